Source: an optimization exercise on an open RTL-to-GDS flow (aim: small area, a short achievable clock period and few clock cycles per item). Production flows keep margins and buffers that such runs may drop.
At most, simulation tests tie the RTL to the original design; equivalence was not proved.
Runs are listed by start time; runs that overlapped did not see each other's results, and the first one shown may already differ from the original design.
The series may have gaps, and a smaller design here may also do less where the tests do not look.
Function not checked in runs 5 to 10, 15, 16 and 24 to 29: the RTL went through the layout flow alone.
Power is estimated from default activity; no workload was simulated.

$ cat design/flow/config.mk
export PLATFORM = sky130hd
export DESIGN_NAME = processor
export DESIGN_NICKNAME = processor
export VERILOG_FILES = /design/flow/design.v
export SDC_FILE = /design/flow/constraint.sdc
export NUM_CORES = 4
export LEC_CHECK = 0
export CAP_MARGIN = 20
export CORE_MARGIN = 2
export CORE_UTILIZATION = 40
export PLACE_DENSITY = 0.6
export SLEW_MARGIN = 20
$ cat design/flow/constraint.sdc
create_clock -name core_clock -period 6.0 [get_ports {clk}]
set_input_delay 1.2000 -clock core_clock [delete_from_list [all_inputs] [get_ports {clk}]]
set_output_delay 1.2000 -clock core_clock [all_outputs]
set_load 0.01 [all_outputs]
$ cat design/flow/design.v
module instruction_memory(clk, state, imem_data, instr);
    input clk;
    input [2:0] state;
    input [31:0] imem_data;
    output reg[31:0] instr;
    always @(posedge clk) begin
        if(state == 3'd0) begin           
            instr <= imem_data;          
        end
    end
endmodule
module decoder(clk, state, instruct, 
    format, opcode, rs, rt, rd, 
    shift_amt, immediate, target);
    input [31:0] instruct;               
    input [2:0] state;
    input clk;
    output reg [1:0] format;
    output reg [4:0] rs, rt, rd, shift_amt;
    output reg [5:0] opcode;
    output reg [15:0] immediate;
    output reg [25:0] target;
    always @(posedge clk) begin
        if(state == 3'd1) begin                                 
            if(instruct[31:26] == 6'd0) begin                  
                format <= 2'd0;
                rs <= instruct[25:21];
                rt <= instruct[20:16];
                rd <= instruct[15:11];
                shift_amt <= instruct[10:6];
                opcode <= instruct[5:0];
            end
            else if(instruct[31:26] == 6'b000011) begin             
                format <= 2'd1;
                opcode <= instruct[31:26];
                target <= instruct[25:0];
            end
            else begin                                        
                format <= 2'd2;
                opcode <= instruct[31:26];
                rs <= instruct[25:21];
                if(instruct[31:26] == 6'b000100 || instruct[31:26] == 6'b000101) begin   
                    rt <= instruct[20:16];
                end
                else begin
                    rd <= instruct[20:16];
                end
                immediate <= instruct[15:0];
            end
        end
    end
endmodule
module register_file(clk, rst, state, read_address1, read_address2,
    write_address1, write_address2, write, format, valid, 
    read_out1, read_out2, write_in, done);
    input [7:0] write_in;
    input [4:0] read_address1, read_address2;
    input [4:0] write_address1, write_address2;
    input [2:0] state;
    input [1:0] format;
    input clk, rst, write, valid;
    output reg [7:0] read_out1, read_out2;
    output reg done;
    reg [7:0] registers[31:0];
    integer k;
    always @(posedge clk) begin
        if(rst == 1'b1) begin                         
            for(k = 0; k < 32; k = k + 1) begin
                registers[k] <= 8'd0;
            end
            done <= 1'b0;
        end
        else if(state == 3'd2) begin                        
            read_out1 <= registers[read_address1];
            read_out2 <= registers[read_address2];
        end
        else if(state == 3'd5) begin                  
            if(write == 1'b1 && valid == 1'b1) begin         
                if(format == 2'd1 && write_address2 != 5'd0) begin 
                    registers[write_address2] <= write_in;     
                end
                else if(write_address1 != 5'd0) begin
                    registers[write_address1] <= write_in;     
                end
            end
        end
        else if(state == 3'd6) begin                 
            read_out1 <= registers[4];
            done <= 1'b1;
        end
    end
endmodule
module data_memory(clk, state, data_en, 
    dmem_data, row_data);
    input clk, data_en;
    input [2:0] state;
    input [7:0] dmem_data;
    output reg [7:0] row_data;
    always @(posedge clk) begin
        if(state == 3'd4 && data_en == 1'b1) begin       
            row_data <= dmem_data;                       
        end
    end
endmodule
module alu_unit(clk, rst, state, pc, 
    format, opcode, op1, op2, 
    shift, imm, jumpt, new_pc, 
    data_addr, reg_addr, data_out, 
    data_en, valid, write);
    input clk, rst;
    input [1:0] format;
    input [2:0] state;
    input [4:0] shift;
    input [5:0] opcode;
    input [7:0] op1, op2, pc;
    input [15:0] imm;
    input [25:0] jumpt;
    output reg [7:0] data_out, new_pc;
    output reg [4:0] reg_addr;
    output reg [3:0] data_addr;
    output reg valid, write, data_en;
    always @(posedge clk) begin
        if(rst == 1'b1) begin
            data_addr <= 4'd0;                       
        end
        else if(state == 3'd3) begin
            valid <= 1'b1;
            write <= 1'b0;
            data_en <= 1'b0;
            reg_addr <= 5'd0;
            if(format == 2'd0) begin
                case (opcode) 
                    6'b101010: begin
                        if($signed(op1) < $signed(op2)) begin    
                            data_out <= 8'd1;        
                        end
                        else begin
                            data_out <= 8'd0;        
                        end
                        write <= 1'b1;               
                        new_pc <= pc + 1;
                    end
                    6'b100001: begin
                        data_out <= op1 + op2;       
                        write <= 1'b1;               
                        new_pc <= pc + 1;
                    end
                    6'b001000: begin
                        new_pc <= op1;               
                    end
                    default: begin
                        valid <= 1'b0;               
                        new_pc <= pc + 1;            
                    end
                endcase
            end
            else if(format == 2'd2) begin
                case (opcode)
                    6'b001001: begin
                        data_out <= op1 + imm[7:0];          
                        write <= 1'b1;                       
                        new_pc <= pc + 1;
                    end
                    6'b000100: begin
                        if(op1 == op2) begin
                            new_pc <= pc + imm[7:0];         
                        end
                        else begin
                            new_pc <= pc + 1;                
                        end
                    end
                    6'b100011: begin
                        data_addr <= op1 + imm[7:0];         
                        data_en <= 1'b1;                     
                        write <= 1'b1;                       
                        new_pc <= pc + 1;
                    end
                    6'b000101: begin
                        if(op1 != op2) begin
                            new_pc <= pc + imm[7:0];     
                        end
                        else begin
                            new_pc <= pc + 1;            
                        end
                    end
                    default: begin
                        valid <= 1'b0;               
                        new_pc <= pc + 1;            
                    end
                endcase
            end
            else if(format == 2'd1) begin              
                data_out <= pc + 8'd4;               
                reg_addr <= 5'd31;                   
                write <= 1'b1;                       
                new_pc <= jumpt[7:0];                
            end
            else begin
                valid <= 1'b0;               
                new_pc <= pc + 1;            
            end
        end
    end
endmodule
module processor(clk, rst, max_pc, imem_addr, imem_data, dmem_addr, dmem_data, done, out);
    input clk, rst;
    input [7:0] max_pc;                  
    output [7:0] imem_addr;              
    input [31:0] imem_data;              
    output [3:0] dmem_addr;              
    input [7:0] dmem_data;               
    output reg done;
    output reg [7:0] out;
    reg [2:0] state;
    reg [7:0] pc;
    wire [31:0] instr;
    wire [1:0] format;
    wire [5:0] opcode;
    wire [4:0] rs, rd, rt, shift;
    wire [15:0] imm;
    wire [25:0] jt;
    wire [7:0] r_data1, r_data2;
    reg [7:0] w_data;
    wire [3:0] data_addr;
    wire [4:0] reg_addr;
    wire valid, write, data_en, exec_done;
    wire [7:0] new_pc, res_data, data_out;
    assign imem_addr = pc;
    assign dmem_addr = data_addr;
    instruction_memory INSTR(clk, state, imem_data, instr);
    decoder DEC(clk, state, instr, 
            format, opcode, rs, rt, rd, 
            shift, imm, jt);
    register_file REGFILE(clk, rst, state, 
            rs, rt, rd, reg_addr, 
            write, format, valid, 
            r_data1, r_data2, w_data, 
            exec_done);
    alu_unit ALU(clk, rst, state, pc, 
            format, opcode, r_data1, r_data2, 
            shift, imm, jt, new_pc, 
            data_addr, reg_addr, res_data, 
            data_en, valid, write);
    data_memory DATA(clk, state, data_en, dmem_data, data_out);
    always @(posedge clk) begin
        if(rst == 1'b1) begin
            state <= 3'd0;
            done <= 1'd0;
            pc <= 0;
        end
        else begin
            if(state == 3'd5 && pc < max_pc) begin        
                state <= 3'd0;                           
            end
            else if(state != 3'd6) begin                 
                state <= state + 3'd1;                   
            end
            else begin                                   
                out <= r_data1;                          
                done <= exec_done;                       
            end
            if(state == 3'd4) begin
                pc <= new_pc;                            
            end
        end
    end
    always @(*) begin
        if(data_en == 1'b1) begin
            w_data = data_out;                   
        end
        else begin
            w_data = res_data;                   
        end
    end
endmodule
$ cat design/flow/run.sh
#!/bin/bash
# synth_recipe.tcl (not shown) runs the flow's synth.tcl, then flattens the netlist and writes it again
# the make line also repeats each setting of config.mk as NAME=value (left out here)
make -C /OpenROAD-flow-scripts/flow DESIGN_CONFIG=/design/flow/config.mk WORK_HOME=/design/flow/orfs CLKGATE_MAP_FILE= SYNTH_SCRIPT=/design/flow/synth_recipe.tcl finish
==> results.toml, run 1 <==
[run_status]
status = "timing/DRC/antenna clean"

[placement]
gp_congestion = 0.873
pre_cts_ws_ns = 2.09
io_buffers = 67
dpl.hpwl_mm = 35.8

[floorplanning]
io_pins = 71
die-area_mm2 = 0.0519
coreArea_mm2 = 0.0498
fp.dieH_um = 228
die_x_um = 228
initial_utilization_pct = 40.3
num_rows = 82

[timing]
fmax_mhz = 276
tightest_slew_ns = 1.05
max_slew_margin_pct = 30.1
setup_tns_ns = 0
finalSetupViolations = 0
hold_viol = 0
grt_setup_unrepaired = "false"
period_share_pct = 60.3
holdWs_ns = 0.439
slew_viol_final = 0
fin_worst_skew_ns = 0.0197
period_needed_ns = 3.62
finalWorstSetupSlack_ns = 2.38

[finish]
largest_reg_flops = 256
syn2layout_area_growth_pct = 14.3
multiInputGateArea_mm2 = 0.00790
drive_above_1_share_pct = 18.0
nNetsFinal = 1597
layout.area.seq_mm2 = 0.0117
fillCellCount = 4376
top_register = "REGFILE.registers"
top_regs = "REGFILE.registers: 256 flops, INSTR.instr: 29 flops"

[synth]
synth-seq-cells = 398
yosys-top-cells-count = "edfxtp_1, nor2_1, mux4_2"
synth_top_area_share_pct = 56.4
yosysTopAreaCell = "edfxtp_1"
netlist_area_mm2 = 0.0200
synthArstFlopShare_pct = 0
synth_edf_count = 376
synth-seq-area-share_pct = 58.6
yosysWarnings = 6
synth.distinct_cells = 59
synthTopCellsByArea = "edfxtp_1, mux4_2, nor2_1"
yosysMostFrequentCell = "edfxtp_1"
synth-main-ff-cell = "edfxtp_1"
avgSynthCellArea_um2 = 13.7
synthCells = 1457

[clock_network]
cts_max_path_buffers = 3
post_cts_resized = 0
cts.sinks = 398
insertion_delay_ns = 0.58
clockRootBuffer = "clkbuf_16"
cts.clk_slew.worst_paths_ns = 0.06
numCtsBuffers = 44
cts_htree_levels = 2
ctsHoldBuffers = 0
postCtsSetupRepairBufs = 0
cts_tree = "yes"

[route]
routed_via_density = 5.70
drt_drc_violations_left = 0
drt_iter0_drc = 1105
antenna_left = 0
wl_per_cell_um = 23.7
wl_mm = 52.5
vias = 12608
dr.pass1.iters = 7

[worst_setup_path]
startpoint_type = "flip-flop"
cp_num_buf_inv = 0
arrival_ns = 3.85
worstSetupEndpointType = "flip-flop"
cp_top_family = "simple AND/OR/NAND/NOR gates"
critPathMaxStageDelay_ns = 0.94
critPathRequiredTime_ns = 6.23
critical_path_class = "flip-flop to flip-flop"
critical_path.cell_chain = "ha_1 -> nand4_1 -> a211oi_1 -> nor4b_4 -> nand2_2 -> nand2b_1"
crit_path_max_fanout = 9
slowest_stage = "nor4b_4"

[grt]
grt-ovfl-total = 0
grt_max_degree = 65
grt.total_usage_pct = 20.4
antenna_found_initial = 2
grt_pass1_wl_mm = 79.4
grt_pass1_vias = 12846

[pwr]
peakVddDrop_v = 0.000171
powerDensity_mw_per_mm2 = 306
leakage_nw = 8.03

[run]
maxCapViolations = 0

[min_path]
min_path_type = "flip-flop to flip-flop"
stage by stage:
| step | cells | util (%) | area, µm² | power [mW] |
|---|---|---|---|---|
| floorplan | 1464 | - | 20100 | 4.01 |
| global placement | 2127 | 43.1 | 21400 | 4.34 |
| detailed placement | 2127 | 43.1 | 21400 | 4.36 |
| CTS | 2209 | 46.0 | 22900 | 7.06 |
| global route | 2209 | 46.0 | 22900 | 7.25 |
| finish | 2210 | 46.0 | 22900 | 7.02 |
power breakdown:
group,internal [mW],total [mW],switching (mW)
sequential,3.21,3.39,0.180
clock,1.58,2.71,1.13
combinational,0.418,0.921,0.503
total,5.21,7.02,1.81
metal layers:
metal  GRT usage [%]  vias to the layer above  part of all wire (%)
li1                -                     5592                     -
met1            27.5                     6374                    41
met2            32.6                      527                    47
met3            3.85                      113                   7.8
met4            8.63                        2                   4.0
met5               0                        -                 0.025
tightest hold or removal path, stage by stage, from the launching register on:
cell      delay (ns)
edfxtp_1        0.32
nand2_1         0.04
nand2_1         0.05
kinds of logic after synthesis:
kind of cell / count (synthesis) / synth area share [%]
xor+xnor: 26 / 1.14
flops: 398 / 58.6
buf+inv: 131 / 2.66
mux: 178 / 18.0
compound gates: 168 / 5.48
simple gates: 509 / 11.2
fa+ha+maj: 46 / 2.99
other cells: 1 / 0.0187
layout by cell type, fill, tap and decap left out, drive strengths merged, types with 8 or more instances in the layout:
cell type	count
a22oi	32
nand2	99
nor2	289
a21o	13
conb	8
xor2	11
xnor2	15
o21ai	28
nor2b	15
clkdlybuf4s50	66
mux2i	17
inv	35
buf	23
nor3	17
nand3	18
a211oi	10
clkbuf	52
edfxtp	376
nand2b	39
ha	43
clkinv	20
dfxtp	22
mux4	144
a21oi	51
mux2	17
path summary, 6_finish.rpt:
check | startpoint | cells after the start | end | slack [ns]
worst max-delay path | state[0]$_SDFFE_PP0N_ | 6 | REGFILE.registers[8][6]$_SDFFCE_PN0P_ | 2.38
worst min register to register | DEC.rs[2]$_DFFE_PP_ | 2 | flip-flop | 0.44
worst min-delay path | DEC.rs[2]$_DFFE_PP_ | 2 | flip-flop | 0.44
worst max register to register | state[0]$_SDFFE_PP0N_ | 6 | REGFILE.registers[8][6]$_SDFFCE_PN0P_ | 2.38
layout make-up:
class	count	area share [%]
inverter	33	0.541
multi-input combinational	935	34.5
clock inverter	30	1.22
sequential	398	51.3
timing repair buffer	89	3.68
tap	672	3.67
clock buffer	52	5.13
antenna	1	0.0109
Testbench counts, summed over its fixed seeds: cycles 92,064, instructions 15,104.
==> run 2, diff against run 1 <==
==> design/flow/design.v (replaced) <==
module register_file(clk, rst, ra1, ra2, wa, wd, rd1, rd2, r4);
    input clk, rst;
    input [4:0] ra1, ra2;
    input [4:0] wa;                
    input [7:0] wd;
    output [7:0] rd1, rd2;
    output [7:0] r4;
    reg [7:0] regs [1:31];
    wire [7:0] wd_m = rst ? 8'd0 : wd;
    genvar i;
    generate
        for (i = 1; i < 32; i = i + 1) begin : g_reg
            always @(posedge clk)
                if (rst || wa == i)
                    regs[i] <= wd_m;
        end
    endgenerate
    assign rd1 = (ra1 == 5'd0) ? 8'd0 : regs[ra1];
    assign rd2 = (ra2 == 5'd0) ? 8'd0 : regs[ra2];
    assign r4 = regs[4];
endmodule
module processor(clk, rst, max_pc, imem_addr, imem_data, dmem_addr, dmem_data, done, out);
    input clk, rst;
    input [7:0] max_pc;
    output [7:0] imem_addr;
    input [31:0] imem_data;
    output [3:0] dmem_addr;
    input [7:0] dmem_data;
    output reg done;
    output [7:0] out;
    reg       e_valid;           
    reg [7:0] e_pc;              
    reg [7:0] e_pc1;             
    reg [7:0] e_tgt;             
    reg [7:0] e_imm;             
    reg [7:0] e_a, e_b;          
    reg [4:0] e_wa;              
    reg       e_br, e_bne;       
    reg       e_jal, e_jr;
    reg       e_useimm;          
    reg       e_slt, e_lw;
    wire       eq    = (e_a == e_b);
    wire       taken = e_br & (eq ^ e_bne);
    wire [7:0] seq   = e_jal ? e_imm : (e_jr ? e_a : e_pc1);
    wire [7:0] npc   = taken ? e_tgt : seq;
    wire [7:0] sum   = e_a + (e_useimm ? e_imm : e_b);
    wire       lt    = $signed(e_a) < $signed(e_b);
    wire [7:0] wd    = e_lw  ? dmem_data :
                       e_jal ? (e_pc + 8'd4) :
                       e_slt ? {7'd0, lt} : sum;
    wire       finish = e_valid & (npc >= max_pc);
    assign imem_addr = npc;
    assign dmem_addr = sum[3:0];
    wire [4:0] f_rs = imem_data[25:21];
    wire [4:0] f_rt = imem_data[20:16];
    wire [7:0] rd1, rd2;
    register_file REGFILE(.clk(clk), .rst(rst), .ra1(f_rs), .ra2(f_rt),
                          .wa(e_wa), .wd(wd), .rd1(rd1), .rd2(rd2), .r4(out));
    wire [7:0] f_a = (f_rs != 5'd0 && f_rs == e_wa) ? wd : rd1;
    wire [7:0] f_b = (f_rt != 5'd0 && f_rt == e_wa) ? wd : rd2;
    wire [5:0] f_op = imem_data[31:26];
    wire [5:0] f_fn = imem_data[5:0];
    wire [7:0] f_imm = imem_data[7:0];
    wire f_rtype = (f_op == 6'b000000);
    wire f_slt   = f_rtype && f_fn == 6'b101010;
    wire f_addu  = f_rtype && f_fn == 6'b100001;
    wire f_jr    = f_rtype && f_fn == 6'b001000;
    wire f_jal   = (f_op == 6'b000011);
    wire f_addiu = (f_op == 6'b001001);
    wire f_beq   = (f_op == 6'b000100);
    wire f_bne   = (f_op == 6'b000101);
    wire f_lw    = (f_op == 6'b100011);
    wire [4:0] f_wa = (f_slt | f_addu)  ? imem_data[15:11] :
                      (f_addiu | f_lw)  ? f_rt :
                      f_jal             ? 5'd31 : 5'd0;
    wire go = ~rst & ~done & ~finish;
    always @(posedge clk) begin
        e_pc   <= npc;
        e_pc1  <= npc + 8'd1;
        e_tgt  <= npc + f_imm;
        e_a    <= f_a;
        e_b    <= f_b;
        e_useimm <= f_addiu | f_lw;
        e_slt  <= f_slt;
        e_lw   <= f_lw;
        e_jr   <= f_jr;
        e_bne  <= f_bne;
        if (rst) begin
            e_valid <= 1'b0;
            e_wa    <= 5'd0;
            e_br    <= 1'b0;
            e_jal   <= 1'b1;
            e_imm   <= 8'd0;
            done    <= 1'b0;
        end else begin
            e_valid <= go;
            e_wa    <= go ? f_wa : 5'd0;
            e_br    <= f_beq | f_bne;
            e_jal   <= f_jal;
            e_imm   <= f_imm;
            if (finish) done <= 1'b1;
        end
    end
endmodule
==> run 2 against run 1 <==
Compared with the run above:
- maximum frequency is 27% lower
- sequential share of layout area is 5.2 points lower
- clock skew is 0.0029 ns lower
- via count is 15% higher
- total power is 8.8% lower
- clock power is 15% lower
- count of clock-buffer cells in the layout is 4 lower
- critical endpoint is now imem_addr[1]
- largest cell class unchanged
==> results.toml, run 2 <==
[run_status]
status = "timing/DRC/antenna clean"

[finish]
nNetsFinal = 1626
syn2layout_area_growth_pct = 16.4
design_area_mm2 = 0.0189
top_register = "REGFILE.regs"
drive_above_1_share_pct = 13.5
layout_commonest_cell = "edfxtp_1"
layout_common_cells = "edfxtp_1, nand2_1, nand3_1"
largest_reg_flops = 248

[placement]
pre_cts_ws_ns = 1.64
dpl.hpwl_mm = 55.8
placed_area_mm2 = 0.0177
gp_congestion = 0.995
io_buffers = 67

[synth]
synth-adder-area-share_pct = 2.72
synth_top_family_by_area = "simple AND/OR/NAND/NOR gates"
synth-seq-cells = 310
yosysTopAreaCell = "edfxtp_1"
synth.distinct_cells = 80
synth-seq-area-share_pct = 53.6
synthMuxAreaShare_pct = 4.62
synth_top_area_share_pct = 45.9
synthCells = 1469
synth-main-ff-cell = "edfxtp_1"
yosysWarnings = 11
synth_compound_area_share_pct = 15.9
synthTopCellsByArea = "edfxtp_1, dfxtp_1, nand3_1"
synth_edf_count = 248
synthXorXnorAreaFrac_pct = 1.51
synthArstFlopShare_pct = 0
avgSynthCellArea_um2 = 11.0
synthSimpleGateAreaFrac_pct = 17.9
netlist_area_mm2 = 0.0162
yosys-top-cells-count = "edfxtp_1, nand2_1, nand3_1"
yosysMostFrequentCell = "edfxtp_1"

[clock_network]
cts.sinks = 310
postCtsSetupRepairBufs = 0
numCtsBuffers = 37
clockRootBuffer = "clkbuf_16"
insertion_delay_ns = 0.57
post_cts_resized = 0
ctsHoldBuffers = 0
cts_tree = "yes"
cts_htree_levels = 2
cts.clk_slew.worst_paths_ns = 0.06
cts_max_path_buffers = 3

[route]
drt_drc_violations_left = 0
antenna_left = 0
dr.pass1.iters = 8
wl_mm = 78.9
drt_iter0_drc = 2447
vias = 14468
routed_via_density = 6.90
wl_per_cell_um = 37.6

[timing]
finalSetupViolations = 0
period_needed_ns = 4.96
grt_setup_unrepaired = "false"
hold_viol = 0
fmax_mhz = 202
fin_worst_skew_ns = 0.0168
slew_viol_final = 0
finalWorstSetupSlack_ns = 1.04
tightest_slew_ns = 1.11
max_slew_margin_pct = 25.8
setup_tns_ns = 0
period_share_pct = 82.7

[floorplanning]
die-area_mm2 = 0.0422
num_rows = 73
coreArea_mm2 = 0.0399
io_pins = 71
initial_utilization_pct = 40.6
die_x_um = 205
fp.dieH_um = 205

[worst_setup_path]
critPathRequiredTime_ns = 4.80
critPathMaxStageDelay_ns = 0.63
critical_path_class = "flip-flop to output pin"
arrival_ns = 3.76
critical_path.cell_chain = "ha_1 -> nand4_1 -> or3_1 -> a21boi_2 -> o21ai_0 -> clkdlybuf4s50_1"
worstSetupEndpointType = "output pin"
crit_path_max_fanout = 16
slowest_stage = "clkdlybuf4s50_1"
startpoint_type = "flip-flop"

[grt]
grt_pass1_vias = 13702
grt_max_degree = 32
antenna_found_initial = 3
grt_pass1_wl_mm = 108
grt-ovfl-total = 0
grt.total_usage_pct = 37.4

[min_path]
min_path_type = "flip-flop to flip-flop"

[pwr]
peakVddDrop_v = 0.000254
leakage_nw = 6.78
powerDensity_mw_per_mm2 = 339

[run]
maxCapViolations = 0
[run 2: cell count changes after synthesis, moves of 27 or more]
cell | previous run | this run
nor2_1 | 289 | 50
mux4_2 | 144 | 1
edfxtp_1 | 376 | 248
nand3_1 | 18 | 98
o21ai_0 | 28 | 82
a32oi_1 | 2 | 47
nand4_1 | 4 | 45
dfxtp_1 | 22 | 62
and3_1 | 5 | 37
a31oi_1 | 2 | 31
buf_2 | 9 | 36
[run 2: routing by layer]
metal	track usage, %	share of wire [%]	vias up
met5	0	0.015	-
met4	20.0	6.6	2
met3	10.4	12	278
met2	55.1	42	1154
met1	50.0	40	7134
li1	-	-	5900
[run 2: power breakdown]
part / switching, mW / internal [mW] / leakage, nW
Combinational: 0.756 / 0.397 / 3.14
Sequential: 0.231 / 2.72 / 3.05
Clock: 0.974 / 1.33 / 0.591
[run 2: per-stage QoR]
stage / total power, mW / utilization, % / std cells / hold WS (ns)
floorplan: 3.48 / - / 1469 / 0.484
global placement: 4.08 / 44.2 / 2028 / 0.544
detailed placement: 4.09 / 44.2 / 2028 / 0.554
CTS: 6.36 / 47.3 / 2096 / 0.571
global route: 6.55 / 47.3 / 2096 / 0.592
finish: 6.40 / 47.3 / 2097 / 0.575
[run 2: logic make-up after synthesis]
| group | after synthesis |
|---|---|
| simple gates | 527 |
| compound gates | 362 |
| flops | 310 |
| buf+inv | 139 |
| mux | 69 |
| fa+ha+maj | 34 |
| xor+xnor | 28 |
[run 2: path summary, 6_finish.rpt]
kind         slack, ns  cells after the start                          from               end
max reg2reg       1.72                     12                e_a[7]$_DFF_P_  e_tgt[7]$_DFF_P_
min               0.58                      2  REGFILE.regs[1][1]$_DFFE_PP_    e_b[1]$_DFF_P_
min reg2reg       0.58                      2  REGFILE.regs[1][1]$_DFFE_PP_    e_b[1]$_DFF_P_
max               1.04                      6                e_a[7]$_DFF_P_      imem_addr[1]
[run 2: final cells by class]
| cell class | count | area [µm²] |
|---|---|---|
| antenna | 1 | 2.50 |
| clock buffer | 48 | 1050 |
| clock inverter | 20 | 165 |
| fill | 3715 | 21000 |
| inverter | 35 | 131 |
| multi-input combinational | 1020 | 7020 |
| sequential | 310 | 8690 |
| tap | 525 | 657 |
| timing repair buffer | 138 | 1160 |
[run 2: critical path, delay by kind of cell, from the launching register on]
| kind | cells | cell delay, ns |
|---|---|---|
| AOI/OAI and AO/OA | 2 | 1.19 |
| adders and majority gates | 1 | 0.37 |
| DFF | 1 | 0.35 |
| buffers and inverters | 1 | 0.63 |
| and+or+nand+nor | 2 | 0.65 |
Testbench counts for the RTL of run 2, summed over its fixed seeds: cycles 16,064, instructions 15,104.
==> run 3, diff against run 2 <==
--- a/design/flow/config.mk
+++ b/design/flow/config.mk
@@ -11,2 +11,3 @@
 export PLACE_DENSITY = 0.6
+export SETUP_SLACK_MARGIN = 3
 export SLEW_MARGIN = 20
==> run 3 against run 2 <==
Compared with the run above:
- area after synthesis is the same
- core utilization grew 3.2 points
- wire length up 2.9%
- clock skew up 0.017 ns
- count of clock-buffer cells in the layout rose by 1
- die area did not move
- non-clock buffer count increased by 54
- critical endpoint is now imem_addr[6]
==> results.toml, run 3 <==
[floorplanning]
die_x_um = 205
initial_utilization_pct = 40.6
fp.dieH_um = 205
io_pins = 71
coreArea_mm2 = 0.0399
die-area_mm2 = 0.0422
num_rows = 73

[grt]
grt-ovfl-total = 0
grt_pass1_vias = 14051
grt_max_degree = 39
grt.total_usage_pct = 38.2
grt_pass1_wl_mm = 110
antenna_found_initial = 1

[finish]
layout.area.seq_mm2 = 0.00870
fillCellCount = 3546
largest_reg_flops = 248
nNetsFinal = 1681
instances_no_fill = 2153
multiInputGateArea_mm2 = 0.00760
syn2layout_area_growth_pct = 24.2
utilization_pct = 50.5
drive_above_1_share_pct = 22.8
top_register = "REGFILE.regs"
layout_common_cells = "edfxtp_1, nand2_1, nand3_1"
design_area_mm2 = 0.0201
layout_commonest_cell = "edfxtp_1"

[clock_network]
cts_max_path_buffers = 3
cts.sinks = 310
cts.clk_slew.worst_paths_ns = 0.07
cts_tree = "yes"
ctsHoldBuffers = 0
insertion_delay_ns = 0.59
clockRootBuffer = "clkbuf_16"
cts_htree_levels = 2
numCtsBuffers = 36

[synth]
synth-seq-area-share_pct = 53.6
synth-main-ff-cell = "edfxtp_1"
yosys-top-cells-count = "edfxtp_1, nand2_1, nand3_1"
synthTopCellsByArea = "edfxtp_1, dfxtp_1, nand3_1"
synthCells = 1469
synth_edf_count = 248
synthArstFlopShare_pct = 0
yosysTopAreaCell = "edfxtp_1"
yosysWarnings = 11
avgSynthCellArea_um2 = 11.0
netlist_area_mm2 = 0.0162
yosysMostFrequentCell = "edfxtp_1"
synth_top_area_share_pct = 45.9
synth-seq-cells = 310
synth.distinct_cells = 80

[worst_setup_path]
rr_startpoint = "e_b[7]$_DFF_P_"
critical_path_class = "flip-flop to output pin"
worstSetupEndpointType = "output pin"
crit_path_max_fanout = 8
arrival_ns = 2.73
startpoint_type = "flip-flop"
r2r_setup_slack_ns = 2.46
critPathRequiredTime_ns = 4.80
r2r_cells = 18
rr_endpoint = "e_wa[2]$_SDFF_PP0_"

[timing]
fmax_mhz = 255
grt_setup_unrepaired = "true"
max_slew_margin_pct = 24.6
period_share_pct = 65.5
tightest_slew_ns = 1.12
hold_viol = 0
slew_viol_final = 0
period_needed_ns = 3.93
finalSetupViolations = 0
setup_tns_ns = 0
fin_worst_skew_ns = 0.0343

[pwr]
switching_share_pct = 30.8
p_comb_share_pct = 20.8
total_power_mw = 6.61
switchingPower_mw = 2.04
powerDensity_mw_per_mm2 = 328
leakage_nw = 7.32
clkPwrFrac_pct = 34.5
seq_power_share_pct = 44.7
peakVddDrop_v = 0.000201
p_int_mw = 4.58

[run_status]
status = "timing/DRC/antenna clean"

[min_path]
min_path_type = "flip-flop to flip-flop"
holdCritStartpoint = "REGFILE.regs[1][7]$_DFFE_PP_"
hold_end = "e_b[7]$_DFF_P_"
min_path_cells = 2

[route]
wl_per_cell_um = 37.7
vias = 14790
routed_via_density = 6.87
dr.pass1.iters = 8
drt_iter0_drc = 2090
drt_drc_violations_left = 0
wl_mm = 81.2
antenna_left = 0

[placement]
io_buffers = 67
dp_cells = 2026
placed_area_mm2 = 0.0178
dpl.hpwl_mm = 55.9
gp_congestion = 1.03

[run]
maxCapViolations = 0
-- run 3: cell counts after synthesis --
Identical to the previous run, type by type.
-- run 3: metrics by stage --
| stage | worst slack [ns] | hold WS [ns] |
|---|---|---|
| global route | 2.02 | 0.587 |
| CTS | 2.05 | 0.554 |
| detailed placement | 1.54 | 0.540 |
| global placement | 1.54 | 0.542 |
| finish | 2.07 | 0.563 |
| floorplan | 2.89 | 0.513 |
-- run 3: kinds of logic after synthesis --
kind of cell    synth area share, %
flops                          53.6
buf+inv                        3.83
mux                            4.62
fa+ha+maj                      2.72
simple gates                   17.9
xor+xnor                       1.51
compound gates                 15.9
-- run 3: worst max-delay path, cell delays in order, from the launching register on --
cell,delay [ns]
dfxtp_2,0.35
inv_2,0.05
ha_4,0.27
nand4_1,0.10
buf_6,0.15
or3_4,0.38
a21boi_4,0.17
buf_12,0.16
buf_6,0.10
mux2_4,0.30
buf_6,0.12
-- run 3: per-layer routing --
metal  share of wire [%]  global-route usage, %  vias up
met5                   0                      0        -
met4                 6.4                   19.6        0
met3                  13                   12.1      278
met2                  43                   58.0     1144
met1                  38                   49.1     7351
li1                    -                      -     6017
-- run 3: layout make-up --
class	instances	area share, %
tap	525	3.26
antenna	3	0.0373
timing repair buffer	192	9.08
clock buffer	49	5.17
clock inverter	17	0.838
sequential	310	43.2
inverter	35	0.677
multi-input combinational	1022	37.7
-- run 3: what timing repair did --
item / in CTS / in global routing
endpoints found under the setup margin: 227 / 138
cloned: 3 / 0
gates resized for setup: 155 / 74
setup buffers: 36 / 19
pin swaps: 24 / 32
-- run 3: worst max-delay path by stage --
stage	startpoint	to	slack, ns	cells after the start
global placement	imem_data[24]	e_a[5]$_DFF_P_	1.54	8
finish	e_b[7]$_DFF_P_	imem_addr[6]	2.07	10
CTS	e_b[7]$_DFF_P_	imem_addr[6]	2.05	10
detailed placement	imem_data[19]	e_b[0]$_DFF_P_	1.54	8
global route	e_b[7]$_DFF_P_	imem_addr[6]	2.02	10
floorplan	e_b[5]$_DFF_P_	e_tgt[6]$_DFF_P_	2.89	15
-- run 3: power by group through the flow --
stage	registers (mW)	logic, mW	clock network (mW)
finish	2.96	1.38	2.28
global route	2.97	1.43	2.36
floorplan	2.86	0.638	0
global placement	2.98	1.13	0
CTS	2.94	1.25	2.28
detailed placement	2.98	1.14	0
==> run 4, diff against run 3 <==
--- a/design/flow/config.mk
+++ b/design/flow/config.mk
@@ -11,3 +11,3 @@
 export PLACE_DENSITY = 0.6
-export SETUP_SLACK_MARGIN = 3
+export SETUP_SLACK_MARGIN = 2
 export SLEW_MARGIN = 20
==> run 4 against run 3 <==
Compared with the run above:
- sequential power about the same
- setup slack lost 0.072 ns
- still clean on timing, DRC and antenna
- critical endpoint is now imem_addr[3]
- clock power about the same
- cell count down 1.5%
- first-iteration DRC count rose by 15%
- non-clock buffer count down 32
- worst hold slack better by 0.014 ns
- sequential share of layout area rose by 2.2 points
- register-to-register slack worse by 0.29 ns
==> results.toml, run 4 <==
[floorplanning]
coreArea_mm2 = 0.0399
die_x_um = 205
initial_utilization_pct = 40.6
fp.dieH_um = 205
die-area_mm2 = 0.0422
num_rows = 73
io_pins = 71

[synth]
synth-main-ff-cell = "edfxtp_1"
yosysWarnings = 11
yosysMostFrequentCell = "edfxtp_1"
netlist_area_mm2 = 0.0162
synthArstFlopShare_pct = 0
synthTopCellsByArea = "edfxtp_1, dfxtp_1, nand3_1"
avgSynthCellArea_um2 = 11.0
yosys-top-cells-count = "edfxtp_1, nand2_1, nand3_1"
synth-seq-cells = 310
synth-seq-area-share_pct = 53.6
synth_top_area_share_pct = 45.9
synthCells = 1469
synth.distinct_cells = 80
synth_edf_count = 248
yosysTopAreaCell = "edfxtp_1"

[worst_setup_path]
arrival_ns = 2.80
crit_path_max_fanout = 3
startpoint_type = "flip-flop"
worstSetupEndpointType = "output pin"
critPathRequiredTime_ns = 4.80
critical_path_class = "flip-flop to output pin"

[finish]
largest_reg_flops = 248
fillCellCount = 3683
layout_commonest_cell = "edfxtp_1"
drive_above_1_share_pct = 16.3
design_area_mm2 = 0.0192
nNetsFinal = 1648
layout_common_cells = "edfxtp_1, nand2_1, nand3_1"
syn2layout_area_growth_pct = 18.2
top_register = "REGFILE.regs"

[grt]
antenna_found_initial = 3
grt_pass1_vias = 13867
grt_max_degree = 32
grt.total_usage_pct = 37.7
grt-ovfl-total = 0
grt_pass1_wl_mm = 109

[route]
dr.pass1.iters = 6
antenna_left = 0
wl_per_cell_um = 37.5
drt_drc_violations_left = 0
vias = 14530
wl_mm = 79.5
drt_iter0_drc = 2412
routed_via_density = 6.85

[placement]
pre_cts_ws_ns = 1.64
placed_area_mm2 = 0.0177
gp_congestion = 0.995
dpl.hpwl_mm = 55.8
io_buffers = 67

[min_path]
min_path_type = "flip-flop to flip-flop"

[timing]
holdWs_ns = 0.577
tightest_slew_ns = 1.12
slew_viol_final = 0
grt_setup_unrepaired = "true"
period_needed_ns = 4.00
setup_tns_ns = 0
finalWorstSetupSlack_ns = 2.00
hold_viol = 0
max_slew_margin_pct = 25.4
fin_worst_skew_ns = 0.0172
finalSetupViolations = 0
period_share_pct = 66.7
fmax_mhz = 250

[pwr]
total_power_mw = 6.44
powerDensity_mw_per_mm2 = 336
p_comb_share_pct = 18.3
leakage_nw = 6.93
p_int_mw = 4.46
seq_power_share_pct = 45.9
clkPwrFrac_pct = 35.8
switching_share_pct = 30.7
switchingPower_mw = 1.98
peakVddDrop_v = 0.000256

[clock_network]
numCtsBuffers = 37
cts.sinks = 310
insertion_delay_ns = 0.57
cts_max_path_buffers = 3
cts.clk_slew.worst_paths_ns = 0.06
clockRootBuffer = "clkbuf_16"
cts_tree = "yes"
cts_htree_levels = 2

[run_status]
status = "timing/DRC/antenna clean"

[run]
maxCapViolations = 0
==> run 4: worst max-delay path: stages, from the launching register on <==
cell      delay [ns]
dfxtp_1         0.36
ha_1            0.29
nand4_1         0.22
or3_4           0.45
a21boi_4        0.21
buf_6           0.14
buf_4           0.11
mux2_4          0.33
buf_6           0.13
==> run 4: through the flow <==
step           util [%]  std cells
6_report           48.0       2120
5_1_grt            48.0       2118
4_1_cts            47.9       2114
3_5_place_dp       44.2       2028
3_3_place_gp       44.2       2028
2_1_floorplan         -       1469
==> run 4: what timing repair did <==
item	CTS	global route
setup endpoints to repair	80	9
hold buffers	0	0
resized for setup	45	21
setup buffers	18	4
pin swaps	3	4
==> run 4: cells by family (layout without fill, tap and decap cells) <==
kind of cell    Yosys count  count (layout)  share of synthesized area (%)
mux                      69              69                           4.62
flops                   310             310                           53.6
compound gates          362             362                           15.9
buf+inv                 139             263                           3.83
other cells               0               2                              0
xor+xnor                 28              28                           1.51
simple gates            527             527                           17.9
fa+ha+maj                34              34                           2.72
==> run 4: worst paths after layout <==
path	start	end	slack (ns)	cells after the start
max reg2reg	e_a[4]$_DFF_P_	e_tgt[6]$_DFF_P_	2.17	16
max	e_a[4]$_DFF_P_	imem_addr[3]	2.00	8
min reg2reg	REGFILE.regs[1][3]$_DFFE_PP_	e_a[3]$_DFF_P_	0.58	2
min	REGFILE.regs[1][3]$_DFFE_PP_	e_a[3]$_DFF_P_	0.58	2
==> run 4: power by group through the flow <==
| stage | combinational [mW] | clock [mW] | sequential, mW |
|---|---|---|---|
| after global routing | 1.24 | 2.37 | 2.97 |
| final | 1.18 | 2.31 | 2.96 |
| after CTS | 1.14 | 2.31 | 2.94 |
| after global placement | 1.10 | 0 | 2.98 |
| after detailed placement | 1.11 | 0 | 2.97 |
| after floorplan | 0.619 | 0 | 2.86 |
==> run 4: final cells by class <==
cell class | count | area [µm²] | area share [%]
antenna | 2 | 5.00 | 0.0261
clock buffer | 48 | 1050 | 5.48
clock inverter | 20 | 165 | 0.861
inverter | 35 | 131 | 0.685
multi-input combinational | 1020 | 7120 | 37.1
sequential | 310 | 8700 | 45.4
tap | 525 | 657 | 3.43
timing repair buffer | 160 | 1350 | 7.02
==> run 4: routing by layer <==
| metal | track usage (%) | wire (µm) | up-vias |
|---|---|---|---|
| met1 | 50.2 | 31400 | 7217 |
| met4 | 19.9 | 5390 | 2 |
| met5 | 0 | 12 | - |
| li1 | - | - | 5946 |
| met3 | 10.4 | 9590 | 267 |
| met2 | 56.0 | 33200 | 1098 |
==> run 5, diff against run 4 <==
--- a/design/flow/design.v
+++ b/design/flow/design.v
@@ -31,22 +31,16 @@
     reg       e_valid;           
-    reg [7:0] e_pc;              
-    reg [7:0] e_pc1;             
+    reg       e_taken;           
     reg [7:0] e_tgt;             
-    reg [7:0] e_imm;             
+    reg [7:0] e_seq;             
     reg [7:0] e_a, e_b;          
     reg [4:0] e_wa;              
-    reg       e_br, e_bne;       
-    reg       e_jal, e_jr;
-    reg       e_useimm;          
-    reg       e_slt, e_lw;
-    wire       eq    = (e_a == e_b);
-    wire       taken = e_br & (eq ^ e_bne);
-    wire [7:0] seq   = e_jal ? e_imm : (e_jr ? e_a : e_pc1);
-    wire [7:0] npc   = taken ? e_tgt : seq;
-    wire [7:0] sum   = e_a + (e_useimm ? e_imm : e_b);
+    reg       e_jal, e_slt, e_lw;
+    reg [7:0] mp;                
+    wire [7:0] npc   = e_taken ? e_tgt : e_seq;
+    wire [7:0] sum   = e_a + e_b;
     wire       lt    = $signed(e_a) < $signed(e_b);
     wire [7:0] wd    = e_lw  ? dmem_data :
-                       e_jal ? (e_pc + 8'd4) :
+                       e_jal ? e_tgt :
                        e_slt ? {7'd0, lt} : sum;
-    wire       finish = e_valid & (npc >= max_pc);
+    wire       finish = e_valid & (npc >= mp);
     assign imem_addr = npc;
@@ -75,14 +69,14 @@
                       f_jal             ? 5'd31 : 5'd0;
+    wire f_eq    = (f_a == f_b);
+    wire f_taken = (f_beq & f_eq) | (f_bne & ~f_eq);
+    wire [7:0] f_seq = f_jal ? f_imm : f_jr ? f_a : npc + 8'd1;
     wire go = ~rst & ~done & ~finish;
     always @(posedge clk) begin
-        e_pc   <= npc;
-        e_pc1  <= npc + 8'd1;
-        e_tgt  <= npc + f_imm;
+        mp     <= max_pc;
+        e_tgt  <= npc + (f_jal ? 8'd4 : f_imm);
         e_a    <= f_a;
-        e_b    <= f_b;
-        e_useimm <= f_addiu | f_lw;
+        e_b    <= (f_addiu | f_lw) ? f_imm : f_b;
         e_slt  <= f_slt;
         e_lw   <= f_lw;
-        e_jr   <= f_jr;
-        e_bne  <= f_bne;
+        e_jal  <= f_jal;
         if (rst) begin
@@ -90,5 +84,4 @@
             e_wa    <= 5'd0;
-            e_br    <= 1'b0;
-            e_jal   <= 1'b1;
-            e_imm   <= 8'd0;
+            e_taken <= 1'b0;
+            e_seq   <= 8'd0;
             done    <= 1'b0;
@@ -97,5 +90,4 @@
             e_wa    <= go ? f_wa : 5'd0;
-            e_br    <= f_beq | f_bne;
-            e_jal   <= f_jal;
-            e_imm   <= f_imm;
+            e_taken <= f_taken;
+            e_seq   <= f_seq;
             if (finish) done <= 1'b1;
--- a/design/flow/config.mk
+++ b/design/flow/config.mk
@@ -11,3 +11,3 @@
 export PLACE_DENSITY = 0.6
-export SETUP_SLACK_MARGIN = 2
+export SETUP_SLACK_MARGIN = 2.5
 export SLEW_MARGIN = 20
==> run 5 against run 4 <==
Compared with the run above:
- setup slack better by 0.39 ns
- non-clock buffer count is 84 higher
- global-route usage is 1.3 points lower
- register-to-register slack better by 0.48 ns
- worst hold slack better by 0.019 ns
- critical path depth is 5 higher
- largest cell class unchanged
==> results.toml, run 5 <==
[synth]
yosysTopAreaCell = "edfxtp_1"
synthCells = 1505
synth-seq-area-share_pct = 52.4
synth-main-ff-cell = "edfxtp_1"
synth_top_area_share_pct = 46.0
avgSynthCellArea_um2 = 10.7
synthArstFlopShare_pct = 0
yosysWarnings = 11
synthTopCellsByArea = "edfxtp_1, dfxtp_1, nand3_1"
synth.distinct_cells = 87
synth-seq-cells = 299
yosysMostFrequentCell = "edfxtp_1"
yosys-top-cells-count = "edfxtp_1, nand2_1, nand3_1"
netlist_area_mm2 = 0.0162
synth_edf_count = 248

[route]
antenna_left = 0
vias = 15380
wl_mm = 79.5
dr.pass1.iters = 8
routed_via_density = 6.90
drt_iter0_drc = 2517
wl_per_cell_um = 35.7
drt_drc_violations_left = 0

[grt]
grt_use_met3_pct = 11.6
grt-ovfl-total = 0
busiest_layer = "met2"
antenna_found_initial = 3
grt_max_degree = 35
grt_pass1_wl_mm = 106
grt.total_usage_pct = 36.4
grt_pass1_vias = 13875
use_met2_pct = 52.1
grt_use_met1_pct = 47.0

[placement]
dp_cells = 2088
gp_congestion = 1.04
io_buffers = 67
placed_area_mm2 = 0.0179
dpl.hpwl_mm = 53.5

[clock_network]
clockRootBuffer = "clkbuf_16"
cts.sinks = 299
ctsHoldBuffers = 0
numCtsBuffers = 35
insertion_delay_ns = 0.57
cts.clk_slew.worst_paths_ns = 0.06
cts_htree_levels = 2
cts_tree = "yes"
cts_max_path_buffers = 3

[finish]
syn2layout_area_growth_pct = 27.5
instances_no_fill = 2229
largest_reg_flops = 248
layout_common_cells = "edfxtp_1, buf_4, nand2_1"
drive_above_1_share_pct = 22.1
design_area_mm2 = 0.0206
nNetsFinal = 1761
layout_commonest_cell = "edfxtp_1"
top_register = "REGFILE.regs"

[floorplanning]
initial_utilization_pct = 40.6
num_rows = 73
io_pins = 71
die_x_um = 205
fp.dieH_um = 205
die-area_mm2 = 0.0421
coreArea_mm2 = 0.0398

[timing]
fin_worst_skew_ns = 0.0359
slew_viol_final = 0
tightest_slew_ns = 1.18
max_slew_margin_pct = 21.0
period_needed_ns = 3.61
setup_tns_ns = 0
grt_setup_unrepaired = "true"
finalSetupViolations = 0
period_share_pct = 60.2
holdWs_ns = 0.596
hold_viol = 0
fmax_mhz = 277

[worst_setup_path]
cp_num_buf_inv = 3
critical_path.cell_chain = "buf_12 -> buf_12 -> nand3b_1 -> nor2_1 -> buf_4 -> a22oi_1 -> nand4_1 -> or4_4 -> a32o_2 -> xor2_1 -> nand3_1 -> o31a_1 -> o2111a_1"
worstSetupEndpointType = "flip-flop"
arrival_ns = 4.04
critPathMaxStageDelay_ns = 0.52
cpMostUsedCell = "buf_12"
r2r_setup_slack_ns = 2.65
critical_path_class = "input pin to flip-flop"
critPathRequiredTime_ns = 6.43
crit_path_max_fanout = 22
cp_top_family = "simple AND/OR/NAND/NOR gates"
slowest_stage = "or4_4"
startpoint_type = "input pin"

[run]
maxCapViolations = 0

[pwr]
leakage_nw = 7.91
peakVddDrop_v = 0.000260
powerDensity_mw_per_mm2 = 358

[min_path]
min_path_type = "flip-flop to flip-flop"

[run_status]
status = "timing/DRC/antenna clean"
run 5: worst paths after layout:
path	startpoint	to	cells past startpoint
worst min-delay path	done$_SDFFE_PP0P_	done$_SDFFE_PP0P_	3
worst max register to register	e_b[0]$_DFF_P_	e_taken$_SDFF_PP0_	12
worst max-delay path	imem_data[18]	e_taken$_SDFF_PP0_	13
worst min register to register	done$_SDFFE_PP0P_	done$_SDFFE_PP0P_	3
run 5: power by group:
part | total, mW | switching, mW | leakage (nW) | internal [mW]
sequential | 3.43 | 0.403 | 2.95 | 3.03
clock | 2.13 | 0.901 | 0.549 | 1.23
combinational | 1.81 | 1.13 | 4.40 | 0.674
total | 7.37 | 2.44 | 7.91 | 4.93
run 5: routing by layer:
metal	share of wire [%]	vias up
met5	0.031	-
met4	9.0	4
met3	14	406
met2	40	1368
met1	36	7443
li1	-	6159
run 5: cell type report:
cell class,instances,area (µm²)
flip-flops and latches,299,8470
inverters,46,176
clock inverters,22,181
fillers,3608,19200
well taps,525,657
clock buffers,40,926
repair buffers,244,2510
multi-input cells,1052,7700
diodes,1,2.50
run 5: timing repair:
action / 4_1_cts / 5_1_grt
gates cloned: 2 / 7
pin swaps: 9 / 41
hold endpoints to repair: 0 / 0
endpoints found under the setup margin: 24 / 5
gates resized for setup: 106 / 88
buffers inserted: 22 / 47
run 5: per-stage QoR:
| stage | worst slack, ns | utilization (%) | power, mW |
|---|---|---|---|
| CTS | 2.39 | 49.4 | 7.19 |
| global route | 2.42 | 51.8 | 7.56 |
| detailed placement | 1.00 | 44.9 | 5.01 |
| floorplan | 2.40 | - | 4.12 |
| global placement | 1.02 | 44.9 | 5.01 |
| finish | 2.39 | 51.8 | 7.37 |
run 5: tightest hold or removal path, stage by stage (launching register included):
cell	delay [ns]
dfxtp_1	0.33
inv_1	0.06
o21ai_0	0.06
and2_1	0.12
run 5: cell families (layout without fill, tap and decap cells):
group | after synthesis | count (layout) | share of synthesized area, %
AOI/OAI and AO/OA | 337 | 337 | 15.5
DFF | 299 | 299 | 52.4
and+or+nand+nor | 593 | 594 | 19.6
adders and majority gates | 33 | 33 | 2.65
other | 0 | 1 | 0
muxes | 56 | 56 | 3.77
buffers and inverters | 155 | 352 | 4.42
xor gates and xnor gates | 32 | 32 | 1.73
==> run 6, diff against run 5 <==
--- a/design/flow/config.mk
+++ b/design/flow/config.mk
@@ -7,2 +7,3 @@
 export LEC_CHECK = 0
+export ABC_AREA = 1
 export CAP_MARGIN = 20
==> run 6 against run 5 <==
Compared with the run above:
- synthesized cell count up 35%
- die area rose by 1.4%
- sequential power is 6% lower
- clock power increased by 19%
- cell count rose by 21%
- sequential share of layout area up 2.4 points
- register-to-register slack improved by 0.14 ns
- critical path depth is 6 higher
- design area is 5.4% lower
- non-clock buffer count fell by 119
- maximum frequency rose by 2.9%
- worst hold slack got worse by 0.080 ns
- largest power group unchanged
- highest routed layer is now met4
==> results.toml, run 6 <==
[synth]
synthArstFlopShare_pct = 0
synth_top_area_share_pct = 45.4
synthSimpleGateAreaFrac_pct = 34.7
synth-seq-cells = 299
avgSynthCellArea_um2 = 8.06
yosysMostFrequentCell = "nand2_1"
synth_compound_area_share_pct = 4.58
synth-adder-area-share_pct = 2.61
synthTopCellsByArea = "edfxtp_1, nand2_1, dfxtp_1"
synthXorXnorAreaFrac_pct = 1.12
synthCells = 2034
synth_edf_count = 248
yosysTopAreaCell = "edfxtp_1"
synthMuxAreaShare_pct = 0.137
yosys-top-cells-count = "nand2_1, nor2_1, edfxtp_1"
yosysWarnings = 11
synth-seq-area-share_pct = 51.6
synth-main-ff-cell = "edfxtp_1"
netlist_area_mm2 = 0.0164
synth_top_family_by_area = "simple AND/OR/NAND/NOR gates"
synth.distinct_cells = 44

[finish]
layout_commonest_cell = "nand2_1"
drive_above_1_share_pct = 11.9
largest_reg_flops = 248
top_register = "REGFILE.regs"
syn2layout_area_growth_pct = 18.9
layout_common_cells = "nand2_1, edfxtp_1, nor2_1"
nNetsFinal = 2227
fillCellCount = 3942
instances_no_fill = 2706

[timing]
finalSetupViolations = 0
setup_tns_ns = 0
max_slew_margin_pct = 27.7
slew_viol_final = 0
hold_viol = 0
grt_setup_unrepaired = "true"
fmax_mhz = 285
period_share_pct = 58.5
finalWorstSetupSlack_ns = 2.49
period_needed_ns = 3.51
tightest_slew_ns = 1.08
fin_worst_skew_ns = 0.0258

[worst_setup_path]
crit_path_max_fanout = 51
startpoint_type = "input pin"
critPathRequiredTime_ns = 6.47
critPathMaxStageDelay_ns = 0.56
rr_startpoint = "e_taken$_SDFF_PP0_"
cp_num_buf_inv = 3
critical_path.cell_chain = "buf_2 -> buf_6 -> nand2_2 -> nor2_2 -> nand2_1 -> nand2_1 -> nor2_1 -> nand2_1 -> nor2_1 -> nand2_1 -> a21oi_1 -> nand2_1 -> nand2_1 -> inv_1 -> nand3_1 -> nor2_1 -> nand3_1 -> nand2_1 -> nor2_1"
crit_path_start = "imem_data[20]"
cp_top_family = "simple AND/OR/NAND/NOR gates"
slowest_stage = "nor2_2"
worstSetupEndpointType = "flip-flop"
arrival_ns = 3.98
cpMostUsedCell = "nand2_1"
critical_path_class = "input pin to flip-flop"
r2r_setup_slack_ns = 2.79

[placement]
gp_congestion = 0.991
dpl.hpwl_mm = 52.3
dp_cells = 2626
pre_cts_ws_ns = 1.29
io_buffers = 67

[pwr]
switching_share_pct = 31.6
p_comb_share_pct = 19.8
seq_power_share_pct = 45.0
clkPwrFrac_pct = 35.3
powerDensity_mw_per_mm2 = 369
p_int_mw = 4.93
switchingPower_mw = 2.27
peakVddDrop_v = 0.000241
leakage_nw = 8.86
total_power_mw = 7.20

[grt]
grt_pass1_vias = 14446
antenna_found_initial = 1
grt_pass1_wl_mm = 98.3
grt.total_usage_pct = 33.1
grt-ovfl-total = 0
grt_max_degree = 52

[clock_network]
insertion_delay_ns = 0.58
clockRootBuffer = "clkbuf_16"
cts.clk_slew.worst_paths_ns = 0.06
cts_tree = "yes"
cts_max_path_buffers = 3
ctsHoldBuffers = 0
cts.sinks = 299
cts_htree_levels = 2
numCtsBuffers = 37

[floorplanning]
die_x_um = 206
initial_utilization_pct = 40.4
fp.dieH_um = 206
num_rows = 74
io_pins = 71
coreArea_mm2 = 0.0406
die-area_mm2 = 0.0426

[min_path]
min_path_type = "flip-flop to flip-flop"
holdCritStartpoint = "e_valid$_SDFF_PP0_"

[route]
wl_mm = 69.3
dr.pass1.iters = 6
routed_via_density = 5.64
drt_iter0_drc = 1975
antenna_left = 0
vias = 15261
wl_per_cell_um = 25.6
drt_drc_violations_left = 0

[run]
maxCapViolations = 0

[run_status]
status = "timing/DRC/antenna clean"
## run 6: changes by cell type in the layout (fill, tap and decap cells not counted), moves of 33 or more
cell	previous run	this run
inv_1	42	130
nor2_2	5	43
and3_1	36	3
nand3_1	101	141
mux2i_1	36	0
nand2_1	121	785
buf_4	140	55
nor2_1	73	234
## run 6: layout make-up
class / instances / area [µm²] / area share [%]
clock inverters: 25 / 382 / 1.96
inverters: 144 / 554 / 2.84
flip-flops and latches: 299 / 8470 / 43.4
multi-input cells: 1536 / 7370 / 37.8
diodes: 2 / 5.00 / 0.0257
repair buffers: 125 / 1070 / 5.51
repair inverters: 1 / 5.00 / 0.0257
clock buffers: 42 / 976 / 5.00
well taps: 532 / 666 / 3.41
## run 6: worst reg2reg max path: stages, from the launching register on
cell	delay, ns
dfxtp_2	0.41
o21ai_0	0.37
inv_1	0.20
ha_1	0.32
o21ai_0	0.08
nand2_1	0.08
a21o_1	0.18
a21oi_1	0.35
o21ai_0	0.20
a21oi_1	0.17
o21bai_1	0.08
a21oi_1	0.18
nand2_1	0.26
a21oi_1	0.24
## run 6: power groups by stage
stage	logic [mW]	registers, mW	clock network (mW)
floorplan	0.749	3.18	0
global placement	1.34	3.26	0
detailed placement	1.37	3.27	0
CTS	1.39	3.24	2.55
global route	1.55	3.29	2.63
finish	1.42	3.24	2.54
## run 6: metal layers
layer	part of all wire, %	global-route usage (%)	up-vias
met2	43	49.5	898
met4	5.8	17.0	0
met1	42	45.8	7226
met5	0	0	-
li1	-	-	6931
met3	9.6	5.87	206
## run 6: path summary, 6_finish.rpt
path | end | cells past startpoint
worst max-delay path | e_taken$_SDFF_PP0_ | 19
worst min-delay path | done$_SDFFE_PP0P_ | 2
worst max register to register | e_wa[3]$_SDFF_PP0_ | 13
worst min register to register | done$_SDFFE_PP0P_ | 2
## run 6: stage by stage
stage / instance area [µm²] / utilization (%) / hold slack, ns
2_1_floorplan: 16400 / - / 0.455
3_3_place_gp: 17800 / 43.8 / 0.479
3_5_place_dp: 17800 / 43.9 / 0.506
4_1_cts: 19400 / 47.8 / 0.524
5_1_grt: 19500 / 48.0 / 0.555
6_report: 19500 / 48.0 / 0.517
## run 6: cell families after synthesis
| group | Yosys count |
|---|---|
| xor gates and xnor gates | 21 |
| and+or+nand+nor | 1336 |
| buffers and inverters | 199 |
| DFF | 299 |
| AOI/OAI and AO/OA | 144 |
| muxes | 2 |
| adders and majority gates | 33 |
## run 6: what timing repair did
item	4_1_cts	5_1_grt
pin swaps	3	0
gates cloned	1	0
buffers inserted	7	2
gates resized for setup	59	32
setup endpoints to repair	27	19
==> run 7, diff against run 6 <==
--- a/design/flow/design.v
+++ b/design/flow/design.v
@@ -31,3 +31,4 @@
     reg       e_valid;           
-    reg       e_taken;           
+    reg       e_beq, e_bne;      
+    reg       e_eql, e_eqh;      
     reg [7:0] e_tgt;             
@@ -38,3 +39,5 @@
     reg [7:0] mp;                
-    wire [7:0] npc   = e_taken ? e_tgt : e_seq;
+    wire       e_eq  = e_eql & e_eqh;
+    wire       taken = (e_beq & e_eq) | (e_bne & ~e_eq);
+    wire [7:0] npc   = taken ? e_tgt : e_seq;
     wire [7:0] sum   = e_a + e_b;
@@ -69,4 +72,2 @@
                       f_jal             ? 5'd31 : 5'd0;
-    wire f_eq    = (f_a == f_b);
-    wire f_taken = (f_beq & f_eq) | (f_bne & ~f_eq);
     wire [7:0] f_seq = f_jal ? f_imm : f_jr ? f_a : npc + 8'd1;
@@ -81,2 +82,4 @@
         e_jal  <= f_jal;
+        e_eql  <= (f_a[3:0] == f_b[3:0]);
+        e_eqh  <= (f_a[7:4] == f_b[7:4]);
         if (rst) begin
@@ -84,3 +87,4 @@
             e_wa    <= 5'd0;
-            e_taken <= 1'b0;
+            e_beq   <= 1'b0;
+            e_bne   <= 1'b0;
             e_seq   <= 8'd0;
@@ -90,3 +94,4 @@
             e_wa    <= go ? f_wa : 5'd0;
-            e_taken <= f_taken;
+            e_beq   <= f_beq;
+            e_bne   <= f_bne;
             e_seq   <= f_seq;
==> run 7 against run 6 <==
Compared with the run above:
- still clean
- cell count rose by 0.18%
- synthesized cell count rose by 1.1%
- flip-flop and latch count rose by 3
- sequential share of layout area rose by 0.42 points
- worst hold slack got worse by 0.012 ns
- non-clock buffer count rose by 1
- die area rose by 0.98%
- wire length rose by 4.8%
- maximum frequency fell by 1.1%
- clock power fell by 11%
- global-route usage fell by 0.052 points
- critical endpoint is now e_eql$_DFF_P_
==> results.toml, run 7 <==
[run_status]
status = "timing/DRC/antenna clean"

[route]
antenna_left = 0
met2_length_mm = 31.8
dr.pass1.iters = 5
dr.max_layer_used = "met5"
vias = 15772
wl_mm = 72.6
dr_wl_met3_mm = 7.39
drt_iter0_drc = 2260
routed_via_density = 5.82
drt_drc_violations_left = 0
wl_per_cell_um = 26.8
drt-met1-wl_mm = 28.7

[pwr]
peakVddDrop_v = 0.000238
powerDensity_mw_per_mm2 = 366
leakage_nw = 8.65

[worst_setup_path]
worstSetupEndpointType = "flip-flop"
crit_path_max_fanout = 7
critPathMaxStageDelay_ns = 0.59
startpoint_type = "input pin"
critical_path_class = "input pin to flip-flop"
arrival_ns = 4.04
critical_path.cell_chain = "clkdlybuf4s15_1 -> inv_2 -> nand2_2 -> nor3_2 -> nand2_1 -> nand2_1 -> nor2_1 -> nand2_1 -> nor2_1 -> nand2_1 -> nand2_1 -> nand2_1 -> nand2_1 -> nand2_1 -> nand2_1 -> nor2_1"
cpMostUsedCell = "nand2_1"
critPathRequiredTime_ns = 6.49
slowest_stage = "nor3_2"

[finish]
fillCellCount = 4017
layout_commonest_cell = "nand2_1"
design_area_mm2 = 0.0195
largest_reg_flops = 248
instances_no_fill = 2711
top_register = "REGFILE.regs"
nNetsFinal = 2235
drive_above_1_share_pct = 10.4
syn2layout_area_growth_pct = 17.4
insertedDiodeCount = 0
layout_common_cells = "nand2_1, edfxtp_1, nor2_1"

[grt]
grt_pass1_wl_mm = 102
antenna_found_initial = 5
grt_max_degree = 76
grt_pass1_vias = 14720
grt-ovfl-total = 0
grt.total_usage_pct = 33.0

[clock_network]
numCtsBuffers = 37
insertion_delay_ns = 0.58
cts.clk_slew.worst_paths_ns = 0.06
ctsHoldBuffers = 0
clockRootBuffer = "clkbuf_16"
cts_htree_levels = 2
cts.sinks = 302
cts_tree = "yes"
cts_max_path_buffers = 3

[timing]
hold_viol = 0
tightest_slew_ns = 1.15
fin_worst_skew_ns = 0.0416
grt_setup_unrepaired = "true"
slew_viol_final = 0
period_share_pct = 59.2
holdWs_ns = 0.505
fmax_mhz = 282
max_slew_margin_pct = 22.7
period_needed_ns = 3.55
finalSetupViolations = 0
setup_tns_ns = 0

[synth]
yosysMostFrequentCell = "nand2_1"
synth_top_area_share_pct = 45.0
avgSynthCellArea_um2 = 8.06
synthTopCellsByArea = "edfxtp_1, nand2_1, dfxtp_1"
synth_edf_count = 248
synthCells = 2056
synth-main-ff-cell = "edfxtp_1"
netlist_area_mm2 = 0.0166
synthArstFlopShare_pct = 0
synth.distinct_cells = 45
yosysWarnings = 11
synth-seq-area-share_pct = 51.5
synth-seq-cells = 302
yosys-top-cells-count = "nand2_1, nor2_1, edfxtp_1"
yosysTopAreaCell = "edfxtp_1"

[floorplanning]
fp.dieH_um = 208
die-area_mm2 = 0.0431
die_x_um = 208
io_pins = 71
coreArea_mm2 = 0.0408
num_rows = 74
initial_utilization_pct = 40.6

[placement]
io_buffers = 67
dp_cells = 2630
gp_congestion = 1.03
placed_area_mm2 = 0.0179
dpl.hpwl_mm = 53.5

[min_path]
min_path_type = "flip-flop to flip-flop"

[run]
maxCapViolations = 0
## run 7: cell types whose count changed after synthesis, moves of 10 or more
cell,previous run,this run
a21oi_1,70,58
nand4_1,53,83
nor2_2,27,15
nor3_1,12,22
nand2_1,787,714
nand3_1,141,205
buf_2,16,29
buf_1,3,13
## run 7: power breakdown
group	switching [mW]	internal, mW
registers	0.315	3.01
clock network	0.924	1.33
logic	1.12	0.408
total	2.36	4.75
## run 7: through the flow
stage                     worst slack [ns]  util, %  power [mW]
after floorplan                       2.72        -        4.00
after global placement                1.58     43.8        4.79
after detailed placement              1.58     43.8        4.82
after CTS                             2.44     47.4        7.07
after global routing                  2.45     47.6        7.35
final                                 2.45     47.6        7.11
## run 7: final timing paths
kind         slack, ns               start  cells past startpoint                       endpoint
max               2.45       imem_data[21]                     16                  e_eql$_DFF_P_
min               0.50  e_valid$_SDFF_PP0_                      2              done$_SDFFE_PP0P_
max reg2reg       3.05  e_wa[4]$_SDFF_PP0_                      2  REGFILE.regs[25][6]$_DFFE_PP_
min reg2reg       0.50  e_valid$_SDFF_PP0_                      2              done$_SDFFE_PP0P_
## run 7: critical path, delay by kind of cell
family,cells,cell delay [ns]
buf+inv,2,0.66
simple gates,14,2.17
## run 7: repair_timing
item | in CTS | in global routing
pin swaps | 4 | 3
endpoints found under the hold margin | 0 | 0
buffers inserted | 10 | 4
setup endpoints to repair | 34 | 24
cloned | 1 | 0
gates resized for setup | 50 | 28
## run 7: layout make-up
class	instances	area [µm²]	share of cell area [%]
Clock buffer	50	1030	5.27
Sequential cell	302	8530	43.8
Tap cell	532	666	3.42
Clock inverter	16	176	0.907
Timing Repair Buffer	126	1120	5.77
Multi-Input combinational cell	1540	7390	38.0
Inverter	145	544	2.80
## run 7: routing by layer
metal / GRT usage (%) / up-vias
li1: - / 7062
met1: 44.2 / 7543
met2: 49.9 / 945
met3: 6.51 / 214
met4: 19.0 / 8
met5: 0 / -
## run 7: kinds of logic (layout without fill, tap and decap cells)
family | count (synthesis) | count (layout) | share of synthesized area (%)
compound gates | 145 | 146 | 4.63
flops | 302 | 302 | 51.5
simple gates | 1346 | 1346 | 35.0
buf+inv | 215 | 337 | 5.48
fa+ha+maj | 33 | 33 | 2.58
xor+xnor | 15 | 15 | 0.793
==> run 8, diff against run 7 <==
--- a/design/flow/design.v
+++ b/design/flow/design.v
@@ -31,4 +31,3 @@
     reg       e_valid;           
-    reg       e_beq, e_bne;      
-    reg       e_eql, e_eqh;      
+    reg       e_taken;           
     reg [7:0] e_tgt;             
@@ -39,5 +38,3 @@
     reg [7:0] mp;                
-    wire       e_eq  = e_eql & e_eqh;
-    wire       taken = (e_beq & e_eq) | (e_bne & ~e_eq);
-    wire [7:0] npc   = taken ? e_tgt : e_seq;
+    wire [7:0] npc   = e_taken ? e_tgt : e_seq;
     wire [7:0] sum   = e_a + e_b;
@@ -72,2 +69,4 @@
                       f_jal             ? 5'd31 : 5'd0;
+    wire f_eq    = (f_a == f_b);
+    wire f_taken = (f_beq & f_eq) | (f_bne & ~f_eq);
     wire [7:0] f_seq = f_jal ? f_imm : f_jr ? f_a : npc + 8'd1;
@@ -82,4 +81,2 @@
         e_jal  <= f_jal;
-        e_eql  <= (f_a[3:0] == f_b[3:0]);
-        e_eqh  <= (f_a[7:4] == f_b[7:4]);
         if (rst) begin
@@ -87,4 +84,3 @@
             e_wa    <= 5'd0;
-            e_beq   <= 1'b0;
-            e_bne   <= 1'b0;
+            e_taken <= 1'b0;
             e_seq   <= 8'd0;
@@ -94,4 +90,3 @@
             e_wa    <= go ? f_wa : 5'd0;
-            e_beq   <= f_beq;
-            e_bne   <= f_bne;
+            e_taken <= f_taken;
             e_seq   <= f_seq;
--- a/design/flow/config.mk
+++ b/design/flow/config.mk
@@ -12,3 +12,3 @@
 export PLACE_DENSITY = 0.6
-export SETUP_SLACK_MARGIN = 2.5
+export SETUP_SLACK_MARGIN = 3.2
 export SLEW_MARGIN = 20
==> run 8 against run 7 <==
Compared with the run above:
- clock power decreased by 5%
- clock skew decreased by 0.0063 ns
- sequential share of layout area decreased by 4.8 points
- wire length increased by 1.6%
- register-to-register slack improved by 0.26 ns
- maximum frequency increased by 19%
- largest cell class unchanged
- critical endpoint is now dmem_addr[2]
- critical path depth decreased by 12
==> results.toml, run 8 <==
[placement]
dpl.hpwl_mm = 52.5
io_buffers = 67
gp_congestion = 0.999
pre_cts_ws_ns = 1.32

[clock_network]
insertion_delay_ns = 0.57
clockRootBuffer = "clkbuf_16"
cts.sinks = 299
numCtsBuffers = 37
cts_htree_levels = 2
cts.clk_slew.worst_paths_ns = 0.06
cts_max_path_buffers = 3
cts_tree = "yes"

[grt]
antenna_found_initial = 1
grt.total_usage_pct = 34.4
grt_pass1_wl_mm = 102
grt-ovfl-total = 0
grt_max_degree = 48
grt_pass1_vias = 14942

[worst_setup_path]
critical_path_class = "flip-flop to output pin"
worstSetupEndpointType = "output pin"
arrival_ns = 1.78
r2r_setup_slack_ns = 3.31
crit_path_max_fanout = 2
startpoint_type = "flip-flop"
critPathRequiredTime_ns = 4.80

[synth]
yosysWarnings = 11
avgSynthCellArea_um2 = 8.06
synth-seq-area-share_pct = 51.6
synthArstFlopShare_pct = 0
synth.distinct_cells = 44
yosys-top-cells-count = "nand2_1, nor2_1, edfxtp_1"
synth-seq-cells = 299
netlist_area_mm2 = 0.0164
synth_edf_count = 248
yosysMostFrequentCell = "nand2_1"
synth_top_area_share_pct = 45.4
synthTopCellsByArea = "edfxtp_1, nand2_1, dfxtp_1"
synthCells = 2034
synth-main-ff-cell = "edfxtp_1"
yosysTopAreaCell = "edfxtp_1"

[route]
antenna_left = 0
wl_mm = 73.8
vias = 16066
drt_drc_violations_left = 0
dr.pass1.iters = 5
routed_via_density = 5.66
wl_per_cell_um = 26.0
drt_iter0_drc = 2055

[run]
maxCapViolations = 0

[timing]
period_share_pct = 49.7
slew_viol_final = 0
finalWorstSetupSlack_ns = 3.02
setup_tns_ns = 0
max_slew_margin_pct = 46.8
tightest_slew_ns = 0.797
grt_setup_unrepaired = "true"
holdWs_ns = 0.618
fin_worst_skew_ns = 0.0353
finalSetupViolations = 0
fmax_mhz = 336
period_needed_ns = 2.98
hold_viol = 0

[floorplanning]
initial_utilization_pct = 40.4
num_rows = 74
die_x_um = 206
fp.dieH_um = 206
coreArea_mm2 = 0.0406
die-area_mm2 = 0.0426
io_pins = 71

[finish]
layout_commonest_cell = "nand2_1"
drive_above_1_share_pct = 23.6
largest_reg_flops = 248
top_register = "REGFILE.regs"
insertedDiodeCount = 0
nNetsFinal = 2365
syn2layout_area_growth_pct = 32.6
layout_common_cells = "nand2_1, edfxtp_1, nor2_1"

[pwr]
peakVddDrop_v = 0.000221
powerDensity_mw_per_mm2 = 325
leakage_nw = 9.76

[min_path]
min_path_type = "flip-flop to flip-flop"

[run_status]
status = "timing/DRC/antenna clean"
-- run 8: layer usage --
| metal | track usage [%] | vias up | share of wire, % |
|---|---|---|---|
| met2 | 51.6 | 991 | 43 |
| li1 | - | 7229 | - |
| met1 | 46.2 | 7592 | 39 |
| met5 | 0 | - | 0.018 |
| met4 | 20.3 | 2 | 7.2 |
| met3 | 6.54 | 252 | 10 |
-- run 8: timing repair --
item	in CTS	in global routing
pin swaps	46	57
buffers inserted	69	78
gates resized for setup	271	138
endpoints found under the hold margin	0	0
cloned	4	2
endpoints found under the setup margin	163	100
hold buffers	0	0
-- run 8: logic make-up after synthesis --
group                      synth area share [%]
xor gates and xnor gates                   1.12
buffers and inverters                      5.23
muxes                                     0.137
AOI/OAI and AO/OA                          4.58
and+or+nand+nor                            34.7
adders and majority gates                  2.61
DFF                                        51.6
-- run 8: cell type report --
| cell class | instances | area [µm²] |
|---|---|---|
| clock buffer | 50 | 1030 |
| clock inverter | 16 | 108 |
| fill | 3708 | 18900 |
| inverter | 144 | 609 |
| multi-input combinational | 1536 | 8310 |
| sequential | 299 | 8480 |
| tap | 532 | 666 |
| timing repair buffer | 260 | 2510 |
| timing repair inverter | 4 | 35.0 |
-- run 8: report_power, final --
part	switching (mW)	internal, mW	leakage, nW
sequential	0.284	2.97	2.95
clock	0.904	1.24	0.555
combinational	1.13	0.538	6.26
-- run 8: final timing paths --
| kind | from | endpoint | depth (start not counted) |
|---|---|---|---|
| setup / recovery | e_b[0]$_DFF_P_ | dmem_addr[2] | 4 |
| hold / removal | e_valid$_SDFF_PP0_ | e_wa[3]$_SDFF_PP0_ | 3 |
| setup reg to reg | e_taken$_SDFF_PP0_ | e_wa[1]$_SDFF_PP0_ | 13 |
| hold reg to reg | e_valid$_SDFF_PP0_ | e_wa[3]$_SDFF_PP0_ | 3 |
-- run 8: through the flow --
stage | power (mW) | std cells | utilization (%) | cell area, µm²
2_1_floorplan | 3.96 | 2034 | - | 16800
5_1_grt | 7.35 | 2841 | 53.5 | 21700
3_3_place_gp | 4.64 | 2621 | 44.4 | 18000
3_5_place_dp | 4.66 | 2622 | 44.4 | 18100
6_report | 7.07 | 2841 | 53.5 | 21700
4_1_cts | 6.95 | 2761 | 50.6 | 20600
-- run 8: critical path, stage by stage (launching register included) --
cell and delay [ns]:
dfxtp_2 0.33, ha_4 0.16, fa_2 0.37, xnor2_2 0.20
buf_2 0.17
==> run 9, diff against run 8 <==
--- a/design/flow/design.v
+++ b/design/flow/design.v
@@ -1,21 +1,89 @@
-module register_file(clk, rst, ra1, ra2, wa, wd, rd1, rd2, r4);
-    input clk, rst;
-    input [4:0] ra1, ra2;
-    input [4:0] wa;                
+module rf_read_port(ra, we, wa, wd, rall, rd);
+    input [4:0] ra;
+    input we;
+    input [4:0] wa;
     input [7:0] wd;
-    output [7:0] rd1, rd2;
-    output [7:0] r4;
-    reg [7:0] regs [1:31];
-    wire [7:0] wd_m = rst ? 8'd0 : wd;
-    genvar i;
+    input [255:0] rall;
+    output [7:0] rd;
+    wire byp;
+    wire [3:0] nlo;
+    wire [7:0] nhi;
+    rf_bypass BYP(.ra(ra), .we(we), .wa(wa), .byp(byp));
+    rf_predecode PDEC(.ra(ra), .nlo(nlo), .nhi(nhi));
+    wire [31:0] s;
+    assign s[0] = byp;
+    genvar i, b;
     generate
-        for (i = 1; i < 32; i = i + 1) begin : g_reg
-            always @(posedge clk)
-                if (rst || wa == i)
-                    regs[i] <= wd_m;
+        for (i = 1; i < 32; i = i + 1) begin : g_sel
+            rf_nor3 SEL(.a(nlo[i % 4]), .b(nhi[i / 4]), .c(byp), .y(s[i]));
+        end
+        for (b = 0; b < 8; b = b + 1) begin : g_bit
+            wire [31:0] d;
+            wire [10:0] g;
+            wire [2:0] p;
+            assign d[0] = wd[b];
+            for (i = 1; i < 32; i = i + 1) begin : g_d
+                assign d[i] = rall[8 * i + b];
+            end
+            for (i = 0; i < 10; i = i + 1) begin : g_aoi
+                rf_a222oi AOI(.a1(s[3*i]), .a2(d[3*i]), .b1(s[3*i+1]), .b2(d[3*i+1]),
+                              .c1(s[3*i+2]), .c2(d[3*i+2]), .y(g[i]));
+            end
+            rf_a22oi AOI2(.a1(s[30]), .a2(d[30]), .b1(s[31]), .b2(d[31]), .y(g[10]));
+            rf_nand4 N0(.a(g[0]), .b(g[1]), .c(g[2]), .d(g[3]), .y(p[0]));
+            rf_nand4 N1(.a(g[4]), .b(g[5]), .c(g[6]), .d(g[7]), .y(p[1]));
+            rf_nand3 N2(.a(g[8]), .b(g[9]), .c(g[10]), .y(p[2]));
+            rf_or3 O(.a(p[0]), .b(p[1]), .c(p[2]), .y(rd[b]));
         end
     endgenerate
-    assign rd1 = (ra1 == 5'd0) ? 8'd0 : regs[ra1];
-    assign rd2 = (ra2 == 5'd0) ? 8'd0 : regs[ra2];
-    assign r4 = regs[4];
+endmodule
+module rf_bypass(ra, we, wa, byp);
+    input [4:0] ra, wa;
+    input we;
+    output byp;
+    assign byp = we & (ra == wa);
+endmodule
+module rf_predecode(ra, nlo, nhi);
+    input [4:0] ra;
+    output [3:0] nlo;
+    output [7:0] nhi;
+    genvar j;
+    generate
+        for (j = 0; j < 4; j = j + 1) begin : g_lo
+            assign nlo[j] = ~(ra[1:0] == j);
+        end
+        for (j = 0; j < 8; j = j + 1) begin : g_hi
+            assign nhi[j] = ~(ra[4:2] == j);
+        end
+    endgenerate
+endmodule
+module rf_nor3(a, b, c, y);
+    input a, b, c;
+    output y;
+    assign y = ~(a | b | c);
+endmodule
+module rf_a222oi(a1, a2, b1, b2, c1, c2, y);
+    input a1, a2, b1, b2, c1, c2;
+    output y;
+    assign y = ~((a1 & a2) | (b1 & b2) | (c1 & c2));
+endmodule
+module rf_a22oi(a1, a2, b1, b2, y);
+    input a1, a2, b1, b2;
+    output y;
+    assign y = ~((a1 & a2) | (b1 & b2));
+endmodule
+module rf_nand4(a, b, c, d, y);
+    input a, b, c, d;
+    output y;
+    assign y = ~(a & b & c & d);
+endmodule
+module rf_nand3(a, b, c, y);
+    input a, b, c;
+    output y;
+    assign y = ~(a & b & c);
+endmodule
+module rf_or3(a, b, c, y);
+    input a, b, c;
+    output y;
+    assign y = a | b | c;
 endmodule
@@ -31,3 +99,4 @@
     reg       e_valid;           
-    reg       e_taken;           
+    reg       e_beq, e_bne;      
+    reg       e_eql, e_eqh;      
     reg [7:0] e_tgt;             
@@ -38,3 +107,5 @@
     reg [7:0] mp;                
-    wire [7:0] npc   = e_taken ? e_tgt : e_seq;
+    wire       e_eq  = e_eql & e_eqh;
+    wire       taken = (e_beq & e_eq) | (e_bne & ~e_eq);
+    wire [7:0] npc   = taken ? e_tgt : e_seq;
     wire [7:0] sum   = e_a + e_b;
@@ -47,9 +118,22 @@
     assign dmem_addr = sum[3:0];
+    reg [7:0] rf [1:31];
+    wire [255:0] rall;
+    wire [7:0] wd_m = rst ? 8'd0 : wd;
+    assign rall[7:0] = 8'd0;
+    genvar i;
+    generate
+        for (i = 1; i < 32; i = i + 1) begin : g_rf
+            always @(posedge clk)
+                if (rst || e_wa == i)
+                    rf[i] <= wd_m;
+            assign rall[8 * i +: 8] = rf[i];
+        end
+    endgenerate
+    assign out = rf[4];
     wire [4:0] f_rs = imem_data[25:21];
     wire [4:0] f_rt = imem_data[20:16];
-    wire [7:0] rd1, rd2;
-    register_file REGFILE(.clk(clk), .rst(rst), .ra1(f_rs), .ra2(f_rt),
-                          .wa(e_wa), .wd(wd), .rd1(rd1), .rd2(rd2), .r4(out));
-    wire [7:0] f_a = (f_rs != 5'd0 && f_rs == e_wa) ? wd : rd1;
-    wire [7:0] f_b = (f_rt != 5'd0 && f_rt == e_wa) ? wd : rd2;
+    wire       e_we = (e_wa != 5'd0);
+    wire [7:0] f_a, f_b;     
+    rf_read_port RPA(.ra(f_rs), .we(e_we), .wa(e_wa), .wd(wd), .rall(rall), .rd(f_a));
+    rf_read_port RPB(.ra(f_rt), .we(e_we), .wa(e_wa), .wd(wd), .rall(rall), .rd(f_b));
     wire [5:0] f_op = imem_data[31:26];
@@ -69,4 +153,2 @@
                       f_jal             ? 5'd31 : 5'd0;
-    wire f_eq    = (f_a == f_b);
-    wire f_taken = (f_beq & f_eq) | (f_bne & ~f_eq);
     wire [7:0] f_seq = f_jal ? f_imm : f_jr ? f_a : npc + 8'd1;
@@ -81,2 +163,4 @@
         e_jal  <= f_jal;
+        e_eql  <= (f_a[3:0] == f_b[3:0]);
+        e_eqh  <= (f_a[7:4] == f_b[7:4]);
         if (rst) begin
@@ -84,3 +168,4 @@
             e_wa    <= 5'd0;
-            e_taken <= 1'b0;
+            e_beq   <= 1'b0;
+            e_bne   <= 1'b0;
             e_seq   <= 8'd0;
@@ -90,3 +175,4 @@
             e_wa    <= go ? f_wa : 5'd0;
-            e_taken <= f_taken;
+            e_beq   <= f_beq;
+            e_bne   <= f_bne;
             e_seq   <= f_seq;
--- a/design/flow/config.mk
+++ b/design/flow/config.mk
@@ -7,3 +7,2 @@
 export LEC_CHECK = 0
-export ABC_AREA = 1
 export CAP_MARGIN = 20
@@ -12,3 +11,5 @@
 export PLACE_DENSITY = 0.6
-export SETUP_SLACK_MARGIN = 3.2
+export SETUP_SLACK_MARGIN = 2.5
 export SLEW_MARGIN = 20
+export SYNTH_HIERARCHICAL = 1
+export SYNTH_MINIMUM_KEEP_SIZE = 0
==> run 9 against run 8 <==
Compared with the run above:
- synthesized cell count fell by 50%
- cell count fell by 42%
- sequential power rose by 4%
- wire length fell by 38%
- area after synthesis fell by 13%
- largest cell class unchanged
- register-to-register slack got worse by 0.89 ns
- critical endpoint is now e_eqh$_DFF_P_
- critical path type is now input pin to flip-flop
- total power fell by 3.4%
- non-clock buffer count fell by 148
- worst hold slack got worse by 0.12 ns
- core utilization fell by 3.4 points
- critical path depth rose by 9
- design area fell by 20%
==> results.toml, run 9 <==
[clock_network]
numCtsBuffers = 34
cts.sinks = 302
cts_htree_levels = 2
cts_max_path_buffers = 3
clockRootBuffer = "clkbuf_16"
cts_tree = "yes"
insertion_delay_ns = 0.53
ctsHoldBuffers = 0
cts.clk_slew.worst_paths_ns = 0.06

[route]
routed_via_density = 6.67
antenna_left = 0
wl_per_cell_um = 27.8
drt_iter0_drc = 1696
vias = 10895
drt_drc_violations_left = 0
wl_mm = 45.5
dr.pass1.iters = 7

[finish]
nNetsFinal = 1234
drive_above_1_share_pct = 23.5
design_area_mm2 = 0.0174
syn2layout_area_growth_pct = 22.4
multiInputGateArea_mm2 = 0.00596
layout_common_cells = "edfxtp_1, a222oi_1, clkdlybuf4s50_1"
insertedDiodeCount = 0
layout.area.seq_mm2 = 0.00853
instances_no_fill = 1634
largest_reg_flops = 248
top_register = "rf"
fillCellCount = 2969
layout_commonest_cell = "edfxtp_1"

[worst_setup_path]
worstSetupEndpointType = "flip-flop"
crit_path_max_fanout = 8
critPathRequiredTime_ns = 6.41
critical_path_class = "input pin to flip-flop"
startpoint_type = "input pin"
arrival_ns = 4.09

[grt]
use_met2_pct = 39.0
grt_pass1_vias = 10607
grt_use_met1_pct = 32.1
antenna_found_initial = 0
grt_max_degree = 46
grt_use_met3_pct = 5.42
grt-ovfl-total = 0
grt.total_usage_pct = 24.3
busiest_layer = "met2"
grt_pass1_wl_mm = 66.2

[placement]
dpl.hpwl_mm = 30.9
io_buffers = 67
gp_congestion = 0.976
placed_area_mm2 = 0.0155
dp_cells = 1529
pre_cts_ws_ns = 0.816

[floorplanning]
num_rows = 68
initial_utilization_pct = 40.9
die-area_mm2 = 0.0370
fp.dieH_um = 192
io_pins = 71
coreArea_mm2 = 0.0347
die_x_um = 192

[synth]
synthCells = 1017
avgSynthCellArea_um2 = 14.0
netlist_area_mm2 = 0.0142
yosysWarnings = 8

[timing]
tightest_slew_ns = 1.06
finalWorstSetupSlack_ns = 2.32
grt_setup_unrepaired = "true"
fin_worst_skew_ns = 0.0211
fmax_mhz = 272
max_slew_margin_pct = 29.0
hold_viol = 0
slew_viol_final = 0
setup_tns_ns = 0
period_share_pct = 61.4
period_needed_ns = 3.68
finalSetupViolations = 0

[min_path]
min_path_type = "flip-flop to flip-flop"

[pwr]
leakage_nw = 6.04
powerDensity_mw_per_mm2 = 393
peakVddDrop_v = 0.000273
total_power_mw = 6.82

[run]
maxCapViolations = 0

[run_status]
status = "timing/DRC/antenna clean"
-- run 9: critical path, stage by stage --
cell and delay [ns]:
buf_12 0.11, xor2_2 0.14, nor4_2 0.27, buf_4 0.17, buf_6 0.11, and3_4 0.25
buf_12 0.12, nor3_2 0.08, a222oi_1 0.42, nand4_1 0.33, or3_4 0.45, xor2_1 0.17
nor4_1 0.26
-- run 9: worst paths after layout --
check,from,endpoint,slack (ns),cells after the start
max,imem_data[16],e_eqh$_DFF_P_,2.32,13
min,done$_SDFFE_PP0P_,done$_SDFFE_PP0P_,0.50,2
max reg2reg,e_wa[2]$_SDFF_PP0_,e_eqh$_DFF_P_,2.42,9
min reg2reg,done$_SDFFE_PP0P_,done$_SDFFE_PP0P_,0.50,2
-- run 9: cell type report --
type	count	share of cell area, %
repair buffers	112	6.10
inverters	38	0.821
clock inverters	10	0.569
well taps	455	3.28
flip-flops and latches	302	49.1
clock buffers	52	5.81
multi-input cells	665	34.3
-- run 9: per-layer routing --
layer | wire length [µm] | up-vias
met5 | 0 | -
met4 | 1810 | 0
met3 | 4780 | 106
met2 | 21100 | 724
met1 | 17800 | 5344
li1 | - | 4721
-- run 9: where the power goes --
| part | internal, mW | total [mW] | leakage, nW | switching, mW |
|---|---|---|---|---|
| Sequential | 3.07 | 3.39 | 2.98 | 0.325 |
| Clock | 1.25 | 2.07 | 0.541 | 0.820 |
| Combinational | 0.504 | 1.37 | 2.51 | 0.862 |
-- run 9: repair_timing --
item | CTS | global route
buffers inserted | 27 | 6
gates cloned | 9 | 1
endpoints found under the setup margin | 33 | 29
pin swaps | 95 | 35
gates resized for setup | 111 | 34
-- run 9: per-stage QoR --
step	hold slack, ns	utilization (%)
finish	0.502	50.1
floorplan	0.512	-
global route	0.534	50.1
global placement	0.474	44.5
CTS	0.507	49.5
detailed placement	0.497	44.5
==> run 10, diff against run 9 <==
--- a/design/flow/config.mk
+++ b/design/flow/config.mk
@@ -11,3 +11,3 @@
 export PLACE_DENSITY = 0.6
-export SETUP_SLACK_MARGIN = 2.5
+export SETUP_SLACK_MARGIN = 3.2
 export SLEW_MARGIN = 20
==> run 10 against run 9 <==
Compared with the run above:
- still clean on timing, DRC and antenna
- setup slack got worse by 0.11 ns
- wire length up 2.5%
- flip-flop and latch count unchanged
- worst hold slack better by 0.0044 ns
- maximum frequency decreased by 3.0%
- design area increased by 3.7%
- first-iteration DRC count grew 5.4%
- critical endpoint is now e_b[6]$_DFF_P_
- largest power group unchanged
- highest routed layer unchanged
==> results.toml, run 10 <==
[timing]
tightest_slew_ns = 1.00
setup_tns_ns = 0
grt_setup_unrepaired = "true"
fin_worst_skew_ns = 0.0139
finalSetupViolations = 0
period_needed_ns = 3.79
hold_viol = 0
slew_viol_final = 0
fmax_mhz = 264
period_share_pct = 63.2
max_slew_margin_pct = 32.9

[worst_setup_path]
rr_endpoint = "e_eqh$_DFF_P_"
startpoint_type = "input pin"
rr_startpoint = "e_wa[4]$_SDFF_PP0_"
cp_num_buf_inv = 3
slowest_stage = "a222oi_1"
r2r_setup_slack_ns = 2.33
worstSetupPathDepth = 11
cp_top_family = "simple AND/OR/NAND/NOR gates"
cpMostUsedCell = "buf_4"
crit_path_max_fanout = 8
critPathRequiredTime_ns = 6.45
critical_path_class = "input pin to flip-flop"
critical_path.cell_chain = "buf_12 -> xor2_4 -> nor4_4 -> buf_4 -> and3_4 -> nor3_4 -> a222oi_1 -> nand4_1 -> or3_4 -> buf_4 -> mux2_4"
arrival_ns = 4.25
r2r_cells = 9
critPathMaxStageDelay_ns = 0.58
worstSetupEndpointType = "flip-flop"

[floorplanning]
io_pins = 71
fp.dieH_um = 192
coreArea_mm2 = 0.0347
die-area_mm2 = 0.0370
num_rows = 68
die_x_um = 192
initial_utilization_pct = 40.9

[pwr]
leakage_nw = 6.28
total_power_mw = 6.85
powerDensity_mw_per_mm2 = 380
peakVddDrop_v = 0.000250

[grt]
grt-ovfl-total = 0
antenna_found_initial = 0
grt_pass1_vias = 10724
grt_max_degree = 32
grt.total_usage_pct = 24.6
grt_pass1_wl_mm = 67.4

[finish]
fillCellCount = 2875
syn2layout_area_growth_pct = 26.9
nNetsFinal = 1282
top_register = "rf"
largest_reg_flops = 248
insertedDiodeCount = 0
drive_above_1_share_pct = 32.4
layout_commonest_cell = "edfxtp_1"
layout_common_cells = "edfxtp_1, a222oi_1, buf_4"

[run_status]
status = "timing/DRC/antenna clean"

[clock_network]
cts_htree_levels = 1
cts.sinks = 302
cts.clk_slew.worst_paths_ns = 0.06
clockRootBuffer = "clkbuf_16"
ctsHoldBuffers = 0
insertion_delay_ns = 0.58
cts_tree = "yes"
numCtsBuffers = 31
cts_max_path_buffers = 3

[synth]
avgSynthCellArea_um2 = 14.0
synthCells = 1017
netlist_area_mm2 = 0.0142
yosysWarnings = 8

[min_path]
holdCritStartpoint = "done$_SDFFE_PP0P_"
min_path_cells = 2
hold_end = "done$_SDFFE_PP0P_"
min_path_type = "flip-flop to flip-flop"

[placement]
dpl.hpwl_mm = 31.0
io_buffers = 67
gp_congestion = 0.999

[route]
antenna_left = 0
routed_via_density = 6.70
vias = 11266
drt_iter0_drc = 1788
wl_per_cell_um = 27.7
wl_mm = 46.6
drt_drc_violations_left = 0
dr.pass1.iters = 10

[run]
maxCapViolations = 0
## run 10: power breakdown
group	switching, mW	internal (mW)
Sequential	0.326	3.07
Combinational	0.902	0.582
Clock	0.815	1.16
## run 10: timing repair
action                     CTS  global route
gates cloned                 9             0
hold endpoints to repair     0             0
pin swaps                  105            73
gates resized for setup    237            70
buffers inserted            50            37
setup endpoints to repair  141            86
## run 10: final cells by class
cell class,count,area (µm²),area share (%)
Inverter,38,148,0.819
Tap cell,455,569,3.16
Sequential cell,302,8550,47.4
Timing Repair Buffer,165,1500,8.31
Clock buffer,39,836,4.64
Clock inverter,19,206,1.15
Multi-Input combinational cell,663,6210,34.5
## run 10: worst reg2reg max path, stage by stage, from the launching register on
cell and delay [ns]:
dfxtp_1 0.62, nor3_1 0.19, nand2_1 0.35, and3_4 0.35, nor3_2 0.12, a222oi_1 0.60, nand4_1 0.37, or3_4 0.49
xor2_1 0.18, nor4_2 0.28
## run 10: per-layer routing
layer	up-vias	share of wire, %	wire, µm	GRT usage (%)
met5	-	0	0	0
met4	0	5.2	2410	10.9
met3	157	9.6	4500	5.11
met2	718	46	21600	40.0
met1	5585	39	18100	31.8
li1	4806	-	-	-
## run 10: through the flow
| stage | instance area (µm²) | hold WS [ns] | utilization, % | worst slack [ns] | std cells |
|---|---|---|---|---|---|
| 6_report | 18000 | 0.507 | 51.9 | 2.21 | 1681 |
| 2_1_floorplan | 14300 | 0.512 | - | 2.39 | 1017 |
| 3_3_place_gp | 15500 | 0.475 | 44.6 | 0.924 | 1527 |
| 3_5_place_dp | 15500 | 0.488 | 44.6 | 0.780 | 1527 |
| 4_1_cts | 17500 | 0.506 | 50.4 | 2.43 | 1644 |
| 5_1_grt | 18000 | 0.522 | 51.9 | 2.28 | 1681 |
## run 10: worst max path at each step
stage	start	slack (ns)	end
after floorplan	imem_data[21]	2.39	e_eql$_DFF_P_
after global placement	imem_data[25]	0.92	e_eqh$_DFF_P_
after detailed placement	imem_data[25]	0.78	e_eqh$_DFF_P_
after CTS	imem_data[18]	2.43	e_eqh$_DFF_P_
after global routing	imem_data[23]	2.28	e_eqh$_DFF_P_
final	imem_data[18]	2.21	e_b[6]$_DFF_P_
==> run 11, diff against run 10 <==
--- a/design/flow/design.v
+++ b/design/flow/design.v
@@ -7,9 +7,9 @@
     output [7:0] rd;
-    wire byp;
+    wire byp, nbyp;
     wire [3:0] nlo;
     wire [7:0] nhi;
-    rf_bypass BYP(.ra(ra), .we(we), .wa(wa), .byp(byp));
+    rf_bypass BYP(.ra(ra), .we(we), .wa(wa), .byp(byp), .nbyp(nbyp));
     rf_predecode PDEC(.ra(ra), .nlo(nlo), .nhi(nhi));
     wire [31:0] s;
-    assign s[0] = byp;
+    assign s[0] = 1'b0;
     genvar i, b;
@@ -17,17 +17,14 @@
         for (i = 1; i < 32; i = i + 1) begin : g_sel
-            rf_nor3 SEL(.a(nlo[i % 4]), .b(nhi[i / 4]), .c(byp), .y(s[i]));
+            rf_nor2 SEL(.a(nlo[i % 4]), .b(nhi[i / 4]), .y(s[i]));
         end
         for (b = 0; b < 8; b = b + 1) begin : g_bit
-            wire [31:0] d;
             wire [10:0] g;
             wire [2:0] p;
-            assign d[0] = wd[b];
-            for (i = 1; i < 32; i = i + 1) begin : g_d
-                assign d[i] = rall[8 * i + b];
+            wire t, nwd;
+            for (i = 0; i < 10; i = i + 1) begin : g_aoi
+                rf_a222oi AOI(.a1(s[3*i+1]), .a2(rall[8*(3*i+1)+b]),
+                              .b1(s[3*i+2]), .b2(rall[8*(3*i+2)+b]),
+                              .c1(s[3*i+3]), .c2(rall[8*(3*i+3)+b]), .y(g[i]));
             end
-            for (i = 0; i < 10; i = i + 1) begin : g_aoi
-                rf_a222oi AOI(.a1(s[3*i]), .a2(d[3*i]), .b1(s[3*i+1]), .b2(d[3*i+1]),
-                              .c1(s[3*i+2]), .c2(d[3*i+2]), .y(g[i]));
-            end
-            rf_a22oi AOI2(.a1(s[30]), .a2(d[30]), .b1(s[31]), .b2(d[31]), .y(g[10]));
+            rf_nand2 AOI1(.a(s[31]), .b(rall[8*31+b]), .y(g[10]));
             rf_nand4 N0(.a(g[0]), .b(g[1]), .c(g[2]), .d(g[3]), .y(p[0]));
@@ -35,3 +32,5 @@
             rf_nand3 N2(.a(g[8]), .b(g[9]), .c(g[10]), .y(p[2]));
-            rf_or3 O(.a(p[0]), .b(p[1]), .c(p[2]), .y(rd[b]));
+            rf_nor3 T(.a(p[0]), .b(p[1]), .c(p[2]), .y(t));
+            rf_inv IW(.a(wd[b]), .y(nwd));
+            rf_o22ai O(.a1(t), .a2(byp), .b1(nbyp), .b2(nwd), .y(rd[b]));
         end
@@ -39,7 +38,8 @@
 endmodule
-module rf_bypass(ra, we, wa, byp);
+module rf_bypass(ra, we, wa, byp, nbyp);
     input [4:0] ra, wa;
     input we;
-    output byp;
+    output byp, nbyp;
     assign byp = we & (ra == wa);
+    assign nbyp = ~byp;
 endmodule
@@ -69,6 +69,21 @@
 endmodule
-module rf_a22oi(a1, a2, b1, b2, y);
+module rf_o22ai(a1, a2, b1, b2, y);
     input a1, a2, b1, b2;
     output y;
-    assign y = ~((a1 & a2) | (b1 & b2));
+    assign y = ~((a1 | a2) & (b1 | b2));
+endmodule
+module rf_nor2(a, b, y);
+    input a, b;
+    output y;
+    assign y = ~(a | b);
+endmodule
+module rf_nand2(a, b, y);
+    input a, b;
+    output y;
+    assign y = ~(a & b);
+endmodule
+module rf_inv(a, y);
+    input a;
+    output y;
+    assign y = ~a;
 endmodule
@@ -83,7 +98,2 @@
     assign y = ~(a & b & c);
-endmodule
-module rf_or3(a, b, c, y);
-    input a, b, c;
-    output y;
-    assign y = a | b | c;
 endmodule
@@ -106,3 +116,2 @@
     reg       e_jal, e_slt, e_lw;
-    reg [7:0] mp;                
     wire       e_eq  = e_eql & e_eqh;
@@ -115,3 +124,5 @@
                        e_slt ? {7'd0, lt} : sum;
-    wire       finish = e_valid & (npc >= mp);
+    wire       tgt_ge = (e_tgt >= max_pc);
+    wire       seq_ge = (e_seq >= max_pc);
+    wire       finish = e_valid & (taken ? tgt_ge : seq_ge);
     assign imem_addr = npc;
@@ -156,3 +167,2 @@
     always @(posedge clk) begin
-        mp     <= max_pc;
         e_tgt  <= npc + (f_jal ? 8'd4 : f_imm);
==> design/flow/flow/run.sh (new file) <==
#!/bin/bash
# The standard layout, with strong buffers on the ports (in place of the
# delay cells buffer_ports picks by default) and cell sizing in repair not
# held to the original cell's footprint.
set -euo pipefail
export BUFFER_PORTS_ARGS="-buffer_cell sky130_fd_sc_hd__buf_4"
bash standard.sh MATCH_CELL_FOOTPRINT=0 finish > standard.log 2>&1
==> design/flow/standard.sh (new file) <==
#!/bin/bash
# synth_recipe.tcl (not shown) runs the flow's synth.tcl, then flattens the netlist and writes it again
# the make line also repeats each setting of config.mk as NAME=value (left out here)
make -C /OpenROAD-flow-scripts/flow DESIGN_CONFIG=/design/flow/config.mk WORK_HOME=/design/flow/orfs CLKGATE_MAP_FILE= SYNTH_SCRIPT=/design/flow/synth_recipe.tcl "${@:-finish}"
--- a/design/flow/config.mk
+++ b/design/flow/config.mk
@@ -11,3 +11,3 @@
 export PLACE_DENSITY = 0.6
-export SETUP_SLACK_MARGIN = 3.2
+export SETUP_SLACK_MARGIN = 2.5
 export SLEW_MARGIN = 20
removed: design/flow/run.sh
==> run 11 against run 10 <==
Compared with the run above:
- core utilization fell by 5.6 points
- wire length fell by 10%
- design area fell by 11%
- critical path type unchanged
- worst hold slack improved by 0.13 ns
- sequential power fell by 2%
- global-route usage fell by 2.1 points
- cell count fell by 2.0%
- critical path depth fell by 2
- setup slack improved by 0.33 ns
- largest power group unchanged
- largest cell class unchanged
- die area fell by 1.1%
- clock skew fell by 0.00055 ns
==> results.toml, run 11 <==
[floorplanning]
die_x_um = 191
initial_utilization_pct = 40.6
die-area_mm2 = 0.0366
num_rows = 68
fp.dieH_um = 191
coreArea_mm2 = 0.0345
io_pins = 71

[clock_network]
cts_max_path_buffers = 3
cts_htree_levels = 1
cts.sinks = 294
insertion_delay_ns = 0.57
cts_tree = "yes"
numCtsBuffers = 31
clockRootBuffer = "clkbuf_16"
ctsHoldBuffers = 0
cts.clk_slew.worst_paths_ns = 0.06

[synth]
synthCells = 1085
yosysWarnings = 8
avgSynthCellArea_um2 = 12.9
netlist_area_mm2 = 0.0140

[pwr]
leakage_nw = 5.85
powerDensity_mw_per_mm2 = 398
peakVddDrop_v = 0.000264
p_int_mw = 4.45
seq_power_share_pct = 52.0
switching_share_pct = 30.2
switchingPower_mw = 1.93
total_power_mw = 6.38
clkPwrFrac_pct = 27.3
p_comb_share_pct = 20.7

[worst_setup_path]
crit_path_max_fanout = 9
worstSetupEndpointType = "flip-flop"
critical_path_class = "input pin to flip-flop"
startpoint_type = "input pin"
critPathRequiredTime_ns = 6.44
arrival_ns = 3.90

[grt]
grt-ovfl-total = 0
grt_pass1_wl_mm = 61.9
grt_pass1_vias = 10244
grt.total_usage_pct = 22.5
grt_max_degree = 59
antenna_found_initial = 0

[timing]
finalSetupViolations = 0
period_needed_ns = 3.47
tightest_slew_ns = 1.02
setup_tns_ns = 0
fmax_mhz = 289
hold_viol = 0
grt_setup_unrepaired = "false"
max_slew_margin_pct = 32.0
fin_worst_skew_ns = 0.0134
holdWs_ns = 0.634
period_share_pct = 57.8
slew_viol_final = 0

[placement]
io_buffers = 67
gp_congestion = 0.960
dp_cells = 1589
dpl.hpwl_mm = 30.7

[finish]
insertedDiodeCount = 0
nNetsFinal = 1260
instances_no_fill = 1647
largest_reg_flops = 248
syn2layout_area_growth_pct = 14.2
top_register = "rf"
layout_commonest_cell = "edfxtp_1"
layout_common_cells = "edfxtp_1, a222oi_1, nor2_1"
drive_above_1_share_pct = 15.4

[route]
dr.max_layer_used = "met4"
wl_mm = 41.8
dr.pass1.iters = 8
drt-met1-wl_mm = 17.1
drt_iter0_drc = 1836
antenna_left = 0
vias = 10545
drt_drc_violations_left = 0
routed_via_density = 6.40
dr_wl_met3_mm = 3.78
wl_per_cell_um = 25.4
met2_length_mm = 18.9

[min_path]
min_path_type = "flip-flop to flip-flop"

[run_status]
status = "timing/DRC/antenna clean"

[run]
maxCapViolations = 0
run 11: worst max-delay path: stages:
cell and delay (ns):
buf_4 0.16, or3b_1 0.48, nor2_1 0.56, a222oi_1 0.22, nand4_1 0.19, nor3_2 0.07
o22ai_1 0.46, xor2_1 0.14, nor4_1 0.41
run 11: metal layers:
layer	GRT usage, %	vias to the layer above
li1	-	4717
met1	30.1	5118
met2	35.8	605
met3	3.69	105
met4	10.7	0
met5	0	-
run 11: path summary, 6_finish.rpt:
kind	slack (ns)	endpoint	depth (start not counted)	start
setup / recovery	2.53	e_eqh$_DFF_P_	9	imem_data[25]
hold / removal	0.63	e_valid$_SDFF_PP0_	3	e_valid$_SDFF_PP0_
setup reg to reg	2.88	rf[19][2]$_DFFE_PP_	7	e_a[0]$_DFF_P_
hold reg to reg	0.63	e_valid$_SDFF_PP0_	3	e_valid$_SDFF_PP0_
run 11: cell type report:
class | count | area (µm²)
fill | 3131 | 18500
timing repair buffer | 76 | 583
clock inverter | 19 | 119
clock buffer | 37 | 798
multi-input combinational | 718 | 5400
tap | 455 | 569
sequential | 294 | 8370
inverter | 48 | 180
run 11: power by group through the flow:
stage | sequential, mW | combinational [mW] | clock, mW
floorplan | 3.24 | 0.780 | 0
global placement | 3.32 | 1.30 | 0
detailed placement | 3.35 | 1.32 | 0
CTS | 3.31 | 1.32 | 1.77
global route | 3.37 | 1.43 | 1.85
finish | 3.32 | 1.32 | 1.74
run 11: repair_timing:
item,in CTS,in global routing
resized for setup,0,7
gates cloned,0,0
pin swaps,0,1
buffers inserted,2,0
endpoints found under the setup margin,2,4
run 11: metrics by stage:
stage	worst slack, ns	util, %	cell area, µm²
2_1_floorplan	2.56	-	14000
6_report	2.53	46.4	16000
5_1_grt	2.51	46.4	16000
3_5_place_dp	1.97	43.6	15100
4_1_cts	2.55	46.3	16000
3_3_place_gp	2.04	43.6	15000
Testbench counts for the RTL of run 11, summed over its fixed seeds: cycles 16,064, instructions 15,104.
==> run 12, diff against run 11 <==
==> design/flow/run.sh (new file) <==
#!/bin/bash
# synth_recipe.tcl (not shown) runs the flow's synth.tcl, then flattens the netlist and writes it again
# the make line also repeats each setting of config.mk as NAME=value (left out here)
make -C /OpenROAD-flow-scripts/flow DESIGN_CONFIG=/design/flow/config.mk WORK_HOME=/design/flow/orfs CLKGATE_MAP_FILE= SYNTH_SCRIPT=/design/flow/synth_recipe.tcl finish
removed: design/flow/flow/run.sh
removed: design/flow/standard.sh
==> run 12 against run 11 <==
Compared with the run above:
- core utilization rose by 1.5 points
- sequential share of layout area decreased by 1.6 points
- setup slack worse by 0.15 ns
- flip-flop and latch count unchanged
- synthesized cell count did not move
- count of clock-buffer cells in the layout fell by 2
- clock skew increased by 0.0041 ns
- register-to-register slack gained 0.02 ns
- design area rose by 3.3%
- combinational power increased by 3%
- area after synthesis stayed put
- critical path type unchanged
- largest power group unchanged
- highest routed layer unchanged
==> results.toml, run 12 <==
[route]
drt_drc_violations_left = 0
dr.pass1.iters = 11
vias = 10604
wl_per_cell_um = 25.8
antenna_left = 0
drt_iter0_drc = 1666
routed_via_density = 6.41
wl_mm = 42.6

[min_path]
holdCritStartpoint = "e_valid$_SDFF_PP0_"
min_path_type = "flip-flop to flip-flop"
hold_end = "e_valid$_SDFF_PP0_"
min_path_cells = 3

[worst_setup_path]
cp_top_family = "simple AND/OR/NAND/NOR gates"
crit_path_max_fanout = 10
arrival_ns = 4.09
critical_path.cell_chain = "dlygate4sd2_1 -> or3b_1 -> nor2_2 -> a222oi_1 -> nand4_1 -> nor3_2 -> o22ai_1 -> xor2_1 -> nor4_1"
critical_path_class = "input pin to flip-flop"
cp_num_buf_inv = 1
critPathMaxStageDelay_ns = 0.60
r2r_setup_slack_ns = 2.90
rr_endpoint = "rf[20][1]$_DFFE_PP_"
critPathRequiredTime_ns = 6.48
r2r_cells = 7
worstSetupEndpointType = "flip-flop"
rr_startpoint = "e_a[0]$_DFF_P_"
worstSetupPathDepth = 9
slowest_stage = "dlygate4sd2_1"
startpoint_type = "input pin"

[timing]
grt_setup_unrepaired = "false"
slew_viol_final = 0
fin_worst_skew_ns = 0.0175
setup_tns_ns = 0
period_share_pct = 60.2
period_needed_ns = 3.61
fmax_mhz = 277
holdWs_ns = 0.652
finalSetupViolations = 0
max_slew_margin_pct = 34.7
finalWorstSetupSlack_ns = 2.39
tightest_slew_ns = 0.978
hold_viol = 0

[finish]
drive_above_1_share_pct = 15.3
top_register = "rf"
syn2layout_area_growth_pct = 17.9
nNetsFinal = 1266
insertedDiodeCount = 0
layout_commonest_cell = "edfxtp_1"
instances_no_fill = 1654
layout_common_cells = "edfxtp_1, a222oi_1, nand2_1"
largest_reg_flops = 248

[pwr]
switching_share_pct = 30.1
p_int_mw = 4.61
seq_power_share_pct = 50.4
total_power_mw = 6.59
peakVddDrop_v = 0.000267
switchingPower_mw = 1.98
powerDensity_mw_per_mm2 = 398
clkPwrFrac_pct = 29.0
p_comb_share_pct = 20.6
leakage_nw = 5.96

[floorplanning]
die_x_um = 191
io_pins = 71
die-area_mm2 = 0.0366
num_rows = 68
coreArea_mm2 = 0.0345
fp.dieH_um = 191
initial_utilization_pct = 40.6

[clock_network]
clockRootBuffer = "clkbuf_16"
cts_tree = "yes"
insertion_delay_ns = 0.57
cts_htree_levels = 1
cts_max_path_buffers = 3
cts.clk_slew.worst_paths_ns = 0.06
ctsHoldBuffers = 0
cts.sinks = 294
numCtsBuffers = 30

[placement]
gp_congestion = 1.01
pre_cts_ws_ns = 1.41
io_buffers = 67
dp_cells = 1591
dpl.hpwl_mm = 30.2

[synth]
synthCells = 1085
netlist_area_mm2 = 0.0140
avgSynthCellArea_um2 = 12.9
yosysWarnings = 8

[grt]
grt_pass1_vias = 10094
grt-ovfl-total = 0
antenna_found_initial = 0
grt_pass1_wl_mm = 62.4
grt.total_usage_pct = 22.8
grt_max_degree = 59

[run_status]
status = "timing/DRC/antenna clean"

[run]
maxCapViolations = 0
[run 12: worst reg2reg max path, delay by kind of cell, from the launching register on]
kind                       cells  cell delay, ns
and+or+nand+nor                2            0.91
adders and majority gates      2            0.74
AOI/OAI and AO/OA              2            0.58
buffers and inverters          1            0.36
DFF                            1            0.31
[run 12: repair_timing]
action / CTS / global route
pin swaps: 1 / 6
setup endpoints to repair: 32 / 14
buffers inserted: 3 / 4
resized for setup: 60 / 45
[run 12: metrics by stage]
stage,utilization [%],area [µm²]
floorplan,-,14000
global placement,44.1,15200
detailed placement,44.1,15200
CTS,47.5,16400
global route,47.9,16500
finish,47.9,16500
[run 12: power by group through the flow]
stage               clock network, mW  logic, mW  registers [mW]
finish                           1.91       1.36            3.32
global route                     2.02       1.48            3.38
CTS                              1.93       1.35            3.30
detailed placement                  0       1.34            3.34
global placement                    0       1.32            3.32
floorplan                           0      0.780            3.24
[run 12: layer usage]
layer	wire (µm)	part of all wire [%]	vias to the layer above	global-route usage [%]
met5	0	0	-	0
met2	19800	46	569	37.3
met1	17700	41	5232	31.0
li1	-	-	4716	-
met4	1400	3.3	0	8.34
met3	3750	8.8	87	3.25
[run 12: how the worst max path moves through the flow]
stage | startpoint | endpoint | slack, ns
floorplan | imem_data[26] | e_tgt[6]$_DFF_P_ | 2.56
global placement | imem_data[21] | e_eqh$_DFF_P_ | 1.52
detailed placement | imem_data[25] | e_eqh$_DFF_P_ | 1.41
CTS | e_eqh$_DFF_P_ | imem_addr[1] | 2.41
global route | imem_data[16] | e_eqh$_DFF_P_ | 2.48
finish | imem_data[19] | e_eqh$_DFF_P_ | 2.39
[run 12: layout make-up]
class | instances | area (µm²)
fillers | 3066 | 18000
flip-flops and latches | 294 | 8370
multi-input cells | 718 | 5630
clock buffers | 35 | 791
repair buffers | 83 | 774
well taps | 455 | 569
clock inverters | 21 | 221
inverters | 48 | 180
==> run 13, diff against run 12 <==
==> design/flow/flow/run.sh (new file) <==
#!/bin/bash
# The standard layout, with strong buffers on the ports (in place of the
# delay cells buffer_ports picks by default) and cell sizing in repair not
# held to the original cell's footprint.
set -euo pipefail
export BUFFER_PORTS_ARGS="-buffer_cell sky130_fd_sc_hd__buf_4"
bash standard.sh MATCH_CELL_FOOTPRINT=0 finish > standard.log 2>&1
==> design/flow/standard.sh (new file) <==
#!/bin/bash
# synth_recipe.tcl (not shown) runs the flow's synth.tcl, then flattens the netlist and writes it again
# the make line also repeats each setting of config.mk as NAME=value (left out here)
make -C /OpenROAD-flow-scripts/flow DESIGN_CONFIG=/design/flow/config.mk WORK_HOME=/design/flow/orfs CLKGATE_MAP_FILE= SYNTH_SCRIPT=/design/flow/synth_recipe.tcl "${@:-finish}"
--- a/design/flow/config.mk
+++ b/design/flow/config.mk
@@ -10,4 +10,5 @@
 export CORE_UTILIZATION = 40
+export CTS_BUF_LIST = sky130_fd_sc_hd__clkbuf_4 sky130_fd_sc_hd__clkbuf_8
 export PLACE_DENSITY = 0.6
-export SETUP_SLACK_MARGIN = 2.5
+export SETUP_SLACK_MARGIN = 3.2
 export SLEW_MARGIN = 20
removed: design/flow/run.sh
==> run 13 against run 12 <==
Compared with the run above:
- via count up 6.6%
- global-route usage up 1.6 points
- wire length up 7.7%
- clock skew up 0.0039 ns
- highest routed layer unchanged
==> results.toml, run 13 <==
[route]
antenna_left = 0
routed_via_density = 6.35
dr.pass1.iters = 9
wl_mm = 45.9
vias = 11300
drt_iter0_drc = 1881
drt_drc_violations_left = 0
wl_per_cell_um = 25.8

[clock_network]
cts.sinks = 294
cts_htree_levels = 2
numCtsBuffers = 49
clockRootBuffer = "clkbuf_8"
cts_tree = "yes"
cts.clk_slew.worst_paths_ns = 0.07
cts_max_path_buffers = 3
insertion_delay_ns = 0.59

[timing]
grt_setup_unrepaired = "true"
tightest_slew_ns = 0.981
fin_worst_skew_ns = 0.0213
hold_viol = 0
period_share_pct = 52.4
max_slew_margin_pct = 34.5
finalWorstSetupSlack_ns = 2.86
period_needed_ns = 3.14
setup_tns_ns = 0
fmax_mhz = 318
slew_viol_final = 0
finalSetupViolations = 0

[grt]
antenna_found_initial = 0
grt-ovfl-total = 0
grt_max_degree = 59
grt.total_usage_pct = 24.4
grt_pass1_vias = 10840
grt_pass1_wl_mm = 66.3

[pwr]
leakage_nw = 6.58
powerDensity_mw_per_mm2 = 371
switching_share_pct = 31.6
p_int_mw = 4.54
seq_power_share_pct = 50.1
switchingPower_mw = 2.10
p_comb_share_pct = 23.5
peakVddDrop_v = 0.000243
clkPwrFrac_pct = 26.4

[worst_setup_path]
startpoint_type = "flip-flop"
crit_path_max_fanout = 6
critPathRequiredTime_ns = 4.80
critical_path_class = "flip-flop to output pin"
arrival_ns = 1.94
worstSetupEndpointType = "output pin"

[placement]
placed_area_mm2 = 0.0154
gp_congestion = 1.03
io_buffers = 67
pre_cts_ws_ns = 2.18
dpl.hpwl_mm = 31.1

[finish]
fillCellCount = 3012
multiInputGateArea_mm2 = 0.00620
layout_commonest_cell = "edfxtp_1"
nNetsFinal = 1378
utilization_pct = 51.8
insertedDiodeCount = 0
layout_common_cells = "edfxtp_1, a222oi_1, buf_4"
design_area_mm2 = 0.0179
syn2layout_area_growth_pct = 27.6
top_register = "rf"
drive_above_1_share_pct = 33.7
largest_reg_flops = 248
layout.area.seq_mm2 = 0.00838

[run]
maxCapViolations = 0

[floorplanning]
coreArea_mm2 = 0.0345
num_rows = 68
die_x_um = 191
io_pins = 71
fp.dieH_um = 191
die-area_mm2 = 0.0366
initial_utilization_pct = 40.6

[min_path]
min_path_type = "flip-flop to flip-flop"

[synth]
avgSynthCellArea_um2 = 12.9
netlist_area_mm2 = 0.0140
synthCells = 1085
yosysWarnings = 8

[run_status]
status = "timing/DRC/antenna clean"
## run 13: power by group through the flow
stage                     clock network (mW)  registers, mW  logic (mW)
after floorplan                            0           3.24       0.807
final                                   1.75           3.33        1.56
after global routing                    1.86           3.38        1.67
after global placement                     0           3.32        1.32
after CTS                               1.77           3.31        1.48
after detailed placement                   0           3.34        1.35
## run 13: layer usage
metal / up-vias / wire length, µm / global-route usage, % / share of wire [%]
li1: 4960 / - / - / -
met2: 644 / 21700 / 39.6 / 47
met4: 0 / 1610 / 9.50 / 3.5
met5: - / 0 / 0 / 0
met3: 98 / 4070 / 4.31 / 8.9
met1: 5598 / 18500 / 32.6 / 40
## run 13: worst paths after layout
kind | endpoint | slack, ns | cells after the start | from
max | imem_addr[4] | 2.86 | 6 | e_eql$_DFF_P_
min | e_valid$_SDFF_PP0_ | 0.68 | 3 | e_valid$_SDFF_PP0_
max reg2reg | e_tgt[7]$_DFF_P_ | 3.01 | 21 | e_eql$_DFF_P_
min reg2reg | e_valid$_SDFF_PP0_ | 0.68 | 3 | e_valid$_SDFF_PP0_
## run 13: area by class of cell
type,count,share of cell area [%]
Multi-Input combinational cell,718,34.7
Sequential cell,294,46.8
Timing Repair Buffer,176,9.01
Clock inverter,29,1.06
Tap cell,455,3.18
Inverter,48,1.01
Clock buffer,60,4.26
## run 13: through the flow
stage | hold WS, ns | power (mW) | cells
after floorplan | 0.562 | 4.05 | 1085
after global placement | 0.610 | 4.64 | 1590
after detailed placement | 0.626 | 4.69 | 1590
after CTS | 0.640 | 6.57 | 1752
after global routing | 0.727 | 6.92 | 1780
final | 0.681 | 6.65 | 1780
## run 13: worst max-delay path: stages, from the launching register on
cell and delay [ns]:
dfxtp_2 0.33, nand2_4 0.08, mux2i_4 0.24, buf_12 0.16, buf_8 0.11, mux2_4 0.31
buf_6 0.12
## run 13: repair_timing
| item | in CTS | in global routing |
|---|---|---|
| pin swaps | 87 | 95 |
| buffers inserted | 73 | 27 |
| setup endpoints to repair | 80 | 47 |
| resized for setup | 98 | 71 |
| hold buffers | 0 | 0 |
| cloned | 0 | 1 |
==> run 14, diff against run 13 <==
--- a/design/flow/config.mk
+++ b/design/flow/config.mk
@@ -10,3 +10,2 @@
 export CORE_UTILIZATION = 40
-export CTS_BUF_LIST = sky130_fd_sc_hd__clkbuf_4 sky130_fd_sc_hd__clkbuf_8
 export PLACE_DENSITY = 0.6
==> run 14 against run 13 <==
Compared with the run above:
- combinational power is essentially flat
- count of clock-buffer cells in the layout down 29
- cell count fell by 3.1%
- setup slack got worse by 0.0074 ns
==> results.toml, run 14 <==
[route]
dr.pass1.iters = 9
antenna_left = 0
routed_via_density = 6.41
drt_drc_violations_left = 0
wl_mm = 44.8
wl_per_cell_um = 26.0
drt_iter0_drc = 1753
vias = 11058

[floorplanning]
fp.dieH_um = 191
num_rows = 68
io_pins = 71
coreArea_mm2 = 0.0345
initial_utilization_pct = 40.6
die-area_mm2 = 0.0366
die_x_um = 191

[placement]
gp_congestion = 1.03
io_buffers = 67
dpl.hpwl_mm = 31.1

[clock_network]
insertion_delay_ns = 0.58
clockRootBuffer = "clkbuf_16"
cts.clk_slew.worst_paths_ns = 0.07
numCtsBuffers = 31
cts_max_path_buffers = 3
ctsHoldBuffers = 0
cts_htree_levels = 1
cts.sinks = 294
cts_tree = "yes"

[pwr]
peakVddDrop_v = 0.000263
powerDensity_mw_per_mm2 = 387
leakage_nw = 6.45
total_power_mw = 6.85

[finish]
fillCellCount = 3021
layout_common_cells = "edfxtp_1, a222oi_1, buf_4"
top_register = "rf"
multiInputGateArea_mm2 = 0.00613
layout.area.seq_mm2 = 0.00838
insertedDiodeCount = 0
largest_reg_flops = 248
drive_above_1_share_pct = 31.1
nNetsFinal = 1336
syn2layout_area_growth_pct = 26.2
layout_commonest_cell = "edfxtp_1"

[worst_setup_path]
rr_endpoint = "e_tgt[7]$_DFF_P_"
worstSetupEndpointType = "output pin"
endpoint = "imem_addr[4]"
r2r_cells = 16
crit_path_start = "e_eql$_DFF_P_"
startpoint_type = "flip-flop"
critPathRequiredTime_ns = 4.80
arrival_ns = 1.95
crit_path_max_fanout = 6
critical_path_class = "flip-flop to output pin"
r2r_setup_slack_ns = 3.07
rr_startpoint = "e_eql$_DFF_P_"

[grt]
grt_use_met3_pct = 2.86
use_met2_pct = 39.8
grt_max_degree = 59
grt_pass1_wl_mm = 65.6
grt_use_met1_pct = 32.8
grt.total_usage_pct = 24.1
grt-ovfl-total = 0
busiest_layer = "met2"
antenna_found_initial = 0
grt_pass1_vias = 10559

[synth]
synthCells = 1085
yosysWarnings = 8
avgSynthCellArea_um2 = 12.9
netlist_area_mm2 = 0.0140

[timing]
period_needed_ns = 3.15
fmax_mhz = 317
fin_worst_skew_ns = 0.0241
setup_tns_ns = 0
hold_viol = 0
grt_setup_unrepaired = "true"
tightest_slew_ns = 0.998
period_share_pct = 52.5
slew_viol_final = 0
holdWs_ns = 0.641
finalSetupViolations = 0
max_slew_margin_pct = 33.3

[run_status]
status = "timing/DRC/antenna clean"

[min_path]
min_path_type = "flip-flop to flip-flop"

[run]
maxCapViolations = 0
-- run 14: worst min path at each step --
| stage | start | end | slack (ns) | cells after the start |
|---|---|---|---|---|
| after floorplan | e_valid$_SDFF_PP0_ | e_valid$_SDFF_PP0_ | 0.56 | 3 |
| after global placement | e_valid$_SDFF_PP0_ | e_valid$_SDFF_PP0_ | 0.61 | 3 |
| after detailed placement | e_valid$_SDFF_PP0_ | e_valid$_SDFF_PP0_ | 0.63 | 3 |
| after CTS | e_valid$_SDFF_PP0_ | e_valid$_SDFF_PP0_ | 0.64 | 3 |
| after global routing | e_valid$_SDFF_PP0_ | e_valid$_SDFF_PP0_ | 0.69 | 3 |
| final | e_valid$_SDFF_PP0_ | e_valid$_SDFF_PP0_ | 0.64 | 3 |
-- run 14: what timing repair did --
item                                    CTS  global route
endpoints found under the setup margin   83            63
cloned                                    0             0
buffers inserted                         62            15
gates resized for setup                 104            36
pin swaps                                77            58
-- run 14: report_power, final --
| group | internal [mW] | leakage [nW] | switching [mW] |
|---|---|---|---|
| clock | 1.10 | 0.506 | 0.863 |
| sequential | 3.01 | 2.91 | 0.311 |
| combinational | 0.598 | 3.03 | 0.964 |
-- run 14: per-layer routing --
metal	routed length, µm	share of wire, %
met5	0	0
met4	1630	3.6
met3	3830	8.5
met2	21100	47
met1	18300	41
-- run 14: through the flow --
stage	util (%)	std cells	cell area, µm²	setup WS [ns]
after floorplan	-	1085	14400	2.77
after global placement	44.6	1590	15400	2.24
after detailed placement	44.6	1590	15400	2.18
after CTS	50.5	1710	17400	2.84
after global routing	51.3	1725	17700	2.82
final	51.3	1725	17700	2.85
-- run 14: worst max-delay path, stage by stage (launching register included) --
cell and delay [ns]:
dfxtp_1 0.31, nand2_2 0.10, mux2i_4 0.26, buf_12 0.16, buf_8 0.11, mux2_4 0.31, buf_6 0.12
-- run 14: cell type report --
type | count | area share (%)
inverters | 48 | 1.02
clock inverters | 27 | 1.56
flip-flops and latches | 294 | 47.3
multi-input cells | 718 | 34.6
repair buffers | 152 | 7.91
well taps | 455 | 3.22
clock buffers | 31 | 4.38
==> run 15, diff against run 14 <==
--- a/design/flow/design.v
+++ b/design/flow/design.v
@@ -20,15 +20,18 @@
         for (b = 0; b < 8; b = b + 1) begin : g_bit
-            wire [10:0] g;
-            wire [2:0] p;
+            wire [15:0] g;
+            wire [3:0] p;
+            wire [1:0] x;
             wire t, nwd;
-            for (i = 0; i < 10; i = i + 1) begin : g_aoi
-                rf_a222oi AOI(.a1(s[3*i+1]), .a2(rall[8*(3*i+1)+b]),
-                              .b1(s[3*i+2]), .b2(rall[8*(3*i+2)+b]),
-                              .c1(s[3*i+3]), .c2(rall[8*(3*i+3)+b]), .y(g[i]));
+            for (i = 0; i < 15; i = i + 1) begin : g_aoi
+                rf_a22oi AOI(.a1(s[2*i+1]), .a2(rall[8*(2*i+1)+b]),
+                             .b1(s[2*i+2]), .b2(rall[8*(2*i+2)+b]), .y(g[i]));
             end
-            rf_nand2 AOI1(.a(s[31]), .b(rall[8*31+b]), .y(g[10]));
+            rf_nand2 AOI1(.a(s[31]), .b(rall[8*31+b]), .y(g[15]));
             rf_nand4 N0(.a(g[0]), .b(g[1]), .c(g[2]), .d(g[3]), .y(p[0]));
             rf_nand4 N1(.a(g[4]), .b(g[5]), .c(g[6]), .d(g[7]), .y(p[1]));
-            rf_nand3 N2(.a(g[8]), .b(g[9]), .c(g[10]), .y(p[2]));
-            rf_nor3 T(.a(p[0]), .b(p[1]), .c(p[2]), .y(t));
+            rf_nand4 N2(.a(g[8]), .b(g[9]), .c(g[10]), .d(g[11]), .y(p[2]));
+            rf_nand4 N3(.a(g[12]), .b(g[13]), .c(g[14]), .d(g[15]), .y(p[3]));
+            rf_nor2 X0(.a(p[0]), .b(p[1]), .y(x[0]));
+            rf_nor2 X1(.a(p[2]), .b(p[3]), .y(x[1]));
+            rf_and2 T(.a(x[0]), .b(x[1]), .y(t));
             rf_inv IW(.a(wd[b]), .y(nwd));
@@ -59,11 +62,11 @@
 endmodule
-module rf_nor3(a, b, c, y);
-    input a, b, c;
+module rf_a22oi(a1, a2, b1, b2, y);
+    input a1, a2, b1, b2;
     output y;
-    assign y = ~(a | b | c);
+    assign y = ~((a1 & a2) | (b1 & b2));
 endmodule
-module rf_a222oi(a1, a2, b1, b2, c1, c2, y);
-    input a1, a2, b1, b2, c1, c2;
+module rf_and2(a, b, y);
+    input a, b;
     output y;
-    assign y = ~((a1 & a2) | (b1 & b2) | (c1 & c2));
+    assign y = a & b;
 endmodule
@@ -94,7 +97,2 @@
 endmodule
-module rf_nand3(a, b, c, y);
-    input a, b, c;
-    output y;
-    assign y = ~(a & b & c);
-endmodule
 module processor(clk, rst, max_pc, imem_addr, imem_data, dmem_addr, dmem_data, done, out);
@@ -109,4 +107,3 @@
     reg       e_valid;           
-    reg       e_beq, e_bne;      
-    reg       e_eql, e_eqh;      
+    reg       e_taken;           
     reg [7:0] e_tgt;             
@@ -116,5 +113,3 @@
     reg       e_jal, e_slt, e_lw;
-    wire       e_eq  = e_eql & e_eqh;
-    wire       taken = (e_beq & e_eq) | (e_bne & ~e_eq);
-    wire [7:0] npc   = taken ? e_tgt : e_seq;
+    wire [7:0] npc   = e_taken ? e_tgt : e_seq;
     wire [7:0] sum   = e_a + e_b;
@@ -126,3 +121,3 @@
     wire       seq_ge = (e_seq >= max_pc);
-    wire       finish = e_valid & (taken ? tgt_ge : seq_ge);
+    wire       finish = e_valid & (e_taken ? tgt_ge : seq_ge);
     assign imem_addr = npc;
@@ -164,2 +159,4 @@
                       f_jal             ? 5'd31 : 5'd0;
+    wire f_eq    = (f_a == f_b);
+    wire f_taken = (f_beq & f_eq) | (f_bne & ~f_eq);
     wire [7:0] f_seq = f_jal ? f_imm : f_jr ? f_a : npc + 8'd1;
@@ -173,4 +170,2 @@
         e_jal  <= f_jal;
-        e_eql  <= (f_a[3:0] == f_b[3:0]);
-        e_eqh  <= (f_a[7:4] == f_b[7:4]);
         if (rst) begin
@@ -178,4 +173,3 @@
             e_wa    <= 5'd0;
-            e_beq   <= 1'b0;
-            e_bne   <= 1'b0;
+            e_taken <= 1'b0;
             e_seq   <= 8'd0;
@@ -185,4 +179,3 @@
             e_wa    <= go ? f_wa : 5'd0;
-            e_beq   <= f_beq;
-            e_bne   <= f_bne;
+            e_taken <= f_taken;
             e_seq   <= f_seq;
--- a/design/flow/config.mk
+++ b/design/flow/config.mk
@@ -11,3 +11,3 @@
 export PLACE_DENSITY = 0.6
-export SETUP_SLACK_MARGIN = 3.2
+export SETUP_SLACK_MARGIN = 3.0
 export SLEW_MARGIN = 20
==> run 15 against run 14 <==
Compared with the run above:
- still clean
- non-clock buffer count is 62 higher
- first-iteration DRC count decreased by 47%
- cell count increased by 15%
- critical path type is now input pin to flip-flop
==> results.toml, run 15 <==
[pwr]
total_power_mw = 7.19
p_comb_share_pct = 23.9
leakage_nw = 7.07
p_int_mw = 4.91
switching_share_pct = 31.8
clkPwrFrac_pct = 29.5
switchingPower_mw = 2.29
seq_power_share_pct = 46.6
powerDensity_mw_per_mm2 = 349
peakVddDrop_v = 0.000248

[clock_network]
insertion_delay_ns = 0.53
cts_htree_levels = 2
clockRootBuffer = "clkbuf_16"
cts_max_path_buffers = 3
cts.sinks = 291
cts.clk_slew.worst_paths_ns = 0.06
numCtsBuffers = 34
cts_tree = "yes"

[timing]
finalWorstSetupSlack_ns = 2.76
setup_tns_ns = 0
slew_viol_final = 0
grt_setup_unrepaired = "true"
fin_worst_skew_ns = 0.0150
hold_viol = 0
tightest_slew_ns = 0.939
fmax_mhz = 309
finalSetupViolations = 0
max_slew_margin_pct = 37.0
period_share_pct = 54.0
period_needed_ns = 3.24
holdWs_ns = 0.670

[synth]
synthCells = 1218
avgSynthCellArea_um2 = 12.7
yosysWarnings = 8
netlist_area_mm2 = 0.0155

[grt]
grt_pass1_wl_mm = 72.6
grt_pass1_vias = 11870
grt.total_usage_pct = 23.9
antenna_found_initial = 1
grt-ovfl-total = 0
grt_max_degree = 38

[route]
dr.pass1.iters = 5
drt_drc_violations_left = 0
antenna_left = 0
routed_via_density = 5.91
vias = 11768
wl_mm = 49.5
drt_iter0_drc = 927
wl_per_cell_um = 24.9

[min_path]
min_path_type = "flip-flop to flip-flop"
holdCritStartpoint = "e_valid$_SDFF_PP0_"
min_path_cells = 3
hold_end = "done$_SDFFE_PP0P_"

[run]
maxCapViolations = 0

[worst_setup_path]
worstSetupEndpointType = "flip-flop"
crit_path_start = "imem_data[20]"
critPathRequiredTime_ns = 6.43
r2r_setup_slack_ns = 2.92
crit_path_max_fanout = 6
arrival_ns = 3.66
critical_path.cell_chain = "buf_12 -> or3b_4 -> nor2_4 -> buf_12 -> a22oi_2 -> nand4_1 -> nor2_2 -> and2_4 -> o22ai_4 -> xnor2_2 -> nand4_1 -> nor2_2 -> xnor2_1 -> nor4b_1"
critical_path_class = "input pin to flip-flop"
critPathMaxStageDelay_ns = 0.47
r2r_cells = 14
startpoint_type = "input pin"
slowest_stage = "or3b_4"
rr_startpoint = "e_b[0]$_DFF_P_"
cp_num_buf_inv = 2
rr_endpoint = "e_taken$_SDFF_PP0_"
cp_top_family = "simple AND/OR/NAND/NOR gates"

[floorplanning]
fp.dieH_um = 201
io_pins = 71
die-area_mm2 = 0.0403
coreArea_mm2 = 0.0385
num_rows = 72
initial_utilization_pct = 40.3
die_x_um = 201

[finish]
largest_reg_flops = 248
layout_common_cells = "edfxtp_1, a22oi_2, buf_4"
nNetsFinal = 1537
design_area_mm2 = 0.0206
instances_no_fill = 1990
utilization_pct = 53.6
layout_commonest_cell = "edfxtp_1"
drive_above_1_share_pct = 47.7
syn2layout_area_growth_pct = 33.1
top_register = "rf"
insertedDiodeCount = 0

[placement]
dpl.hpwl_mm = 34.0
dp_cells = 1796
placed_area_mm2 = 0.0173
gp_congestion = 0.891
io_buffers = 67
pre_cts_ws_ns = 2.02

[run_status]
status = "timing/DRC/antenna clean"
run 15: worst max-delay path by stage:
stage	depth (start not counted)	slack (ns)	end
2_1_floorplan	12	2.84	e_tgt[7]$_DFF_P_
3_3_place_gp	13	2.02	e_taken$_SDFF_PP0_
3_5_place_dp	13	2.02	e_taken$_SDFF_PP0_
4_1_cts	3	2.75	imem_addr[2]
5_1_grt	17	2.71	e_taken$_SDFF_PP0_
6_report	14	2.76	e_taken$_SDFF_PP0_
run 15: power groups by stage:
stage	combinational (mW)	sequential [mW]	clock (mW)
floorplan	0.859	3.30	0
global placement	1.38	3.36	0
detailed placement	1.40	3.39	0
CTS	1.54	3.35	2.15
global route	1.83	3.41	2.23
finish	1.72	3.35	2.12
run 15: final cells by class:
class	instances	area, µm²
clock buffers	41	898
clock inverters	21	243
fillers	3207	17800
inverters	54	206
multi-input cells	851	7950
flip-flops and latches	291	8310
well taps	518	648
repair buffers	214	2360
run 15: layer usage:
| metal | wire length (µm) | part of all wire (%) | vias up | global-route usage [%] |
|---|---|---|---|---|
| li1 | - | - | 5304 | - |
| met1 | 21300 | 43 | 5937 | 31.7 |
| met2 | 22900 | 46 | 422 | 37.9 |
| met3 | 3630 | 7.3 | 103 | 5.68 |
| met4 | 1700 | 3.4 | 2 | 9.15 |
| met5 | 13 | 0.026 | - | 0 |
run 15: what timing repair did:
action,4_1_cts,5_1_grt
pin swaps,78,93
resized for setup,60,77
endpoints found under the setup margin,279,35
hold buffers,0,0
cloned,2,1
buffers inserted,86,43
run 15: worst reg2reg max path: cells and delay by family (launching register included):
kind | cells | cell delay [ns]
AND/OR/NAND/NOR | 5 | 0.87
AO/OA/AOI/OAI | 4 | 0.83
adder cells (fa/ha/maj) | 2 | 0.58
flip-flops | 1 | 0.32
XOR/XNOR | 2 | 0.24
buffers and inverters | 1 | 0.13
==> run 16, diff against run 15 <==
--- a/design/flow/design.v
+++ b/design/flow/design.v
@@ -12,4 +12,3 @@
     rf_predecode PDEC(.ra(ra), .nlo(nlo), .nhi(nhi));
-    wire [31:0] s;
-    assign s[0] = 1'b0;
+    wire [31:1] s;
     genvar i, b;
@@ -20,20 +19,18 @@
         for (b = 0; b < 8; b = b + 1) begin : g_bit
-            wire [15:0] g;
-            wire [3:0] p;
-            wire [1:0] x;
-            wire t, nwd;
-            for (i = 0; i < 15; i = i + 1) begin : g_aoi
-                rf_a22oi AOI(.a1(s[2*i+1]), .a2(rall[8*(2*i+1)+b]),
-                             .b1(s[2*i+2]), .b2(rall[8*(2*i+2)+b]), .y(g[i]));
+            wire [31:1] n;
+            wire [7:0] p;
+            wire [2:0] x;
+            wire nbw;
+            for (i = 1; i < 32; i = i + 1) begin : g_n
+                rf_nand2 N(.a(s[i]), .b(rall[8*i+b]), .y(n[i]));
             end
-            rf_nand2 AOI1(.a(s[31]), .b(rall[8*31+b]), .y(g[15]));
-            rf_nand4 N0(.a(g[0]), .b(g[1]), .c(g[2]), .d(g[3]), .y(p[0]));
-            rf_nand4 N1(.a(g[4]), .b(g[5]), .c(g[6]), .d(g[7]), .y(p[1]));
-            rf_nand4 N2(.a(g[8]), .b(g[9]), .c(g[10]), .d(g[11]), .y(p[2]));
-            rf_nand4 N3(.a(g[12]), .b(g[13]), .c(g[14]), .d(g[15]), .y(p[3]));
-            rf_nor2 X0(.a(p[0]), .b(p[1]), .y(x[0]));
-            rf_nor2 X1(.a(p[2]), .b(p[3]), .y(x[1]));
-            rf_and2 T(.a(x[0]), .b(x[1]), .y(t));
-            rf_inv IW(.a(wd[b]), .y(nwd));
-            rf_o22ai O(.a1(t), .a2(byp), .b1(nbyp), .b2(nwd), .y(rd[b]));
+            for (i = 0; i < 7; i = i + 1) begin : g_p
+                rf_nand4 P(.a(n[4*i+1]), .b(n[4*i+2]), .c(n[4*i+3]), .d(n[4*i+4]), .y(p[i]));
+            end
+            rf_nand3 P7(.a(n[29]), .b(n[30]), .c(n[31]), .y(p[7]));
+            rf_o31ai X0(.a1(p[0]), .a2(p[1]), .a3(p[2]), .b1(nbyp), .y(x[0]));
+            rf_o31ai X1(.a1(p[3]), .a2(p[4]), .a3(p[5]), .b1(nbyp), .y(x[1]));
+            rf_o21ai X2(.a1(p[6]), .a2(p[7]), .b1(nbyp), .y(x[2]));
+            rf_nand2 BW(.a(byp), .b(wd[b]), .y(nbw));
+            rf_nand4 O(.a(x[0]), .b(x[1]), .c(x[2]), .d(nbw), .y(rd[b]));
         end
@@ -62,17 +59,2 @@
 endmodule
-module rf_a22oi(a1, a2, b1, b2, y);
-    input a1, a2, b1, b2;
-    output y;
-    assign y = ~((a1 & a2) | (b1 & b2));
-endmodule
-module rf_and2(a, b, y);
-    input a, b;
-    output y;
-    assign y = a & b;
-endmodule
-module rf_o22ai(a1, a2, b1, b2, y);
-    input a1, a2, b1, b2;
-    output y;
-    assign y = ~((a1 | a2) & (b1 | b2));
-endmodule
 module rf_nor2(a, b, y);
@@ -87,7 +69,2 @@
 endmodule
-module rf_inv(a, y);
-    input a;
-    output y;
-    assign y = ~a;
-endmodule
 module rf_nand4(a, b, c, d, y);
@@ -96,2 +73,17 @@
     assign y = ~(a & b & c & d);
+endmodule
+module rf_nand3(a, b, c, y);
+    input a, b, c;
+    output y;
+    assign y = ~(a & b & c);
+endmodule
+module rf_o31ai(a1, a2, a3, b1, y);
+    input a1, a2, a3, b1;
+    output y;
+    assign y = ~((a1 | a2 | a3) & b1);
+endmodule
+module rf_o21ai(a1, a2, b1, y);
+    input a1, a2, b1;
+    output y;
+    assign y = ~((a1 | a2) & b1);
 endmodule
@@ -119,5 +111,3 @@
                        e_slt ? {7'd0, lt} : sum;
-    wire       tgt_ge = (e_tgt >= max_pc);
-    wire       seq_ge = (e_seq >= max_pc);
-    wire       finish = e_valid & (e_taken ? tgt_ge : seq_ge);
+    wire       finish = e_valid & (npc >= max_pc);
     assign imem_addr = npc;
--- a/design/flow/config.mk
+++ b/design/flow/config.mk
@@ -11,3 +11,3 @@
 export PLACE_DENSITY = 0.6
-export SETUP_SLACK_MARGIN = 3.0
+export SETUP_SLACK_MARGIN = 3.2
 export SLEW_MARGIN = 20
==> run 16 against run 15 <==
Compared with the run above:
- still clean on timing, DRC and antenna
- combinational power decreased by 7%
- count of clock-buffer cells in the layout is 7 higher
- worst hold slack lost 0.16 ns
- die area down 4.6%
- global-route usage increased by 1.7 points
- first-iteration DRC count is 32% higher
- flip-flop and latch count unchanged
- wire length increased by 0.93%
- sequential power decreased by 2%
- clock power shrank 2%
- sequential share of layout area is 3.3 points higher
- clock skew rose by 0.014 ns
- highest routed layer is now met4
==> results.toml, run 16 <==
[grt]
grt_max_degree = 51
antenna_found_initial = 0
grt-ovfl-total = 0
grt_pass1_wl_mm = 73.7
grt_pass1_vias = 12141
grt.total_usage_pct = 25.6

[pwr]
leakage_nw = 7.05
peakVddDrop_v = 0.000240
total_power_mw = 6.95
powerDensity_mw_per_mm2 = 364

[worst_setup_path]
rr_startpoint = "e_b[2]$_DFF_P_"
critPathRequiredTime_ns = 6.41
crit_path_start = "imem_data[20]"
worstSetupEndpointType = "flip-flop"
critical_path_class = "input pin to flip-flop"
crit_path_max_fanout = 10
endpoint = "e_taken$_SDFF_PP0_"
startpoint_type = "input pin"
arrival_ns = 3.64
r2r_cells = 14
r2r_setup_slack_ns = 2.89
rr_endpoint = "e_taken$_SDFF_PP0_"

[finish]
insertedDiodeCount = 0
fillCellCount = 3135
syn2layout_area_growth_pct = 29.4
utilization_pct = 52.4
nNetsFinal = 1733
layout_common_cells = "nand2_1, edfxtp_1, nand4_1"
design_area_mm2 = 0.0191
drive_above_1_share_pct = 24.7
instances_no_fill = 2143
layout_commonest_cell = "nand2_1"
largest_reg_flops = 248
top_register = "rf"

[floorplanning]
fp.dieH_um = 196
io_pins = 71
die_x_um = 196
num_rows = 70
die-area_mm2 = 0.0385
coreArea_mm2 = 0.0364
initial_utilization_pct = 40.5

[timing]
fin_worst_skew_ns = 0.0286
setup_tns_ns = 0
finalSetupViolations = 0
fmax_mhz = 309
period_share_pct = 53.9
grt_setup_unrepaired = "true"
period_needed_ns = 3.23
holdWs_ns = 0.511
finalWorstSetupSlack_ns = 2.77
slew_viol_final = 0
tightest_slew_ns = 1.06
hold_viol = 0
max_slew_margin_pct = 29.5

[clock_network]
numCtsBuffers = 35
cts_max_path_buffers = 3
clockRootBuffer = "clkbuf_16"
cts.sinks = 291
cts.clk_slew.worst_paths_ns = 0.06
insertion_delay_ns = 0.54
cts_tree = "yes"
ctsHoldBuffers = 0
cts_htree_levels = 2

[route]
vias = 12399
antenna_left = 0
drt_drc_violations_left = 0
routed_via_density = 5.79
wl_mm = 50.0
drt_iter0_drc = 1225
dr.pass1.iters = 5
wl_per_cell_um = 23.3

[synth]
avgSynthCellArea_um2 = 10.1
yosysWarnings = 8
synthCells = 1468
netlist_area_mm2 = 0.0148

[placement]
pre_cts_ws_ns = 1.59
io_buffers = 67
gp_congestion = 0.955
dp_cells = 1986
placed_area_mm2 = 0.0161
dpl.hpwl_mm = 33.4

[run_status]
status = "timing/DRC/antenna clean"

[min_path]
min_path_type = "flip-flop to flip-flop"
min_path_cells = 1

[run]
maxCapViolations = 0
==> run 16: how the worst min path moves through the flow <==
stage	slack [ns]	startpoint	endpoint
floorplan	0.55	done$_SDFFE_PP0P_	done$_SDFFE_PP0P_
global placement	0.49	done$_SDFFE_PP0P_	done$_SDFFE_PP0P_
detailed placement	0.51	done$_SDFFE_PP0P_	done$_SDFFE_PP0P_
CTS	0.52	done$_SDFFE_PP0P_	done$_SDFFE_PP0P_
global route	0.54	done$_SDFFE_PP0P_	done$_SDFFE_PP0P_
finish	0.51	done$_SDFFE_PP0P_	done$_SDFFE_PP0P_
==> run 16: what timing repair did <==
| action | CTS | global route |
|---|---|---|
| endpoints found under the setup margin | 118 | 87 |
| pin swaps | 66 | 70 |
| resized for setup | 151 | 57 |
| cloned | 3 | 2 |
| setup buffers | 73 | 16 |
==> run 16: critical path, cell delays in order <==
cell	delay, ns
buf_6	0.14
or3b_4	0.33
nor2_4	0.09
nand2_1	0.09
nand4_1	0.20
o31ai_4	0.40
nand4_1	0.19
xor2_1	0.22
nor4_2	0.29
nand2_1	0.14
xnor2_1	0.14
and4b_1	0.20
==> run 16: power by group <==
group	switching, mW	internal [mW]	total, mW
registers	0.294	2.97	3.27
logic	0.977	0.628	1.60
clock network	0.841	1.23	2.08
==> run 16: final cells by class <==
type / count / area, µm² / share of cell area [%]
inverter: 30 / 115 / 0.603
multi-input combinational: 1125 / 7350 / 38.5
tap: 468 / 586 / 3.07
timing repair buffer: 166 / 1620 / 8.48
clock buffer: 48 / 946 / 4.95
clock inverter: 15 / 156 / 0.819
sequential: 291 / 8320 / 43.6
==> run 16: routing by layer <==
metal  wire, µm  part of all wire (%)  global-route usage (%)  up-vias
met1      20300                    41                    33.6     5979
li1           -                     -                       -     5664
met5          0                     0                       0        -
met2      23300                    47                    41.9      617
met3       3970                   7.9                    3.89      139
met4       2460                   4.9                    12.0        0
==> run 17, diff against run 16 <==
--- a/design/flow/design.v
+++ b/design/flow/design.v
@@ -12,3 +12,4 @@
     rf_predecode PDEC(.ra(ra), .nlo(nlo), .nhi(nhi));
-    wire [31:1] s;
+    wire [31:0] s;
+    assign s[0] = 1'b0;
     genvar i, b;
@@ -19,18 +20,17 @@
         for (b = 0; b < 8; b = b + 1) begin : g_bit
-            wire [31:1] n;
-            wire [7:0] p;
-            wire [2:0] x;
-            wire nbw;
-            for (i = 1; i < 32; i = i + 1) begin : g_n
-                rf_nand2 N(.a(s[i]), .b(rall[8*i+b]), .y(n[i]));
+            wire [10:0] g;
+            wire [2:0] p;
+            wire t, nwd;
+            for (i = 0; i < 10; i = i + 1) begin : g_aoi
+                rf_a222oi AOI(.a1(s[3*i+1]), .a2(rall[8*(3*i+1)+b]),
+                              .b1(s[3*i+2]), .b2(rall[8*(3*i+2)+b]),
+                              .c1(s[3*i+3]), .c2(rall[8*(3*i+3)+b]), .y(g[i]));
             end
-            for (i = 0; i < 7; i = i + 1) begin : g_p
-                rf_nand4 P(.a(n[4*i+1]), .b(n[4*i+2]), .c(n[4*i+3]), .d(n[4*i+4]), .y(p[i]));
-            end
-            rf_nand3 P7(.a(n[29]), .b(n[30]), .c(n[31]), .y(p[7]));
-            rf_o31ai X0(.a1(p[0]), .a2(p[1]), .a3(p[2]), .b1(nbyp), .y(x[0]));
-            rf_o31ai X1(.a1(p[3]), .a2(p[4]), .a3(p[5]), .b1(nbyp), .y(x[1]));
-            rf_o21ai X2(.a1(p[6]), .a2(p[7]), .b1(nbyp), .y(x[2]));
-            rf_nand2 BW(.a(byp), .b(wd[b]), .y(nbw));
-            rf_nand4 O(.a(x[0]), .b(x[1]), .c(x[2]), .d(nbw), .y(rd[b]));
+            rf_nand2 AOI1(.a(s[31]), .b(rall[8*31+b]), .y(g[10]));
+            rf_nand4 N0(.a(g[0]), .b(g[1]), .c(g[2]), .d(g[3]), .y(p[0]));
+            rf_nand4 N1(.a(g[4]), .b(g[5]), .c(g[6]), .d(g[7]), .y(p[1]));
+            rf_nand3 N2(.a(g[8]), .b(g[9]), .c(g[10]), .y(p[2]));
+            rf_nor3 T(.a(p[0]), .b(p[1]), .c(p[2]), .y(t));
+            rf_inv IW(.a(wd[b]), .y(nwd));
+            rf_o22ai O(.a1(t), .a2(byp), .b1(nbyp), .b2(nwd), .y(rd[b]));
         end
@@ -59,2 +59,17 @@
 endmodule
+module rf_nor3(a, b, c, y);
+    input a, b, c;
+    output y;
+    assign y = ~(a | b | c);
+endmodule
+module rf_a222oi(a1, a2, b1, b2, c1, c2, y);
+    input a1, a2, b1, b2, c1, c2;
+    output y;
+    assign y = ~((a1 & a2) | (b1 & b2) | (c1 & c2));
+endmodule
+module rf_o22ai(a1, a2, b1, b2, y);
+    input a1, a2, b1, b2;
+    output y;
+    assign y = ~((a1 | a2) & (b1 | b2));
+endmodule
 module rf_nor2(a, b, y);
@@ -68,2 +83,7 @@
     assign y = ~(a & b);
+endmodule
+module rf_inv(a, y);
+    input a;
+    output y;
+    assign y = ~a;
 endmodule
@@ -79,12 +99,2 @@
 endmodule
-module rf_o31ai(a1, a2, a3, b1, y);
-    input a1, a2, a3, b1;
-    output y;
-    assign y = ~((a1 | a2 | a3) & b1);
-endmodule
-module rf_o21ai(a1, a2, b1, y);
-    input a1, a2, b1;
-    output y;
-    assign y = ~((a1 | a2) & b1);
-endmodule
 module processor(clk, rst, max_pc, imem_addr, imem_data, dmem_addr, dmem_data, done, out);
@@ -99,3 +109,4 @@
     reg       e_valid;           
-    reg       e_taken;           
+    reg       e_beq, e_bne;      
+    reg       e_eql, e_eqh;      
     reg [7:0] e_tgt;             
@@ -105,3 +116,5 @@
     reg       e_jal, e_slt, e_lw;
-    wire [7:0] npc   = e_taken ? e_tgt : e_seq;
+    wire       e_eq  = e_eql & e_eqh;
+    wire       taken = (e_beq & e_eq) | (e_bne & ~e_eq);
+    wire [7:0] npc   = taken ? e_tgt : e_seq;
     wire [7:0] sum   = e_a + e_b;
@@ -149,4 +162,2 @@
                       f_jal             ? 5'd31 : 5'd0;
-    wire f_eq    = (f_a == f_b);
-    wire f_taken = (f_beq & f_eq) | (f_bne & ~f_eq);
     wire [7:0] f_seq = f_jal ? f_imm : f_jr ? f_a : npc + 8'd1;
@@ -160,2 +171,4 @@
         e_jal  <= f_jal;
+        e_eql  <= (f_a[3:0] == f_b[3:0]);
+        e_eqh  <= (f_a[7:4] == f_b[7:4]);
         if (rst) begin
@@ -163,3 +176,4 @@
             e_wa    <= 5'd0;
-            e_taken <= 1'b0;
+            e_beq   <= 1'b0;
+            e_bne   <= 1'b0;
             e_seq   <= 8'd0;
@@ -169,3 +183,4 @@
             e_wa    <= go ? f_wa : 5'd0;
-            e_taken <= f_taken;
+            e_beq   <= f_beq;
+            e_bne   <= f_bne;
             e_seq   <= f_seq;
==> run 17 against run 16 <==
Compared with the run above:
- count of clock-buffer cells in the layout down 11
- combinational power about the same
- area after synthesis decreased by 6.8%
- critical path depth is 7 lower
- sequential share of layout area grew 5.0 points
- worst hold slack improved by 0.010 ns
- synthesized cell count down 27%
- via count shrank 13%
- register-to-register slack gained 0.28 ns
- highest routed layer unchanged
- still clean on timing, DRC and antenna
- critical path type is now flip-flop to output pin
- wire length shrank 11%
- first-iteration DRC count up 21%
- die area shrank 6.7%
==> results.toml, run 17 <==
[synth]
yosysWarnings = 8
synthCells = 1066
avgSynthCellArea_um2 = 12.9
netlist_area_mm2 = 0.0138

[min_path]
min_path_type = "flip-flop to flip-flop"

[placement]
io_buffers = 67
gp_congestion = 0.893
placed_area_mm2 = 0.0151
dpl.hpwl_mm = 31.0

[finish]
layout_common_cells = "edfxtp_1, a222oi_1, buf_4"
design_area_mm2 = 0.0172
layout_commonest_cell = "edfxtp_1"
syn2layout_area_growth_pct = 25.2
top_register = "rf"
drive_above_1_share_pct = 29.3
fillCellCount = 2915
nNetsFinal = 1301
largest_reg_flops = 248
insertedDiodeCount = 0

[floorplanning]
die-area_mm2 = 0.0359
coreArea_mm2 = 0.0337
num_rows = 67
fp.dieH_um = 189
io_pins = 71
die_x_um = 189
initial_utilization_pct = 40.8

[grt]
grt_pass1_vias = 10418
grt.total_usage_pct = 24.0
grt_pass1_wl_mm = 64.5
grt_max_degree = 52
grt-ovfl-total = 0
antenna_found_initial = 0

[worst_setup_path]
slowest_stage = "dfxtp_4"
r2r_setup_slack_ns = 3.17
cp_num_buf_inv = 2
worstSetupEndpointType = "output pin"
critPathMaxStageDelay_ns = 0.37
critPathRequiredTime_ns = 4.80
startpoint_type = "flip-flop"
critical_path.cell_chain = "and3_4 -> nor2_4 -> mux2i_4 -> inv_2 -> buf_4"
critical_path_class = "flip-flop to output pin"
cp_top_family = "simple AND/OR/NAND/NOR gates"
crit_path_max_fanout = 4
arrival_ns = 1.88

[route]
wl_per_cell_um = 26.3
drt_iter0_drc = 1482
drt_drc_violations_left = 0
vias = 10782
wl_mm = 44.4
antenna_left = 0
routed_via_density = 6.38
dr.pass1.iters = 7

[timing]
max_slew_margin_pct = 29.9
slew_viol_final = 0
fin_worst_skew_ns = 0.0130
grt_setup_unrepaired = "true"
finalSetupViolations = 0
tightest_slew_ns = 1.05
period_share_pct = 51.4
hold_viol = 0
setup_tns_ns = 0
period_needed_ns = 3.08
fmax_mhz = 325

[clock_network]
cts_tree = "yes"
cts_max_path_buffers = 3
cts.sinks = 294
clockRootBuffer = "clkbuf_16"
insertion_delay_ns = 0.59
cts.clk_slew.worst_paths_ns = 0.07
numCtsBuffers = 31
cts_htree_levels = 1

[pwr]
leakage_nw = 6.25
peakVddDrop_v = 0.000220
powerDensity_mw_per_mm2 = 394

[run]
maxCapViolations = 0

[run_status]
status = "timing/DRC/antenna clean"
[run 17: metal layers]
metal	up-vias	track usage [%]	wire, µm
met3	107	3.41	3630
met2	574	39.4	20700
met4	0	10.2	2070
li1	4770	-	-
met5	-	0	0
met1	5331	31.9	18000
[run 17: per-stage QoR]
step	std cells	util (%)	setup slack [ns]	hold slack (ns)	power (mW)
2_1_floorplan	1066	-	2.67	0.512	4.07
6_report	1689	51.1	2.92	0.522	6.79
5_1_grt	1689	51.1	2.86	0.567	7.07
3_5_place_dp	1564	44.7	2.04	0.497	4.70
4_1_cts	1659	49.9	2.94	0.511	6.75
3_3_place_gp	1564	44.7	2.07	0.480	4.65
[run 17: worst reg2reg max path, cell delays in order (launching register included)]
cell and delay [ns]:
dfxtp_4 0.37, and3_4 0.20, nor2_4 0.22, mux2i_4 0.29
inv_2 0.07, buf_4 0.16, ha_4 0.21, a21o_1 0.18
a21o_1 0.19, a21oi_2 0.14, a21boi_1 0.09, or3_4 0.48
nor2_1 0.16
[run 17: worst paths after layout]
kind | start | end | depth (start not counted)
worst max-delay path | e_eqh$_DFF_P_ | imem_addr[5] | 5
worst min-delay path | done$_SDFFE_PP0P_ | done$_SDFFE_PP0P_ | 2
worst max register to register | e_eqh$_DFF_P_ | e_wa[3]$_SDFF_PP0_ | 12
worst min register to register | done$_SDFFE_PP0P_ | done$_SDFFE_PP0P_ | 2
[run 17: final cells by class]
type                       count  area (µm²)  area share (%)
clock buffer                  37         798            4.63
clock inverter                17         171           0.995
inverter                      55         206            1.20
multi-input combinational    692        5850            34.0
sequential                   294        8380            48.6
tap                          448         561            3.25
timing repair buffer         146        1260            7.34
[run 17: timing repair]
action | CTS | global route
resized for setup | 119 | 41
hold buffers | 0 | 0
setup endpoints to repair | 154 | 87
buffers inserted | 40 | 30
pin swaps | 90 | 69
gates cloned | 1 | 0
endpoints found under the hold margin | 0 | 0
[run 17: where the power goes]
group          leakage (nW)  internal (mW)  total, mW  switching, mW
Sequential             2.92           3.03       3.34          0.308
Combinational          2.87          0.621       1.59          0.967
Clock                 0.464           1.07       1.86          0.795
Testbench counts for the RTL of run 17, summed over its fixed seeds: cycles 16,064, instructions 15,104.
==> run 18, diff against run 17 <==
--- a/design/flow/flow/run.sh
+++ b/design/flow/flow/run.sh
@@ -5,3 +5,3 @@
 set -euo pipefail
-export BUFFER_PORTS_ARGS="-buffer_cell sky130_fd_sc_hd__buf_4"
+export BUFFER_PORTS_ARGS="-buffer_cell sky130_fd_sc_hd__buf_2"
 bash standard.sh MATCH_CELL_FOOTPRINT=0 finish > standard.log 2>&1
--- a/design/flow/config.mk
+++ b/design/flow/config.mk
@@ -10,2 +10,4 @@
 export CORE_UTILIZATION = 40
+export CTS_CLUSTER_DIAMETER = 100
+export CTS_CLUSTER_SIZE = 30
 export PLACE_DENSITY = 0.6
==> run 18 against run 17 <==
Compared with the run above:
- via count down 0.59%
- area after synthesis unchanged
- synthesized cell count stayed put
- largest cell class unchanged
- still clean
- total power shrank 11%
- critical path type is now input pin to flip-flop
- non-clock buffer count is 3 higher
- critical endpoint is now e_eql$_DFF_P_
- wire length shrank 2.1%
- die area is the same
- worst hold slack worse by 0.0075 ns
- cell count is 1.8% lower
- flip-flop and latch count is the same
- setup slack worse by 0.13 ns
- sequential power is essentially flat
==> results.toml, run 18 <==
[placement]
io_buffers = 67
dpl.hpwl_mm = 30.6
gp_congestion = 0.894
pre_cts_ws_ns = 1.94
dp_cells = 1565

[grt]
grt_pass1_wl_mm = 62.5
grt.total_usage_pct = 23.4
grt-ovfl-total = 0
antenna_found_initial = 0
grt_pass1_vias = 10084
grt_max_degree = 52

[pwr]
peakVddDrop_v = 0.000195
leakage_nw = 5.98
powerDensity_mw_per_mm2 = 363

[route]
antenna_left = 0
wl_per_cell_um = 26.2
vias = 10718
dr.max_layer_used = "met4"
drt_drc_violations_left = 0
dr_wl_met3_mm = 3.89
dr.pass1.iters = 9
routed_via_density = 6.46
drt_iter0_drc = 1632
wl_mm = 43.5
met2_length_mm = 20.2
drt-met1-wl_mm = 17.8

[finish]
fillCellCount = 3003
top_register = "rf"
largest_reg_flops = 248
syn2layout_area_growth_pct = 20.8
drive_above_1_share_pct = 28.3
layout_common_cells = "edfxtp_1, a222oi_1, buf_4"
nNetsFinal = 1287
instances_no_fill = 1659
utilization_pct = 49.3
layout_commonest_cell = "edfxtp_1"

[timing]
finalSetupViolations = 0
grt_setup_unrepaired = "true"
tightest_slew_ns = 1.00
holdWs_ns = 0.514
setup_tns_ns = 0
fin_worst_skew_ns = 0.0186
finalWorstSetupSlack_ns = 2.79
period_share_pct = 53.6
fmax_mhz = 311
max_slew_margin_pct = 33.1
hold_viol = 0
slew_viol_final = 0
period_needed_ns = 3.21

[synth]
synthCells = 1066
netlist_area_mm2 = 0.0138
avgSynthCellArea_um2 = 12.9
yosysWarnings = 8

[worst_setup_path]
slowest_stage = "a222oi_1"
r2r_setup_slack_ns = 3.04
critical_path_class = "input pin to flip-flop"
critical_path.cell_chain = "buf_12 -> or3b_4 -> nor2_4 -> a222oi_1 -> nand4_1 -> nor3_2 -> o22ai_1 -> xor2_1 -> nor4_2"
critPathRequiredTime_ns = 6.40
arrival_ns = 3.61
worstSetupEndpointType = "flip-flop"
critPathMaxStageDelay_ns = 0.51
startpoint_type = "input pin"
crit_path_max_fanout = 10

[clock_network]
numCtsBuffers = 14
insertion_delay_ns = 0.52
ctsHoldBuffers = 0
clockRootBuffer = "clkbuf_16"
cts_max_path_buffers = 3
cts_htree_levels = 1
cts.sinks = 294
cts.clk_slew.worst_paths_ns = 0.11
cts_tree = "yes"

[floorplanning]
fp.dieH_um = 189
coreArea_mm2 = 0.0337
io_pins = 71
num_rows = 67
die-area_mm2 = 0.0359
die_x_um = 189
initial_utilization_pct = 40.8

[run_status]
status = "timing/DRC/antenna clean"

[run]
maxCapViolations = 0

[min_path]
min_path_type = "flip-flop to flip-flop"
## run 18: critical path: cells and delay by family
family          cells  cell delay (ns)
xor+xnor            1             0.20
compound gates      2             0.66
simple gates        5             1.40
buf+inv             1             0.13
## run 18: layer usage
| metal | vias to the layer above | global-route usage [%] |
|---|---|---|
| met5 | - | 0 |
| met4 | 0 | 8.11 |
| met3 | 73 | 3.74 |
| met2 | 604 | 38.1 |
| met1 | 5308 | 31.7 |
| li1 | 4733 | - |
## run 18: per-stage QoR
stage / cell area, µm² / total power, mW
after floorplan: 14100 / 4.07
after global placement: 14900 / 4.62
after detailed placement: 14900 / 4.67
after CTS: 16100 / 5.94
after global routing: 16600 / 6.29
final: 16600 / 6.04
## run 18: power by group
| group | internal [mW] | switching [mW] | total [mW] |
|---|---|---|---|
| sequential | 3.02 | 0.309 | 3.33 |
| combinational | 0.602 | 0.965 | 1.57 |
| clock | 0.474 | 0.661 | 1.14 |
| total | 4.10 | 1.94 | 6.04 |
## run 18: what timing repair did
item / 4_1_cts / 5_1_grt
buffers inserted: 41 / 29
resized for setup: 130 / 44
gates cloned: 2 / 1
pin swaps: 75 / 60
setup endpoints to repair: 182 / 118
## run 18: worst paths after layout
kind	startpoint	endpoint	cells past startpoint
max	imem_data[20]	e_eql$_DFF_P_	9
min	done$_SDFFE_PP0P_	done$_SDFFE_PP0P_	2
max reg2reg	e_eql$_DFF_P_	e_wa[0]$_SDFF_PP0_	14
min reg2reg	done$_SDFFE_PP0P_	done$_SDFFE_PP0P_	2
## run 18: final cells by class
type	instances	area, µm²	area share (%)
multi-input combinational	692	5860	35.2
clock buffer	17	383	2.30
inverter	55	206	1.24
antenna	1	2.50	0.0151
clock inverter	3	43.8	0.263
tap	448	561	3.37
timing repair buffer	149	1190	7.18
sequential	294	8380	50.4
==> run 19, diff against run 18 <==
--- a/design/flow/flow/run.sh
+++ b/design/flow/flow/run.sh
@@ -5,3 +5,3 @@
 set -euo pipefail
-export BUFFER_PORTS_ARGS="-buffer_cell sky130_fd_sc_hd__buf_2"
+export BUFFER_PORTS_ARGS="-buffer_cell sky130_fd_sc_hd__buf_4"
 bash standard.sh MATCH_CELL_FOOTPRINT=0 finish > standard.log 2>&1
--- a/design/flow/config.mk
+++ b/design/flow/config.mk
@@ -9,6 +9,4 @@
 export CORE_MARGIN = 2
-export CORE_UTILIZATION = 40
-export CTS_CLUSTER_DIAMETER = 100
-export CTS_CLUSTER_SIZE = 30
-export PLACE_DENSITY = 0.6
+export CORE_UTILIZATION = 55
+export PLACE_DENSITY = 0.7
 export SETUP_SLACK_MARGIN = 3.2
==> run 19 against run 18 <==
Compared with the run above:
- critical path depth stayed put
- flip-flop and latch count is the same
- combinational power rose by 5%
- setup slack improved by 0.069 ns
- wire length rose by 3.3%
==> results.toml, run 19 <==
[finish]
layout_commonest_cell = "edfxtp_1"
design_area_mm2 = 0.0175
instances_no_fill = 1592
drive_above_1_share_pct = 31.7
layout_common_cells = "edfxtp_1, a222oi_1, buf_4"
largest_reg_flops = 248
insertedDiodeCount = 0
top_register = "rf"
syn2layout_area_growth_pct = 26.8
nNetsFinal = 1327

[worst_setup_path]
critical_path.cell_chain = "buf_12 -> or3b_4 -> nor2_4 -> a222oi_1 -> nand4_1 -> nor3_2 -> o22ai_2 -> xor2_1 -> nor4_1"
startpoint_type = "input pin"
r2r_setup_slack_ns = 3.14
critPathMaxStageDelay_ns = 0.63
arrival_ns = 3.59
slowest_stage = "a222oi_1"
critical_path_class = "input pin to flip-flop"
worstSetupEndpointType = "flip-flop"
cp_num_buf_inv = 1
critPathRequiredTime_ns = 6.45
cp_top_family = "simple AND/OR/NAND/NOR gates"
crit_path_max_fanout = 8

[placement]
dp_cells = 1439
io_buffers = 67
dpl.hpwl_mm = 29.9
gp_congestion = 0.954
placed_area_mm2 = 0.0149

[pwr]
total_power_mw = 6.86
powerDensity_mw_per_mm2 = 393
leakage_nw = 6.42
peakVddDrop_v = 0.000319

[floorplanning]
initial_utilization_pct = 56.2
die_x_um = 162
num_rows = 57
fp.dieH_um = 162
die-area_mm2 = 0.0263
coreArea_mm2 = 0.0245
io_pins = 71

[route]
wl_mm = 45.0
antenna_left = 0
vias = 11304
drt_drc_violations_left = 0
drt_iter0_drc = 2284
dr.pass1.iters = 10
wl_per_cell_um = 28.2
routed_via_density = 7.10

[clock_network]
cts_tree = "yes"
cts.sinks = 294
insertion_delay_ns = 0.56
clockRootBuffer = "clkbuf_16"
cts.clk_slew.worst_paths_ns = 0.07
cts_htree_levels = 1
cts_max_path_buffers = 3
numCtsBuffers = 30

[timing]
period_needed_ns = 3.15
grt_setup_unrepaired = "true"
fin_worst_skew_ns = 0.0138
setup_tns_ns = 0
slew_viol_final = 0
hold_viol = 0
finalSetupViolations = 0
holdWs_ns = 0.526
period_share_pct = 52.4
fmax_mhz = 318
tightest_slew_ns = 0.989
max_slew_margin_pct = 33.9

[synth]
avgSynthCellArea_um2 = 12.9
netlist_area_mm2 = 0.0138
synthCells = 1066
yosysWarnings = 8

[grt]
grt-ovfl-total = 0
grt_pass1_vias = 10799
grt.total_usage_pct = 32.9
grt_max_degree = 52
antenna_found_initial = 0
grt_pass1_wl_mm = 64.7

[run_status]
status = "timing/DRC/antenna clean"

[run]
maxCapViolations = 0

[min_path]
min_path_type = "flip-flop to flip-flop"
-- run 19: per-layer routing --
layer / global-route usage, % / routed length [µm]
met1: 44.0 / 16700
met2: 52.4 / 20600
met3: 6.41 / 4980
met4: 15.6 / 2700
met5: 0 / 0
-- run 19: worst min-delay path: cells and delay by family (launching register included) --
kind	cells	cell delay [ns]
flops	1	0.35
simple gates	2	0.14
-- run 19: power by group --
| group | total (mW) | switching [mW] | internal [mW] |
|---|---|---|---|
| clock | 1.85 | 0.771 | 1.08 |
| sequential | 3.36 | 0.324 | 3.04 |
| combinational | 1.65 | 0.993 | 0.658 |
-- run 19: path summary, 6_finish.rpt --
kind,end,cells past startpoint,start
worst min-delay path,done$_SDFFE_PP0P_,2,done$_SDFFE_PP0P_
worst min register to register,done$_SDFFE_PP0P_,2,done$_SDFFE_PP0P_
worst max register to register,e_wa[4]$_SDFF_PP0_,14,e_eql$_DFF_P_
worst max-delay path,e_eql$_DFF_P_,9,imem_data[24]
-- run 19: cell type report --
type | count | area [µm²]
Multi-Input combinational cell | 692 | 5920
Timing Repair Buffer | 173 | 1570
Sequential cell | 294 | 8380
Clock buffer | 39 | 806
Inverter | 55 | 206
Clock inverter | 15 | 170
Fill cell | 1629 | 7010
Tap cell | 324 | 405
-- run 19: timing repair --
| item | in CTS | in global routing |
|---|---|---|
| cloned | 1 | 0 |
| endpoints found under the setup margin | 152 | 80 |
| buffers inserted | 63 | 34 |
| hold buffers | 0 | 0 |
| resized for setup | 122 | 54 |
| pin swaps | 110 | 77 |
-- run 19: through the flow --
stage               utilization (%)  setup slack (ns)
floorplan                         -              2.67
global placement               60.9              2.17
detailed placement             60.9              2.18
CTS                            69.1              2.96
global route                   71.3              2.87
finish                         71.3              2.85
==> run 20, diff against run 19 <==
--- a/design/flow/config.mk
+++ b/design/flow/config.mk
@@ -9,4 +9,6 @@
 export CORE_MARGIN = 2
-export CORE_UTILIZATION = 55
-export PLACE_DENSITY = 0.7
+export CORE_UTILIZATION = 40
+export CTS_CLUSTER_DIAMETER = 80
+export CTS_CLUSTER_SIZE = 22
+export PLACE_DENSITY = 0.6
 export SETUP_SLACK_MARGIN = 3.2
==> run 20 against run 19 <==
Compared with the run above:
- still clean on timing, DRC and antenna
- critical path depth did not move
- total power fell by 8.9%
- wire length down 2.2%
- via count fell by 5.3%
- cell count is 4.6% higher
- worst hold slack barely moved
- sequential power barely moved
- design area down 3.3%
- synthesized cell count is the same
- register-to-register slack improved by 0.07 ns
- first-iteration DRC count shrank 28%
==> results.toml, run 20 <==
[worst_setup_path]
worstSetupEndpointType = "flip-flop"
crit_path_max_fanout = 10
critPathRequiredTime_ns = 6.41
arrival_ns = 3.57
startpoint_type = "input pin"
critical_path_class = "input pin to flip-flop"

[synth]
synthCells = 1066
avgSynthCellArea_um2 = 12.9
netlist_area_mm2 = 0.0138
yosysWarnings = 8

[timing]
setup_tns_ns = 0
period_needed_ns = 3.16
tightest_slew_ns = 1.01
fmax_mhz = 317
max_slew_margin_pct = 32.3
period_share_pct = 52.6
finalSetupViolations = 0
grt_setup_unrepaired = "true"
hold_viol = 0
fin_worst_skew_ns = 0.0251
slew_viol_final = 0

[finish]
largest_reg_flops = 248
nNetsFinal = 1290
layout_common_cells = "edfxtp_1, a222oi_1, buf_4"
syn2layout_area_growth_pct = 22.6
fillCellCount = 2935
insertedDiodeCount = 0
layout_commonest_cell = "edfxtp_1"
top_register = "rf"
drive_above_1_share_pct = 28.8

[placement]
dpl.hpwl_mm = 31.0
io_buffers = 67
gp_congestion = 0.893

[floorplanning]
num_rows = 67
die_x_um = 189
coreArea_mm2 = 0.0337
die-area_mm2 = 0.0359
io_pins = 71
fp.dieH_um = 189
initial_utilization_pct = 40.8

[grt]
grt_pass1_vias = 10287
antenna_found_initial = 0
grt_pass1_wl_mm = 63.7
grt.total_usage_pct = 23.8
grt-ovfl-total = 0
grt_max_degree = 52

[pwr]
powerDensity_mw_per_mm2 = 371
total_power_mw = 6.25
peakVddDrop_v = 0.000220
leakage_nw = 6.07

[run_status]
status = "timing/DRC/antenna clean"

[clock_network]
cts_tree = "yes"
cts_htree_levels = 1
ctsHoldBuffers = 0
numCtsBuffers = 19
cts_max_path_buffers = 3
cts.clk_slew.worst_paths_ns = 0.08
clockRootBuffer = "clkbuf_16"
cts.sinks = 294
insertion_delay_ns = 0.54

[run]
maxCapViolations = 0

[route]
wl_per_cell_um = 26.4
drt_drc_violations_left = 0
drt_iter0_drc = 1637
vias = 10705
antenna_left = 0
dr.pass1.iters = 7
routed_via_density = 6.43
wl_mm = 44.0

[min_path]
min_path_type = "flip-flop to flip-flop"
-- run 20: changes by cell type in the layout (fill, tap and decap cells not counted), sizes merged --
cell      delta
bufinv       -3
clkinvlp     -1
inv          +5
buf         -27
clkbuf      -16
clkinv       -9
-- run 20: worst paths after layout --
| kind | from | endpoint | slack (ns) | cells after the start |
|---|---|---|---|---|
| worst max-delay path | imem_data[20] | e_eql$_DFF_P_ | 2.84 | 9 |
| worst min-delay path | done$_SDFFE_PP0P_ | done$_SDFFE_PP0P_ | 0.53 | 2 |
| worst max register to register | e_eql$_DFF_P_ | e_wa[0]$_SDFF_PP0_ | 3.21 | 12 |
| worst min register to register | done$_SDFFE_PP0P_ | done$_SDFFE_PP0P_ | 0.53 | 2 |
-- run 20: worst max-delay path, stage by stage --
cell and delay, ns:
buf_8 0.13, or3b_4 0.31, nor2_4 0.09, a222oi_1 0.52, nand4_1 0.33, nor3_2 0.34
o22ai_2 0.13, xor2_1 0.19, nor4_2 0.30
-- run 20: per-layer routing --
layer	vias to the layer above	wire length [µm]	global-route usage [%]
li1	4743	-	-
met1	5288	17600	31.8
met2	570	20600	39.1
met3	104	3790	3.45
met4	0	1940	9.54
met5	-	0	0
-- run 20: what timing repair did --
item,CTS,global route
pin swaps,100,76
gates cloned,2,0
resized for setup,117,40
setup endpoints to repair,160,90
setup buffers,43,27
-- run 20: per-stage QoR --
stage / instance area (µm²) / util [%] / setup WS, ns / instances / hold slack, ns
floorplan: 14100 / - / 2.67 / 1066 / 0.512
global placement: 15100 / 44.7 / 2.07 / 1564 / 0.480
detailed placement: 15100 / 44.7 / 2.04 / 1564 / 0.497
CTS: 16500 / 48.9 / 2.96 / 1638 / 0.513
global route: 16900 / 50.1 / 2.89 / 1665 / 0.542
finish: 16900 / 50.1 / 2.84 / 1665 / 0.526
-- run 20: where the power goes --
part / total, mW / switching (mW) / leakage, nW / internal, mW
registers: 3.34 / 0.308 / 2.92 / 3.03
logic: 1.58 / 0.963 / 2.87 / 0.619
clock network: 1.33 / 0.718 / 0.282 / 0.616
total: 6.25 / 1.99 / 6.07 / 4.26
-- run 20: layout make-up --
class,instances,area [µm²],share of cell area (%)
sequential,294,8380,49.7
clock buffer,22,497,2.94
tap,448,561,3.32
clock inverter,7,76.3,0.452
multi-input combinational,692,5830,34.6
timing repair buffer,147,1320,7.80
inverter,55,206,1.22
==> run 21, diff against run 20 <==
--- a/design/flow/config.mk
+++ b/design/flow/config.mk
@@ -10,6 +10,4 @@
 export CORE_UTILIZATION = 40
-export CTS_CLUSTER_DIAMETER = 80
-export CTS_CLUSTER_SIZE = 22
 export PLACE_DENSITY = 0.6
-export SETUP_SLACK_MARGIN = 3.2
+export SETUP_SLACK_MARGIN = 3.5
 export SLEW_MARGIN = 20
==> run 21 against run 20 <==
Compared with the run above:
- area after synthesis stayed put
- register-to-register slack hardly changed
- first-iteration DRC count is 18% higher
- maximum frequency is 1.6% higher
- wire length is 5.9% higher
- worst hold slack worse by 0.018 ns
- die area stayed put
- critical path type unchanged
==> results.toml, run 21 <==
[timing]
fin_worst_skew_ns = 0.0133
slew_viol_final = 0
fmax_mhz = 322
max_slew_margin_pct = 30.2
hold_viol = 0
grt_setup_unrepaired = "true"
period_needed_ns = 3.11
period_share_pct = 51.8
finalSetupViolations = 0
tightest_slew_ns = 1.04
setup_tns_ns = 0
holdWs_ns = 0.508

[floorplanning]
num_rows = 67
io_pins = 71
die-area_mm2 = 0.0359
initial_utilization_pct = 40.8
coreArea_mm2 = 0.0337
fp.dieH_um = 189
die_x_um = 189

[pwr]
powerDensity_mw_per_mm2 = 406
leakage_nw = 6.55
seq_power_share_pct = 45.9
p_comb_share_pct = 26.8
p_int_mw = 5.07
peakVddDrop_v = 0.000295
switching_share_pct = 30.6
switchingPower_mw = 2.24
clkPwrFrac_pct = 27.2

[finish]
layout_common_cells = "edfxtp_1, a222oi_1, buf_4"
layout_commonest_cell = "edfxtp_1"
nNetsFinal = 1335
top_register = "rf"
drive_above_1_share_pct = 34.2
insertedDiodeCount = 0
largest_reg_flops = 248
syn2layout_area_growth_pct = 30.6
fillCellCount = 2821

[synth]
synthCells = 1066
avgSynthCellArea_um2 = 12.9
netlist_area_mm2 = 0.0138
yosysWarnings = 8

[route]
routed_via_density = 6.49
dr.pass1.iters = 9
antenna_left = 0
drt_iter0_drc = 1934
wl_mm = 46.6
drt_drc_violations_left = 0
vias = 11210
wl_per_cell_um = 27.0

[min_path]
holdCritStartpoint = "done$_SDFFE_PP0P_"
min_path_type = "flip-flop to flip-flop"

[grt]
grt_pass1_wl_mm = 66.8
grt-ovfl-total = 0
grt_max_degree = 55
grt.total_usage_pct = 25.0
antenna_found_initial = 1
grt_pass1_vias = 10603

[clock_network]
cts_tree = "yes"
numCtsBuffers = 31
cts.sinks = 294
clockRootBuffer = "clkbuf_16"
ctsHoldBuffers = 0
insertion_delay_ns = 0.58
cts.clk_slew.worst_paths_ns = 0.06
cts_htree_levels = 1
cts_max_path_buffers = 3

[placement]
io_buffers = 67
dpl.hpwl_mm = 31.1
gp_congestion = 1.00

[worst_setup_path]
critPathRequiredTime_ns = 6.46
crit_path_start = "imem_data[17]"
critical_path_class = "input pin to flip-flop"
crit_path_max_fanout = 8
worstSetupEndpointType = "flip-flop"
arrival_ns = 3.57
rr_startpoint = "e_b[0]$_DFF_P_"
startpoint_type = "input pin"

[run]
maxCapViolations = 0

[run_status]
status = "timing/DRC/antenna clean"
## run 21: path summary, 6_finish.rpt
path                                     endpoint  slack [ns]  cells after the start
worst min-delay path            done$_SDFFE_PP0P_        0.51                      2
worst max-delay path                e_eqh$_DFF_P_        2.89                     10
worst max register to register      e_eqh$_DFF_P_        3.22                     14
worst min register to register  done$_SDFFE_PP0P_        0.51                      2
## run 21: power by group through the flow
stage                     sequential [mW]  clock [mW]  combinational (mW)
final                                3.35        1.99                1.96
after global routing                 3.42        2.08                2.06
after CTS                            3.34        2.00                1.75
after detailed placement             3.37           0                1.39
after global placement               3.34           0                1.38
after floorplan                      3.26           0               0.851
## run 21: routing by layer
metal,wire length [µm],track usage (%)
met1,18500,34.2
met2,21600,39.3
met3,4250,3.78
met4,2190,12.0
met5,13,0
## run 21: critical path, cell delays in order
cell and delay, ns:
buf_4 0.15, nand2b_4 0.27, buf_4 0.16, nor2_4 0.05
a222oi_1 0.51, nand4_1 0.38, nor3_2 0.23, o22ai_2 0.12
xor2_1 0.19, nor4_1 0.30
## run 21: what timing repair did
action | in CTS | in global routing
pin swaps | 90 | 86
setup endpoints to repair | 236 | 234
setup buffers | 65 | 38
cloned | 3 | 2
resized for setup | 126 | 63
## run 21: area by class of cell
cell class	count	area (µm²)	share of cell area, %
Sequential cell	294	8390	46.7
Multi-Input combinational cell	695	6100	34.0
Timing Repair Buffer	177	1670	9.29
Clock buffer	39	816	4.54
Tap cell	448	561	3.12
Clock inverter	19	231	1.29
Inverter	55	206	1.15
## run 21: per-stage QoR
step	util (%)	cell area [µm²]	cells	total power [mW]	setup slack (ns)
6_report	53.3	18000	1727	7.30	2.89
5_1_grt	53.3	18000	1727	7.56	2.88
4_1_cts	51.6	17400	1687	7.09	2.87
3_5_place_dp	45.2	15200	1561	4.76	2.28
3_3_place_gp	45.2	15200	1561	4.72	2.31
2_1_floorplan	-	14300	1066	4.11	2.67
==> run 22, diff against run 21 <==
--- a/design/flow/flow/run.sh
+++ b/design/flow/flow/run.sh
@@ -5,3 +5,3 @@
 set -euo pipefail
-export BUFFER_PORTS_ARGS="-buffer_cell sky130_fd_sc_hd__buf_4"
+export BUFFER_PORTS_ARGS="-buffer_cell sky130_fd_sc_hd__buf_2"
 bash standard.sh MATCH_CELL_FOOTPRINT=0 finish > standard.log 2>&1
--- a/design/flow/config.mk
+++ b/design/flow/config.mk
@@ -11,3 +11,3 @@
 export PLACE_DENSITY = 0.6
-export SETUP_SLACK_MARGIN = 3.5
+export SETUP_SLACK_MARGIN = 3.2
 export SLEW_MARGIN = 20
==> run 22 against run 21 <==
Compared with the run above:
- critical endpoint is now e_eql$_DFF_P_
- largest cell class unchanged
- maximum frequency is 2.2% lower
- design area is 3.7% lower
- synthesized cell count is the same
- core utilization shrank 2.0 points
- clock power about the same
- sequential power barely moved
- cell count down 1.5%
- critical path type unchanged
==> results.toml, run 22 <==
[worst_setup_path]
startpoint_type = "input pin"
critPathMaxStageDelay_ns = 0.57
critical_path_class = "input pin to flip-flop"
cp_num_buf_inv = 1
cp_top_family = "simple AND/OR/NAND/NOR gates"
arrival_ns = 3.57
crit_path_max_fanout = 8
slowest_stage = "a222oi_1"
critPathRequiredTime_ns = 6.39
worstSetupEndpointType = "flip-flop"
critical_path.cell_chain = "buf_12 -> or3b_4 -> nor2_4 -> a222oi_1 -> nand4_1 -> nor3_2 -> o22ai_2 -> xor2_1 -> nor4_2"

[pwr]
clkPwrFrac_pct = 29.1
leakage_nw = 6.31
p_comb_share_pct = 22.5
peakVddDrop_v = 0.000291
powerDensity_mw_per_mm2 = 400
switchingPower_mw = 2.13
p_int_mw = 4.79
switching_share_pct = 30.8
seq_power_share_pct = 48.4

[timing]
max_slew_margin_pct = 32.1
hold_viol = 0
fin_worst_skew_ns = 0.0234
tightest_slew_ns = 1.02
grt_setup_unrepaired = "true"
holdWs_ns = 0.502
period_share_pct = 53.0
fmax_mhz = 315
slew_viol_final = 0
finalSetupViolations = 0
period_needed_ns = 3.18
setup_tns_ns = 0

[finish]
layout.area.seq_mm2 = 0.00838
largest_reg_flops = 248
top_register = "rf"
layout_commonest_cell = "edfxtp_1"
design_area_mm2 = 0.0173
drive_above_1_share_pct = 29.9
fillCellCount = 2905
nNetsFinal = 1309
multiInputGateArea_mm2 = 0.00584
syn2layout_area_growth_pct = 25.8
layout_common_cells = "edfxtp_1, a222oi_1, buf_4"

[route]
wl_per_cell_um = 26.3
wl_mm = 44.7
routed_via_density = 6.44
drt_drc_violations_left = 0
dr.pass1.iters = 9
vias = 10952
antenna_left = 0
drt_iter0_drc = 1733

[floorplanning]
io_pins = 71
coreArea_mm2 = 0.0337
die-area_mm2 = 0.0359
fp.dieH_um = 189
num_rows = 67
die_x_um = 189
initial_utilization_pct = 40.8

[grt]
grt_pass1_wl_mm = 64.1
grt_max_degree = 52
grt-ovfl-total = 0
grt_pass1_vias = 10300
grt.total_usage_pct = 24.0
antenna_found_initial = 0

[placement]
io_buffers = 67
gp_congestion = 0.894
placed_area_mm2 = 0.0149
dpl.hpwl_mm = 30.6

[clock_network]
insertion_delay_ns = 0.53
cts.clk_slew.worst_paths_ns = 0.06
cts_tree = "yes"
numCtsBuffers = 34
cts_max_path_buffers = 3
cts.sinks = 294
clockRootBuffer = "clkbuf_16"
cts_htree_levels = 2

[synth]
yosysWarnings = 8
netlist_area_mm2 = 0.0138
synthCells = 1066
avgSynthCellArea_um2 = 12.9

[min_path]
min_path_type = "flip-flop to flip-flop"

[run_status]
status = "timing/DRC/antenna clean"

[run]
maxCapViolations = 0
[run 22: final timing paths]
path                            slack, ns  depth (start not counted)                 to               from
worst min-delay path                 0.50                          2  done$_SDFFE_PP0P_  done$_SDFFE_PP0P_
worst max register to register       3.05                         12      e_eqh$_DFF_P_     e_b[1]$_DFF_P_
worst min register to register       0.50                          2  done$_SDFFE_PP0P_  done$_SDFFE_PP0P_
worst max-delay path                 2.82                          9      e_eql$_DFF_P_      imem_data[25]
[run 22: per-stage QoR]
stage	cells	util [%]	total power, mW	setup WS (ns)
finish	1701	51.4	6.92	2.82
global route	1700	51.4	7.19	2.81
global placement	1565	44.2	4.62	2.01
detailed placement	1565	44.2	4.67	1.94
CTS	1669	50.1	6.85	2.96
floorplan	1066	-	4.07	2.67
[run 22: per-layer routing]
metal  track usage (%)  vias to the layer above  share of wire, %  wire [µm]
met5                 0                        -                 0          0
met3              3.69                       98               9.4       4200
met2              38.8                      648                46      20800
met4              8.20                        0               3.5       1550
met1              33.0                     5398                41      18200
li1                  -                     4808                 -          -
[run 22: final cells by class]
class / count / area share (%)
diodes: 1 / 0.0145
clock buffers: 41 / 5.19
clock inverters: 19 / 1.07
inverters: 55 / 1.19
multi-input cells: 692 / 33.7
flip-flops and latches: 294 / 48.4
well taps: 448 / 3.24
repair buffers: 151 / 7.19
[run 22: power by group through the flow]
stage	clock network, mW	logic, mW	registers [mW]
floorplan	0	0.804	3.26
global placement	0	1.29	3.33
detailed placement	0	1.31	3.36
CTS	2.04	1.48	3.33
global route	2.13	1.66	3.40
finish	2.02	1.56	3.34
[run 22: what timing repair did]
item,CTS,global route
gates cloned,3,2
hold buffers,0,0
buffers inserted,41,29
gates resized for setup,141,32
pin swaps,75,25
endpoints found under the setup margin,162,102
[run 22: tightest hold or removal path: stages, from the launching register on]
cell	delay (ns)
dfxtp_1	0.34
nor2_1	0.05
nor2_1	0.07
==> run 23, diff against run 22 <==
--- a/design/flow/flow/run.sh
+++ b/design/flow/flow/run.sh
@@ -5,3 +5,3 @@
 set -euo pipefail
-export BUFFER_PORTS_ARGS="-buffer_cell sky130_fd_sc_hd__buf_2"
+export BUFFER_PORTS_ARGS="-buffer_cell sky130_fd_sc_hd__buf_4"
 bash standard.sh MATCH_CELL_FOOTPRINT=0 finish > standard.log 2>&1
--- a/design/flow/config.mk
+++ b/design/flow/config.mk
@@ -11,3 +11,3 @@
 export PLACE_DENSITY = 0.6
-export SETUP_SLACK_MARGIN = 3.2
+export SETUP_SLACK_MARGIN = 2.9
 export SLEW_MARGIN = 20
==> run 23 against run 22 <==
Compared with the run above:
- still clean on timing, DRC and antenna
- sequential share of layout area grew 1.8 points
- synthesized cell count stayed put
- core utilization fell by 1.9 points
- register-to-register slack improved by 0.04 ns
- setup slack improved by 0.013 ns
- non-clock buffer count decreased by 49
- wire length down 3.4%
- first-iteration DRC count fell by 6.6%
- combinational power is 4% lower
- clock power about the same
- total power fell by 0.96%
- critical endpoint is now e_eqh$_DFF_P_
- largest power group unchanged
- highest routed layer is now met5
==> results.toml, run 23 <==
[clock_network]
cts.sinks = 294
insertion_delay_ns = 0.52
cts.clk_slew.worst_paths_ns = 0.06
ctsHoldBuffers = 0
clockRootBuffer = "clkbuf_16"
cts_max_path_buffers = 3
cts_tree = "yes"
numCtsBuffers = 34
cts_htree_levels = 2

[pwr]
seq_power_share_pct = 48.9
switching_share_pct = 30.5
powerDensity_mw_per_mm2 = 411
switchingPower_mw = 2.09
total_power_mw = 6.85
leakage_nw = 6.03
p_comb_share_pct = 22.0
peakVddDrop_v = 0.000282
clkPwrFrac_pct = 29.2
p_int_mw = 4.76

[route]
wl_per_cell_um = 26.2
vias = 10670
drt_iter0_drc = 1619
routed_via_density = 6.47
wl_mm = 43.2
dr.pass1.iters = 7
drt_drc_violations_left = 0
antenna_left = 0

[worst_setup_path]
crit_path_max_fanout = 10
worstSetupPathDepth = 9
startpoint_type = "input pin"
critical_path_class = "input pin to flip-flop"
cp_num_buf_inv = 1
cp_top_family = "simple AND/OR/NAND/NOR gates"
r2r_cells = 13
worstSetupEndpointType = "flip-flop"
critPathRequiredTime_ns = 6.42
arrival_ns = 3.58
critical_path.cell_chain = "buf_4 -> or3b_4 -> nor2_4 -> a222oi_1 -> nand4_1 -> nor3_2 -> o22ai_1 -> xor2_1 -> nor4_2"
critPathMaxStageDelay_ns = 0.55
slowest_stage = "a222oi_1"

[timing]
finalWorstSetupSlack_ns = 2.83
slew_viol_final = 0
hold_viol = 0
period_share_pct = 52.8
setup_tns_ns = 0
fmax_mhz = 316
grt_setup_unrepaired = "true"
period_needed_ns = 3.17
fin_worst_skew_ns = 0.0291
max_slew_margin_pct = 31.4
tightest_slew_ns = 1.03
finalSetupViolations = 0

[finish]
top_register = "rf"
largest_reg_flops = 248
layout_common_cells = "edfxtp_1, a222oi_1, buf_4"
nNetsFinal = 1260
utilization_pct = 49.5
drive_above_1_share_pct = 25.3
syn2layout_area_growth_pct = 21.3
design_area_mm2 = 0.0167
fillCellCount = 2965
layout_commonest_cell = "edfxtp_1"
insertedDiodeCount = 0

[placement]
pre_cts_ws_ns = 1.84
placed_area_mm2 = 0.0148
gp_congestion = 0.942
io_buffers = 67
dpl.hpwl_mm = 30.7

[floorplanning]
coreArea_mm2 = 0.0337
fp.dieH_um = 189
num_rows = 67
die_x_um = 189
die-area_mm2 = 0.0359
io_pins = 71
initial_utilization_pct = 40.8

[synth]
synthCells = 1066
avgSynthCellArea_um2 = 12.9
yosysWarnings = 8
netlist_area_mm2 = 0.0138

[grt]
antenna_found_initial = 0
grt_max_degree = 52
grt_pass1_wl_mm = 62.8
grt_pass1_vias = 10199
grt-ovfl-total = 0
grt.total_usage_pct = 23.4

[min_path]
min_path_cells = 2
min_path_type = "flip-flop to flip-flop"

[run]
maxCapViolations = 0

[run_status]
status = "timing/DRC/antenna clean"
run 23: changes by cell type in the layout (fill, tap and decap cells not counted), sizes merged:
cell / previous run / this run
clkinvlp: 4 / 1
diode: 1 / 0
buf: 146 / 102
clkinv: 10 / 18
inv: 58 / 55
bufinv: 2 / 3
clkbuf: 46 / 37
run 23: tightest hold or removal path: stages (launching register included):
cell and delay (ns):
dfxtp_1 0.32, nor2_1 0.10, nor2_1 0.04
run 23: path summary, 6_finish.rpt:
check	startpoint	to	slack, ns
worst max register to register	e_b[1]$_DFF_P_	e_seq[7]$_SDFF_PP0_	3.09
worst min register to register	done$_SDFFE_PP0P_	done$_SDFFE_PP0P_	0.50
worst max-delay path	imem_data[19]	e_eqh$_DFF_P_	2.83
worst min-delay path	done$_SDFFE_PP0P_	done$_SDFFE_PP0P_	0.50
run 23: power by group through the flow:
stage / Clock, mW / Sequential (mW) / Combinational, mW
after floorplan: 0 / 3.26 / 0.787
after global placement: 0 / 3.34 / 1.31
after detailed placement: 0 / 3.37 / 1.34
after CTS: 2.02 / 3.33 / 1.44
after global routing: 2.10 / 3.41 / 1.62
final: 2.00 / 3.35 / 1.50
run 23: area by class of cell:
cell class	instances	area (µm²)	share of cell area, %
Clock inverter	22	201	1.21
Timing Repair Buffer	102	815	4.88
Clock buffer	37	862	5.17
Multi-Input combinational cell	692	5670	34.0
Inverter	55	206	1.24
Sequential cell	294	8370	50.2
Tap cell	448	561	3.36
run 23: through the flow:
stage,std cells,hold slack [ns]
2_1_floorplan,1066,0.512
5_1_grt,1650,0.559
4_1_cts,1629,0.500
3_3_place_gp,1563,0.484
6_report,1650,0.497
3_5_place_dp,1564,0.488
run 23: timing repair:
action	4_1_cts	5_1_grt
setup endpoints to repair	70	78
buffers inserted	6	21
gates resized for setup	81	76
pin swaps	22	68
run 23: metal layers:
layer / routed length (µm) / GRT usage (%) / up-vias
met5: 77 / 1.51 / -
met4: 1530 / 9.09 / 2
met3: 4250 / 4.43 / 92
met2: 20400 / 37.7 / 631
met1: 16900 / 31.1 / 5238
li1: - / - / 4707
==> run 24, diff against run 23 <==
--- a/design/flow/design.v
+++ b/design/flow/design.v
@@ -1,2 +1,2 @@
-module rf_read_port(ra, we, wa, wd, rall, rd);
+module rf_read_port(ra, we, wa, wd, rall, rd, rdn_raw, byp);
     input [4:0] ra;
@@ -7,3 +7,5 @@
     output [7:0] rd;
-    wire byp, nbyp;
+    output [7:0] rdn_raw;        
+    output byp;                  
+    wire nbyp;
     wire [3:0] nlo;
@@ -35,2 +37,3 @@
             rf_o22ai O(.a1(t), .a2(byp), .b1(nbyp), .b2(nwd), .y(rd[b]));
+            assign rdn_raw[b] = t;
         end
@@ -116,5 +119,7 @@
     reg       e_jal, e_slt, e_lw;
-    wire       e_eq  = e_eql & e_eqh;
-    wire       taken = (e_beq & e_eq) | (e_bne & ~e_eq);
-    wire [7:0] npc   = taken ? e_tgt : e_seq;
+    wire [7:0] npc;              
+    next_pc NPCL(.eql(e_eql), .eqh(e_eqh), .beq(e_beq), .bne(e_bne),
+                 .tgt(e_tgt[3:0]), .seq(e_seq[3:0]), .npc(npc[3:0]));
+    next_pc NPCH(.eql(e_eql), .eqh(e_eqh), .beq(e_beq), .bne(e_bne),
+                 .tgt(e_tgt[7:4]), .seq(e_seq[7:4]), .npc(npc[7:4]));
     wire [7:0] sum   = e_a + e_b;
@@ -145,4 +150,13 @@
     wire [7:0] f_a, f_b;     
-    rf_read_port RPA(.ra(f_rs), .we(e_we), .wa(e_wa), .wd(wd), .rall(rall), .rd(f_a));
-    rf_read_port RPB(.ra(f_rt), .we(e_we), .wa(e_wa), .wd(wd), .rall(rall), .rd(f_b));
+    wire [7:0] f_an, f_bn;   
+    wire       f_ba, f_bb;   
+    rf_read_port RPA(.ra(f_rs), .we(e_we), .wa(e_wa), .wd(wd), .rall(rall), .rd(f_a),
+                     .rdn_raw(f_an), .byp(f_ba));
+    rf_read_port RPB(.ra(f_rt), .we(e_we), .wa(e_wa), .wd(wd), .rall(rall), .rd(f_b),
+                     .rdn_raw(f_bn), .byp(f_bb));
+    wire [7:0] x_ab = f_an ^ f_bn;       
+    wire [7:0] x_wb = ~(wd ^ f_bn);      
+    wire [7:0] x_aw = ~(wd ^ f_an);      
+    wire f_eql = f_ba ? (f_bb | ~|x_wb[3:0]) : (f_bb ? ~|x_aw[3:0] : ~|x_ab[3:0]);
+    wire f_eqh = f_ba ? (f_bb | ~|x_wb[7:4]) : (f_bb ? ~|x_aw[7:4] : ~|x_ab[7:4]);
     wire [5:0] f_op = imem_data[31:26];
@@ -171,4 +185,4 @@
         e_jal  <= f_jal;
-        e_eql  <= (f_a[3:0] == f_b[3:0]);
-        e_eqh  <= (f_a[7:4] == f_b[7:4]);
+        e_eql  <= f_eql;
+        e_eqh  <= f_eqh;
         if (rst) begin
@@ -190 +204,9 @@
 endmodule
+module next_pc(eql, eqh, beq, bne, tgt, seq, npc);
+    input eql, eqh, beq, bne;
+    input [3:0] tgt, seq;
+    output [3:0] npc;
+    wire eq = eql & eqh;
+    wire taken = (beq & eq) | (bne & ~eq);
+    assign npc = taken ? tgt : seq;
+endmodule
--- a/design/flow/config.mk
+++ b/design/flow/config.mk
@@ -11,3 +11,3 @@
 export PLACE_DENSITY = 0.6
-export SETUP_SLACK_MARGIN = 2.9
+export SETUP_SLACK_MARGIN = 3.2
 export SLEW_MARGIN = 20
==> run 24 against run 23 <==
Compared with the run above:
- clock skew fell by 0.015 ns
- non-clock buffer count rose by 72
- design area rose by 10%
- first-iteration DRC count rose by 26%
- count of clock-buffer cells in the layout fell by 4
- synthesized cell count rose by 6.6%
- critical endpoint unchanged
- critical path type unchanged
- register-to-register slack barely moved
- still clean
- area after synthesis rose by 4.0%
- maximum frequency fell by 8.7%
==> results.toml, run 24 <==
[timing]
max_slew_margin_pct = 33.4
finalSetupViolations = 0
period_share_pct = 57.8
fin_worst_skew_ns = 0.0140
finalWorstSetupSlack_ns = 2.53
hold_viol = 0
grt_setup_unrepaired = "true"
period_needed_ns = 3.47
fmax_mhz = 288
slew_viol_final = 0
setup_tns_ns = 0
tightest_slew_ns = 0.996

[clock_network]
insertion_delay_ns = 0.59
numCtsBuffers = 31
cts_tree = "yes"
cts_max_path_buffers = 3
clockRootBuffer = "clkbuf_16"
cts.clk_slew.worst_paths_ns = 0.07
cts_htree_levels = 1
cts.sinks = 294

[min_path]
min_path_cells = 4
min_path_type = "flip-flop to flip-flop"

[run]
maxCapViolations = 0

[grt]
grt_pass1_vias = 10776
grt_pass1_wl_mm = 66.3
antenna_found_initial = 0
grt-ovfl-total = 0
grt.total_usage_pct = 24.0
grt_max_degree = 54

[worst_setup_path]
critical_path_class = "input pin to flip-flop"
critPathMaxStageDelay_ns = 0.36
startpoint_type = "input pin"
crit_path_max_fanout = 8
r2r_cells = 8
slowest_stage = "a222oi_1"
arrival_ns = 4.00
r2r_setup_slack_ns = 3.08
critPathRequiredTime_ns = 6.53
worstSetupEndpointType = "flip-flop"
critical_path.cell_chain = "buf_12 -> or3b_4 -> buf_4 -> nor2_4 -> a222oi_1 -> nand4_1 -> nor3_4 -> buf_12 -> xnor2_1 -> a221o_1 -> a221o_1 -> o41ai_2 -> and4_1"

[pwr]
switchingPower_mw = 2.40
p_comb_share_pct = 28.3
switching_share_pct = 32.2
p_int_mw = 5.06
powerDensity_mw_per_mm2 = 406
leakage_nw = 6.75
clkPwrFrac_pct = 27.1
seq_power_share_pct = 44.6
peakVddDrop_v = 0.000291

[floorplanning]
die_x_um = 193
die-area_mm2 = 0.0373
io_pins = 71
initial_utilization_pct = 40.4
coreArea_mm2 = 0.0354
fp.dieH_um = 193
num_rows = 69

[route]
dr.pass1.iters = 8
vias = 11494
wl_per_cell_um = 26.2
drt_drc_violations_left = 0
drt_iter0_drc = 2043
wl_mm = 46.8
antenna_left = 0
routed_via_density = 6.44

[finish]
top_register = "rf"
nNetsFinal = 1382
utilization_pct = 51.9
multiInputGateArea_mm2 = 0.00644
drive_above_1_share_pct = 31.3
layout.area.seq_mm2 = 0.00838
largest_reg_flops = 248
layout_common_cells = "edfxtp_1, a222oi_1, buf_4"
instances_no_fill = 1785
fillCellCount = 2995
layout_commonest_cell = "edfxtp_1"
syn2layout_area_growth_pct = 28.4

[synth]
avgSynthCellArea_um2 = 12.6
netlist_area_mm2 = 0.0143
yosysWarnings = 8
synthCells = 1136

[run_status]
status = "timing/DRC/antenna clean"

[placement]
dpl.hpwl_mm = 31.9
pre_cts_ws_ns = 1.59
gp_congestion = 0.975
io_buffers = 67
dp_cells = 1629
## run 24: through the flow
stage	instance area (µm²)	total power, mW	hold slack [ns]
floorplan	14700	4.32	0.566
global placement	15600	4.89	0.612
detailed placement	15600	4.93	0.604
CTS	17500	7.18	0.620
global route	18400	7.72	0.698
finish	18400	7.45	0.618
## run 24: timing repair
| item | in CTS | in global routing |
|---|---|---|
| hold buffers | 0 | 0 |
| gates cloned | 1 | 4 |
| pin swaps | 81 | 100 |
| buffers inserted | 46 | 46 |
| resized for setup | 96 | 84 |
| endpoints found under the setup margin | 198 | 170 |
## run 24: final timing paths
kind,startpoint,end
min,e_valid$_SDFF_PP0_,done$_SDFFE_PP0P_
max,imem_data[23],e_eqh$_DFF_P_
max reg2reg,e_wa[0]$_SDFF_PP0_,e_seq[3]$_SDFF_PP0_
min reg2reg,e_valid$_SDFF_PP0_,done$_SDFFE_PP0P_
## run 24: layout make-up
cell class                      count  area share, %
Sequential cell                   294           45.6
Antenna cell                        1         0.0136
Clock buffer                       33           4.26
Tap cell                          461           3.14
Clock inverter                     24           1.55
Inverter                           52           1.06
Multi-Input combinational cell    746           35.1
Timing Repair Buffer              174           9.30
## run 24: power groups by stage
stage / Sequential (mW) / Clock, mW / Combinational [mW]
after floorplan: 3.23 / 0 / 1.08
after global placement: 3.32 / 0 / 1.57
after detailed placement: 3.34 / 0 / 1.58
after CTS: 3.31 / 2.04 / 1.84
after global routing: 3.37 / 2.11 / 2.23
final: 3.32 / 2.02 / 2.11
## run 24: worst max-delay path: cells and delay by family
family          cells  cell delay (ns)
compound gates      4             1.20
simple gates        5             1.13
buf+inv             3             0.40
xor+xnor            1             0.06
## run 24: per-layer routing
layer | wire length (µm) | up-vias | global-route usage, %
met5 | 0 | - | 0
met2 | 22000 | 644 | 39.2
met1 | 18600 | 5666 | 32.1
li1 | - | 5045 | -
met4 | 2320 | 0 | 11.3
met3 | 3910 | 139 | 2.91
==> run 25, diff against run 24 <==
--- a/design/flow/config.mk
+++ b/design/flow/config.mk
@@ -11,3 +11,3 @@
 export PLACE_DENSITY = 0.6
-export SETUP_SLACK_MARGIN = 3.2
+export SETUP_SLACK_MARGIN = 3.5
 export SLEW_MARGIN = 20
==> run 25 against run 24 <==
Compared with the run above:
- still clean
- critical path depth shrank 1
- design area shrank 0.17%
- synthesized cell count is the same
- count of clock-buffer cells in the layout grew 4
- sequential power is essentially flat
- register-to-register slack gained 0.04 ns
- critical endpoint unchanged
- largest cell class unchanged
==> results.toml, run 25 <==
[finish]
insertedDiodeCount = 0
syn2layout_area_growth_pct = 28.2
top_register = "rf"
layout_commonest_cell = "edfxtp_1"
nNetsFinal = 1376
instances_no_fill = 1778
largest_reg_flops = 248
layout_common_cells = "edfxtp_1, a222oi_1, buf_4"
drive_above_1_share_pct = 31.1

[clock_network]
cts.clk_slew.worst_paths_ns = 0.06
cts_htree_levels = 1
clockRootBuffer = "clkbuf_16"
numCtsBuffers = 31
insertion_delay_ns = 0.60
cts_max_path_buffers = 3
cts_tree = "yes"
cts.sinks = 294
ctsHoldBuffers = 0

[timing]
tightest_slew_ns = 1.00
holdWs_ns = 0.636
max_slew_margin_pct = 33.3
period_share_pct = 59.1
finalWorstSetupSlack_ns = 2.45
finalSetupViolations = 0
fmax_mhz = 282
period_needed_ns = 3.55
grt_setup_unrepaired = "true"
slew_viol_final = 0
hold_viol = 0
fin_worst_skew_ns = 0.0233
setup_tns_ns = 0

[pwr]
total_power_mw = 7.65
leakage_nw = 6.72
clkPwrFrac_pct = 25.5
p_comb_share_pct = 31.1
peakVddDrop_v = 0.000372
powerDensity_mw_per_mm2 = 417
seq_power_share_pct = 43.4
switching_share_pct = 32.6
p_int_mw = 5.16
switchingPower_mw = 2.49

[floorplanning]
die-area_mm2 = 0.0373
coreArea_mm2 = 0.0354
num_rows = 69
die_x_um = 193
initial_utilization_pct = 40.4
fp.dieH_um = 193
io_pins = 71

[route]
dr.pass1.iters = 11
routed_via_density = 6.53
vias = 11603
antenna_left = 0
drt_iter0_drc = 1853
wl_mm = 46.8
drt_drc_violations_left = 0
wl_per_cell_um = 26.3

[synth]
netlist_area_mm2 = 0.0143
avgSynthCellArea_um2 = 12.6
synthCells = 1136
yosysWarnings = 8

[worst_setup_path]
critPathRequiredTime_ns = 6.52
arrival_ns = 4.06
crit_path_max_fanout = 8
critical_path_class = "input pin to flip-flop"
worstSetupEndpointType = "flip-flop"
startpoint_type = "input pin"

[grt]
antenna_found_initial = 1
grt_pass1_wl_mm = 68.0
grt_max_degree = 60
grt-ovfl-total = 0
grt.total_usage_pct = 24.7
grt_pass1_vias = 10967

[placement]
io_buffers = 67
dp_cells = 1624
gp_congestion = 1.03
pre_cts_ws_ns = 1.61
dpl.hpwl_mm = 31.3

[run]
maxCapViolations = 0

[run_status]
status = "timing/DRC/antenna clean"

[min_path]
min_path_type = "flip-flop to flip-flop"
==> run 25: worst paths after layout <==
path	slack (ns)	startpoint	cells past startpoint	end
hold / removal	0.64	e_valid$_SDFF_PP0_	4	done$_SDFFE_PP0P_
setup reg to reg	3.12	rf[13][7]$_DFFE_PP_	9	e_eqh$_DFF_P_
hold reg to reg	0.64	e_valid$_SDFF_PP0_	4	done$_SDFFE_PP0P_
setup / recovery	2.45	imem_data[22]	12	e_eqh$_DFF_P_
==> run 25: repair_timing <==
action / 4_1_cts / 5_1_grt
pin swaps: 98 / 39
cloned: 6 / 0
resized for setup: 145 / 40
endpoints found under the setup margin: 269 / 251
buffers inserted: 69 / 22
==> run 25: power groups by stage <==
| stage | registers (mW) | clock network (mW) | logic [mW] |
|---|---|---|---|
| after floorplan | 3.23 | 0 | 1.12 |
| after global placement | 3.32 | 0 | 1.56 |
| after detailed placement | 3.35 | 0 | 1.59 |
| after CTS | 3.31 | 1.96 | 2.16 |
| after global routing | 3.38 | 2.05 | 2.51 |
| final | 3.32 | 1.95 | 2.38 |
==> run 25: layout make-up <==
cell class	count	area, µm²
clock inverters	20	205
clock buffers	37	841
fillers	2983	17100
repair buffers	162	1570
inverters	52	195
multi-input cells	752	6570
well taps	461	577
flip-flops and latches	294	8380
==> run 25: per-stage QoR <==
step | utilization, % | cell area [µm²]
after global routing | 51.8 | 18300
after CTS | 50.9 | 18000
after floorplan | - | 14800
after detailed placement | 44.1 | 15600
after global placement | 44.1 | 15600
final | 51.8 | 18300
==> run 25: worst max-delay path, cell delays in order <==
cell	delay, ns
buf_8	0.12
nand2b_4	0.25
nor2_4	0.09
a222oi_1	0.52
nand4_1	0.30
nor3_4	0.26
buf_6	0.16
xnor2_1	0.06
a221o_1	0.32
a221o_1	0.32
o41ai_1	0.21
and4_1	0.23
==> run 25: per-layer routing <==
metal	share of wire, %	global-route usage, %
met2	47	41.1
met3	10	3.64
met4	4.3	9.35
met1	39	32.8
met5	0.028	0
==> run 26, diff against run 25 <==
--- a/design/flow/design.v
+++ b/design/flow/design.v
@@ -1,2 +1,2 @@
-module rf_read_port(ra, we, wa, wd, rall, rd, rdn_raw, byp);
+module rf_read_port(ra, we, wa, wd, rall, rd);
     input [4:0] ra;
@@ -7,5 +7,3 @@
     output [7:0] rd;
-    output [7:0] rdn_raw;        
-    output byp;                  
-    wire nbyp;
+    wire byp, nbyp;
     wire [3:0] nlo;
@@ -37,3 +35,2 @@
             rf_o22ai O(.a1(t), .a2(byp), .b1(nbyp), .b2(nwd), .y(rd[b]));
-            assign rdn_raw[b] = t;
         end
@@ -119,6 +116,10 @@
     reg       e_jal, e_slt, e_lw;
-    wire [7:0] npc;              
-    next_pc NPCL(.eql(e_eql), .eqh(e_eqh), .beq(e_beq), .bne(e_bne),
+    wire [7:0] npc, npc_out;
+    next_pc NPOL(.eql(e_eql), .eqh(e_eqh), .beq(e_beq), .bne(e_bne),
+                 .tgt(e_tgt[3:0]), .seq(e_seq[3:0]), .npc(npc_out[3:0]));
+    next_pc NPOH(.eql(e_eql), .eqh(e_eqh), .beq(e_beq), .bne(e_bne),
+                 .tgt(e_tgt[7:4]), .seq(e_seq[7:4]), .npc(npc_out[7:4]));
+    next_pc NPIL(.eql(e_eql), .eqh(e_eqh), .beq(e_beq), .bne(e_bne),
                  .tgt(e_tgt[3:0]), .seq(e_seq[3:0]), .npc(npc[3:0]));
-    next_pc NPCH(.eql(e_eql), .eqh(e_eqh), .beq(e_beq), .bne(e_bne),
+    next_pc NPIH(.eql(e_eql), .eqh(e_eqh), .beq(e_beq), .bne(e_bne),
                  .tgt(e_tgt[7:4]), .seq(e_seq[7:4]), .npc(npc[7:4]));
@@ -130,3 +131,3 @@
     wire       finish = e_valid & (npc >= max_pc);
-    assign imem_addr = npc;
+    assign imem_addr = npc_out;
     assign dmem_addr = sum[3:0];
@@ -150,13 +151,4 @@
     wire [7:0] f_a, f_b;     
-    wire [7:0] f_an, f_bn;   
-    wire       f_ba, f_bb;   
-    rf_read_port RPA(.ra(f_rs), .we(e_we), .wa(e_wa), .wd(wd), .rall(rall), .rd(f_a),
-                     .rdn_raw(f_an), .byp(f_ba));
-    rf_read_port RPB(.ra(f_rt), .we(e_we), .wa(e_wa), .wd(wd), .rall(rall), .rd(f_b),
-                     .rdn_raw(f_bn), .byp(f_bb));
-    wire [7:0] x_ab = f_an ^ f_bn;       
-    wire [7:0] x_wb = ~(wd ^ f_bn);      
-    wire [7:0] x_aw = ~(wd ^ f_an);      
-    wire f_eql = f_ba ? (f_bb | ~|x_wb[3:0]) : (f_bb ? ~|x_aw[3:0] : ~|x_ab[3:0]);
-    wire f_eqh = f_ba ? (f_bb | ~|x_wb[7:4]) : (f_bb ? ~|x_aw[7:4] : ~|x_ab[7:4]);
+    rf_read_port RPA(.ra(f_rs), .we(e_we), .wa(e_wa), .wd(wd), .rall(rall), .rd(f_a));
+    rf_read_port RPB(.ra(f_rt), .we(e_we), .wa(e_wa), .wd(wd), .rall(rall), .rd(f_b));
     wire [5:0] f_op = imem_data[31:26];
@@ -185,4 +177,4 @@
         e_jal  <= f_jal;
-        e_eql  <= f_eql;
-        e_eqh  <= f_eqh;
+        e_eql  <= (f_a[3:0] == f_b[3:0]);
+        e_eqh  <= (f_a[7:4] == f_b[7:4]);
         if (rst) begin
--- a/design/flow/config.mk
+++ b/design/flow/config.mk
@@ -11,3 +11,3 @@
 export PLACE_DENSITY = 0.6
-export SETUP_SLACK_MARGIN = 3.5
+export SETUP_SLACK_MARGIN = 3.2
 export SLEW_MARGIN = 20
==> run 26 against run 25 <==
Compared with the run above:
- sequential share of layout area rose by 1.5 points
- clock skew shrank 0.0077 ns
- cell count is 3.8% lower
- first-iteration DRC count down 2.5%
- critical path type is now flip-flop to output pin
==> results.toml, run 26 <==
[pwr]
leakage_nw = 6.47
peakVddDrop_v = 0.000244
switchingPower_mw = 2.13
switching_share_pct = 30.8
powerDensity_mw_per_mm2 = 390
clkPwrFrac_pct = 29.0
seq_power_share_pct = 47.6
p_comb_share_pct = 23.4
p_int_mw = 4.80

[route]
antenna_left = 0
wl_mm = 46.6
wl_per_cell_um = 27.3
dr.pass1.iters = 12
routed_via_density = 6.56
vias = 11219
drt_iter0_drc = 1806
drt_drc_violations_left = 0

[finish]
layout_common_cells = "edfxtp_1, a222oi_1, buf_4"
drive_above_1_share_pct = 31.0
top_register = "rf"
fillCellCount = 2930
largest_reg_flops = 248
layout_commonest_cell = "edfxtp_1"
nNetsFinal = 1313
instances_no_fill = 1710
syn2layout_area_growth_pct = 27.5
insertedDiodeCount = 0
design_area_mm2 = 0.0178

[timing]
holdWs_ns = 0.625
finalWorstSetupSlack_ns = 2.80
max_slew_margin_pct = 45.9
period_share_pct = 53.4
finalSetupViolations = 0
slew_viol_final = 0
tightest_slew_ns = 0.806
setup_tns_ns = 0
hold_viol = 0
period_needed_ns = 3.20
grt_setup_unrepaired = "true"
fmax_mhz = 312
fin_worst_skew_ns = 0.0156

[min_path]
min_path_cells = 3
holdCritStartpoint = "e_valid$_SDFF_PP0_"
hold_end = "done$_SDFFE_PP0P_"
min_path_type = "flip-flop to flip-flop"

[run]
maxCapViolations = 0

[placement]
placed_area_mm2 = 0.0154
gp_congestion = 0.984
io_buffers = 67
dp_cells = 1579
pre_cts_ws_ns = 2.15
dpl.hpwl_mm = 31.5

[clock_network]
numCtsBuffers = 31
insertion_delay_ns = 0.58
cts_tree = "yes"
cts.clk_slew.worst_paths_ns = 0.06
cts_htree_levels = 1
cts.sinks = 294
clockRootBuffer = "clkbuf_16"
ctsHoldBuffers = 0
cts_max_path_buffers = 3

[synth]
avgSynthCellArea_um2 = 13.1
yosysWarnings = 8
synthCells = 1062
netlist_area_mm2 = 0.0139

[run_status]
status = "timing/DRC/antenna clean"

[floorplanning]
num_rows = 68
die-area_mm2 = 0.0363
fp.dieH_um = 191
io_pins = 71
die_x_um = 191
initial_utilization_pct = 40.4
coreArea_mm2 = 0.0345

[worst_setup_path]
critical_path_class = "flip-flop to output pin"
crit_path_max_fanout = 3
worstSetupEndpointType = "output pin"
rr_endpoint = "e_eqh$_DFF_P_"
r2r_setup_slack_ns = 3.05
rr_startpoint = "e_lw$_DFF_P_"
arrival_ns = 2.00
critPathRequiredTime_ns = 4.80
startpoint_type = "flip-flop"
r2r_cells = 9

[grt]
grt-ovfl-total = 0
grt.total_usage_pct = 25.0
grt_pass1_vias = 10750
antenna_found_initial = 0
grt_pass1_wl_mm = 67.1
grt_max_degree = 38
[run 26: worst max path at each step]
stage / startpoint / depth (start not counted) / endpoint / slack, ns
CTS: e_b[1]$_DFF_P_ / 7 / dmem_addr[3] / 2.80
global route: e_b[1]$_DFF_P_ / 7 / dmem_addr[3] / 2.75
global placement: imem_data[25] / 9 / e_eql$_DFF_P_ / 2.17
finish: e_b[1]$_DFF_P_ / 7 / dmem_addr[3] / 2.80
detailed placement: imem_data[25] / 9 / e_eql$_DFF_P_ / 2.15
floorplan: imem_data[26] / 12 / e_tgt[6]$_DFF_P_ / 3.03
[run 26: through the flow]
step,utilization (%),power (mW)
after floorplan,-,4.00
after global placement,44.8,4.59
after detailed placement,44.8,4.64
after CTS,50.1,6.81
after global routing,51.5,7.19
final,51.5,6.94
[run 26: critical path, cell delays in order (launching register included)]
cell and delay (ns):
dfxtp_2 0.32, inv_1 0.06, ha_4 0.26, nor2b_1 0.06
o21ba_2 0.21, or3_4 0.34, nand2_2 0.09, buf_6 0.10
[run 26: cell type report]
type / instances / area, µm² / share of cell area, %
clock inverters: 26 / 288 / 1.62
flip-flops and latches: 294 / 8380 / 47.2
well taps: 455 / 569 / 3.21
clock buffers: 32 / 779 / 4.39
inverters: 46 / 176 / 0.993
multi-input cells: 703 / 6120 / 34.4
repair buffers: 154 / 1450 / 8.15
[run 26: power by group through the flow]
stage / logic [mW] / registers, mW / clock network (mW)
after floorplan: 0.789 / 3.21 / 0
after global placement: 1.30 / 3.29 / 0
after detailed placement: 1.32 / 3.32 / 0
after CTS: 1.48 / 3.28 / 2.04
after global routing: 1.72 / 3.36 / 2.11
final: 1.62 / 3.30 / 2.01
[run 26: timing repair]
item / CTS / global route
resized for setup: 78 / 63
pin swaps: 101 / 87
endpoints found under the setup margin: 299 / 130
cloned: 2 / 1
buffers inserted: 49 / 21
[run 26: metal layers]
layer | global-route usage (%) | share of wire [%]
met1 | 33.2 | 39
met3 | 4.32 | 11
met2 | 41.2 | 47
met4 | 8.65 | 4.0
met5 | 0 | 0
==> run 27, diff against run 26 <==
--- a/design/flow/config.mk
+++ b/design/flow/config.mk
@@ -11,3 +11,3 @@
 export PLACE_DENSITY = 0.6
-export SETUP_SLACK_MARGIN = 3.2
+export SETUP_SLACK_MARGIN = 3.5
 export SLEW_MARGIN = 20
==> run 27 against run 26 <==
Compared with the run above:
- synthesized cell count unchanged
- total power is 0.23% lower
- clock power shrank 6%
- count of clock-buffer cells in the layout grew 11
- design area rose by 2.2%
- die area is the same
==> results.toml, run 27 <==
[finish]
syn2layout_area_growth_pct = 30.3
top_register = "rf"
drive_above_1_share_pct = 34.4
insertedDiodeCount = 0
fillCellCount = 2809
nNetsFinal = 1336
largest_reg_flops = 248
layout_commonest_cell = "edfxtp_1"
layout_common_cells = "edfxtp_1, a222oi_1, buf_4"
design_area_mm2 = 0.0182

[clock_network]
cts.clk_slew.worst_paths_ns = 0.06
cts_max_path_buffers = 3
clockRootBuffer = "clkbuf_16"
cts_tree = "yes"
insertion_delay_ns = 0.58
cts.sinks = 294
ctsHoldBuffers = 0
cts_htree_levels = 1
numCtsBuffers = 31

[worst_setup_path]
arrival_ns = 1.98
startpoint_type = "flip-flop"
critical_path_class = "flip-flop to output pin"
worstSetupEndpointType = "output pin"
slowest_stage = "dfxtp_2"
critical_path.cell_chain = "inv_2 -> ha_4 -> nor2b_4 -> o21ba_4 -> or3_4 -> nand2_2 -> buf_6"
critPathMaxStageDelay_ns = 0.34
r2r_setup_slack_ns = 3.31
critPathRequiredTime_ns = 4.80
crit_path_max_fanout = 2
r2r_cells = 10

[floorplanning]
die_x_um = 191
fp.dieH_um = 191
die-area_mm2 = 0.0363
io_pins = 71
num_rows = 68
initial_utilization_pct = 40.4
coreArea_mm2 = 0.0345

[route]
vias = 11400
dr_wl_met3_mm = 4.30
drt_drc_violations_left = 0
met2_length_mm = 21.8
dr.pass1.iters = 10
wl_per_cell_um = 27.3
drt-met1-wl_mm = 18.7
drt_iter0_drc = 2060
routed_via_density = 6.58
dr.max_layer_used = "met4"
antenna_left = 0
wl_mm = 47.2

[grt]
grt_pass1_vias = 10759
grt-ovfl-total = 0
antenna_found_initial = 0
grt_max_degree = 32
grt_pass1_wl_mm = 68.2
grt.total_usage_pct = 25.2

[placement]
dpl.hpwl_mm = 31.3
placed_area_mm2 = 0.0155
io_buffers = 67
pre_cts_ws_ns = 2.28
gp_congestion = 1.02

[min_path]
min_path_type = "flip-flop to flip-flop"
min_path_cells = 3

[timing]
period_share_pct = 53.0
grt_setup_unrepaired = "true"
finalSetupViolations = 0
period_needed_ns = 3.18
hold_viol = 0
max_slew_margin_pct = 53.4
finalWorstSetupSlack_ns = 2.82
tightest_slew_ns = 0.699
fmax_mhz = 314
setup_tns_ns = 0
fin_worst_skew_ns = 0.0217
slew_viol_final = 0
holdWs_ns = 0.600

[synth]
avgSynthCellArea_um2 = 13.1
netlist_area_mm2 = 0.0139
synthCells = 1062
yosysWarnings = 8

[pwr]
powerDensity_mw_per_mm2 = 381
leakage_nw = 6.62
peakVddDrop_v = 0.000297

[run]
maxCapViolations = 0

[run_status]
status = "timing/DRC/antenna clean"
run 27: worst paths after layout:
| path | from | to |
|---|---|---|
| hold reg to reg | e_valid$_SDFF_PP0_ | done$_SDFFE_PP0P_ |
| hold / removal | e_valid$_SDFF_PP0_ | done$_SDFFE_PP0P_ |
| setup / recovery | e_b[1]$_DFF_P_ | dmem_addr[3] |
| setup reg to reg | e_b[0]$_DFF_P_ | e_eqh$_DFF_P_ |
run 27: repair_timing:
item                                    CTS  global route
endpoints found under the setup margin  423           210
setup buffers                            69            22
cloned                                    5             2
resized for setup                       142            54
pin swaps                                94            75
run 27: power by group:
group	total (mW)	internal (mW)	switching, mW	leakage, nW
registers	3.30	2.99	0.312	2.91
logic	1.74	0.690	1.05	3.24
clock network	1.88	1.09	0.791	0.471
total	6.92	4.77	2.15	6.62
run 27: critical path: cells and delay by family (launching register included):
family	cells	cell delay, ns
AND/OR/NAND/NOR	3	0.45
flip-flops	1	0.34
adder cells (fa/ha/maj)	1	0.28
AO/OA/AOI/OAI	1	0.19
buffers and inverters	2	0.14
run 27: per-layer routing:
| layer | up-vias | track usage (%) |
|---|---|---|
| li1 | 4876 | - |
| met1 | 5617 | 34.3 |
| met2 | 774 | 40.8 |
| met3 | 133 | 3.18 |
| met4 | 0 | 10.6 |
| met5 | - | 0 |
run 27: final cells by class:
type | instances | area, µm² | area share (%)
clock buffer | 43 | 831 | 4.57
clock inverter | 15 | 151 | 0.834
inverter | 46 | 179 | 0.985
multi-input combinational | 706 | 6370 | 35.1
sequential | 294 | 8380 | 46.2
tap | 455 | 569 | 3.13
timing repair buffer | 173 | 1670 | 9.18
timing repair inverter | 1 | 7.51 | 0.0413
run 27: stage by stage:
stage                     std cells  power [mW]  util, %
after floorplan                1062        4.03        -
after global placement         1577        4.60     45.0
after detailed placement       1577        4.65     45.0
after CTS                      1709        6.80     51.5
after global routing           1733        7.16     52.7
final                          1733        6.92     52.7
==> run 28, diff against run 27 <==
--- a/design/flow/design.v
+++ b/design/flow/design.v
@@ -132,3 +132,3 @@
     assign imem_addr = npc_out;
-    assign dmem_addr = sum[3:0];
+    addr4 DADDR(.a(e_a[3:0]), .b(e_b[3:0]), .s(dmem_addr));
     reg [7:0] rf [1:31];
@@ -204 +204,6 @@
 endmodule
+module addr4(a, b, s);
+    input [3:0] a, b;
+    output [3:0] s;
+    assign s = a + b;
+endmodule
--- a/design/flow/config.mk
+++ b/design/flow/config.mk
@@ -11,3 +11,3 @@
 export PLACE_DENSITY = 0.6
-export SETUP_SLACK_MARGIN = 3.5
+export SETUP_SLACK_MARGIN = 3.2
 export SLEW_MARGIN = 20
==> run 28 against run 27 <==
Compared with the run above:
- critical path depth up 3
- setup slack better by 0.070 ns
- first-iteration DRC count shrank 16%
- sequential share of layout area is 1.5 points higher
- clock skew fell by 0.0076 ns
- clock power is 2% higher
- sequential power is 3% lower
- design area decreased by 3.1%
- largest cell class unchanged
- worst hold slack barely moved
- flip-flop and latch count is the same
- cell count decreased by 2.6%
==> results.toml, run 28 <==
[run_status]
status = "timing/DRC/antenna clean"

[finish]
layout_common_cells = "edfxtp_1, a222oi_1, buf_4"
insertedDiodeCount = 0
utilization_pct = 50.9
instances_no_fill = 1688
layout_commonest_cell = "edfxtp_1"
syn2layout_area_growth_pct = 25.5
drive_above_1_share_pct = 29.2
nNetsFinal = 1297
largest_reg_flops = 248
design_area_mm2 = 0.0176
top_register = "rf"

[floorplanning]
coreArea_mm2 = 0.0345
io_pins = 71
fp.dieH_um = 191
die_x_um = 191
num_rows = 68
die-area_mm2 = 0.0366
initial_utilization_pct = 40.6

[worst_setup_path]
rr_startpoint = "e_a[0]$_DFF_P_"
critical_path_class = "input pin to flip-flop"
r2r_cells = 12
worstSetupEndpointType = "flip-flop"
crit_path_max_fanout = 8
endpoint = "e_eqh$_DFF_P_"
startpoint_type = "input pin"
crit_path_start = "imem_data[25]"
r2r_setup_slack_ns = 3.24
arrival_ns = 3.57
critPathRequiredTime_ns = 6.46
rr_endpoint = "e_eqh$_DFF_P_"

[pwr]
clkPwrFrac_pct = 29.1
total_power_mw = 6.58
leakage_nw = 6.42
switchingPower_mw = 1.97
switching_share_pct = 29.9
p_int_mw = 4.61
p_comb_share_pct = 22.4
seq_power_share_pct = 48.5
peakVddDrop_v = 0.000222
powerDensity_mw_per_mm2 = 374

[route]
dr.max_layer_used = "met4"
routed_via_density = 6.35
drt_drc_violations_left = 0
dr_wl_met3_mm = 3.87
drt_iter0_drc = 1739
dr.pass1.iters = 10
met2_length_mm = 21.1
vias = 10720
wl_per_cell_um = 26.1
drt-met1-wl_mm = 17.6
antenna_left = 0
wl_mm = 44.0

[synth]
yosysWarnings = 8
synthCells = 1070
avgSynthCellArea_um2 = 13.1
netlist_area_mm2 = 0.0140

[placement]
gp_congestion = 0.856
dpl.hpwl_mm = 31.1
pre_cts_ws_ns = 2.11
io_buffers = 67
placed_area_mm2 = 0.0155
dp_cells = 1580

[timing]
period_share_pct = 51.8
hold_viol = 0
period_needed_ns = 3.11
fin_worst_skew_ns = 0.0141
holdWs_ns = 0.600
grt_setup_unrepaired = "true"
fmax_mhz = 321
max_slew_margin_pct = 30.5
finalSetupViolations = 0
finalWorstSetupSlack_ns = 2.89
setup_tns_ns = 0
slew_viol_final = 0
tightest_slew_ns = 1.04

[clock_network]
cts_htree_levels = 1
cts.sinks = 294
insertion_delay_ns = 0.57
clockRootBuffer = "clkbuf_16"
cts.clk_slew.worst_paths_ns = 0.07
ctsHoldBuffers = 0
cts_max_path_buffers = 3
numCtsBuffers = 31
cts_tree = "yes"

[grt]
grt-ovfl-total = 0
grt.total_usage_pct = 23.6
antenna_found_initial = 0
grt_pass1_vias = 10426
grt_max_degree = 52
grt_pass1_wl_mm = 64.4

[min_path]
min_path_type = "flip-flop to flip-flop"

[run]
maxCapViolations = 0
-- run 28: power groups by stage --
stage	Clock, mW	Combinational (mW)	Sequential, mW
2_1_floorplan	0	0.742	3.12
3_3_place_gp	0	1.21	3.19
3_5_place_dp	0	1.23	3.21
4_1_cts	1.94	1.39	3.18
5_1_grt	2.03	1.59	3.24
6_report	1.92	1.47	3.19
-- run 28: worst min-delay path by stage --
stage                             startpoint                end  slack, ns  cells past startpoint
final                     e_valid$_SDFF_PP0_  done$_SDFFE_PP0P_       0.60                      2
after global routing      e_valid$_SDFF_PP0_  done$_SDFFE_PP0P_       0.65                      2
after CTS                 e_valid$_SDFF_PP0_  done$_SDFFE_PP0P_       0.55                      2
after detailed placement  e_valid$_SDFF_PP0_  done$_SDFFE_PP0P_       0.52                      2
after global placement    e_valid$_SDFF_PP0_  done$_SDFFE_PP0P_       0.50                      2
after floorplan           e_valid$_SDFF_PP0_  done$_SDFFE_PP0P_       0.49                      2
-- run 28: cell type report --
type | instances | area [µm²]
multi-input cells | 705 | 6170
repair buffers | 128 | 1260
flip-flops and latches | 294 | 8390
well taps | 455 | 569
inverters | 50 | 188
fillers | 2963 | 16900
clock inverters | 22 | 226
clock buffers | 34 | 787
-- run 28: metal layers --
| layer | GRT usage, % | vias to the layer above |
|---|---|---|
| li1 | - | 4787 |
| met1 | 31.1 | 5255 |
| met2 | 39.4 | 595 |
| met3 | 3.98 | 83 |
| met4 | 8.08 | 0 |
| met5 | 0 | - |
-- run 28: worst max-delay path, stage by stage --
cell      delay, ns
buf_12         0.10
nand3b_1       0.18
buf_4          0.15
nor2_4         0.06
a222oi_1       0.47
nand4_1        0.35
nor3_2         0.30
o22ai_2        0.20
xor2_1         0.22
nor4_2         0.32
-- run 28: timing repair --
action	CTS	global route
buffers inserted	33	18
endpoints found under the setup margin	63	86
resized for setup	75	52
gates cloned	0	1
pin swaps	98	46
==> run 29, diff against run 28 <==
--- a/design/flow/design.v
+++ b/design/flow/design.v
@@ -116,11 +116,5 @@
     reg       e_jal, e_slt, e_lw;
-    wire [7:0] npc, npc_out;
-    next_pc NPOL(.eql(e_eql), .eqh(e_eqh), .beq(e_beq), .bne(e_bne),
-                 .tgt(e_tgt[3:0]), .seq(e_seq[3:0]), .npc(npc_out[3:0]));
-    next_pc NPOH(.eql(e_eql), .eqh(e_eqh), .beq(e_beq), .bne(e_bne),
-                 .tgt(e_tgt[7:4]), .seq(e_seq[7:4]), .npc(npc_out[7:4]));
-    next_pc NPIL(.eql(e_eql), .eqh(e_eqh), .beq(e_beq), .bne(e_bne),
-                 .tgt(e_tgt[3:0]), .seq(e_seq[3:0]), .npc(npc[3:0]));
-    next_pc NPIH(.eql(e_eql), .eqh(e_eqh), .beq(e_beq), .bne(e_bne),
-                 .tgt(e_tgt[7:4]), .seq(e_seq[7:4]), .npc(npc[7:4]));
+    wire       e_eq  = e_eql & e_eqh;
+    wire       taken = (e_beq & e_eq) | (e_bne & ~e_eq);
+    wire [7:0] npc   = taken ? e_tgt : e_seq;
     wire [7:0] sum   = e_a + e_b;
@@ -131,3 +125,3 @@
     wire       finish = e_valid & (npc >= max_pc);
-    assign imem_addr = npc_out;
+    assign imem_addr = npc;
     addr4 DADDR(.a(e_a[3:0]), .b(e_b[3:0]), .s(dmem_addr));
@@ -196,10 +190,2 @@
 endmodule
-module next_pc(eql, eqh, beq, bne, tgt, seq, npc);
-    input eql, eqh, beq, bne;
-    input [3:0] tgt, seq;
-    output [3:0] npc;
-    wire eq = eql & eqh;
-    wire taken = (beq & eq) | (bne & ~eq);
-    assign npc = taken ? tgt : seq;
-endmodule
 module addr4(a, b, s);
==> run 29 against run 28 <==
Compared with the run above:
- still clean
- die area fell by 0.87%
- cell count increased by 3.0%
- total power increased by 3.9%
- sequential power grew 2%
- global-route usage up 0.65 points
- setup slack better by 0.048 ns
- via count grew 3.7%
- non-clock buffer count rose by 34
- register-to-register slack worse by 0.09 ns
- highest routed layer unchanged
==> results.toml, run 29 <==
[finish]
top_register = "rf"
insertedDiodeCount = 0
layout.area.seq_mm2 = 0.00839
syn2layout_area_growth_pct = 27.6
multiInputGateArea_mm2 = 0.00606
layout_common_cells = "edfxtp_1, a222oi_1, buf_4"
largest_reg_flops = 248
fillCellCount = 2978
layout_commonest_cell = "edfxtp_1"
drive_above_1_share_pct = 30.3
design_area_mm2 = 0.0177
nNetsFinal = 1344

[placement]
placed_area_mm2 = 0.0153
pre_cts_ws_ns = 2.05
dpl.hpwl_mm = 31.2
io_buffers = 67
gp_congestion = 0.938

[timing]
hold_viol = 0
finalSetupViolations = 0
tightest_slew_ns = 0.812
fin_worst_skew_ns = 0.0124
max_slew_margin_pct = 45.7
finalWorstSetupSlack_ns = 2.94
setup_tns_ns = 0
fmax_mhz = 326
period_share_pct = 51.0
grt_setup_unrepaired = "true"
slew_viol_final = 0
period_needed_ns = 3.06

[pwr]
p_comb_share_pct = 23.3
peakVddDrop_v = 0.000241
clkPwrFrac_pct = 29.3
switching_share_pct = 30.6
seq_power_share_pct = 47.4
p_int_mw = 4.74
switchingPower_mw = 2.09
leakage_nw = 6.44
powerDensity_mw_per_mm2 = 386
total_power_mw = 6.84

[synth]
netlist_area_mm2 = 0.0139
avgSynthCellArea_um2 = 12.7
yosysWarnings = 8
synthCells = 1090

[grt]
grt_max_degree = 43
grt-ovfl-total = 0
grt.total_usage_pct = 24.3
grt_pass1_wl_mm = 66.1
antenna_found_initial = 0
grt_pass1_vias = 10814

[route]
wl_per_cell_um = 26.2
drt_iter0_drc = 1673
vias = 11112
antenna_left = 0
drt_drc_violations_left = 0
dr.pass1.iters = 7
routed_via_density = 6.39
wl_mm = 45.5

[clock_network]
insertion_delay_ns = 0.58
clockRootBuffer = "clkbuf_16"
cts_htree_levels = 1
cts.clk_slew.worst_paths_ns = 0.06
cts_tree = "yes"
cts.sinks = 294
cts_max_path_buffers = 3
numCtsBuffers = 31

[floorplanning]
num_rows = 68
fp.dieH_um = 190
die-area_mm2 = 0.0362
io_pins = 71
coreArea_mm2 = 0.0344
initial_utilization_pct = 40.4
die_x_um = 190

[worst_setup_path]
slowest_stage = "dfxtp_4"
startpoint_type = "flip-flop"
r2r_cells = 12
critPathMaxStageDelay_ns = 0.37
cp_top_family = "flip-flops"
rr_startpoint = "e_a[1]$_DFF_P_"
critical_path.cell_chain = "and3_4 -> nor2_4 -> buf_12 -> mux2_4 -> buf_6"
crit_path_max_fanout = 7
r2r_setup_slack_ns = 3.15
arrival_ns = 1.86
critical_path_class = "flip-flop to output pin"
cp_num_buf_inv = 2
critPathRequiredTime_ns = 4.80
worstSetupEndpointType = "output pin"
rr_endpoint = "e_eqh$_DFF_P_"

[min_path]
min_path_cells = 3
hold_end = "done$_SDFFE_PP0P_"
min_path_type = "flip-flop to flip-flop"
holdCritStartpoint = "e_valid$_SDFF_PP0_"

[run_status]
status = "timing/DRC/antenna clean"

[run]
maxCapViolations = 0
-- run 29: how the worst max path moves through the flow --
stage	startpoint	end	cells past startpoint
floorplan	imem_data[30]	e_tgt[6]$_DFF_P_	12
global placement	imem_data[21]	e_eql$_DFF_P_	9
detailed placement	imem_data[21]	e_eql$_DFF_P_	9
CTS	e_eql$_DFF_P_	imem_addr[4]	5
global route	imem_data[18]	e_eqh$_DFF_P_	10
finish	e_eqh$_DFF_P_	imem_addr[0]	5
-- run 29: layout make-up --
type | count | area share [%]
clock buffers | 34 | 4.67
flip-flops and latches | 294 | 47.3
well taps | 455 | 3.21
clock inverters | 24 | 1.43
multi-input cells | 724 | 34.2
inverters | 46 | 1.02
repair buffers | 162 | 8.22
-- run 29: routing by layer --
layer / part of all wire, % / wire length [µm] / track usage (%) / up-vias
met2: 48 / 21700 / 39.9 / 617
met1: 40 / 18000 / 32.0 / 5482
met3: 8.1 / 3670 / 3.42 / 110
met5: 0 / 0 / 0 / -
met4: 4.7 / 2120 / 11.0 / 0
li1: - / - / - / 4903
-- run 29: power groups by stage --
stage / combinational, mW / sequential (mW) / clock, mW
global placement: 1.23 / 3.24 / 0
floorplan: 0.751 / 3.16 / 0
detailed placement: 1.26 / 3.26 / 0
finish: 1.59 / 3.24 / 2.00
CTS: 1.40 / 3.23 / 2.03
global route: 1.70 / 3.30 / 2.10
-- run 29: what timing repair did --
action / 4_1_cts / 5_1_grt
cloned: 0 / 2
resized for setup: 106 / 64
setup buffers: 37 / 36
pin swaps: 81 / 93
setup endpoints to repair: 199 / 175
hold buffers: 0 / 0
-- run 29: worst register-to-register path: stages, from the launching register on --
cell and delay (ns):
dfxtp_4 0.37, buf_4 0.15, ha_4 0.23, nand2b_4 0.15, a21oi_4 0.16, o21bai_4 0.10
a2111oi_4 0.39, mux2i_1 0.26, o2bb2ai_2 0.20, inv_1 0.13, o22ai_4 0.23, xor2_1 0.11
nor4_1 0.27
-- run 29: stage by stage --
step	cells	utilization, %	hold slack [ns]
after CTS	1700	49.8	0.611
after detailed placement	1605	44.4	0.552
after global routing	1739	51.6	0.721
after global placement	1605	44.4	0.553
after floorplan	1090	-	0.566
final	1739	51.6	0.640
==> run 30, diff against run 29 <==
--- a/design/flow/design.v
+++ b/design/flow/design.v
@@ -126,3 +126,3 @@
     assign imem_addr = npc;
-    addr4 DADDR(.a(e_a[3:0]), .b(e_b[3:0]), .s(dmem_addr));
+    assign dmem_addr = sum[3:0];
     reg [7:0] rf [1:31];
@@ -190,6 +190 @@
 endmodule
-module addr4(a, b, s);
-    input [3:0] a, b;
-    output [3:0] s;
-    assign s = a + b;
-endmodule
--- a/design/flow/config.mk
+++ b/design/flow/config.mk
@@ -10,3 +10,3 @@
 export CORE_UTILIZATION = 40
-export PLACE_DENSITY = 0.6
+export PLACE_DENSITY = 0.7
 export SETUP_SLACK_MARGIN = 3.2
==> run 30 against run 29 <==
Compared with the run above:
- wire length is 3.4% lower
- largest cell class unchanged
- highest routed layer unchanged
- clock skew hardly changed
- worst hold slack worse by 0.14 ns
- largest power group unchanged
- sequential share of layout area is 1.3 points higher
- die area is 0.98% lower
- register-to-register slack worse by 0.04 ns
==> results.toml, run 30 <==
[run_status]
status = "timing/DRC/antenna clean"

[route]
routed_via_density = 6.59
dr.pass1.iters = 9
drt-met1-wl_mm = 16.6
antenna_left = 0
wl_mm = 44.0
vias = 11150
dr_wl_met3_mm = 4.76
dr.max_layer_used = "met4"
drt_drc_violations_left = 0
met2_length_mm = 20.5
drt_iter0_drc = 2041
wl_per_cell_um = 26.0

[synth]
avgSynthCellArea_um2 = 12.9
yosysWarnings = 8
synthCells = 1066
netlist_area_mm2 = 0.0138

[finish]
design_area_mm2 = 0.0173
layout_commonest_cell = "edfxtp_1"
insertedDiodeCount = 0
layout.area.seq_mm2 = 0.00838
largest_reg_flops = 248
drive_above_1_share_pct = 29.3
layout_common_cells = "edfxtp_1, a222oi_1, buf_4"
instances_no_fill = 1692
syn2layout_area_growth_pct = 25.4
top_register = "rf"
nNetsFinal = 1304
fillCellCount = 2806
multiInputGateArea_mm2 = 0.00586

[floorplanning]
io_pins = 71
initial_utilization_pct = 40.8
die-area_mm2 = 0.0359
num_rows = 67
coreArea_mm2 = 0.0337
die_x_um = 189
fp.dieH_um = 189

[timing]
period_share_pct = 53.2
tightest_slew_ns = 0.964
fin_worst_skew_ns = 0.0121
setup_tns_ns = 0
hold_viol = 0
finalSetupViolations = 0
grt_setup_unrepaired = "true"
max_slew_margin_pct = 35.6
slew_viol_final = 0
period_needed_ns = 3.19
fmax_mhz = 313

[grt]
grt_pass1_wl_mm = 63.3
grt_pass1_vias = 10475
grt_max_degree = 52
antenna_found_initial = 0
grt-ovfl-total = 0
grt.total_usage_pct = 23.3

[placement]
dpl.hpwl_mm = 29.7
dp_cells = 1564
placed_area_mm2 = 0.0151
io_buffers = 67
gp_congestion = 0.968

[run]
maxCapViolations = 0

[clock_network]
cts.clk_slew.worst_paths_ns = 0.06
cts_htree_levels = 1
cts_max_path_buffers = 3
ctsHoldBuffers = 0
clockRootBuffer = "clkbuf_16"
insertion_delay_ns = 0.58
cts.sinks = 294
cts_tree = "yes"
numCtsBuffers = 30

[worst_setup_path]
crit_path_max_fanout = 8
critical_path_class = "input pin to flip-flop"
critPathRequiredTime_ns = 6.46
startpoint_type = "input pin"
arrival_ns = 3.65
worstSetupEndpointType = "flip-flop"

[pwr]
leakage_nw = 6.24
powerDensity_mw_per_mm2 = 392
peakVddDrop_v = 0.000299

[min_path]
min_path_type = "flip-flop to flip-flop"
==> run 30: cell types whose count changed in the layout (fill, tap and decap cells not counted), sizes merged, moves of 6 or more <==
cell    delta
a21o       +9
buf       -11
inv        +7
nand2     -20
nor2b      +6
o21ai     -16
o21bai    +13
==> run 30: repair_timing <==
| action | in CTS | in global routing |
|---|---|---|
| buffers inserted | 46 | 28 |
| cloned | 1 | 0 |
| endpoints found under the hold margin | 0 | 0 |
| pin swaps | 95 | 43 |
| resized for setup | 119 | 40 |
| endpoints found under the setup margin | 136 | 132 |
==> run 30: routing by layer <==
layer,vias up,track usage (%)
met4,0,9.72
li1,4785,-
met2,760,37.8
met5,-,0
met3,135,5.15
met1,5470,30.2
==> run 30: path summary, 6_finish.rpt <==
path	startpoint	end	slack [ns]	cells past startpoint
worst max-delay path	imem_data[23]	e_eql$_DFF_P_	2.81	11
worst min-delay path	done$_SDFFE_PP0P_	done$_SDFFE_PP0P_	0.50	2
worst max register to register	e_eql$_DFF_P_	e_wa[1]$_SDFF_PP0_	3.11	13
worst min register to register	done$_SDFFE_PP0P_	done$_SDFFE_PP0P_	0.50	2
==> run 30: metrics by stage <==
step | worst slack (ns) | hold slack, ns | power [mW] | utilization, %
final | 2.81 | 0.504 | 6.76 | 51.2
after global routing | 2.79 | 0.538 | 7.00 | 51.2
after CTS | 2.93 | 0.506 | 6.64 | 50.0
after detailed placement | 2.04 | 0.491 | 4.69 | 44.7
after global placement | 2.07 | 0.477 | 4.62 | 44.7
after floorplan | 2.67 | 0.512 | 4.07 | -
==> run 30: final cells by class <==
class	count	share of cell area [%]
inverters	55	1.21
well taps	448	3.25
repair buffers	150	7.58
multi-input cells	692	33.9
clock inverters	13	0.856
flip-flops and latches	294	48.6
clock buffers	40	4.57
==> run 30: power by group <==
part,internal (mW),switching [mW],leakage (nW)
logic,0.614,0.967,2.87
registers,3.04,0.321,2.92
clock network,1.04,0.782,0.451
==> run 30: worst max-delay path: stages <==
cell      delay, ns
buf_12         0.12
nand3b_1       0.27
buf_4          0.18
buf_4          0.11
nor2_4         0.06
a222oi_1       0.48
nand4_1        0.30
nor3_2         0.20
o22ai_2        0.17
xor2_1         0.21
nor4_2         0.35
Testbench counts for the RTL of run 30, summed over its fixed seeds: cycles 16,064, instructions 15,104.
==> run 31, diff against run 30 <==
--- a/design/flow/config.mk
+++ b/design/flow/config.mk
@@ -10,3 +10,3 @@
 export CORE_UTILIZATION = 40
-export PLACE_DENSITY = 0.7
+export PLACE_DENSITY = 0.5
 export SETUP_SLACK_MARGIN = 3.2
==> run 31 against run 30 <==
Compared with the run above:
- sequential share of layout area decreased by 0.51 points
- still clean on timing, DRC and antenna
- core utilization rose by 0.54 points
- global-route usage up 2.1 points
==> results.toml, run 31 <==
[timing]
holdWs_ns = 0.511
fin_worst_skew_ns = 0.0166
finalSetupViolations = 0
hold_viol = 0
grt_setup_unrepaired = "true"
max_slew_margin_pct = 31.3
period_share_pct = 54.4
period_needed_ns = 3.26
fmax_mhz = 306
slew_viol_final = 0
tightest_slew_ns = 1.03
setup_tns_ns = 0

[grt]
antenna_found_initial = 0
grt_max_degree = 52
grt.total_usage_pct = 25.4
grt-ovfl-total = 0
grt_pass1_vias = 10313
grt_pass1_wl_mm = 67.0

[synth]
yosysWarnings = 8
synthCells = 1066
netlist_area_mm2 = 0.0138
avgSynthCellArea_um2 = 12.9

[route]
dr.pass1.iters = 10
routed_via_density = 6.35
wl_per_cell_um = 27.7
wl_mm = 47.1
drt_iter0_drc = 1586
drt_drc_violations_left = 0
vias = 10801
antenna_left = 0

[finish]
insertedDiodeCount = 0
top_register = "rf"
layout_commonest_cell = "edfxtp_1"
nNetsFinal = 1312
layout_common_cells = "edfxtp_1, a222oi_1, buf_4"
drive_above_1_share_pct = 29.9
syn2layout_area_growth_pct = 26.7
largest_reg_flops = 248

[clock_network]
clockRootBuffer = "clkbuf_16"
numCtsBuffers = 34
cts.clk_slew.worst_paths_ns = 0.05
ctsHoldBuffers = 0
cts_max_path_buffers = 3
insertion_delay_ns = 0.52
cts.sinks = 294
cts_tree = "yes"
cts_htree_levels = 2

[worst_setup_path]
critPathRequiredTime_ns = 6.40
crit_path_max_fanout = 8
worstSetupEndpointType = "flip-flop"
startpoint_type = "input pin"
critical_path_class = "input pin to flip-flop"
arrival_ns = 3.66

[placement]
io_buffers = 67
dpl.hpwl_mm = 32.7
gp_congestion = 0.884

[run_status]
status = "timing/DRC/antenna clean"

[floorplanning]
fp.dieH_um = 189
num_rows = 67
die_x_um = 189
coreArea_mm2 = 0.0337
die-area_mm2 = 0.0359
initial_utilization_pct = 40.8
io_pins = 71

[pwr]
peakVddDrop_v = 0.000294
total_power_mw = 6.97
leakage_nw = 6.34
powerDensity_mw_per_mm2 = 400

[run]
maxCapViolations = 0

[min_path]
min_path_type = "flip-flop to flip-flop"
==> run 31: worst max-delay path, stage by stage <==
cell      delay [ns]
buf_12          0.11
or3b_4          0.27
nor2_4          0.07
a222oi_1        0.69
nand4_1         0.39
nor3_2          0.33
o22ai_4         0.13
xor2_1          0.18
nor4_2          0.28
==> run 31: path summary, 6_finish.rpt <==
| path | start | to | slack (ns) | depth (start not counted) |
|---|---|---|---|---|
| hold reg to reg | done$_SDFFE_PP0P_ | done$_SDFFE_PP0P_ | 0.51 | 2 |
| hold / removal | done$_SDFFE_PP0P_ | done$_SDFFE_PP0P_ | 0.51 | 2 |
| setup reg to reg | e_a[1]$_DFF_P_ | e_seq[7]$_SDFF_PP0_ | 3.19 | 12 |
| setup / recovery | imem_data[24] | e_eqh$_DFF_P_ | 2.74 | 9 |
==> run 31: routing by layer <==
| layer | share of wire [%] | vias up | global-route usage [%] | wire [µm] |
|---|---|---|---|---|
| li1 | - | 4808 | - | - |
| met1 | 42 | 5409 | 34.9 | 19700 |
| met2 | 47 | 497 | 41.2 | 22100 |
| met3 | 7.5 | 87 | 3.84 | 3520 |
| met4 | 3.6 | 0 | 9.06 | 1710 |
| met5 | 0 | - | 0 | 0 |
==> run 31: what timing repair did <==
item,in CTS,in global routing
pin swaps,47,70
gates cloned,0,1
setup endpoints to repair,181,144
buffers inserted,39,39
resized for setup,81,74
==> run 31: power by group <==
group	switching [mW]	internal [mW]
sequential	0.310	3.03
combinational	0.995	0.623
clock	0.809	1.20
total	2.11	4.86
==> run 31: cell type report <==
class | count | area (µm²)
timing repair buffer | 154 | 1360
clock buffer | 42 | 902
sequential | 294 | 8380
multi-input combinational | 692 | 5860
fill | 2874 | 16300
tap | 448 | 561
clock inverter | 16 | 164
inverter | 55 | 206
==> run 31: stage by stage <==
stage	setup WS [ns]	cells	utilization (%)	cell area (µm²)
6_report	2.74	1701	51.7	17400
5_1_grt	2.72	1701	51.7	17400
4_1_cts	2.83	1661	49.8	16800
3_5_place_dp	1.82	1564	44.7	15100
3_3_place_gp	1.91	1564	44.7	15100
2_1_floorplan	2.67	1066	-	14100
==> run 32, diff against run 31 <==
--- a/design/flow/config.mk
+++ b/design/flow/config.mk
@@ -10,3 +10,3 @@
 export CORE_UTILIZATION = 40
-export PLACE_DENSITY = 0.5
+export PLACE_DENSITY = 0.6
 export SETUP_SLACK_MARGIN = 3.2
@@ -15 +15,2 @@
 export SYNTH_MINIMUM_KEEP_SIZE = 0
+export TNS_END_PERCENT = 20
==> run 32 against run 31 <==
Compared with the run above:
- wire length decreased by 7.6%
- still clean on timing, DRC and antenna
- core utilization decreased by 1.5 points
- clock power is 2% higher
- design area down 2.8%
- setup slack better by 0.071 ns
- area after synthesis unchanged
==> results.toml, run 32 <==
[worst_setup_path]
cp_top_family = "simple AND/OR/NAND/NOR gates"
critPathRequiredTime_ns = 6.46
worstSetupEndpointType = "flip-flop"
critical_path_class = "input pin to flip-flop"
cp_num_buf_inv = 1
startpoint_type = "input pin"
slowest_stage = "a222oi_1"
critPathMaxStageDelay_ns = 0.54
critical_path.cell_chain = "buf_4 -> or2_4 -> nor2_2 -> a222oi_1 -> nand4_1 -> nor3_2 -> o22ai_1 -> xor2_1 -> nor4_2"
crit_path_max_fanout = 8
arrival_ns = 3.65

[grt]
grt_pass1_wl_mm = 63.6
grt_max_degree = 52
grt_pass1_vias = 10406
grt.total_usage_pct = 23.5
grt_use_met3_pct = 4.97
grt-ovfl-total = 0
antenna_found_initial = 1
use_met2_pct = 38.4
grt_use_met1_pct = 30.7
busiest_layer = "met2"

[synth]
synthCells = 1066
netlist_area_mm2 = 0.0138
avgSynthCellArea_um2 = 12.9
yosysWarnings = 8

[clock_network]
ctsHoldBuffers = 0
cts.sinks = 294
cts_tree = "yes"
insertion_delay_ns = 0.58
clockRootBuffer = "clkbuf_16"
cts_max_path_buffers = 3
numCtsBuffers = 31
cts.clk_slew.worst_paths_ns = 0.06
cts_htree_levels = 1

[placement]
dpl.hpwl_mm = 30.6
io_buffers = 67
dp_cells = 1564
gp_congestion = 0.913

[finish]
syn2layout_area_growth_pct = 23.2
drive_above_1_share_pct = 26.6
instances_no_fill = 1672
layout_commonest_cell = "edfxtp_1"
largest_reg_flops = 248
layout_common_cells = "edfxtp_1, a222oi_1, buf_4"
nNetsFinal = 1280
insertedDiodeCount = 0
top_register = "rf"

[timing]
period_share_pct = 53.2
setup_tns_ns = 0
fin_worst_skew_ns = 0.0184
max_slew_margin_pct = 32.6
fmax_mhz = 313
tightest_slew_ns = 1.01
slew_viol_final = 0
finalSetupViolations = 0
grt_setup_unrepaired = "true"
hold_viol = 0
period_needed_ns = 3.19

[route]
antenna_left = 0
drt_drc_violations_left = 0
routed_via_density = 6.52
wl_mm = 43.5
vias = 10896
wl_per_cell_um = 26.0
drt_iter0_drc = 1779
dr.pass1.iters = 8

[pwr]
peakVddDrop_v = 0.000269
powerDensity_mw_per_mm2 = 411
leakage_nw = 6.19

[floorplanning]
io_pins = 71
die-area_mm2 = 0.0359
die_x_um = 189
num_rows = 67
fp.dieH_um = 189
initial_utilization_pct = 40.8
coreArea_mm2 = 0.0337

[run_status]
status = "timing/DRC/antenna clean"

[min_path]
min_path_type = "flip-flop to flip-flop"

[run]
maxCapViolations = 0
[run 32: worst paths after layout]
| path | start | endpoint | slack, ns | depth (start not counted) |
|---|---|---|---|---|
| setup / recovery | imem_data[17] | e_eql$_DFF_P_ | 2.81 | 9 |
| hold / removal | done$_SDFFE_PP0P_ | done$_SDFFE_PP0P_ | 0.51 | 2 |
| setup reg to reg | e_b[1]$_DFF_P_ | rf[29][3]$_DFFE_PP_ | 3.11 | 11 |
| hold reg to reg | done$_SDFFE_PP0P_ | done$_SDFFE_PP0P_ | 0.51 | 2 |
[run 32: per-layer routing]
metal  vias up  share of wire [%]
li1       4736                  -
met1      5367                 39
met2       679                 46
met3       112                9.9
met4         2                4.2
met5         -              0.025
[run 32: timing repair]
item | 4_1_cts | 5_1_grt
gates cloned | 2 | 0
setup endpoints to repair | 165 | 208
resized for setup | 147 | 17
buffers inserted | 29 | 19
pin swaps | 64 | 29
[run 32: worst min-delay path, cell delays in order (launching register included)]
cell	delay [ns]
dfxtp_1	0.35
nor2_1	0.06
nor2_1	0.07
[run 32: stage by stage]
step                      util, %  area (µm²)  hold WS, ns  worst slack, ns  total power, mW
after floorplan                 -       13800        0.512             2.67             4.05
after global placement       43.9       14800        0.478             1.89             4.64
after detailed placement     43.9       14800        0.500             1.85             4.71
after CTS                    49.6       16700        0.522             2.95             6.94
after global routing         50.3       16900        0.564             2.88             7.24
final                        50.3       16900        0.510             2.81             6.97
[run 32: power breakdown]
group | switching (mW) | internal [mW]
clock | 0.817 | 1.23
sequential | 0.313 | 3.03
combinational | 0.979 | 0.594
total | 2.11 | 4.86
[run 32: area by class of cell]
type                    instances  area, µm²
multi-input cells             692       5640
inverters                      55        206
well taps                     448        561
flip-flops and latches        294       8380
repair buffers                125       1060
clock inverters                23        289
fillers                      2934      16800
clock buffers                  35        811
==> run 33, diff against run 32 <==
--- a/design/flow/config.mk
+++ b/design/flow/config.mk
@@ -7,3 +7,3 @@
 export LEC_CHECK = 0
-export CAP_MARGIN = 20
+export CAP_MARGIN = 5
 export CORE_MARGIN = 2
@@ -12,5 +12,4 @@
 export SETUP_SLACK_MARGIN = 3.2
-export SLEW_MARGIN = 20
+export SLEW_MARGIN = 5
 export SYNTH_HIERARCHICAL = 1
 export SYNTH_MINIMUM_KEEP_SIZE = 0
-export TNS_END_PERCENT = 20
==> run 33 against run 32 <==
Compared with the run above:
- clock skew decreased by 0.0054 ns
- area after synthesis did not move
- count of clock-buffer cells in the layout grew 2
==> results.toml, run 33 <==
[clock_network]
cts_htree_levels = 1
cts_tree = "yes"
cts.sinks = 294
cts_max_path_buffers = 3
numCtsBuffers = 31
insertion_delay_ns = 0.59
clockRootBuffer = "clkbuf_16"
cts.clk_slew.worst_paths_ns = 0.07

[min_path]
min_path_type = "flip-flop to flip-flop"

[worst_setup_path]
slowest_stage = "dfxtp_4"
arrival_ns = 1.88
critical_path.cell_chain = "and3_4 -> nor2_4 -> mux2i_4 -> inv_2 -> buf_4"
critPathRequiredTime_ns = 4.80
crit_path_max_fanout = 4
worstSetupEndpointType = "output pin"
critPathMaxStageDelay_ns = 0.37
cp_top_family = "simple AND/OR/NAND/NOR gates"
cp_num_buf_inv = 2
startpoint_type = "flip-flop"
critical_path_class = "flip-flop to output pin"

[run]
maxCapViolations = 0

[route]
dr.pass1.iters = 7
wl_mm = 44.4
drt_iter0_drc = 1482
routed_via_density = 6.38
drt_drc_violations_left = 0
wl_per_cell_um = 26.3
vias = 10782
antenna_left = 0

[grt]
antenna_found_initial = 0
grt_max_degree = 52
grt.total_usage_pct = 24.0
grt_pass1_vias = 10418
grt-ovfl-total = 0
grt_pass1_wl_mm = 64.5

[placement]
dpl.hpwl_mm = 31.0
gp_congestion = 0.893
io_buffers = 67
pre_cts_ws_ns = 2.04

[synth]
yosysWarnings = 8
avgSynthCellArea_um2 = 12.9
netlist_area_mm2 = 0.0138
synthCells = 1066

[timing]
period_needed_ns = 3.08
holdWs_ns = 0.522
slew_viol_final = 0
max_slew_margin_pct = 29.9
grt_setup_unrepaired = "true"
period_share_pct = 51.4
setup_tns_ns = 0
tightest_slew_ns = 1.05
finalWorstSetupSlack_ns = 2.92
finalSetupViolations = 0
hold_viol = 0
fmax_mhz = 325
fin_worst_skew_ns = 0.0130

[pwr]
peakVddDrop_v = 0.000220
total_power_mw = 6.79
leakage_nw = 6.25
powerDensity_mw_per_mm2 = 394

[floorplanning]
fp.dieH_um = 189
initial_utilization_pct = 40.8
die_x_um = 189
io_pins = 71
coreArea_mm2 = 0.0337
die-area_mm2 = 0.0359
num_rows = 67

[finish]
utilization_pct = 51.1
insertedDiodeCount = 0
largest_reg_flops = 248
top_register = "rf"
drive_above_1_share_pct = 29.3
layout_commonest_cell = "edfxtp_1"
nNetsFinal = 1301
layout_common_cells = "edfxtp_1, a222oi_1, buf_4"
syn2layout_area_growth_pct = 25.2

[run_status]
status = "timing/DRC/antenna clean"
[run 33: cell count changes in the layout (fill, tap and decap cells not counted), sizes merged]
cell      change
clkinv        -4
clkinvlp      +2
clkbuf        +1
buf          +22
bufinv        -3
inv           -1
[run 33: tightest hold or removal path, delay by kind of cell, from the launching register on]
family           cells  cell delay [ns]
DFF                  1             0.33
and+or+nand+nor      2             0.15
[run 33: power by group]
| group | internal, mW | total (mW) | switching, mW |
|---|---|---|---|
| clock | 1.07 | 1.86 | 0.795 |
| combinational | 0.621 | 1.59 | 0.967 |
| sequential | 3.03 | 3.34 | 0.308 |
[run 33: per-stage QoR]
stage,cell area (µm²),instances
after detailed placement,15100,1564
after CTS,16800,1659
final,17200,1689
after global placement,15100,1564
after floorplan,14100,1066
after global routing,17200,1689
[run 33: path summary, 6_finish.rpt]
path | slack, ns | startpoint | end | cells after the start
setup / recovery | 2.92 | e_eqh$_DFF_P_ | imem_addr[5] | 5
hold / removal | 0.52 | done$_SDFFE_PP0P_ | done$_SDFFE_PP0P_ | 2
setup reg to reg | 3.17 | e_eqh$_DFF_P_ | e_wa[3]$_SDFF_PP0_ | 12
hold reg to reg | 0.52 | done$_SDFFE_PP0P_ | done$_SDFFE_PP0P_ | 2
[run 33: repair_timing]
action	CTS	global route
hold buffers	0	0
pin swaps	90	69
cloned	1	0
endpoints found under the hold margin	0	0
setup endpoints to repair	154	87
buffers inserted	40	30
gates resized for setup	119	41
[run 33: final cells by class]
class / instances / area (µm²)
Sequential cell: 294 / 8380
Timing Repair Buffer: 146 / 1260
Multi-Input combinational cell: 692 / 5850
Fill cell: 2915 / 16500
Clock inverter: 17 / 171
Clock buffer: 37 / 798
Tap cell: 448 / 561
Inverter: 55 / 206
[run 33: metal layers]
| metal | routed length, µm | share of wire, % | global-route usage, % |
|---|---|---|---|
| met1 | 18000 | 40 | 31.9 |
| met2 | 20700 | 47 | 39.4 |
| met3 | 3630 | 8.2 | 3.41 |
| met4 | 2070 | 4.7 | 10.2 |
| met5 | 0 | 0 | 0 |
==> run 34, diff against run 33 <==
--- a/design/flow/flow/run.sh
+++ b/design/flow/flow/run.sh
@@ -6,2 +6,2 @@
 export BUFFER_PORTS_ARGS="-buffer_cell sky130_fd_sc_hd__buf_4"
-bash standard.sh MATCH_CELL_FOOTPRINT=0 finish > standard.log 2>&1
+bash standard.sh MATCH_CELL_FOOTPRINT=0 RECOVER_POWER=100 finish > standard.log 2>&1
--- a/design/flow/config.mk
+++ b/design/flow/config.mk
@@ -7,3 +7,3 @@
 export LEC_CHECK = 0
-export CAP_MARGIN = 5
+export CAP_MARGIN = 20
 export CORE_MARGIN = 2
@@ -12,3 +12,3 @@
 export SETUP_SLACK_MARGIN = 3.2
-export SLEW_MARGIN = 5
+export SLEW_MARGIN = 20
 export SYNTH_HIERARCHICAL = 1
==> run 34 against run 33 <==
Compared with the run above:
- now fails the layout checks on max-capacitance violations, max-slew violations
- core utilization down 1.2 points
- cell count did not move
- critical path depth is 2 lower
- area after synthesis is the same
- total power down 1.9%
- sequential power about the same
- clock skew fell by 0.0016 ns
- critical path type is now input pin to flip-flop
- highest routed layer unchanged
==> results.toml, run 34 <==
[finish]
layout_commonest_cell = "edfxtp_1"
top_register = "rf"
nNetsFinal = 1301
instances_no_fill = 1689
layout_common_cells = "edfxtp_1, a222oi_1, buf_4"
insertedDiodeCount = 0
largest_reg_flops = 248
drive_above_1_share_pct = 22.9
syn2layout_area_growth_pct = 22.3

[timing]
finalSetupViolations = 0
fmax_mhz = 243
grt_setup_unrepaired = "true"
setup_tns_ns = 0
max_slew_margin_pct = -59.5
hold_viol = 0
period_needed_ns = 4.12
slew_viol_final = 116
tightest_slew_ns = 2.39
period_share_pct = 68.6
fin_worst_skew_ns = 0.0114

[min_path]
hold_end = "done$_SDFFE_PP0P_"
min_path_type = "flip-flop to flip-flop"
min_path_cells = 2
holdCritStartpoint = "done$_SDFFE_PP0P_"

[route]
antenna_left = 0
wl_mm = 44.5
drt_iter0_drc = 1603
wl_per_cell_um = 26.4
vias = 10857
dr.pass1.iters = 10
routed_via_density = 6.43
drt_drc_violations_left = 0

[pwr]
p_comb_share_pct = 21.8
leakage_nw = 6.07
switching_share_pct = 30.5
seq_power_share_pct = 50.2
powerDensity_mw_per_mm2 = 396
switchingPower_mw = 2.04
p_int_mw = 4.63
peakVddDrop_v = 0.000222
clkPwrFrac_pct = 28.0

[grt]
grt_pass1_vias = 10418
grt_pass1_wl_mm = 64.5
grt-ovfl-total = 0
antenna_found_initial = 0
grt.total_usage_pct = 24.0
grt_max_degree = 52

[worst_setup_path]
crit_path_max_fanout = 51
startpoint_type = "input pin"
cpMostUsedCell = "clkbuf_1"
rr_startpoint = "e_a[0]$_DFF_P_"
arrival_ns = 4.30
critPathMaxStageDelay_ns = 1.66
critical_path.cell_chain = "clkbuf_1 -> nor2b_1 -> clkbuf_1"
worstSetupEndpointType = "flip-flop"
critPathRequiredTime_ns = 6.18
r2r_setup_slack_ns = 2.29
rr_endpoint = "rf[29][3]$_DFFE_PP_"
r2r_cells = 11
critical_path_class = "input pin to flip-flop"
slowest_stage = "clkbuf_1"

[run_status]
status = "complete, but fails checks"
so_faults = "max-capacitance violations, max-slew violations"

[clock_network]
insertion_delay_ns = 0.59
cts_tree = "yes"
cts_htree_levels = 1
cts.sinks = 294
ctsHoldBuffers = 0
cts.clk_slew.worst_paths_ns = 0.07
clockRootBuffer = "clkbuf_16"
numCtsBuffers = 31
cts_max_path_buffers = 3

[floorplanning]
die-area_mm2 = 0.0359
io_pins = 71
fp.dieH_um = 189
num_rows = 67
initial_utilization_pct = 40.8
coreArea_mm2 = 0.0337
die_x_um = 189

[synth]
yosysWarnings = 8
avgSynthCellArea_um2 = 12.9
synthCells = 1066
netlist_area_mm2 = 0.0138

[placement]
dp_cells = 1564
io_buffers = 67
gp_congestion = 0.893
dpl.hpwl_mm = 31.0

[run]
maxCapViolations = 4
-- run 34: layout make-up --
class,instances,area [µm²]
fillers,2983,16900
clock inverters,17,171
flip-flops and latches,294,8380
clock buffers,37,798
multi-input cells,692,5540
inverters,55,206
repair buffers,146,1170
well taps,448,561
-- run 34: how the worst max path moves through the flow --
stage                   start                  end  slack, ns  cells past startpoint
2_1_floorplan   imem_data[30]     e_tgt[6]$_DFF_P_       2.67                     12
3_3_place_gp    imem_data[22]        e_eql$_DFF_P_       2.07                      9
3_5_place_dp    imem_data[21]        e_eql$_DFF_P_       2.04                      9
4_1_cts        e_b[1]$_DFF_P_         dmem_addr[3]       2.94                      7
5_1_grt                   rst  rf[29][3]$_DFFE_PP_       1.63                      3
6_report                  rst  rf[29][3]$_DFFE_PP_       1.88                      3
-- run 34: stage by stage --
step / instance area, µm² / utilization (%) / hold WS (ns) / setup slack, ns / total power, mW
after floorplan: 14100 / - / 0.512 / 2.67 / 4.07
after global placement: 15100 / 44.7 / 0.480 / 2.07 / 4.65
after detailed placement: 15100 / 44.7 / 0.497 / 2.04 / 4.70
after CTS: 16800 / 49.9 / 0.511 / 2.94 / 6.75
after global routing: 16800 / 49.9 / 0.562 / 1.63 / 6.94
final: 16800 / 49.9 / 0.515 / 1.88 / 6.67
-- run 34: power by group through the flow --
stage / Combinational [mW] / Sequential, mW / Clock, mW
2_1_floorplan: 0.804 / 3.26 / 0
3_5_place_dp: 1.34 / 3.36 / 0
5_1_grt: 1.57 / 3.41 / 1.97
3_3_place_gp: 1.32 / 3.33 / 0
4_1_cts: 1.53 / 3.33 / 1.89
6_report: 1.45 / 3.35 / 1.87
-- run 34: per-layer routing --
layer  track usage, %  part of all wire [%]  up-vias
met5                0                     0        -
met4             10.2                   4.3        0
met3             3.41                   8.2      106
met2             39.4                    47      600
met1             31.9                    41     5370
li1                 -                     -     4781
-- run 34: critical path, delay by kind of cell --
| kind | cells | cell delay (ns) |
|---|---|---|
| AND/OR/NAND/NOR | 1 | 0.82 |
| buffers and inverters | 2 | 2.23 |
-- run 34: timing repair --
item | 4_1_cts | 5_1_grt
pin swaps | 90 | 69
endpoints found under the setup margin | 154 | 87
cloned | 1 | 0
setup buffers | 40 | 30
resized for setup | 119 | 41
==> run 35, diff against run 34 <==
--- a/design/flow/flow/run.sh
+++ b/design/flow/flow/run.sh
@@ -6,2 +6,2 @@
 export BUFFER_PORTS_ARGS="-buffer_cell sky130_fd_sc_hd__buf_4"
-bash standard.sh MATCH_CELL_FOOTPRINT=0 RECOVER_POWER=100 finish > standard.log 2>&1
+bash standard.sh MATCH_CELL_FOOTPRINT=0 RECOVER_POWER=30 finish > standard.log 2>&1
==> run 35 against run 34 <==
Compared with the run above:
- still fails the layout checks on max-capacitance violations, max-slew violations
- count of clock-buffer cells in the layout stayed put
- via count is 0.28% lower
- global-route usage stayed put
- critical endpoint is now rf[17][2]$_DFFE_PP_
- synthesized cell count stayed put
- flip-flop and latch count stayed put
- clock power hardly changed
==> results.toml, run 35 <==
[worst_setup_path]
worstSetupEndpointType = "flip-flop"
rr_startpoint = "e_eqh$_DFF_P_"
arrival_ns = 4.01
rr_endpoint = "e_wa[3]$_SDFF_PP0_"
crit_path_start = "rst"
r2r_setup_slack_ns = 3.17
crit_path_max_fanout = 51
critPathRequiredTime_ns = 6.31
r2r_cells = 12
critical_path_class = "input pin to flip-flop"
endpoint = "rf[17][2]$_DFFE_PP_"
startpoint_type = "input pin"

[placement]
pre_cts_ws_ns = 2.04
io_buffers = 67
dp_cells = 1564
gp_congestion = 0.893
dpl.hpwl_mm = 31.0

[finish]
top_register = "rf"
layout_common_cells = "edfxtp_1, a222oi_1, buf_4"
fillCellCount = 2927
instances_no_fill = 1689
layout_commonest_cell = "edfxtp_1"
insertedDiodeCount = 0
drive_above_1_share_pct = 28.4
syn2layout_area_growth_pct = 24.9
largest_reg_flops = 248
nNetsFinal = 1301

[timing]
setup_tns_ns = 0
holdWs_ns = 0.522
finalWorstSetupSlack_ns = 2.30
period_needed_ns = 3.70
slew_viol_final = 52
grt_setup_unrepaired = "true"
period_share_pct = 61.7
finalSetupViolations = 0
fin_worst_skew_ns = 0.0113
fmax_mhz = 270
hold_viol = 0
tightest_slew_ns = 2.83
max_slew_margin_pct = -88.8

[run_status]
so_faults = "max-capacitance violations, max-slew violations"
status = "complete, but fails checks"

[clock_network]
cts_htree_levels = 1
ctsHoldBuffers = 0
insertion_delay_ns = 0.59
cts_max_path_buffers = 3
cts_tree = "yes"
clockRootBuffer = "clkbuf_16"
numCtsBuffers = 31
cts.clk_slew.worst_paths_ns = 0.07
cts.sinks = 294

[floorplanning]
fp.dieH_um = 189
die-area_mm2 = 0.0359
io_pins = 71
initial_utilization_pct = 40.8
die_x_um = 189
num_rows = 67
coreArea_mm2 = 0.0337

[route]
routed_via_density = 6.41
drt_drc_violations_left = 0
drt_iter0_drc = 1527
vias = 10827
dr.pass1.iters = 7
wl_per_cell_um = 26.2
antenna_left = 0
wl_mm = 44.3

[grt]
grt_max_degree = 52
grt_pass1_vias = 10418
grt-ovfl-total = 0
antenna_found_initial = 0
grt.total_usage_pct = 24.0
grt_pass1_wl_mm = 64.5

[synth]
netlist_area_mm2 = 0.0138
avgSynthCellArea_um2 = 12.9
yosysWarnings = 8
synthCells = 1066

[pwr]
peakVddDrop_v = 0.000223
powerDensity_mw_per_mm2 = 395
leakage_nw = 6.23
total_power_mw = 6.79

[run]
maxCapViolations = 1

[min_path]
min_path_type = "flip-flop to flip-flop"
-- run 35: how the worst min path moves through the flow --
| stage | start | endpoint | depth (start not counted) |
|---|---|---|---|
| after floorplan | done$_SDFFE_PP0P_ | done$_SDFFE_PP0P_ | 2 |
| final | done$_SDFFE_PP0P_ | done$_SDFFE_PP0P_ | 2 |
| after global placement | done$_SDFFE_PP0P_ | done$_SDFFE_PP0P_ | 2 |
| after CTS | done$_SDFFE_PP0P_ | done$_SDFFE_PP0P_ | 2 |
| after global routing | done$_SDFFE_PP0P_ | done$_SDFFE_PP0P_ | 2 |
| after detailed placement | done$_SDFFE_PP0P_ | done$_SDFFE_PP0P_ | 2 |
-- run 35: timing repair --
action,4_1_cts,5_1_grt
pin swaps,90,69
setup buffers,40,30
resized for setup,119,41
cloned,1,0
setup endpoints to repair,154,87
-- run 35: routing by layer --
metal	share of wire, %	global-route usage, %	up-vias
met5	0	0	-
met4	4.6	10.2	0
met3	8.7	3.41	110
met2	47	39.4	592
met1	40	31.9	5351
li1	-	-	4774
-- run 35: power by group --
group	switching, mW	internal, mW	total, mW	leakage, nW
sequential	0.307	3.03	3.34	2.92
combinational	0.963	0.620	1.58	2.85
clock	0.798	1.07	1.87	0.464
total	2.07	4.72	6.79	6.23
-- run 35: worst max-delay path, stage by stage --
cell and delay (ns):
clkbuf_1 1.96, nor2b_4 0.40, buf_4 0.40
-- run 35: area by class of cell --
class                      instances  area [µm²]  share of cell area, %
clock buffer                      37         798                   4.64
multi-input combinational        692        5820                   33.9
clock inverter                    17         171                  0.997
sequential                       294        8380                   48.7
timing repair buffer             146        1250                   7.27
tap                              448         561                   3.26
inverter                          55         206                   1.20
-- run 35: per-stage QoR --
step / util (%) / area (µm²)
after floorplan: - / 14100
after global placement: 44.7 / 15100
after detailed placement: 44.7 / 15100
after CTS: 49.9 / 16800
after global routing: 51.0 / 17200
final: 51.0 / 17200

==> what the ideal ports hide <==
No port has a modelled driver above. Below, the same layouts with a new extraction and two added sets of constraints.
Step 1 (the two cells are an assumption about what drives the block):
set clk [get_ports {clk}]
set_driving_cell -lib_cell sky130_fd_sc_hd__clkbuf_16 $clk
set_driving_cell -lib_cell sky130_fd_sc_hd__buf_2 [delete_from_list [all_inputs] $clk]
Step 2 times the ports against the registers' clock, not the clock port: input delays grow and output delays shrink by t, the midpoint of the rising clock arrivals with the driver on.
Slacks: ideal / step 1 / step 2; pairs: ideal / step 1.
run	t, ns	setup WS [ns]	hold WS [ns]	slew at the worst register clock pin (ns)
run 1	0.625	2.380 / 2.380 / 2.045	0.439 / 0.439 / 0.439	0.07 / 0.07
run 2	0.614	1.038 / 0.983 / 1.405	0.575 / 0.575 / 0.575	0.07 / 0.07
run 3	0.629	2.072 / 2.018 / 2.313	0.563 / 0.563 / 0.563	0.07 / 0.07
run 4	0.615	2.000 / 1.945 / 1.470	0.577 / 0.577 / 0.577	0.07 / 0.07
run 5	0.610	2.389 / 2.289 / 1.679	0.596 / 0.596 / 0.596	0.07 / 0.07
run 6	0.625	2.489 / 2.472 / 1.847	0.517 / 0.517 / 0.517	0.06 / 0.06
run 7	0.617	2.449 / 2.480 / 1.864	0.505 / 0.505 / 0.505	0.07 / 0.07
run 8	0.613	3.021 / 2.964 / 2.402	0.618 / 0.618 / 0.618	0.06 / 0.06
run 9	0.566	2.319 / 2.314 / 1.748	0.502 / 0.502 / 0.502	0.07 / 0.07
run 10	0.622	2.205 / 2.213 / 1.591	0.507 / 0.507 / 0.507	0.07 / 0.07
run 11	0.612	2.535 / 2.562 / 1.950	0.634 / 0.634 / 0.634	0.06 / 0.06
run 12	0.616	2.385 / 2.416 / 1.800	0.652 / 0.652 / 0.652	0.07 / 0.07
run 13	0.620	2.857 / 2.812 / 2.379	0.681 / 0.681 / 0.681	0.07 / 0.07
run 14	0.617	2.850 / 2.797 / 2.392	0.641 / 0.641 / 0.641	0.07 / 0.07
run 15	0.577	2.761 / 2.736 / 2.159	0.670 / 0.670 / 0.670	0.06 / 0.06
run 16	0.571	2.766 / 2.716 / 2.145	0.511 / 0.511 / 0.511	0.06 / 0.06
run 17	0.629	2.919 / 2.870 / 2.297	0.522 / 0.522 / 0.522	0.07 / 0.07
run 18	0.562	2.786 / 2.793 / 2.231	0.514 / 0.514 / 0.514	0.12 / 0.12
run 19	0.602	2.855 / 2.846 / 2.244	0.526 / 0.526 / 0.526	0.07 / 0.07
run 20	0.577	2.843 / 2.836 / 2.259	0.526 / 0.526 / 0.526	0.09 / 0.09
run 21	0.623	2.892 / 2.849 / 2.227	0.508 / 0.508 / 0.508	0.07 / 0.07
run 22	0.563	2.821 / 2.751 / 2.188	0.502 / 0.502 / 0.502	0.07 / 0.07
run 23	0.556	2.835 / 2.865 / 2.309	0.497 / 0.497 / 0.497	0.06 / 0.06
run 24	0.635	2.532 / 2.485 / 1.850	0.618 / 0.618 / 0.618	0.07 / 0.07
run 25	0.633	2.454 / 2.450 / 1.817	0.636 / 0.636 / 0.636	0.07 / 0.07
run 26	0.620	2.796 / 2.746 / 2.156	0.625 / 0.625 / 0.625	0.07 / 0.07
run 27	0.619	2.819 / 2.769 / 2.289	0.600 / 0.600 / 0.600	0.07 / 0.07
run 28	0.613	2.890 / 2.837 / 2.224	0.600 / 0.600 / 0.600	0.07 / 0.07
run 29	0.630	2.937 / 2.884 / 2.320	0.640 / 0.640 / 0.640	0.07 / 0.07
run 30	0.627	2.809 / 2.706 / 2.079	0.504 / 0.504 / 0.504	0.07 / 0.07
run 31	0.564	2.737 / 2.741 / 2.177	0.511 / 0.511 / 0.511	0.07 / 0.07
run 32	0.623	2.808 / 2.784 / 2.161	0.510 / 0.510 / 0.510	0.07 / 0.07
run 33	0.629	2.919 / 2.870 / 2.297	0.522 / 0.522 / 0.522	0.07 / 0.07
run 34	0.629	1.882 / 1.887 / 1.258	0.515 / 0.515 / 0.515	0.07 / 0.07
run 35	0.631	2.299 / 2.302 / 1.671	0.522 / 0.522 / 0.522	0.07 / 0.07
For run 30, which loses most, drivers alone change the setup slack by -0.103 ns; drivers and shift together by -0.730 ns.
